What follows belongs to an exercise in optimizing a design on an open flow for small area; a production flow would make more cautious choices. In this exercise RTL edits were held to simulation tests only and were not proved equivalent to the original. Runs are listed by start time; runs that overlapped did not see each other's results, and the first one shown may already differ from the original design. Not every run is shown, and edits may drop behaviour that the tests do not exercise. No driver is modelled on the clock port, so clocking that relies on it looks cheaper here than on a real chip.

`flow/config.mk`:
```
export PLATFORM = sky130hd
export DESIGN_NAME = wavelet_transform
export DESIGN_NICKNAME = wavelet_transform
export VERILOG_FILES = /design/flow/design.v
export SDC_FILE = /design/flow/constraint.sdc
export NUM_CORES = 4
export LEC_CHECK = 0
export CAP_MARGIN = 20
export CORE_MARGIN = 2
export CORE_UTILIZATION = 40
export SLEW_MARGIN = 20
```
`flow/constraint.sdc`:
```
create_clock -name core_clock -period 6.0 [get_ports {clk}]
set_input_delay 1.2000 -clock core_clock [delete_from_list [all_inputs] [get_ports {clk}]]
set_output_delay 1.2000 -clock core_clock [all_outputs]
set_load 0.01 [all_outputs]
```
`flow/design.v`:
```
module wavelet_transform(clk, rst, data_stream, H_out, L_out, addr);
input clk, rst;
output reg [0:7] H_out;
output reg [0:7] L_out;
output reg  [0:7] addr;
input [0:7] data_stream;
wire [0:7] MUX_A, MUX_B, MUX_C, MUX_D, MUX_E;
wire [0:7] sub1, sub2;
reg  [0:7] d1out, d2out, d3out;
wire [0:7] add1, add2;
reg  [0:7] Ld1out, Ld2out, Ld3out, Ld4out;
reg  sel;
reg  [0:7] BDU_1, BDU_2, BDU_3, BDU_4, BDU_5, BDU_6, BDU_7, BDU_8, BDU_9, BDU_10, BDU_11;
reg  [0:7] HPDU_1, HPDU_2, HPDU_3, HPDU_4, HPDU_5, HPDU_6, HPDU_7, HPDU_8, HPDU_9, HPDU_10, HPDU_11, HPDU_12, HPDU_13, HPDU_14;
reg  [0:7] LPDU_1, LPDU_2, LPDU_3, LPDU_4, LPDU_5, LPDU_6, LPDU_7, LPDU_8, LPDU_9, LPDU_10, LPDU_11, LPDU_12, LPDU_13, LPDU_14;
assign sub1 = MUX_B - d1out;
assign sub2 = MUX_C - d1out;
assign add1 = MUX_D + (H_out >> 2);
assign add2 = MUX_E + (H_out >> 2);
assign MUX_A =  (addr[7] == 1'b1 ? data_stream : (addr[6:7] == 2'b00 ? BDU_2  : (addr[5:7] == 3'b010 ? BDU_9  : (addr[6:7] == 2'b10 ? BDU_3  : 8'h00))));
assign MUX_B =  (addr[7] == 1'b0 ? data_stream : (addr[6:7] == 2'b01 ? BDU_1  : (addr[5:7] == 3'b011 ? BDU_2  : (addr[6:7] == 2'b11 ? L_out  : 8'h00))));
assign MUX_C =  (addr[7] == 1'b0 ? d3out       : (addr[6:7] == 2'b01 ? HPDU_2 : (addr[5:7] == 3'b011 ? HPDU_14: (addr[6:7] == 2'b11 ? HPDU_6 : 8'h00))));
assign MUX_D =  (addr[7] == 1'b1 ? Ld2out      : (addr[6:7] == 2'b10 ? BDU_4  : (addr[5:7] == 3'b100 ? BDU_11 : (addr[6:7] == 2'b00 ? BDU_5  : 8'h00)))); 
assign MUX_E =  (addr[7] == 1'b1 ? Ld4out      : (addr[6:7] == 2'b10 ? LPDU_2 : (addr[5:7] == 3'b100 ? LPDU_14: (addr[6:7] == 2'b00 ? LPDU_6 : 8'h00))));
always@(posedge clk, negedge rst) begin
    if(!rst) begin
        addr <= 0;
    end else begin
        addr <= addr + 1;
    end
end
always@(posedge clk, negedge rst) begin
    if(!rst) begin
        sel <= 0;
    end else begin
        sel <= !sel;
    end
end
always@(posedge clk, negedge rst) begin
    if(!rst) begin
        d1out <= 0;
        d2out <= 0;
        d3out <= 0;
        H_out <= 0;
    end else begin
        d1out <= MUX_A >> 1;
        d2out <= sub1;
        d3out <= d2out;
        H_out <= sub2;
    end
end
always@(posedge clk, negedge rst) begin
    if(!rst) begin
        Ld1out <= 0; 
        Ld2out <= 0; 
        Ld3out <= 0; 
        Ld4out <= 0; 
        L_out  <= 0; 
    end else begin
        Ld1out <= data_stream;
        Ld2out <= Ld1out;
        Ld3out <= add1;
        Ld4out <= Ld3out;
        L_out  <= add2;
    end
end
always@(posedge clk, negedge rst) begin
    if(!rst) begin
        BDU_1 <= 0; 
        BDU_2 <= 0;
        BDU_3 <= 0;
        BDU_4 <= 0;
        BDU_5 <= 0; 
        BDU_6 <= 0; 
        BDU_7 <= 0; 
        BDU_8 <= 0; 
        BDU_9 <= 0; 
        BDU_10 <= 0; 
        BDU_11 <= 0; 
    end else begin
        BDU_1 <= L_out; 
        BDU_2 <= BDU_1;
        BDU_3 <= BDU_2;
        BDU_4 <= BDU_3;
        BDU_5 <= BDU_4; 
        BDU_6 <= BDU_5; 
        BDU_7 <= BDU_6; 
        BDU_8 <= BDU_7; 
        BDU_9 <= BDU_8; 
        BDU_10 <= BDU_9; 
        BDU_11 <= BDU_10; 
    end
end
always@(posedge clk, negedge rst) begin
    if(!rst) begin
        HPDU_1 <= 0; 
        HPDU_2 <= 0;
        HPDU_3 <= 0;
        HPDU_4 <= 0;
        HPDU_5 <= 0; 
        HPDU_6 <= 0; 
        HPDU_7 <= 0; 
        HPDU_8 <= 0; 
        HPDU_9 <= 0; 
        HPDU_10 <= 0; 
        HPDU_11 <= 0; 
        HPDU_12 <= 0; 
        HPDU_13 <= 0; 
        HPDU_14 <= 0; 
    end else begin
        HPDU_1 <= d3out; 
        HPDU_2 <= HPDU_1;
        HPDU_3 <= HPDU_2;
        HPDU_4 <= HPDU_3;
        HPDU_5 <= HPDU_4; 
        HPDU_6 <= HPDU_5; 
        HPDU_7 <= HPDU_6; 
        HPDU_8 <= HPDU_7; 
        HPDU_9 <= HPDU_8; 
        HPDU_10 <= HPDU_9; 
        HPDU_11 <= HPDU_10; 
        HPDU_12 <= HPDU_11; 
        HPDU_13 <= HPDU_12; 
        HPDU_14 <= HPDU_13; 
    end
end
always@(posedge clk, negedge rst) begin
    if(!rst) begin
        LPDU_1 <= 0; 
        LPDU_2 <= 0;
        LPDU_3 <= 0;
        LPDU_4 <= 0;
        LPDU_5 <= 0; 
        LPDU_6 <= 0; 
        LPDU_7 <= 0; 
        LPDU_8 <= 0; 
        LPDU_9 <= 0; 
        LPDU_10 <= 0; 
        LPDU_11 <= 0; 
        LPDU_12 <= 0; 
        LPDU_13 <= 0; 
        LPDU_14 <= 0; 
    end else begin
        LPDU_1 <= Ld4out; 
        LPDU_2 <= LPDU_1;
        LPDU_3 <= LPDU_2;
        LPDU_4 <= LPDU_3;
        LPDU_5 <= LPDU_4; 
        LPDU_6 <= LPDU_5; 
        LPDU_7 <= LPDU_6; 
        LPDU_8 <= LPDU_7;
        LPDU_9 <= LPDU_8;
        LPDU_10 <= LPDU_9;
        LPDU_11 <= LPDU_10; 
        LPDU_12 <= LPDU_11; 
        LPDU_13 <= LPDU_12; 
        LPDU_14 <= LPDU_13; 
    end
end
endmodule
```
`flow/run.sh`:
```
#!/bin/bash
# synth_recipe.tcl (not shown) runs the flow's synth.tcl, then flattens the netlist and writes it again
# the make line also repeats each setting of config.mk as NAME=value (left out here)
make -C /OpenROAD-flow-scripts/flow DESIGN_CONFIG=/design/flow/config.mk WORK_HOME=/design/flow/orfs CLKGATE_MAP_FILE= SYNTH_SCRIPT=/design/flow/synth_recipe.tcl finish
```
==> run summary, run 1 <==
- The number of cells in the design after placement is 1149.
- For this design, the CTS-stage hold fixing added 0 buffers.
- The number of pins with negative max-slew slack in the final report is 0.
- The count of nets left with antenna violations once routing finished came out at 0.
- The clock drives 391 sinks.
- The boundary pin count is 34.
- The per-instance average area after synthesis is 16.7 um^2.
- Of the synthesized area, sequential elements account for 0.800.
- The final design instance area without fill is 14300 um^2.
- The DRC violation total after the first TritonRoute iteration is 375.
- Across every metal layer, demand over resource in global routing totals 0.141.
- The total overflow reported by the global router is 0.
- The largest family of logic cells by synthesized area is compound AO/OA/AOI/OAI gates.
- The top cell family by delay on the critical path is adder cells.
- The number of global-route vias before repair is 5973.
- The clock tree from TritonCTS is done.
- The mapped netlist covers 12200 um^2.
- After clock tree synthesis, the setup repair step added 0 buffers.
- The worst relative slew slack is 0.415.
- The via-per-instance ratio is 4.67.
- In this run the vertical extent of the chip is 179 um.
- The synthesized-area fraction occupied by ao, oa, aoi and oai cells came to 0.0689.
- The initialized floorplan defines 64 standard-cell rows.
- After clock tree synthesis, the repair step resized 0 gates.
- Traced cell by cell, the critical path runs through buf_4, inv_1, ha_1, nor2b_1, a22oi_1, o21ai_0, mux2i_1, ha_1, fa_1, nor2b_1, o21ai_0, a21boi_0, nor4_1, a311o_1.
- The final RePlAce weighted congestion is 0.796.
- The setup TNS after final layout is 0 ns.
- The number of H-tree branching levels is 2.
- The number of setup violations in the final report is 0.
- The post-route clock skew is 0.0139 ns.
- The fraction of the mapped netlist area in adder cells is 0.0382.
- In the synthesized netlist the dominant register cell turns out to be dfrtp_1.
- At the end of the flow, the number of nets in the layout was 838.
- The effective utilization at floorplan is 0.403.
- STA classifies the critical path startpoint as a flop.
- At the pin with the least slew margin, the transition time is 0.877 ns.
- The die extent in x is 179 um.
- The number of distinct standard cells referenced by the synthesized netlist is 42.
- The peak fanout along the critical path is 28.
- After clock tree synthesis, the clock-pin slew on the worst setup and hold paths is 0.07 ns.
- The synthesized flop and latch total is 391.
- The post-layout minimum cycle time is 3.89 ns.
- The type of the most critical hold path is reg -> reg.
- The post-synthesis simple-gate area fraction is 0.0250.
- The floorplan die area is 32000 um^2.
- The share of the clock period used by the worst path is 0.648.
- The worst setup path is of the reg -> reg kind.
- The share of flip-flops with an asynchronous set or reset is 1.00.
- The total DRC errors in the routed layout is 0.
- The instance area at placement is 13000 um^2.
- The met3 track utilization from global routing is 0.0254.
- The routing usage on met2 is 0.207.
- The final cell count without fillers is 1215.
- The region available for standard cell placement spans 30300 um^2.
- The largest stage delay on the critical path is 0.49 ns.
- The post-detailed-routing wire length is 21000 um.
- The data required time at the worst endpoint is 6.40 ns.
- The number of clock buffers added by TritonCTS is 38.
- The layout cell share with drive strength beyond 1 is 0.123.
- The capturing element type of the critical path is a flop.
- Setup repair after global routing left no endpoint under its margin.
- In this run the most used layer during global routing was met1.
- The count of final hold-check violations is 0.
- Among all stages on the critical path, the largest delay is contributed by nor2b_1.
- The clock passes through at most 3 buffers.
- The first global-routing pass estimated 34300 um of wire.
- For this run, global-route usage on met1 was measured as 0.211.
- The root buffer cell chosen for the clock tree is clkbuf_16.
- The total of buffers placed on input and output ports is 33.
- The flow ran to the end and the layout has no timing, DRC or antenna violations.
- After legalization and detailed placement, the total HPWL measured 13100 um.
- The number of enable-type register cells in the synthesized netlist is 0.
- Entering global routing, the biggest net connects 167 pins.
- Data arrives at the worst endpoint at 4.28 ns.
- For this run, the number of Yosys warnings is 1.
- Of the total synthesized cell area, the portion taken by XOR and XNOR cells is 0.0165.
- The number of iterations in the first detailed-routing pass is 4.
- The antenna diode instance count is 0.
- Measured on the finished design, the core utilization comes to 0.471.
- The total number of vias is 5676.
- The number of instances in the synthesized netlist is 735.
- The area growth from synthesis to layout is 16.9%.
- The average wire length per cell after detail routing is 17.3 um.
- Based on the critical path, the design can be clocked at up to 0.257 GHz.
- The max-capacitance violation count is 0.
- The initial antenna violation count is 0.
- The insertion delay to the later sink of the worst-skew pair is 0.51 ns.
- The portion of synthesized area spent on multiplexers is 0.0298.
- The number of buffers and inverters on the critical path is 2.
## path summary, 6_finish.rpt
| kind | start | cells after the start | slack [ns] | end |
|---|---|---|---|---|
| max reg2reg | addr[5] | 14 | 2.11 | H_out[1] |
| min | HPDU_3[6] | 0 | 0.34 | HPDU_4[6] |
| min reg2reg | HPDU_3[6] | 0 | 0.34 | HPDU_4[6] |
| min in group asynchronous | rst | 1 | 0.67 | addr[0] |
| max | addr[5] | 14 | 2.11 | H_out[1] |
| max in group asynchronous | rst | 2 | 4.07 | HPDU_3[5] |
## through the flow
stage	worst slack [ns]	hold WS, ns
2_1_floorplan	2.55	0.331
3_3_place_gp	2.07	0.331
3_5_place_dp	2.08	0.335
4_1_cts	2.06	0.343
5_1_grt	1.81	0.349
6_report	2.11	0.343
## synthesized netlist by cell type, drive strengths merged (5+ instances only)
library cell | count | area (um^2)
nor3 | 5 | 35.0
a221o | 7 | 70.1
nor2b | 8 | 50.1
xor2 | 6 | 52.6
nand2 | 21 | 78.8
o21a | 6 | 45.0
o21ai | 29 | 153
clkbuf | 12 | 46.3
nor2 | 20 | 75.1
buf | 10 | 58.8
xnor2 | 17 | 149
a221oi | 20 | 175
a21oi | 23 | 115
mux2 | 29 | 334
ha | 31 | 388
nand3 | 6 | 30.0
dfrtp | 391 | 9780
inv | 44 | 165
a22oi | 12 | 90.1
## metal layers
layer / wire length (um) / share of wire
met2: 9410 / 0.45
met5: 0 / 0
met3: 636 / 0.030
met4: 558 / 0.027
met1: 10400 / 0.50
## cell families (layout without fill, tap and decap cells)
logic type | count (synthesis) | in the layout
buffers and inverters | 66 | 150
XOR/XNOR | 23 | 23
AND/OR/NAND/NOR | 66 | 66
multiplexers | 32 | 32
AO/OA/AOI/OAI | 122 | 122
adder cells (fa/ha/maj) | 35 | 35
flip-flops | 391 | 391
## layout make-up
cell class,instances,area (um^2)
clock buffer,58,1190
clock inverter,8,75.1
fill,2603,16000
inverter,44,165
multi-input combinational,278,2180
sequential,391,9790
tap,396,495
timing repair buffer,40,413
## placed cells by master, fill, tap and decap left out, drive strengths merged, types with 3 or more instances in the layout
master and count:
a221o 7, nand2 21, clkinv 4, a21oi 23
nand3 6, mux2i 3, xor2 6, buf 8
mux2 29, clkbuf 58, xnor2 17, nor2b 8
o21bai 3, a221oi 20, o21a 6, a211oi 4
o211ai 3, inv 46, nor4 4, o21ai 29
clkdlybuf4s50 32, dfrtp 391, nor3 5, a21o 4
nor2 20, ha 31, fa 4, a22oi 12
## worst reg2reg max path: cells and delay by family, from the launching register on
family	cells	cell delay, ns
adder cells (fa/ha/maj)	3	1.13
AO/OA/AOI/OAI	5	1.05
AND/OR/NAND/NOR	3	0.71
buffers and inverters	2	0.48
flip-flops	1	0.32
multiplexers	1	0.10
Power of run 1 is not shown: the default activity estimate is doubtful for this run.
==> inputs of run 2 (changes only) <==
==> flow/design.v (replaced) <==
module wavelet_transform(clk, rst, data_stream, H_out, L_out, addr);
input clk, rst;
output reg [0:7] H_out;
output reg [0:7] L_out;
output reg  [0:7] addr;
input [0:7] data_stream;
wire [2:0] p = addr[5:7];
reg  [6:0] d1;           
reg  [7:0] xr;           
reg  [7:0] se, sf, sg1, sg2, sk;
reg  [7:0] ao, af, ag1, ag2, ak;
reg  [7:0] lq, lp1a, lp1b, lp3;
reg  [7:0] mux_a, mux_b, mux_c, mux_d, mux_e;
always @* begin
    case (p)
    3'd0: begin mux_a = lq;   mux_b = data_stream; mux_c = se;  mux_d = lp3;  mux_e = ak;  end
    3'd1: begin mux_a = data_stream; mux_b = lp3;  mux_c = sf;  mux_d = xr;   mux_e = ao;  end
    3'd2: begin mux_a = lp1b; mux_b = data_stream; mux_c = se;  mux_d = lq;   mux_e = af;  end
    3'd3: begin mux_a = data_stream; mux_b = lp1a; mux_c = sg2; mux_d = xr;   mux_e = ao;  end
    3'd4: begin mux_a = lq;   mux_b = data_stream; mux_c = se;  mux_d = lp1b; mux_e = ag2; end
    3'd5: begin mux_a = data_stream; mux_b = lp1b; mux_c = sf;  mux_d = xr;   mux_e = ao;  end
    3'd6: begin mux_a = lp3;  mux_b = data_stream; mux_c = se;  mux_d = lq;   mux_e = af;  end
    default: begin mux_a = data_stream; mux_b = L_out; mux_c = sk; mux_d = xr; mux_e = ao; end
    endcase
end
wire [7:0] sub1 = mux_b - {1'b0, d1};
wire [7:0] sub2 = mux_c - {1'b0, d1};
wire [7:0] hq   = {2'b00, H_out[0:5]};
wire [7:0] add1 = mux_d + hq;
wire [7:0] add2 = mux_e + hq;
always @(posedge clk, negedge rst) begin
    if (!rst) begin
        addr  <= 0;
        H_out <= 0;
        L_out <= 0;
        d1    <= 0;
    end else begin
        addr  <= addr + 1;
        H_out <= sub2;
        L_out <= add2;
        d1    <= mux_a[7:1];
    end
end
always @(posedge clk, negedge rst) begin
    if (!rst) begin
        xr <= 0;
        se <= 0; sf <= 0; sg1 <= 0; sg2 <= 0; sk <= 0;
        ao <= 0; af <= 0; ag1 <= 0; ag2 <= 0; ak <= 0;
        lq <= 0; lp1a <= 0; lp1b <= 0; lp3 <= 0;
    end else begin
        if (p[0]) xr <= data_stream;
        if (!p[0]) se <= sub1;
        if (p[1:0] == 2'b01) sf <= sub1;
        if (p == 3'd3) begin sg1 <= sub1; sg2 <= sg1; end
        if (p == 3'd7) sk <= sub1;
        if (p[0]) ao <= add1;
        if (p[1:0] == 2'b10) af <= add1;
        if (p == 3'd4) begin ag1 <= add1; ag2 <= ag1; end
        if (p == 3'd0) ak <= add1;
        if (p[1:0] == 2'b10) lq <= L_out;
        if (p == 3'd1) lp1a <= L_out;
        if (p == 3'd1) lp1b <= lp1a;
        else if (p == 3'd4) lp1b <= L_out;
        if (p == 3'd0 || p == 3'd3) lp3 <= L_out;
    end
end
endmodule
==> run summary, run 2 <==
- The setup TNS after final layout came to 0 ns (unchanged).
- The path class of the tightest hold or removal check is reg -> reg.
- The post-detailed-routing wire length is 18200 um (-13%).
- The worst relative slew slack is 0.413 (-0.00219).
- The synthesized-area fraction occupied by ao, oa, aoi and oai cells is 0.130 (+0.0610).
- The remaining antenna violation count after routing is 0 (unchanged).
- The number of instances in the synthesized netlist is 708 (-3.7%).
- The sort of element at the start of the critical path is a flop.
- The count of final hold-check violations is 0 (unchanged).
- The boundary pin count is 34 (unchanged).
- The worst hold path cell count is 1 (+1).
- The fmax is 0.217 GHz (-16%).
- The data required time at the worst endpoint is 6.29 ns (-0.11 ns).
- The number of nets in the finished design is 778 (-7.2%).
- The overall global routing resource usage is 0.192 (+0.0511).
- The floorplan die area is 20100 um^2 (-37%).
- The most common cell after layout, fill and taps aside is dfrtp_1.
- The proportion of synthesized area in mux cells came to 0.145 (+0.115).
- The worst-case setup slack after placement came to 1.45 ns (-0.637 ns).
- The run finished with no timing, DRC or antenna violations.
- The average wire length per cell after detail routing was 18.6 um (+7.5%).
- The number of iterations in the first detailed-routing pass is 6 (+2).
- The post-route clock skew is 0.0128 ns (-0.00112 ns).
- The global-route wire length before repair came to 29900 um (-13%).
- The number of buffers inserted to repair setup after CTS is 0 (unchanged).
- The clock-pin slew reported for the worst setup and hold paths after clock tree synthesis is 0.07 ns (about the same).
- The post-synthesis instance area is 7580 um^2 (-38%).
- The number of global-route vias before repair was 5666 (-5.1%).
- The total number of vias is 5427 (-4.4%).
- The data arrival time of the critical path came to 4.89 ns (+0.61 ns).
- The cts-stage hold buffer count is 0 (unchanged).
- The insertion delay to the later sink of the worst-skew pair is 0.43 ns (-0.08 ns).
- By area, the combinational part of the netlist is dominated by multiplexers.
- The largest net degree at the start of global routing was 95 (-43%).
- Leaving out fill and tap cells, the most frequent cells in the layout are dfrtp_1 (151), nand2_1 (98), mux2_2 (95).
- The yosys synthesis warning count is 1 (unchanged).
- The core box area came to 18600 um^2 (-39%).
- The parity-gate share of the synthesized area counting xor and xnor cells is 0.0277 (+0.0113).
- The per-instance average area after synthesis is 10.7 um^2 (-36%).
- The most used standard cell by instance count after synthesis is dfrtp_1.
- The via-per-instance ratio came to 5.54 (+19%).
- After synthesis, the most frequently instantiated cells are dfrtp_1 (151), nand2_1 (98), mux2_2 (95).
- The cell chosen for the clock root is clkbuf_16.
- The capturing element type of the critical path is a flop.
- The die extent in x came to 142 um (-21%).
- The area share of the leading cell type in the synthesized netlist is 0.498 (-0.301).
- The least setup slack across all paths after layout was 1.40 ns (-0.716 ns).
- The HPWL after detailed placement is 12600 um (-3.3%).
- The layout cell share with drive strength beyond 1 is 0.187 (+0.0633).
- The slew of the pin with the lowest slew margin is 0.881 ns (+0.00328 ns).
- The number of setup violations in the final report is 0 (unchanged).
- The max-capacitance violation count is 0 (unchanged).
- The number of enable-type register cells in the synthesized netlist is 0 (unchanged).
- The peak fanout along the critical path came to 43 (+54%).
- The maximum number of buffers from clock root to sink was 2 (-1).
- The initial antenna violation count came to 0 (unchanged).
- The critical path class is reg -> reg.
- The floorplan die height is 142 um (-21%).
- The CTS buffer count is 17 (-55%).
- The post-synthesis simple-gate area fraction is 0.103 (+0.0778).
- The top flip-flop cell by instance count after synthesis is dfrtp_1.
- The share of flip-flops with an asynchronous set or reset came to 1.00 (unchanged).
- The number of pins with negative max-slew slack in the final report is 0 (unchanged).
- The number of instances resized during post-cts repair is 0 (unchanged).
- The number of clock sinks is 151 (-61%).
- The total overflow reported by the global router is 0 (unchanged).
- The dominant cell type by area after synthesis is dfrtp_1.
- From synthesis to final layout, the design area changed by 14.5%.
- The post-layout minimum cycle time is 4.60 ns (+0.716 ns).
- The portion of the post-synthesis area used by sequential elements is 0.498 (-0.301).
- Setup repair after global routing left no endpoint under its margin.
- The number of H-tree branching levels is 4 (+2).
- The count of standard-cell rows came to 50 (-22%).
- The effective utilization at floorplan is 0.407 (+0.00340).
- Yosys attributes the largest share of cell area to dfrtp_1 (50%), mux2_2 (14%), ha_1 (5.3%), nand2_1 (4.9%), nor2_1 (3.0%).
- The final design instance area without fill is 8680 um^2 (-39%).
- The total DRC errors in the routed layout was 0 (unchanged).
- The total of buffers placed on input and output ports is 33 (unchanged).
- The antenna diode instance count is 0 (unchanged).
- TritonCTS built the clock tree.
- The instance area at placement is 8120 um^2 (-38%).
- The DRC violation total after the first TritonRoute iteration was 433 (+15%).
- The fraction of the mapped netlist area in adder cells is 0.0634 (+0.0251).
- The share of the clock period used by the worst path came to 0.767 (+0.119).
- The path depth of the worst reg2reg path was 14 (unchanged).
- The synthesized flop and latch total is 151 (-61%).
- The final RePlAce weighted congestion is 0.945 (+19%).
- The number of distinct standard cells referenced by the synthesized netlist is 52 (+24%).
[run 2: worst paths after layout]
| check | start | to | slack [ns] |
|---|---|---|---|
| max in group asynchronous | rst | ag1[7] | 3.82 |
| max | addr[7] | sg1[6] | 1.40 |
| min reg2reg | addr[0] | addr[0] | 0.47 |
| min | addr[0] | addr[0] | 0.47 |
| min in group asynchronous | rst | sg2[2] | 0.84 |
| max reg2reg | addr[7] | sg1[6] | 1.40 |
[run 2: cells by family (layout without fill, tap and decap cells)]
group                    Yosys count  in the layout
AND/OR/NAND/NOR                  189            189
AO/OA/AOI/OAI                    148            148
flip-flops                       151            151
adder cells (fa/ha/maj)           36             36
multiplexers                      98             98
buffers and inverters             62             99
XOR/XNOR                          24             24
[run 2: metal layers]
metal  global-route usage  wire (um)
met5                    0          0
met4               0.0647        241
met3               0.0358        891
met2                0.325       9160
met1                0.249       7940
[run 2: per-stage QoR]
stage	util	instances	hold slack, ns
2_1_floorplan	-	708	0.443
3_3_place_gp	0.436	947	0.457
3_5_place_dp	0.436	947	0.462
4_1_cts	0.466	979	0.475
5_1_grt	0.466	979	0.493
6_report	0.466	979	0.468
[run 2: final cells by class]
cell class | count | area, um^2
fill | 1697 | 9960
sequential | 151 | 3780
multi-input combinational | 495 | 3550
clock buffer | 19 | 443
timing repair buffer | 42 | 399
tap | 234 | 293
clock inverter | 13 | 119
inverter | 25 | 93.8
[run 2: critical path, cell delays in order (launching register included)]
cell,delay (ns)
dfrtp_1,0.70
clkinv_1,0.46
ha_1,0.34
buf_4,0.29
nor2_2,0.29
o211ai_2,0.33
nand2_1,0.12
o21ai_0,0.09
ha_1,0.24
fa_1,0.42
nor2b_1,0.13
o21ai_1,0.08
a21boi_1,0.45
nor2_1,0.13
o311ai_0,0.38
Power of run 2 is not shown: the default activity estimate is doubtful for this run.
==> inputs of run 3 (changes only) <==
--- a/flow/config.mk
+++ b/flow/config.mk
@@ -8,4 +8,5 @@
 export CAP_MARGIN = 20
 export CORE_MARGIN = 2
-export CORE_UTILIZATION = 40
+export CORE_UTILIZATION = 55
+export CTS_BUF_LIST = sky130_fd_sc_hd__clkbuf_8
 export SLEW_MARGIN = 20
==> run summary, run 3 <==
- The flow ran to the end and the layout has no timing, DRC or antenna violations.
- The dominant cell type by area after synthesis is dfrtp_1.
- The number of setup violations in the final report is 0 (unchanged).
- In this run the critical register-to-register path is captured at se[6].
- The setup TNS after final layout came to 0 ns (unchanged).
- The area share of the leading cell type in the synthesized netlist is 0.498 (unchanged).
- The number of clock sinks is 151 (unchanged).
- The largest net degree at the start of global routing is 98 (+3.2%).
- The remaining antenna violation count after routing was 0 (unchanged).
- The most used standard cell by instance count after synthesis is dfrtp_1.
- By area the synthesized netlist is led by dfrtp_1 (50%), mux2_2 (14%), ha_1 (5.3%), nand2_1 (4.9%), nor2_1 (3.0%).
- The number of iterations in the first detailed-routing pass was 5 (-1).
- The number of instances resized during post-cts repair came to 0 (unchanged).
- The HPWL after detailed placement is 11500 um (-8.9%).
- The worst relative slew slack is 0.400 (-0.0133).
- The fmax is 0.237 GHz (+9.3%).
- The final cell count without fillers is 921 (-5.9%).
- The area added between synthesis and finish is 11.7%.
- The slew of the pin with the lowest slew margin was 0.901 ns (+0.0199 ns).
- The post-route clock skew is 0.0160 ns (+0.00319 ns).
- The min-delay analysis places its worst path in the category reg -> reg.
- The count of final hold-check violations is 0 (unchanged).
- The core box area was 13300 um^2 (-28%).
- The number of cells in the design after placement was 889 (-6.1%).
- The post-layout minimum cycle time is 4.21 ns (-0.391 ns).
- The maximum number of buffers from clock root to sink is 2 (unchanged).
- The via-per-instance ratio is 5.83 (+5.1%).
- The total DRC errors in the routed layout was 0 (unchanged).
- The root buffer cell chosen for the clock tree is clkbuf_8.
- The cts-stage hold buffer count is 0 (unchanged).
- The layout cell share with drive strength beyond 1 is 0.188 (+0.00134).
- The overall global routing resource usage is 0.256 (+0.0640).
- Setup repair after global routing left no endpoint under its margin.
- The number of global-route vias before repair is 5471 (-3.4%).
- The initial antenna violation count is 0 (unchanged).
- The CTS buffer count is 17 (unchanged).
- The yosys synthesis warning count came to 1 (unchanged).
- Counting instances in the post-synthesis netlist gives the leading cell types as dfrtp_1 (151), nand2_1 (98), mux2_2 (95).
- The worst setup path endpoint is se[6].
- The post-detailed-routing wire length is 17400 um (-4.5%).
- The max-capacitance violation count is 0 (unchanged).
- The portion of the post-synthesis area used by sequential elements is 0.498 (unchanged).
- The average wire length per cell after detail routing was 18.9 um (+1.5%).
- The number of pins with negative max-slew slack in the final report is 0 (unchanged).
- The share of the clock period used by the worst path is 0.702 (-0.0652).
- The setup slack of the most critical reg-to-reg path came to 1.79 ns (+0.39 ns).
- The die extent in x is 121 um (-14%).
- STA classifies the critical path startpoint as a flop.
- The data arrival time of the critical path is 4.54 ns (-0.35 ns).
- The synthesized flop and latch total was 151 (unchanged).
- The number of distinct standard cells referenced by the synthesized netlist came to 52 (unchanged).
- The storage element area is 3780 um^2 (unchanged).
- The filler cell count is 1130 (-33%).
- TritonCTS built the clock tree.
- The number of buffers inserted to repair setup after CTS is 0 (unchanged).
- The number of instances in the synthesized netlist was 708 (unchanged).
- The area of combinational cells with multiple inputs came to 3560 um^2 (about the same).
- The effective utilization at floorplan is 0.568 (+0.161).
- The share of flip-flops with an asynchronous set or reset was 1.00 (unchanged).
- The total number of vias is 5367 (-1.1%).
- The number of enable-type register cells in the synthesized netlist came to 0 (unchanged).
- The worst hold path cell count is 1 (unchanged).
- The path depth of the worst reg2reg path came to 14 (unchanged).
- The top flip-flop cell by instance count after synthesis is dfrtp_1.
- The boundary pin count is 34 (unchanged).
- The clock-pin slew reported for the worst setup and hold paths after clock tree synthesis was 0.08 ns (about the same).
- The floorplan die height is 121 um (-14%).
- The final RePlAce weighted congestion is 0.795 (-16%).
- The total overflow reported by the global router is 0 (unchanged).
- The count of standard-cell rows is 42 (-16%).
- The number of nets in the finished design came to 778 (unchanged).
- The DRC violation total after the first TritonRoute iteration is 470 (+8.5%).
- The post-synthesis instance area is 7580 um^2 (unchanged).
- The worst setup path is of the reg -> reg kind.
- The floorplan die area came to 14700 um^2 (-27%).
- The antenna diode instance count came to 0 (unchanged).
- The global-route wire length before repair was 28800 um (-3.5%).
- Leaving out fill and tap cells, the most frequent cell in the layout is dfrtp_1.
- In this run the worst setup path begins at addr[7].
- The total of buffers placed on input and output ports is 33 (unchanged).
- The per-instance average area after synthesis came to 10.7 um^2 (unchanged).
- The worst setup path is captured at a flop.
- The peak fanout along the critical path is 44 (+2.3%).
- The number of H-tree branching levels is 4 (unchanged).
- The startpoint identified for the worst register-to-register timing path is addr[7].
- In the layout the commonest cells are dfrtp_1 (151), nand2_1 (98), mux2_2 (95).
- The data required time at the worst endpoint was 6.33 ns (+0.04 ns).
- The insertion delay to the later sink of the worst-skew pair is 0.45 ns (+0.02 ns).
-- run 3: cell count changes in the layout (fill, tap and decap cells not counted), sizes merged --
cell      delta
bufinv       +2
clkbuf       -1
clkinv       +1
clkinvlp     -1
inv          -1
-- run 3: cell families after synthesis --
| family | Yosys count | synth area share |
|---|---|---|
| flip-flops | 151 | 0.498 |
| buffers and inverters | 62 | 0.0327 |
| AND/OR/NAND/NOR | 189 | 0.103 |
| multiplexers | 98 | 0.145 |
| XOR/XNOR | 24 | 0.0277 |
| adder cells (fa/ha/maj) | 36 | 0.0634 |
| AO/OA/AOI/OAI | 148 | 0.130 |
-- run 3: routing by layer --
| layer | vias up | track usage | wire [um] |
|---|---|---|---|
| met3 | 12 | 0.0583 | 829 |
| met5 | - | 0 | 0 |
| li1 | 2564 | - | - |
| met1 | 2655 | 0.369 | 8430 |
| met2 | 136 | 0.395 | 8010 |
| met4 | 0 | 0.0618 | 138 |
-- run 3: critical path, stage by stage, from the launching register on --
cell and delay (ns):
dfrtp_1 0.39, clkinv_1 0.19, ha_2 0.21, buf_4 0.43
or2_1 0.63, a222oi_1 0.19, nand2_1 0.10, o21ai_0 0.10
ha_1 0.25, fa_1 0.41, nor2b_1 0.13, o21ai_1 0.08
a21boi_1 0.49, nor2_1 0.14, o311ai_0 0.33
-- run 3: final cells by class --
cell class	instances	share of cell area
clock buffer	18	0.0292
clock inverter	14	0.0205
inverter	25	0.0111
multi-input combinational	495	0.420
sequential	151	0.446
tap	176	0.0260
timing repair buffer	42	0.0471
-- run 3: worst min path at each step --
stage                     endpoint  startpoint
after floorplan              se[2]       se[2]
after global placement      ag1[6]      ag1[6]
after detailed placement   addr[0]     addr[0]
after CTS                  addr[0]     addr[0]
after global routing       addr[0]     addr[0]
final                      addr[0]     addr[0]
-- run 3: metrics by stage --
| stage | util | setup slack [ns] | hold WS (ns) | area [um^2] |
|---|---|---|---|---|
| after CTS | 0.635 | 1.82 | 0.477 | 8470 |
| after detailed placement | 0.603 | 1.87 | 0.466 | 8050 |
| final | 0.635 | 1.79 | 0.475 | 8470 |
| after global placement | 0.603 | 1.95 | 0.457 | 8050 |
| after global routing | 0.635 | 1.30 | 0.509 | 8470 |
| after floorplan | - | 2.36 | 0.443 | 7580 |
Power of run 3 is not shown: the default activity estimate is doubtful for this run.
==> inputs of run 4 (changes only) <==
==> flow/design.v (replaced) <==
module wavelet_transform(clk, rst, data_stream, H_out, L_out, addr);
input clk, rst;
output reg [0:7] H_out;
output reg [0:7] L_out;
output reg  [0:7] addr;
input [0:7] data_stream;
wire [2:0] p = addr[5:7];
reg  [7:0] a1, a2;       
reg  [7:0] se, sf, sg1, sg2, sk;
reg  [7:0] ao, af, ag1, ag2, ak;
reg  [7:0] lp1, lpx, lp3;
reg  [7:0] mux_a, mux_b, mux_c, mux_e;
always @* begin
    case (p)
    3'd0: begin mux_a = lpx;         mux_b = data_stream; mux_c = se;  mux_e = ak;  end
    3'd1: begin mux_a = data_stream; mux_b = lpx;         mux_c = sf;  mux_e = ao;  end
    3'd2: begin mux_a = lpx;         mux_b = data_stream; mux_c = se;  mux_e = af;  end
    3'd3: begin mux_a = data_stream; mux_b = lp1;         mux_c = sg2; mux_e = ao;  end
    3'd4: begin mux_a = lpx;         mux_b = data_stream; mux_c = se;  mux_e = ag2; end
    3'd5: begin mux_a = data_stream; mux_b = lpx;         mux_c = sf;  mux_e = ao;  end
    3'd6: begin mux_a = lp3;         mux_b = data_stream; mux_c = se;  mux_e = af;  end
    default: begin mux_a = data_stream; mux_b = L_out;    mux_c = sk;  mux_e = ao;  end
    endcase
end
function [7:0] add8(input [7:0] x, input [7:0] y, input ci);
    integer i;
    reg c;
    begin
        c = ci;
        for (i = 0; i < 8; i = i + 1) begin
            add8[i] = (x[i] ^ y[i]) ^ c;
            c = (x[i] & y[i]) | (c & (x[i] ^ y[i]));
        end
    end
endfunction
wire [7:0] nd1  = ~{1'b0, a1[7:1]};
wire [7:0] sub1 = add8(mux_b, nd1, 1'b1);
wire [7:0] sub2 = add8(mux_c, nd1, 1'b1);
wire [7:0] hq   = {2'b00, H_out[0:5]};
wire [7:0] add1 = add8(a2, hq, 1'b0);
wire [7:0] add2 = add8(mux_e, hq, 1'b0);
always @(posedge clk, negedge rst) begin
    if (!rst) begin
        addr  <= 0;
        H_out <= 0;
        L_out <= 0;
        a1    <= 0;
        a2    <= 0;
    end else begin
        addr  <= addr + 1;
        H_out <= sub2;
        L_out <= add2;
        a1    <= mux_a;
        a2    <= a1;
    end
end
always @(posedge clk, negedge rst) begin
    if (!rst) begin
        se <= 0; sf <= 0; sg1 <= 0; sg2 <= 0; sk <= 0;
        ao <= 0; af <= 0; ag1 <= 0; ag2 <= 0; ak <= 0;
        lp1 <= 0; lpx <= 0; lp3 <= 0;
    end else begin
        if (!p[0]) se <= sub1;
        if (p[1:0] == 2'b01) sf <= sub1;
        if (p == 3'd3) begin sg1 <= sub1; sg2 <= sg1; end
        if (p == 3'd7) sk <= sub1;
        if (p[0]) ao <= add1;
        if (p[1:0] == 2'b10) af <= add1;
        if (p == 3'd4) begin ag1 <= add1; ag2 <= ag1; end
        if (p == 3'd0) ak <= add1;
        if (p == 3'd1) lp1 <= L_out;
        if (p == 3'd1) lpx <= lp1;
        else if (p[1:0] != 2'b11) lpx <= L_out;
        if (p == 3'd3) lp3 <= L_out;
    end
end
endmodule
==> run summary, run 4 <==
- The flow ran to the end and the layout has no timing, DRC or antenna violations.
- The largest net degree at the start of global routing is 99 (+1.0%).
- The largest stage delay on the critical path is 0.49 ns (-0.14 ns).
- The die extent in x is 112 um (-7.8%).
- The worst hold path cell count was 0 (-1).
- The worst-case setup slack after placement is 0.944 ns (-0.922 ns).
- Ranked by instance count, the synthesized netlist is headed by dfrtp_1 (144), mux2_2 (87), nand2_1 (44).
- The most used flip-flop cell after synthesis is dfrtp_1.
- The top cell types in the final layout, fill and taps aside, are dfrtp_1 (144), mux2_2 (87), nand2_1 (44).
- The most used standard cell by instance count after synthesis is dfrtp_1.
- Setup repair after global routing left no endpoint under its margin.
- The setup slack of the most critical reg-to-reg path came to 1.17 ns (-0.62 ns).
- The global-route wire length before repair is 21500 um (-25%).
- The data arrival time of the critical path came to 5.17 ns (+0.63 ns).
- The final design instance area without fill came to 7350 um^2 (-13%).
- The average wire length per cell after detail routing is 19.0 um (+0.40%).
- The number of instances in the synthesized netlist was 484 (-32%).
- The total DRC errors in the routed layout was 0 (unchanged).
- The total overflow reported by the global router is 0 (unchanged).
- Grouping stages by cell kind, the critical path spends the most delay in adder cells.
- The final RePlAce weighted congestion is 0.779 (-2.0%).
- The dominant cell type by area after synthesis is dfrtp_1.
- The fmax is 0.207 GHz (-13%).
- The initial antenna violation count is 0 (unchanged).
- The yosys synthesis warning count is 1 (unchanged).
- The per-instance average area after synthesis is 13.2 um^2 (+24%).
- The count of standard-cell rows is 39 (-7.1%).
- The least setup slack across all paths after layout came to 1.17 ns (-0.622 ns).
- The core box area is 11400 um^2 (-14%).
- The worst relative slew slack was 0.371 (-0.0288).
- The number of buffers and inverters on the critical path is 3 (+1).
- The filler cell count was 865 (-23%).
- The instance area at placement is 6900 um^2 (-14%).
- The remaining antenna violation count after routing is 0 (unchanged).
- TritonCTS built the clock tree.
- The area share of the leading cell type in the synthesized netlist came to 0.562 (+0.0635).
- The number of H-tree branching levels is 4 (unchanged).
- The insertion delay to the later sink of the worst-skew pair is 0.45 ns (about the same).
- Counting stages on the worst path, the most repeated cell is fa_1.
- The data required time at the worst endpoint is 6.34 ns (about the same).
- The slew of the pin with the lowest slew margin is 0.942 ns (+0.0413 ns).
- The share of flip-flops with an asynchronous set or reset came to 1.00 (unchanged).
- The setup TNS after final layout came to 0 ns (unchanged).
- The path depth of the worst reg2reg path is 15 (+1).
- The share of the clock period used by the worst path is 0.806 (+0.104).
- Walking the worst path, the cells encountered are buf_4, ha_1, ha_2, nor4_4, buf_4, a221oi_1, ha_1, inv_1, fa_1, fa_1, fa_1, fa_1, fa_1, fa_1, mux2_2.
- The floorplan die area came to 12500 um^2 (-15%).
- The effective utilization at floorplan is 0.562 (-0.00638).
- The overall global routing resource usage came to 0.224 (-0.0318).
- The floorplan die height is 112 um (-7.8%).
- The number of setup violations in the final report was 0 (unchanged).
- The number of distinct standard cells referenced by the synthesized netlist is 29 (-44%).
- In this run the critical register-to-register path is launched from addr[7].
- The via-per-instance ratio is 5.69 (-2.4%).
- The slowest stage of the critical path belongs to the cell fa_1.
- The HPWL after detailed placement is 8550 um (-26%).
- The portion of the post-synthesis area used by sequential elements is 0.562 (+0.0635).
- The start point of the worst min-delay path is a1[0].
- The cts-stage hold buffer count is 0 (unchanged).
- The area added between synthesis and finish is 14.6%.
- The layout cell share with drive strength beyond 1 came to 0.255 (+0.0668).
- The most common cell after layout, fill and taps aside is dfrtp_1.
- The count of final hold-check violations is 0 (unchanged).
- The CTS buffer count was 17 (unchanged).
- The boundary pin count is 34 (unchanged).
- The clock-pin slew reported for the worst setup and hold paths after clock tree synthesis came to 0.08 ns (about the same).
- The sort of element at the start of the critical path is a flop.
- STA classifies the critical path endpoint as a flop.
- The number of pins with negative max-slew slack in the final report is 0 (unchanged).
- The maximum number of buffers from clock root to sink is 2 (unchanged).
- The capture instance of the worst register-to-register path is sf[6].
- The setup path with the least slack is of type reg -> reg.
- The cell chosen for the clock root is clkbuf_8.
- The number of buffers inserted to repair setup after CTS is 0 (unchanged).
- The peak fanout along the critical path is 19 (-57%).
- The area of combinational cells with multiple inputs came to 2550 um^2 (-28%).
- The number of enable-type register cells in the synthesized netlist is 0 (unchanged).
- The post-detailed-routing wire length is 12800 um (-26%).
- The final cell count without fillers is 677 (-26%).
- The storage element area was 3600 um^2 (-4.6%).
- The number of nets in the finished design is 565 (-27%).
- The total number of vias was 3850 (-28%).
- The total of buffers placed on input and output ports is 33 (unchanged).
- The DRC violation total after the first TritonRoute iteration is 222 (-53%).
- The number of cells in the design after placement came to 645 (-27%).
- The post-layout minimum cycle time is 4.83 ns (+0.622 ns).
- The number of iterations in the first detailed-routing pass came to 5 (unchanged).
- The terminating pin of the worst hold path is a2[0].
- Sorting the synthesized cells by area gives the leading types as dfrtp_1 (56%), mux2_2 (15%), fa_1 (6.9%), a222oi_1 (3.3%), nand2_1 (2.6%).
- The number of clock sinks is 144 (-4.6%).
- The post-route clock skew was 0.0107 ns (-0.00529 ns).
- The number of instances resized during post-cts repair is 0 (unchanged).
- The post-synthesis instance area is 6410 um^2 (-15%).
- The min-delay analysis places its worst path in the category reg -> reg.
- The number of global-route vias before repair came to 4133 (-24%).
- The max-capacitance violation count is 0 (unchanged).
- The synthesized flop and latch total came to 144 (-4.6%).
- The antenna diode instance count is 0 (unchanged).
run 4: area by class of cell:
type | count | area share
flip-flops and latches | 144 | 0.490
clock inverters | 11 | 0.0218
repair buffers | 45 | 0.0574
clock buffers | 21 | 0.0393
inverters | 39 | 0.0199
well taps | 143 | 0.0243
multi-input cells | 274 | 0.347
run 4: worst max path at each step:
stage / startpoint / end / depth (start not counted)
after CTS: addr[7] / sk[7] / 16
final: addr[7] / sf[6] / 15
after floorplan: addr[7] / sf[6] / 16
after global routing: addr[7] / se[7] / 16
after global placement: data_stream[7] / sg1[6] / 11
after detailed placement: data_stream[7] / se[7] / 12
run 4: cells by family (layout without fill, tap and decap cells):
kind of cell | after synthesis | after routing | share of synthesized area
DFF | 144 | 144 | 0.562
muxes | 98 | 98 | 0.170
and+or+nand+nor | 67 | 67 | 0.0453
buffers and inverters | 66 | 116 | 0.0408
AOI/OAI and AO/OA | 65 | 65 | 0.0763
adders and majority gates | 34 | 34 | 0.0921
xor gates and xnor gates | 10 | 10 | 0.0137
run 4: stage by stage:
stage	hold WS, ns	utilization
floorplan	0.331	-
global placement	0.345	0.604
detailed placement	0.352	0.604
CTS	0.363	0.644
global route	0.369	0.644
finish	0.360	0.644
run 4: routing by layer:
layer / vias to the layer above / share of wire / wire, um / GRT usage
met5: - / 0 / 0 / 0
met4: 0 / 0.019 / 240 / 0.0911
met3: 23 / 0.046 / 590 / 0.0561
met2: 94 / 0.48 / 6200 / 0.354
met1: 1985 / 0.45 / 5820 / 0.302
li1: 1748 / - / - / -
Power of run 4 is not shown: the default activity estimate is doubtful for this run.
==> inputs of run 5 (changes only) <==
--- a/flow/config.mk
+++ b/flow/config.mk
@@ -9,4 +9,5 @@
 export CORE_MARGIN = 2
 export CORE_UTILIZATION = 55
-export CTS_BUF_LIST = sky130_fd_sc_hd__clkbuf_8
+export CTS_BUF_LIST = sky130_fd_sc_hd__clkbuf_4 sky130_fd_sc_hd__clkbuf_8
+export CTS_CLUSTER_SIZE = 8
 export SLEW_MARGIN = 20
==> run summary, run 5 <==
- The number of instances resized during post-cts repair is 0 (unchanged).
- The final RePlAce weighted congestion was 0.779 (unchanged).
- The number of enable-type register cells in the synthesized netlist is 0 (unchanged).
- The data arrival time of the critical path is 5.15 ns (-0.02 ns).
- The peak fanout along the critical path is 19 (unchanged).
- The per-instance average area after synthesis is 13.2 um^2 (unchanged).
- The clock-pin slew reported for the worst setup and hold paths after clock tree synthesis was 0.08 ns (about the same).
- The total of buffers placed on input and output ports is 33 (unchanged).
- The number of nets in the finished design is 565 (unchanged).
- The dominant cell type by area after synthesis is dfrtp_1.
- The commonest cells after synthesis are dfrtp_1 (144), mux2_2 (87), nand2_1 (44).
- The post-route clock skew is 0.0113 ns (+0.000576 ns).
- The core box area is 11400 um^2 (unchanged).
- The slew of the pin with the lowest slew margin is 0.942 ns (-0.0000248 ns).
- The total overflow reported by the global router is 0 (unchanged).
- Setup repair after global routing left no endpoint under its margin.
- The capturing element type of the critical path is a flop.
- Ranked by total cell area, the synthesized netlist is headed by dfrtp_1 (56%), mux2_2 (15%), fa_1 (6.9%), a222oi_1 (3.3%), nand2_1 (2.6%).
- The CTS buffer count came to 17 (unchanged).
- The boundary pin count was 34 (unchanged).
- The floorplan die height is 112 um (unchanged).
- The DRC violation total after the first TritonRoute iteration is 201 (-9.5%).
- The cts-stage hold buffer count came to 0 (unchanged).
- The post-detailed-routing wire length is 12800 um (-0.20%).
- The number of global-route vias before repair is 4134 (+0.024%).
- The share of the clock period used by the worst path is 0.805 (about the same).
- The number of distinct standard cells referenced by the synthesized netlist is 29 (unchanged).
- Among the stages of the critical path, the cell type that occurs most often is fa_1.
- The critical path class is reg -> reg.
- The tightest min-delay check is of the reg -> reg type.
- The largest stage delay on the critical path is 0.43 ns (-0.06 ns).
- The fmax is 0.207 GHz (about the same).
- The insertion delay to the later sink of the worst-skew pair is 0.45 ns (about the same).
- The number of instances in the synthesized netlist is 484 (unchanged).
- The largest net degree at the start of global routing was 99 (unchanged).
- The run finished with no timing, DRC or antenna violations.
- The HPWL after detailed placement is 8550 um (unchanged).
- The top flip-flop cell by instance count after synthesis is dfrtp_1.
- The filler cell count is 864 (-0.12%).
- The number of setup violations in the final report is 0 (unchanged).
- The via-per-instance ratio is 5.71 (+0.39%).
- The portion of the post-synthesis area used by sequential elements came to 0.562 (unchanged).
- The overall global routing resource usage came to 0.224 (-0.000353).
- Traced cell by cell, the critical path runs through buf_4, ha_1, ha_2, nor4_4, buf_4, a221oi_1, ha_1, inv_1, fa_1, fa_1, fa_1, fa_1, fa_1, fa_1, xnor2_1, a21oi_1.
- The number of iterations in the first detailed-routing pass came to 8 (+3).
- The root buffer cell chosen for the clock tree is clkbuf_8.
- The cell with the largest stage delay on the worst path is fa_1.
- The layout cell share with drive strength beyond 1 came to 0.257 (+0.00187).
- The number of H-tree branching levels came to 4 (unchanged).
- The worst relative slew slack was 0.371 (about the same).
- The number of buffers inserted to repair setup after CTS is 0 (unchanged).
- The max-capacitance violation count is 0 (unchanged).
- The total number of vias came to 3865 (+0.39%).
- The yosys synthesis warning count was 1 (unchanged).
- The post-synthesis instance area was 6410 um^2 (unchanged).
- The average wire length per cell after detail routing was 18.9 um (-0.20%).
- The most used standard cell by instance count after synthesis is dfrtp_1.
- The number of clock sinks is 144 (unchanged).
- The setup TNS after final layout is 0 ns (unchanged).
- STA classifies the critical path startpoint as a flop.
- The most common cell after layout, fill and taps aside is dfrtp_1.
- The global-route wire length before repair was 21400 um (-0.16%).
- The share of flip-flops with an asynchronous set or reset is 1.00 (unchanged).
- The count of final hold-check violations is 0 (unchanged).
- The number of pins with negative max-slew slack in the final report was 0 (unchanged).
- The maximum number of buffers from clock root to sink is 2 (unchanged).
- The remaining antenna violation count after routing is 0 (unchanged).
- The area share of the leading cell type in the synthesized netlist is 0.562 (unchanged).
- The floorplan die area is 12500 um^2 (unchanged).
- The effective utilization at floorplan was 0.562 (unchanged).
- The post-layout minimum cycle time was 4.83 ns (-0.00342 ns).
- TritonCTS built the clock tree.
- The die extent in x is 112 um (unchanged).
- The data required time at the worst endpoint is 6.32 ns (-0.02 ns).
- The total DRC errors in the routed layout is 0 (unchanged).
- The synthesized flop and latch total came to 144 (unchanged).
- In the layout the commonest cells are dfrtp_1 (144), mux2_2 (87), nand2_1 (44).
- The initial antenna violation count is 0 (unchanged).
- The antenna diode instance count came to 0 (unchanged).
- The area added between synthesis and finish is 14.7% (about the same).
- The count of standard-cell rows is 39 (unchanged).
[run 5: cell count changes in the layout (fill, tap and decap cells not counted), sizes merged]
cell	change
inv	-1
clkbuf	+1
[run 5: area by class of cell]
class | count | area, um^2 | area share
inverters | 39 | 146 | 0.0199
well taps | 143 | 179 | 0.0243
clock buffers | 22 | 297 | 0.0403
clock inverters | 10 | 156 | 0.0213
flip-flops and latches | 144 | 3600 | 0.490
multi-input cells | 274 | 2550 | 0.347
repair buffers | 45 | 422 | 0.0573
[run 5: cell families (layout without fill, tap and decap cells)]
logic type / Yosys count / count (layout) / synth area share
AOI/OAI and AO/OA: 65 / 65 / 0.0763
buffers and inverters: 66 / 116 / 0.0408
DFF: 144 / 144 / 0.562
adders and majority gates: 34 / 34 / 0.0921
and+or+nand+nor: 67 / 67 / 0.0453
muxes: 98 / 98 / 0.170
xor gates and xnor gates: 10 / 10 / 0.0137
[run 5: path summary, 6_finish.rpt]
path / startpoint / endpoint / slack [ns] / cells past startpoint
max in group asynchronous: rst / lp1[5] / 4.08 / 2
min: a1[0] / a2[0] / 0.36 / 0
min in group asynchronous: rst / ag2[1] / 0.81 / 1
max reg2reg: addr[7] / sf[7] / 1.17 / 16
max: addr[7] / sf[7] / 1.17 / 16
min reg2reg: a1[0] / a2[0] / 0.36 / 0
[run 5: worst max-delay path: cells and delay by family, from the launching register on]
family | cells | cell delay (ns)
xor gates and xnor gates | 1 | 0.23
adders and majority gates | 9 | 3.09
buffers and inverters | 3 | 0.58
DFF | 1 | 0.35
and+or+nand+nor | 1 | 0.06
AOI/OAI and AO/OA | 2 | 0.38
[run 5: metrics by stage]
step / util / area [um^2] / setup WS, ns / hold slack [ns] / std cells
finish: 0.644 / 7350 / 1.17 / 0.360 / 677
global route: 0.644 / 7350 / 0.811 / 0.369 / 677
CTS: 0.644 / 7350 / 1.13 / 0.363 / 677
detailed placement: 0.604 / 6900 / 0.944 / 0.352 / 645
global placement: 0.604 / 6900 / 0.977 / 0.345 / 645
floorplan: - / 6410 / 1.18 / 0.331 / 484
[run 5: layer usage]
metal / global-route usage / vias to the layer above / part of all wire
met1: 0.301 / 1989 / 0.45
met4: 0.0911 / 0 / 0.018
li1: - / 1750 / -
met2: 0.354 / 105 / 0.48
met3: 0.0561 / 21 / 0.048
met5: 0 / - / 0
Power of run 5 is not shown: the default activity estimate is doubtful for this run.
==> inputs of run 6 (changes only) <==
==> flow/design.v (replaced) <==
module wavelet_transform(clk, rst, data_stream, H_out, L_out, addr);
input clk, rst;
output reg [0:7] H_out;
output reg [0:7] L_out;
output reg  [0:7] addr;
input [0:7] data_stream;
wire [2:0] p = addr[5:7];
reg  [7:0] a1, a2;       
reg  [7:0] se, sf, sg1, sg2, sk;
reg  [7:0] ao, af, ag1, ag2, ak;
reg  [7:0] lp1, lpx, lp3;
reg  [7:0] mux_a, mux_b, mux_c, mux_e;
reg  warm;
wire early = !warm && !addr[4];
always @* begin
    case (p)
    3'd0: begin mux_a = early ? 8'h00 : lpx; mux_b = data_stream;
                mux_c = early ? 8'h00 : se;  mux_e = early ? 8'h00 : ak;  end
    3'd1: begin mux_a = data_stream;         mux_b = lpx;
                mux_c = early ? 8'h00 : sf;  mux_e = early ? 8'h00 : ao;  end
    3'd2: begin mux_a = early ? 8'h00 : lpx; mux_b = data_stream;
                mux_c = se;                  mux_e = early ? 8'h00 : af;  end
    3'd3: begin mux_a = data_stream;         mux_b = lp1;
                mux_c = warm ? sg2 : 8'h00;  mux_e = ao;  end
    3'd4: begin mux_a = lpx;                 mux_b = data_stream;
                mux_c = se;                  mux_e = warm ? ag2 : 8'h00; end
    3'd5: begin mux_a = data_stream;         mux_b = lpx;
                mux_c = sf;                  mux_e = ao;  end
    3'd6: begin mux_a = lp3;                 mux_b = data_stream;
                mux_c = se;                  mux_e = af;  end
    default: begin mux_a = data_stream;      mux_b = L_out;
                mux_c = early ? 8'h00 : sk;  mux_e = ao;  end
    endcase
end
function [7:0] add8(input [7:0] x, input [7:0] y, input ci);
    integer i;
    reg c;
    begin
        c = ci;
        for (i = 0; i < 8; i = i + 1) begin
            add8[i] = (x[i] ^ y[i]) ^ c;
            c = (x[i] & y[i]) | (c & (x[i] ^ y[i]));
        end
    end
endfunction
wire [7:0] nd1  = ~{1'b0, a1[7:1]};
wire [7:0] sub1 = add8(mux_b, nd1, 1'b1);
wire [7:0] sub2 = add8(mux_c, nd1, 1'b1);
wire [7:0] hq   = {2'b00, H_out[0:5]};
wire [7:0] add1 = add8(a2, hq, 1'b0);
wire [7:0] add2 = add8(mux_e, hq, 1'b0);
always @(posedge clk, negedge rst) begin
    if (!rst) begin
        addr  <= 0;
        H_out <= 0;
        L_out <= 0;
        a1    <= 0;
        a2    <= 0;
    end else begin
        addr  <= addr + 1;
        H_out <= sub2;
        L_out <= add2;
        a1    <= mux_a;
        a2    <= a1;
    end
end
always @(posedge clk, negedge rst) begin
    if (!rst)
        warm <= 1'b0;
    else if (addr[4:7] == 4'hf)
        warm <= 1'b1;
end
always @(posedge clk) begin
    if (!p[0]) se <= sub1;
    if (p[1:0] == 2'b01) sf <= sub1;
    if (p == 3'd3) begin sg1 <= sub1; sg2 <= sg1; end
    if (p == 3'd7) sk <= sub1;
    if (p[0]) ao <= add1;
    if (p[1:0] == 2'b10) af <= add1;
    if (p == 3'd4) begin ag1 <= add1; ag2 <= ag1; end
    if (p == 3'd0) ak <= add1;
    if (p == 3'd1) lp1 <= L_out;
    if (p == 3'd1) lpx <= lp1;
    else if (p[1:0] != 2'b11) lpx <= L_out;
    if (p == 3'd3) lp3 <= L_out;
end
endmodule
--- a/flow/config.mk
+++ b/flow/config.mk
@@ -9,5 +9,4 @@
 export CORE_MARGIN = 2
 export CORE_UTILIZATION = 55
-export CTS_BUF_LIST = sky130_fd_sc_hd__clkbuf_4 sky130_fd_sc_hd__clkbuf_8
-export CTS_CLUSTER_SIZE = 8
+export CTS_BUF_LIST = sky130_fd_sc_hd__clkbuf_8
 export SLEW_MARGIN = 20
==> run summary, run 6 <==
- The remaining antenna violation count after routing was 0 (unchanged).
- The peak fanout along the critical path is 14 (-5).
- The number of H-tree branching levels was 4 (unchanged).
- The most used standard cell by instance count after synthesis is edfxtp_1.
- The flow ran to the end and the layout has no timing, DRC or antenna violations.
- In the layout the commonest cells are edfxtp_1 (104), dfrtp_1 (41), nand2_1 (37).
- The number of instances in the synthesized netlist came to 382 (-21%).
- By area the synthesized netlist is led by edfxtp_1 (52%), dfrtp_1 (17%), fa_1 (7.4%), a222oi_1 (3.2%), ha_1 (2.5%).
- The number of setup violations in the final report is 0 (unchanged).
- The post-detailed-routing wire length came to 12200 um (-5.2%).
- The total of buffers placed on input and output ports was 33 (unchanged).
- The critical path in this run is classified as reg -> reg.
- The core box area is 10700 um^2 (-6.3%).
- The total number of vias came to 3359 (-13%).
- The worst relative slew slack was 0.365 (-0.00599).
- The cts-stage hold buffer count was 0 (unchanged).
- Setup repair after global routing left no endpoint under its margin.
- The number of pins with negative max-slew slack in the final report is 0 (unchanged).
- The setup slack of the most critical reg-to-reg path was 0.90 ns (-0.27 ns).
- The insertion delay to the later sink of the worst-skew pair was 0.44 ns (about the same).
- The overall global routing resource usage was 0.229 (+0.00540).
- The fmax is 0.196 GHz (-5.2%).
- STA classifies the critical path startpoint as a flop.
- The antenna diode instance count is 0 (unchanged).
- The post-route clock skew is 0.00897 ns (-0.00228 ns).
- The number of distinct standard cells referenced by the synthesized netlist was 44 (+52%).
- The post-synthesis instance area is 5960 um^2 (-7.0%).
- The critical path goes through inv_1, ha_1, or3_1, a211oi_2, o21a_1, ha_1, inv_1, fa_1, fa_1, fa_1, fa_1, fa_1, fa_1, xnor2_1.
- The setup TNS after final layout was 0 ns (unchanged).
- The number of instances resized during post-cts repair is 0 (unchanged).
- The number of nets in the finished design is 473 (-16%).
- The DRC violation total after the first TritonRoute iteration is 286 (+42%).
- The average wire length per cell after detail routing is 20.9 um (+10%).
- The max-capacitance violation count is 0 (unchanged).
- The number of enable-type register cells in the synthesized netlist was 104 (+104).
- The largest stage delay on the critical path is 0.66 ns (+0.23 ns).
- Leaving out fill and tap cells, the most frequent cell in the layout is edfxtp_1.
- The number of clock sinks came to 145 (+0.69%).
- The clock tree from TritonCTS is done.
- The die extent in x is 108 um (-3.4%).
- The cell chosen for the clock root is clkbuf_8.
- The clock-pin slew reported for the worst setup and hold paths after clock tree synthesis is 0.08 ns (about the same).
- The capturing element type of the critical path is a flop.
- The data required time at the worst endpoint is 6.33 ns (about the same).
- The HPWL after detailed placement came to 8400 um (-1.8%).
- The slowest stage of the critical path belongs to the cell a211oi_2.
- The CTS buffer count is 17 (unchanged).
- The share of the clock period used by the worst path came to 0.849 (+0.0445).
- The initial antenna violation count came to 0 (unchanged).
- For this run, the leading register cell type out of synthesis is edfxtp_1.
- The boundary pin count was 34 (unchanged).
- The yosys synthesis warning count came to 1 (unchanged).
- The count of final hold-check violations is 0 (unchanged).
- The layout cell share with drive strength beyond 1 was 0.124 (-0.132).
- The per-instance average area after synthesis came to 15.6 um^2 (+18%).
- The floorplan die area is 11700 um^2 (-6.8%).
- The largest net degree at the start of global routing is 42 (-58%).
- The total DRC errors in the routed layout is 0 (unchanged).
- The final RePlAce weighted congestion came to 0.812 (+4.1%).
- The number of iterations in the first detailed-routing pass came to 5 (-3).
- The synthesized flop and latch total is 145 (+0.69%).
- The most numerous cell on the critical path is fa_1.
- The global-route wire length before repair is 19200 um (-11%).
- The type of the most critical hold path is reg -> reg.
- The post-layout minimum cycle time is 5.10 ns (+0.267 ns).
- The number of buffers inserted to repair setup after CTS was 0 (unchanged).
- The count of standard-cell rows was 38 (-2.6%).
- Relative to the synthesized area, the layout overhead comes to 15.2%.
- The via-per-instance ratio is 5.77 (+1.1%).
- The filler cell count is 832 (-3.7%).
- The total overflow reported by the global router is 0 (unchanged).
- The data arrival time of the critical path is 5.42 ns (+0.27 ns).
- The floorplan die height is 108 um (-3.4%).
- The biggest area contributor in the post-synthesis netlist is edfxtp_1.
- The slew of the pin with the lowest slew margin was 0.953 ns (+0.0109 ns).
- The maximum number of buffers from clock root to sink is 2 (unchanged).
- The number of global-route vias before repair is 3390 (-18%).
- The share of flip-flops with an asynchronous set or reset is 0.283 (-0.717).
- The effective utilization at floorplan was 0.557 (-0.00427).
- The portion of the post-synthesis area used by sequential elements is 0.696 (+0.134).
- By count the netlist is led by edfxtp_1 (104), dfrtp_1 (41), nand2_1 (37).
- The area share of the leading cell type in the synthesized netlist came to 0.524 (-0.0381).
==> run 6: cell count changes in the layout (fill, tap and decap cells not counted), sizes merged, moves of 8 or more <==
cell,before,now
edfxtp,0,104
dfrtp,144,41
mux2,87,9
a21oi,17,1
nand3,3,19
mux2i,11,1
a32oi,0,8
nand2,45,37
nor2,12,4
==> run 6: path summary, 6_finish.rpt <==
check                           endpoint     from  depth (start not counted)
worst max-delay path            H_out[0]  addr[6]                         14
worst min-delay path               a2[0]    a1[0]                          0
worst max register to register  H_out[0]  addr[6]                         14
worst min register to register     a2[0]    a1[0]                          0
max in group asynchronous        addr[4]      rst                          1
min in group asynchronous       L_out[0]      rst                          1
==> run 6: logic make-up after synthesis <==
logic type                 synth area share
AOI/OAI and AO/OA                    0.0839
xor gates and xnor gates             0.0132
adders and majority gates            0.0991
buffers and inverters                0.0306
DFF                                   0.696
muxes                                0.0193
and+or+nand+nor                      0.0579
==> run 6: stage by stage <==
stage                util  instance area, um^2  setup slack, ns  cells  hold WS [ns]
floorplan               -                 5960            0.747    382         0.331
global placement    0.605                 6470            0.790    550         0.337
detailed placement  0.605                 6470            0.719    550         0.337
CTS                 0.642                 6870            0.886    582         0.358
global route        0.642                 6870            0.513    582         0.371
finish              0.642                 6870            0.903    582         0.352
==> run 6: critical path: cells and delay by family, from the launching register on <==
family / cells / cell delay [ns]
flip-flops: 1 / 0.46
XOR/XNOR: 1 / 0.14
adder cells (fa/ha/maj): 8 / 2.89
buffers and inverters: 2 / 0.14
AO/OA/AOI/OAI: 2 / 0.89
AND/OR/NAND/NOR: 1 / 0.46
==> run 6: cell type report <==
cell class	instances	area [um^2]	area share
Clock buffer	17	234	0.0341
Clock inverter	15	161	0.0235
Multi-Input combinational cell	191	1630	0.237
Timing Repair Buffer	44	408	0.0594
Inverter	30	113	0.0164
Sequential cell	145	4150	0.604
Tap cell	140	175	0.0255
==> run 6: layer usage <==
layer  vias to the layer above  track usage  share of wire
met1                      1703        0.322           0.45
met4                         0       0.0879          0.016
met2                       124        0.347           0.48
met5                         -            0              0
li1                       1516            -              -
met3                        16       0.0615          0.060
Power of run 6 is not shown: the default activity estimate is doubtful for this run.
==> inputs of run 7 (changes only) <==
==> flow/design.v: back to that of run 4 <==
==> flow/flow/run.sh (new file) <==
#!/bin/bash
# Own layout flow: the standard synthesis and ORFS steps, with
#  - single-size buffers on the ports (buf_1 instead of clkdlybuf4s50_1),
#  - a clock tree of small clock buffers without dummy loads.
# Each call's full output goes to a log file in the work folder.
set -euo pipefail
export BUFFER_PORTS_ARGS="-buffer_cell sky130_fd_sc_hd__buf_1"
export CTS_ARGS="-sink_clustering_enable -repair_clock_nets -buf_list sky130_fd_sc_hd__clkbuf_8 -dont_use_dummy_load"
bash standard.sh synth > synth.log 2>&1
bash standard.sh finish > layout.log 2>&1
==> flow/standard.sh (new file) <==
#!/bin/bash
# synth_recipe.tcl (not shown) runs the flow's synth.tcl, then flattens the netlist and writes it again
# the make line also repeats each setting of config.mk as NAME=value (left out here)
make -C /OpenROAD-flow-scripts/flow DESIGN_CONFIG=/design/flow/config.mk WORK_HOME=/design/flow/orfs CLKGATE_MAP_FILE= SYNTH_SCRIPT=/design/flow/synth_recipe.tcl "${@:-finish}"
removed: flow/run.sh
==> run summary, run 7 <==
- The share of the clock period used by the worst path was 0.807 (-0.0429).
- The worst hold path cell count came to 0 (unchanged).
- The number of setup violations in the final report is 0 (unchanged).
- The capturing element type of the critical path is a flop.
- The max-capacitance violation count is 0 (unchanged).
- The dominant cell type by area after synthesis is dfrtp_1.
- The terminating pin of the worst hold path is a2[0].
- The global-route wire length before repair is 21600 um (+13%).
- The global-route met1 utilization was 0.314 (-0.00758).
- The library cell used most frequently in the layout, excluding fill and tap cells, is dfrtp_1.
- The largest net degree at the start of global routing is 79 (+88%).
- The boundary pin count is 34 (unchanged).
- The floorplan die area is 12500 um^2 (+7.3%).
- The effective utilization at floorplan is 0.562 (+0.00427).
- The layout cell share with drive strength beyond 1 is 0.238 (+0.114).
- The fmax came to 0.207 GHz (+5.3%).
- The CTS buffer count is 17 (unchanged).
- In this run the clock root is driven by a clkbuf_8.
- The filler cell count is 915 (+10%).
- The commonest cells after synthesis are dfrtp_1 (144), mux2_2 (87), nand2_1 (44).
- In the post-synthesis netlist, the cell with the most instances is dfrtp_1.
- The number of instances resized during post-cts repair is 0 (unchanged).
- The peak fanout along the critical path came to 40 (+26).
- The total overflow reported by the global router came to 0 (unchanged).
- Sorting the synthesized cells by area gives the leading types as dfrtp_1 (56%), mux2_2 (15%), fa_1 (6.9%), a222oi_1 (3.3%), nand2_1 (2.6%).
- Among all flip-flop cells after synthesis, the most frequent one is dfrtp_1.
- The cts-stage hold buffer count is 0 (unchanged).
- The capture instance of the worst register-to-register path is sk[7].
- The count of standard-cell rows is 39 (+2.6%).
- The number of instances in the synthesized netlist is 484 (+27%).
- The worst relative slew slack came to 0.368 (+0.00297).
- met2 is the most crowded layer.
- The slew of the pin with the lowest slew margin is 0.946 ns (-0.00640 ns).
- The HPWL after detailed placement is 8770 um (+4.5%).
- The number of buffers inserted to repair setup after CTS was 0 (unchanged).
- The number of pins with negative max-slew slack in the final report is 0 (unchanged).
- The final RePlAce weighted congestion is 0.794 (-2.1%).
- The data arrival time of the critical path is 5.15 ns (-0.27 ns).
- The core box area is 11400 um^2 (+6.7%).
- The per-instance average area after synthesis is 13.2 um^2 (-15%).
- By instance count, the cell type seen most on the critical path is fa_1.
- The post-route clock skew is 0.0235 ns (+0.0145 ns).
- The routing usage on met2 is 0.354 (+0.00753).
- The overall global routing resource usage was 0.227 (-0.00277).
- The insertion delay to the later sink of the worst-skew pair is 0.45 ns (about the same).
- The largest stage delay on the critical path was 0.42 ns (-0.24 ns).
- The number of nets in the finished design is 567 (+20%).
- The share of flip-flops with an asynchronous set or reset came to 1.00 (+0.717).
- The worst reg2reg path startpoint is addr[7].
- The post-synthesis instance area came to 6410 um^2 (+7.6%).
- The synthesized flop and latch total is 144 (-0.69%).
- The maximum number of buffers from clock root to sink was 2 (unchanged).
- The number of distinct standard cells referenced by the synthesized netlist is 29 (-34%).
- The start point of the worst min-delay path is a1[0].
- The count of final hold-check violations is 0 (unchanged).
- The DRC violation total after the first TritonRoute iteration is 323 (+13%).
- The yosys synthesis warning count is 1 (unchanged).
- The number of enable-type register cells in the synthesized netlist is 0 (-100%).
- The setup TNS after final layout is 0 ns (unchanged).
- The portion of the post-synthesis area used by sequential elements is 0.562 (-0.134).
- On the critical path, the stage with the largest delay is an instance of fa_1.
- The via-per-instance ratio is 5.77 (about the same).
- TritonCTS built the clock tree.
- The number of global-route vias before repair is 4085 (+21%).
- The worst setup path is of the reg -> reg kind.
- The path depth of the worst reg2reg path is 14 (unchanged).
- The data required time at the worst endpoint is 6.31 ns (-0.02 ns).
- The remaining antenna violation count after routing was 0 (unchanged).
- The top cell types in the final layout, fill and taps aside, are dfrtp_1 (144), mux2_2 (87), nand2_1 (44).
- The area growth from synthesis to layout is 8.62%.
- The post-detailed-routing wire length is 12900 um (+5.8%).
- The clock-pin slew reported for the worst setup and hold paths after clock tree synthesis was 0.07 ns (about the same).
- The floorplan die height is 112 um (+3.6%).
- The number of iterations in the first detailed-routing pass is 7 (+2).
- The die extent in x was 112 um (+3.6%).
- The total of buffers placed on input and output ports came to 33 (unchanged).
- The number of clock sinks is 144 (-0.69%).
- The total DRC errors in the routed layout is 0 (unchanged).
- The run finished with no timing, DRC or antenna violations.
- The total number of vias came to 3829 (+14%).
- The initial antenna violation count is 0 (unchanged).
- The area share of the leading cell type in the synthesized netlist was 0.562 (+0.0381).
- The met3 track utilization from global routing is 0.0517 (-0.00977).
- The worst hold path belongs to the class reg -> reg.
- The setup slack of the most critical reg-to-reg path is 1.16 ns (+0.26 ns).
- The worst setup path is launched from a flop.
- The post-layout minimum cycle time was 4.84 ns (-0.257 ns).
- The average wire length per cell after detail routing is 19.4 um (-7.3%).
- The critical path goes through buf_4, ha_1, ha_2, buf_4, a222oi_1, nand2_1, fa_1, fa_1, fa_1, fa_1, fa_1, fa_1, xnor2_1, a21oi_1.
- The antenna diode instance count is 0 (unchanged).
- The number of H-tree branching levels was 4 (unchanged).
- Setup repair after global routing left no endpoint under its margin.
-- run 7: cell types whose count changed in the layout (fill, tap and decap cells not counted), sizes merged, moves of 10 or more --
| cell | delta |
|---|---|
| mux2i | +10 |
| dfrtp | +103 |
| mux2 | +78 |
| clkdlybuf4s50 | -32 |
| edfxtp | -104 |
| a21oi | +16 |
| buf | +35 |
| nand3 | -16 |
-- run 7: how the worst max path moves through the flow --
| stage | start | end | slack [ns] | cells after the start |
|---|---|---|---|---|
| 2_1_floorplan | addr[7] | sf[6] | 1.18 | 16 |
| 3_3_place_gp | addr[7] | sk[7] | 1.23 | 14 |
| 3_5_place_dp | addr[7] | sk[7] | 1.14 | 14 |
| 4_1_cts | addr[7] | sk[7] | 1.13 | 14 |
| 5_1_grt | addr[7] | sk[7] | 0.88 | 16 |
| 6_report | addr[7] | sk[7] | 1.16 | 14 |
-- run 7: cell families after synthesis --
family	Yosys count	share of synthesized area
flip-flops	144	0.562
multiplexers	98	0.170
AND/OR/NAND/NOR	67	0.0453
buffers and inverters	66	0.0408
AO/OA/AOI/OAI	65	0.0763
adder cells (fa/ha/maj)	34	0.0921
XOR/XNOR	10	0.0137
-- run 7: worst max-delay path: cells and delay by family (launching register included) --
kind	cells	cell delay [ns]
fa+ha+maj	8	2.89
buf+inv	2	0.54
compound gates	2	0.50
flops	1	0.38
xor+xnor	1	0.29
simple gates	1	0.12
-- run 7: per-stage QoR --
stage,std cells,area (um^2),setup slack (ns),util,hold slack [ns]
floorplan,484,6410,1.18,-,0.331
global placement,646,6700,1.23,0.587,0.340
detailed placement,646,6700,1.14,0.587,0.348
CTS,663,6940,1.13,0.608,0.362
global route,664,6970,0.883,0.610,0.374
finish,664,6970,1.16,0.610,0.358
-- run 7: cell type report --
class	instances	area [um^2]	area share
clock buffer	17	234	0.0336
inverter	39	146	0.0210
multi-input combinational	274	2550	0.366
sequential	144	3600	0.517
tap	143	179	0.0257
timing repair buffer	47	253	0.0363
-- run 7: per-layer routing --
metal,share of wire,vias to the layer above
met5,0,-
met3,0.049,17
met4,0.015,0
met1,0.46,1967
li1,-,1736
met2,0.48,109
Power of run 7 is not shown: the default activity estimate is doubtful for this run.
==> inputs of run 8 (changes only) <==
==> flow/design.v: back to that of run 6 <==
--- a/flow/flow/run.sh
+++ b/flow/flow/run.sh
@@ -6,5 +6,5 @@
 set -euo pipefail
 export BUFFER_PORTS_ARGS="-buffer_cell sky130_fd_sc_hd__buf_1"
-export CTS_ARGS="-sink_clustering_enable -repair_clock_nets -buf_list sky130_fd_sc_hd__clkbuf_8 -dont_use_dummy_load"
+export CTS_ARGS="-sink_clustering_enable -repair_clock_nets -buf_list sky130_fd_sc_hd__clkbuf_4 -sink_clustering_size 10 -dont_use_dummy_load"
 bash standard.sh synth > synth.log 2>&1
 bash standard.sh finish > layout.log 2>&1
==> run summary, run 8 <==
- The run finished with no timing, DRC or antenna violations.
- The HPWL after detailed placement is 8570 um (-2.3%).
- Sorting the synthesized cells by how often they occur yields edfxtp_1 (104), dfrtp_1 (41), nand2_1 (37).
- The number of instances resized during post-cts repair is 0 (unchanged).
- The total number of vias came to 3303 (-14%).
- The cts-stage hold buffer count was 0 (unchanged).
- The least setup slack across all paths after layout is 0.714 ns (-0.447 ns).
- The dominant cell type by area after synthesis is edfxtp_1.
- The total DRC errors in the routed layout came to 0 (unchanged).
- The data arrival time of the critical path is 5.67 ns (+0.52 ns).
- STA classifies the critical path startpoint as a flop.
- The share of the clock period used by the worst path is 0.881 (+0.0745).
- The final cell count without fillers came to 568 (-14%).
- The floorplan die area is 11700 um^2 (-6.8%).
- In the layout the commonest cells are edfxtp_1 (104), dfrtp_1 (41), nand2_1 (37).
- The number of enable-type register cells in the synthesized netlist is 104 (+104).
- The number of cells in the design after placement is 551 (-15%).
- The share of flip-flops with an asynchronous set or reset is 0.283 (-0.717).
- STA classifies the critical path endpoint as a flop.
- The signal on the critical path passes through inv_1, ha_1, or3_1, a211oi_2, o21a_1, ha_1, inv_1, fa_1, fa_1, fa_1, fa_1, fa_1, fa_1, xnor2_1.
- The number of nets in the finished design is 474 (-16%).
- The number of instances in the synthesized netlist is 382 (-21%).
- The overall global routing resource usage is 0.235 (+0.00868).
- The total of buffers placed on input and output ports is 33 (unchanged).
- The number of setup violations in the final report is 0 (unchanged).
- Relative to the synthesized area, the layout overhead comes to 7.51%.
- The number of pins with negative max-slew slack in the final report is 0 (unchanged).
- By startpoint and endpoint, the worst setup path is classified as reg -> reg.
- The final RePlAce weighted congestion was 0.800 (+0.68%).
- The yosys synthesis warning count is 1 (unchanged).
- The per-instance average area after synthesis came to 15.6 um^2 (+18%).
- The global-route wire length before repair is 19700 um (-8.8%).
- On the critical path the largest part of the delay comes from adder cells.
- The portion of the post-synthesis area used by sequential elements is 0.696 (+0.134).
- The peak fanout along the critical path is 14 (-65%).
- The most common cell in the synthesized netlist is edfxtp_1.
- The path depth of the worst reg2reg path is 14 (unchanged).
- The post-synthesis instance area is 5960 um^2 (-7.0%).
- The cell chosen for the clock root is clkbuf_4.
- The synthesized flop and latch total is 145 (+0.69%).
- The die extent in x is 108 um (-3.4%).
- Yosys attributes the largest share of cell area to edfxtp_1 (52%), dfrtp_1 (17%), fa_1 (7.4%), a222oi_1 (3.2%), ha_1 (2.5%).
- The top flip-flop cell by instance count after synthesis is edfxtp_1.
- The number of clock sinks is 145 (+0.69%).
- The effective utilization at floorplan is 0.557 (-0.00427).
- On the critical path, the stage with the largest delay is an instance of a211oi_2.
- The remaining antenna violation count after routing is 0 (unchanged).
- The clock-pin slew reported for the worst setup and hold paths after clock tree synthesis is 0.10 ns (+0.03 ns).
- Leaving out fill and tap cells, the most frequent cell in the layout is edfxtp_1.
- The number of iterations in the first detailed-routing pass is 6 (-1).
- The setup slack of the most critical reg-to-reg path came to 0.71 ns (-0.45 ns).
- The most numerous cell on the critical path is fa_1.
- The number of buffers and inverters on the critical path was 2 (unchanged).
- The number of cells on the critical path is 14 (unchanged).
- The final standard cell utilization of the core came to 0.599 (-0.0108).
- The worst relative slew slack is 0.344 (-0.0237).
- The count of final hold-check violations is 0 (unchanged).
- The data required time at the worst endpoint is 6.38 ns (+0.07 ns).
- The number of global-route vias before repair is 3456 (-15%).
- The DRC violation total after the first TritonRoute iteration is 276 (-15%).
- The max-capacitance violation count is 0 (unchanged).
- The worst reg2reg path startpoint is addr[7].
- The type of the most critical hold path is reg -> reg.
- The boundary pin count is 34 (unchanged).
- The slew of the pin with the lowest slew margin came to 0.984 ns (+0.0375 ns).
- The largest stage delay on the critical path came to 0.68 ns (+0.26 ns).
- The path with the worst hold slack has its endpoint at a2[0].
- The post-layout minimum cycle time is 5.29 ns (+0.447 ns).
- The average wire length per cell after detail routing came to 21.6 um (+11%).
- The worst-case setup slack after placement was 0.736 ns (-0.406 ns).
- The worst hold path cell count is 0 (unchanged).
- The antenna diode instance count is 0 (unchanged).
- The largest net degree at the start of global routing was 42 (-47%).
- The setup TNS after final layout is 0 ns (unchanged).
- The worst hold path begins at a1[0].
- The area share of the leading cell type in the synthesized netlist is 0.524 (-0.0381).
- The number of buffers inserted to repair setup after CTS was 0 (unchanged).
- The floorplan die height is 108 um (-3.4%).
- The via-per-instance ratio came to 5.82 (+0.84%).
- The layout cell share with drive strength beyond 1 is 0.0981 (-0.140).
- The endpoint identified for the worst register-to-register timing path is H_out[0].
- The number of H-tree branching levels came to 4 (unchanged).
- The count of standard-cell rows is 38 (-2.6%).
- The initial antenna violation count is 0 (unchanged).
- The number of distinct standard cells referenced by the synthesized netlist was 44 (+52%).
- The clock tree from TritonCTS is done.
- The post-route clock skew is 0.0360 ns (+0.0125 ns).
- Setup repair after global routing left no endpoint under its margin.
- The total overflow reported by the global router came to 0 (unchanged).
- The post-detailed-routing wire length came to 12300 um (-4.7%).
- The insertion delay to the later sink of the worst-skew pair is 0.53 ns (+0.08 ns).
- The fmax is 0.189 GHz (-8.5%).
- The CTS buffer count is 17 (unchanged).
- The maximum number of buffers from clock root to sink is 2 (unchanged).
- The core box area is 10700 um^2 (-6.3%).
==> run 8: through the flow <==
step	hold WS, ns	instance area (um^2)
global placement	0.336	6280
floorplan	0.331	5960
CTS	0.368	6410
detailed placement	0.340	6280
global route	0.398	6410
finish	0.374	6410
==> run 8: layout make-up <==
class                   count  area (um^2)
inverters                  30          113
clock buffers              17          128
well taps                 140          175
multi-input cells         191         1630
repair buffers             45          215
fillers                   854         4290
flip-flops and latches    145         4150
==> run 8: kinds of logic (layout without fill, tap and decap cells) <==
kind of cell    count (synthesis)  after routing  share of synthesized area
compound gates                 62             62                     0.0839
mux                            10             10                     0.0193
simple gates                   76             76                     0.0579
fa+ha+maj                      34             34                     0.0991
xor+xnor                        9              9                     0.0132
buf+inv                        46             92                     0.0306
flops                         145            145                      0.696
==> run 8: how the worst max path moves through the flow <==
stage / startpoint / to
floorplan: addr[7] / se[7]
global placement: addr[7] / H_out[0]
detailed placement: addr[7] / H_out[0]
CTS: addr[7] / H_out[0]
global route: addr[7] / H_out[0]
finish: addr[7] / H_out[0]
==> run 8: metal layers <==
metal,vias to the layer above,part of all wire,GRT usage
li1,1502,-,-
met2,120,0.49,0.366
met4,0,0.0071,0.0632
met5,-,0,0
met1,1675,0.45,0.333
met3,6,0.058,0.0645
Power of run 8 is not shown: the default activity estimate is doubtful for this run.
==> inputs of run 9 (changes only) <==
--- a/flow/flow/run.sh
+++ b/flow/flow/run.sh
@@ -6,5 +6,5 @@
 set -euo pipefail
 export BUFFER_PORTS_ARGS="-buffer_cell sky130_fd_sc_hd__buf_1"
-export CTS_ARGS="-sink_clustering_enable -repair_clock_nets -buf_list sky130_fd_sc_hd__clkbuf_4 -sink_clustering_size 10 -dont_use_dummy_load"
+export CTS_ARGS="-sink_clustering_enable -repair_clock_nets -buf_list sky130_fd_sc_hd__clkbuf_8 -dont_use_dummy_load"
 bash standard.sh synth > synth.log 2>&1
 bash standard.sh finish > layout.log 2>&1
--- a/flow/config.mk
+++ b/flow/config.mk
@@ -6,7 +6,7 @@
 export NUM_CORES = 4
 export LEC_CHECK = 0
-export CAP_MARGIN = 20
+export CAP_MARGIN = 0
 export CORE_MARGIN = 2
-export CORE_UTILIZATION = 55
+export CORE_UTILIZATION = 70
 export CTS_BUF_LIST = sky130_fd_sc_hd__clkbuf_8
-export SLEW_MARGIN = 20
+export SLEW_MARGIN = 0
==> run summary, run 9 <==
- After synthesis, the cell types taking the most area are edfxtp_1 (52%), dfrtp_1 (17%), fa_1 (7.4%), a222oi_1 (3.2%), ha_1 (2.5%).
- The cts-stage hold buffer count is 0 (unchanged).
- The total overflow reported by the global router is 0 (unchanged).
- The flow ran to the end and the layout has no timing, DRC or antenna violations.
- The total number of vias is 3458 (+4.7%).
- The area share of the leading cell type in the synthesized netlist is 0.524 (unchanged).
- The max-capacitance violation count is 0 (unchanged).
- The number of buffers inserted to repair setup after CTS was 0 (unchanged).
- The clock-pin slew reported for the worst setup and hold paths after clock tree synthesis is 0.07 ns (-0.03 ns).
- Setup repair after global routing left no endpoint under its margin.
- The global-route met1 utilization is 0.454 (+0.121).
- The HPWL after detailed placement is 8470 um (-1.2%).
- The number of distinct standard cells referenced by the synthesized netlist came to 44 (unchanged).
- The DRC violation total after the first TritonRoute iteration came to 528 (+91%).
- The worst hold path belongs to the class reg -> reg.
- The number of instances in the synthesized netlist was 382 (unchanged).
- The routing usage on met2 is 0.447 (+0.0817).
- The number of enable-type register cells in the synthesized netlist came to 104 (unchanged).
- The final standard cell utilization of the core is 0.789 (+0.189).
- The via-per-instance ratio came to 6.48 (+11%).
- The count of final hold-check violations is 0 (unchanged).
- The sort of element at the start of the critical path is a flop.
- The post-synthesis instance area came to 5960 um^2 (unchanged).
- The number of clock sinks was 145 (unchanged).
- The slew of the pin with the lowest slew margin is 1.08 ns (+0.100 ns).
- Summed over all instances, the cell type with the most area after synthesis is edfxtp_1.
- The number of nets in the finished design came to 475 (+0.21%).
- The fmax came to 0.191 GHz (+0.86%).
- The effective utilization at floorplan is 0.726 (+0.168).
- The remaining antenna violation count after routing was 0 (unchanged).
- The largest net degree at the start of global routing is 42 (unchanged).
- The overall global routing resource usage is 0.300 (+0.0644).
- The critical path is of the reg -> reg type.
- The per-instance average area after synthesis is 15.6 um^2 (unchanged).
- The setup TNS after final layout is 0 ns (unchanged).
- The insertion delay to the later sink of the worst-skew pair is 0.44 ns (-0.09 ns).
- The capturing element type of the critical path is a flop.
- The antenna diode instance count came to 0 (unchanged).
- The yosys synthesis warning count came to 1 (unchanged).
- The total DRC errors in the routed layout came to 0 (unchanged).
- The layout cell share with drive strength beyond 1 is 0.100 (+0.00210).
- The synthesized flop and latch total is 145 (unchanged).
- TritonCTS built the clock tree.
- The number of instances resized during post-cts repair was 0 (unchanged).
- The average wire length per cell after detail routing is 23.1 um (+7.2%).
- The post-layout minimum cycle time is 5.24 ns (-0.0452 ns).
- The number of H-tree branching levels is 4 (unchanged).
- The number of iterations in the first detailed-routing pass came to 7 (+1).
- The cell chosen for the clock root is clkbuf_8.
- The setup slack of the most critical reg-to-reg path is 0.76 ns (+0.05 ns).
- The post-detailed-routing wire length is 12400 um (+0.74%).
- The share of flip-flops with an asynchronous set or reset was 0.283 (unchanged).
- The maximum number of buffers from clock root to sink was 2 (unchanged).
- The CTS buffer count is 17 (unchanged).
- The worst relative slew slack came to 0.277 (-0.0669).
- The number of setup violations in the final report is 0 (unchanged).
- Relative to the synthesized area, the layout overhead comes to 8.69%.
- Leaving out fill and tap cells, the most frequent cells in the layout are edfxtp_1 (104), dfrtp_1 (41), nand2_1 (37).
- The most common cell after layout, fill and taps aside is edfxtp_1.
- The floorplan die height was 96.3 um (-11%).
- The number of global-route vias before repair was 3446 (-0.29%).
- Counting instances in the post-synthesis netlist gives the leading cell types as edfxtp_1 (104), dfrtp_1 (41), nand2_1 (37).
- The share of the clock period used by the worst path is 0.874 (-0.00753).
- The peak fanout along the critical path was 14 (unchanged).
- In this run the most used layer during global routing was met1.
- The total of buffers placed on input and output ports came to 33 (unchanged).
- The data arrival time of the critical path came to 5.47 ns (-0.20 ns).
- The top flip-flop cell by instance count after synthesis is edfxtp_1.
- The worst-case setup slack after placement is 0.767 ns (+0.0310 ns).
- The boundary pin count was 34 (unchanged).
- The floorplan die area was 9270 um^2 (-21%).
- The die extent in x is 96.3 um (-11%).
- The number of pins with negative max-slew slack in the final report is 0 (unchanged).
- The initial antenna violation count was 0 (unchanged).
- The portion of the post-synthesis area used by sequential elements is 0.696 (unchanged).
- The final RePlAce weighted congestion is 0.860 (+7.5%).
- The core box area is 8220 um^2 (-23%).
- The most used standard cell by instance count after synthesis is edfxtp_1.
- The data required time at the worst endpoint was 6.23 ns (-0.15 ns).
- The global-route wire length before repair was 19200 um (-2.3%).
- The post-route clock skew is 0.0288 ns (-0.00725 ns).
- The count of standard-cell rows is 33 (-13%).
- The met3 track utilization from global routing was 0.0595 (-0.00498).
- The least setup slack across all paths after layout is 0.759 ns (+0.0452 ns).
-- run 9: cell count changes in the layout (fill, tap and decap cells not counted), sizes merged --
cell / change
clkbuf: +1
-- run 9: final cells by class --
| cell class | count | area [um^2] |
|---|---|---|
| clock buffers | 17 | 234 |
| fillers | 466 | 1740 |
| inverters | 30 | 113 |
| multi-input cells | 191 | 1630 |
| flip-flops and latches | 145 | 4150 |
| well taps | 105 | 131 |
| repair buffers | 46 | 223 |
-- run 9: logic make-up after synthesis --
family / Yosys count / share of synthesized area
DFF: 145 / 0.696
and+or+nand+nor: 76 / 0.0579
AOI/OAI and AO/OA: 62 / 0.0839
buffers and inverters: 46 / 0.0306
adders and majority gates: 34 / 0.0991
muxes: 10 / 0.0193
xor gates and xnor gates: 9 / 0.0132
-- run 9: path summary, 6_finish.rpt --
check	startpoint	to	depth (start not counted)
setup / recovery	addr[7]	sk[7]	16
hold / removal	a1[0]	a2[0]	0
setup reg to reg	addr[7]	sk[7]	16
hold reg to reg	a1[0]	a2[0]	0
max in group asynchronous	rst	addr[7]	1
min in group asynchronous	rst	addr[0]	1
-- run 9: through the flow --
stage               hold WS [ns]  std cells  area (um^2)
global route               0.360        534         6480
global placement           0.340        517         6250
finish                     0.350        534         6480
floorplan                  0.331        382         5960
detailed placement         0.361        517         6250
CTS                        0.361        534         6480
-- run 9: critical path, stage by stage, from the launching register on --
cell and delay [ns]:
dfrtp_1 0.35, buf_4 0.22, ha_1 0.26, ha_1 0.64, nor2_1 0.17, nor2_1 0.14
o21ai_0 0.09, o31ai_1 0.08, ha_1 0.18, inv_1 0.05, fa_1 0.41, fa_1 0.44
fa_1 0.45, fa_1 0.43, fa_1 0.43, fa_1 0.41, xnor2_1 0.28
-- run 9: layer usage --
| metal | share of wire | up-vias |
|---|---|---|
| met5 | 0 | - |
| met4 | 0.016 | 0 |
| met3 | 0.066 | 23 |
| met2 | 0.49 | 166 |
| met1 | 0.43 | 1768 |
| li1 | - | 1501 |
Power of run 9 is not shown: the default activity estimate is doubtful for this run.
==> inputs of run 10 (changes only) <==
--- a/flow/config.mk
+++ b/flow/config.mk
@@ -6,7 +6,7 @@
 export NUM_CORES = 4
 export LEC_CHECK = 0
-export CAP_MARGIN = 0
+export CAP_MARGIN = 20
 export CORE_MARGIN = 2
-export CORE_UTILIZATION = 70
+export CORE_UTILIZATION = 55
 export CTS_BUF_LIST = sky130_fd_sc_hd__clkbuf_8
-export SLEW_MARGIN = 0
+export SLEW_MARGIN = 20
==> run summary, run 10 <==
- The synthesized flop and latch total is 145 (unchanged).
- The cell with the largest stage delay on the worst path is a211oi_2.
- The post-synthesis instance area is 5960 um^2 (unchanged).
- The number of buffers inserted to repair setup after CTS is 0 (unchanged).
- The number of enable-type register cells in the synthesized netlist was 104 (unchanged).
- Setup repair after global routing left no endpoint under its margin.
- The most common cell after layout, fill and taps aside is edfxtp_1.
- The number of clock sinks was 145 (unchanged).
- The flow ran to the end and the layout has no timing, DRC or antenna violations.
- The storage element area is 4150 um^2 (unchanged).
- The die extent in x is 108 um (+12%).
- The overall global routing resource usage is 0.235 (-0.0646).
- The max-capacitance violation count is 0 (unchanged).
- The average wire length per cell after detail routing is 21.6 um (-6.5%).
- The slew of the pin with the lowest slew margin is 0.981 ns (-0.103 ns).
- The number of global-route vias before repair was 3468 (+0.64%).
- The total overflow reported by the global router is 0 (unchanged).
- The boundary pin count is 34 (unchanged).
- The parity-gate share of the synthesized area counting xor and xnor cells is 0.0132 (unchanged).
- The count of standard-cell rows came to 38 (+15%).
- The post-synthesis simple-gate area fraction came to 0.0579 (unchanged).
- The peak fanout along the critical path is 14 (unchanged).
- The launching element of the worst setup path is addr[7].
- Walking the worst path, the cells encountered are inv_1, ha_1, or3_1, a211oi_2, o21a_1, ha_1, inv_1, fa_1, fa_1, fa_1, fa_1, fa_1, fa_1, xnor2_1.
- The post-detailed-routing wire length came to 12300 um (-0.57%).
- The worst reg2reg path startpoint is addr[7].
- In the synthesized netlist, the cells that appear most often are edfxtp_1 (104), dfrtp_1 (41), nand2_1 (37).
- The top flip-flop cell by instance count after synthesis is edfxtp_1.
- The worst hold path cell count came to 0 (unchanged).
- The DRC violation total after the first TritonRoute iteration is 249 (-53%).
- The largest net degree at the start of global routing is 42 (unchanged).
- The floorplan die height is 108 um (+12%).
- The number of pins with negative max-slew slack in the final report is 0 (unchanged).
- The number of instances resized during post-cts repair came to 0 (unchanged).
- The remaining antenna violation count after routing is 0 (unchanged).
- The antenna diode instance count is 0 (unchanged).
- The area of combinational cells with multiple inputs is 1630 um^2 (unchanged).
- The CTS buffer count is 17 (unchanged).
- The data required time at the worst endpoint is 6.31 ns (+0.08 ns).
- The area share of the leading cell type in the synthesized netlist came to 0.524 (unchanged).
- The proportion of synthesized area in mux cells is 0.0193 (unchanged).
- The number of setup violations in the final report came to 0 (unchanged).
- The number of H-tree branching levels is 4 (unchanged).
- The post-route clock skew is 0.0242 ns (-0.00452 ns).
- In this design, the critical path's most frequently occurring cell is fa_1.
- The data arrival time of the critical path came to 5.57 ns (+0.10 ns).
- The yosys synthesis warning count is 1 (unchanged).
- The core box area came to 10700 um^2 (+30%).
- The total number of vias came to 3322 (-3.9%).
- Among all cell types in the netlist, the one instantiated most often is edfxtp_1.
- The count of final hold-check violations is 0 (unchanged).
- The per-instance average area after synthesis is 15.6 um^2 (unchanged).
- Compared with the post-synthesis result, the final layout area differs by 9.30%.
- After synthesis, the largest family of logic cells by area is adder cells.
- The worst relative slew slack is 0.346 (+0.0688).
- The floorplan die area is 11700 um^2 (+26%).
- The cts-stage hold buffer count is 0 (unchanged).
- The layout cell share with drive strength beyond 1 is 0.0981 (-0.00210).
- Sorting the synthesized cells by area gives the leading types as edfxtp_1 (52%), dfrtp_1 (17%), fa_1 (7.4%), a222oi_1 (3.2%), ha_1 (2.5%).
- TritonCTS built the clock tree.
- The type of the most critical hold path is reg -> reg.
- The via-per-instance ratio is 5.85 (-9.7%).
- The cell chosen for the clock root is clkbuf_8.
- The total of buffers placed on input and output ports is 33 (unchanged).
- The final RePlAce weighted congestion is 0.800 (-6.9%).
- Leaving out fill and tap cells, the most frequent cells in the layout are edfxtp_1 (104), dfrtp_1 (41), nand2_1 (37).
- The share of the clock period used by the worst path is 0.876 (+0.00288).
- The setup TNS after final layout is 0 ns (unchanged).
- The share of flip-flops with an asynchronous set or reset is 0.283 (unchanged).
- The largest stage delay on the critical path is 0.67 ns (+0.03 ns).
- The fmax is 0.190 GHz (-0.33%).
- The number of iterations in the first detailed-routing pass came to 5 (-2).
- The number of nets in the finished design came to 474 (-0.21%).
- The total DRC errors in the routed layout is 0 (unchanged).
- The critical path in this run is classified as reg -> reg.
- The portion of the post-synthesis area used by sequential elements is 0.696 (unchanged).
- The final cell count without fillers is 568 (+6.4%).
- The number of cells in the design after placement is 551 (+6.6%).
- The fraction of the mapped netlist area in adder cells is 0.0991 (unchanged).
- The effective utilization at floorplan was 0.557 (-0.168).
- The initial antenna violation count is 0 (unchanged).
- The number of distinct standard cells referenced by the synthesized netlist is 44 (unchanged).
- The worst setup path is launched from a flop.
- The start point of the worst min-delay path is a1[0].
- The dominant cell type by area after synthesis is edfxtp_1.
- The HPWL after detailed placement is 8570 um (+1.2%).
- The path depth of the worst reg2reg path came to 14 (-2).
- The insertion delay to the later sink of the worst-skew pair was 0.44 ns (about the same).
- The synthesized-area fraction occupied by ao, oa, aoi and oai cells was 0.0839 (unchanged).
- The capturing element type of the critical path is a flop.
- The number of instances in the synthesized netlist is 382 (unchanged).
- The clock-pin slew reported for the worst setup and hold paths after clock tree synthesis was 0.07 ns (about the same).
- The maximum number of buffers from clock root to sink is 2 (unchanged).
- The filler cell count is 845 (+81%).
- The post-layout minimum cycle time is 5.26 ns (+0.0173 ns).
- The global-route wire length before repair is 19700 um (+2.4%).
run 10: cell counts after synthesis:
Identical to the previous run, type by type.
run 10: worst max-delay path: cells and delay by family, from the launching register on:
kind                       cells  cell delay, ns
AOI/OAI and AO/OA              2            0.90
buffers and inverters          2            0.26
adders and majority gates      8            3.02
DFF                            1            0.35
and+or+nand+nor                1            0.47
xor gates and xnor gates       1            0.14
run 10: final timing paths:
kind,endpoint,slack (ns)
max reg2reg,H_out[0],0.74
max in group asynchronous,H_out[4],4.45
min,a2[0],0.36
min reg2reg,a2[0],0.36
min in group asynchronous,a1[5],0.92
max,H_out[0],0.74
run 10: routing by layer:
| metal | GRT usage | routed length, um |
|---|---|---|
| met1 | 0.332 | 5510 |
| met2 | 0.363 | 5950 |
| met3 | 0.0645 | 705 |
| met4 | 0.0705 | 113 |
| met5 | 0 | 0 |
run 10: area by class of cell:
cell class / count / area share
clock buffers: 17 / 0.0359
inverters: 30 / 0.0173
multi-input cells: 191 / 0.250
well taps: 140 / 0.0269
repair buffers: 45 / 0.0330
flip-flops and latches: 145 / 0.637
run 10: stage by stage:
stage / area [um^2] / setup WS (ns) / hold slack (ns) / util
finish: 6520 / 0.742 / 0.357 / 0.609
global route: 6520 / 0.419 / 0.381 / 0.609
detailed placement: 6280 / 0.736 / 0.340 / 0.587
CTS: 6520 / 0.725 / 0.359 / 0.609
global placement: 6280 / 0.881 / 0.336 / 0.587
floorplan: 5960 / 0.747 / 0.331 / -
run 10: cell families (layout without fill, tap and decap cells):
family | count (synthesis) | after routing
XOR/XNOR | 9 | 9
flip-flops | 145 | 145
AO/OA/AOI/OAI | 62 | 62
multiplexers | 10 | 10
AND/OR/NAND/NOR | 76 | 76
adder cells (fa/ha/maj) | 34 | 34
buffers and inverters | 46 | 92
Power of run 10 is not shown: the default activity estimate is doubtful for this run.
==> inputs of run 11 (changes only) <==
==> flow/flow/run.sh (replaced) <==
#!/bin/bash
# Own layout flow: the standard synthesis and ORFS steps, with
#  - single-size buffers on the ports (buf_1 instead of clkdlybuf4s50_1),
#  - a clock tree of clkbuf_4 cells without dummy loads, where the clock
#    buffers whose loads see too high a slew are upsized to clkbuf_8
#    (flow/fixclk.tcl) before routing.
# Each step's full output goes to a log file of its own in the work folder.
set -euo pipefail
export BUFFER_PORTS_ARGS="-buffer_cell sky130_fd_sc_hd__buf_1"
export CTS_ARGS="-sink_clustering_enable -repair_clock_nets -buf_list sky130_fd_sc_hd__clkbuf_4 -dont_use_dummy_load"
bash standard.sh synth > synth.log 2>&1
bash standard.sh cts > place_cts.log 2>&1
RESULTS="$PWD/orfs/results/$FLOW_PLATFORM/wavelet_transform/base" openroad -no_init -exit flow/fixclk.tcl > fixclk.log 2>&1
bash standard.sh finish > route_finish.log 2>&1
==> flow/flow/fixclk.tcl (new file) <==
# After CTS: the clock tree is built from clkbuf_4 cells. Upsize to clkbuf_8
# every clock buffer whose loads see a slew above the target, then legalise
# the placement again.
set plat $::env(FLOW_HOME)/platforms/sky130hd
set res $::env(RESULTS)
read_liberty $plat/lib/sky130_fd_sc_hd__tt_025C_1v80.lib
read_db $res/4_cts.odb
read_sdc $res/4_cts.sdc
source $plat/setRC.tcl
set_propagated_clock [all_clocks]

set target 0.105
for {set iter 0} {$iter < 5} {incr iter} {
  estimate_parasitics -placement
  set changed 0
  foreach inst [get_cells *] {
    if {[get_property $inst ref_name] ne "sky130_fd_sc_hd__clkbuf_4"} { continue }
    set out [get_pins -of_objects $inst -filter "direction == output"]
    set worst 0
    foreach p [get_pins -of_objects [get_nets -of_objects $out] -filter "direction == input"] {
      set s [get_property $p slew_max]
      if {$s > $worst} { set worst $s }
    }
    if {$worst > $target} {
      replace_cell $inst [get_lib_cells */sky130_fd_sc_hd__clkbuf_8]
      puts "upsized [get_full_name $inst]: load slew [format %.3f $worst] ns"
      set changed 1
    }
  }
  if {!$changed} { break }
}
detailed_placement
check_placement -verbose
estimate_parasitics -placement
set worst 0
foreach p [get_pins -hierarchical */CLK] {
  set s [get_property $p slew_max]
  if {$s > $worst} { set worst $s }
}
puts "worst flip-flop clock pin slew after fix: [format %.3f $worst] ns"
report_checks -path_delay min_max -format end
write_db $res/4_cts.odb
--- a/flow/config.mk
+++ b/flow/config.mk
@@ -9,4 +9,4 @@
 export CORE_MARGIN = 2
 export CORE_UTILIZATION = 55
-export CTS_BUF_LIST = sky130_fd_sc_hd__clkbuf_8
+export GPL_TIMING_DRIVEN = 0
 export SLEW_MARGIN = 20
==> run summary, run 11 <==
- The setup TNS after final layout is 0 ns (unchanged).
- The sort of element at the start of the critical path is a flop.
- The critical path class is reg -> reg.
- The number of setup violations in the final report is 0 (unchanged).
- The cell with the largest stage delay on the worst path is dfrtp_2.
- The number of global-route vias before repair was 3413 (-1.6%).
- The floorplan die height is 108 um (unchanged).
- The fmax is 0.177 GHz (-6.7%).
- The HPWL after detailed placement came to 8690 um (+1.4%).
- The start point of the worst min-delay path is a1[5].
- The setup slack of the most critical reg-to-reg path came to 0.36 ns (-0.38 ns).
- The max-capacitance violation count is 0 (unchanged).
- The core box area is 10700 um^2 (unchanged).
- The area added between synthesis and finish is 9.21% (about the same).
- Among the stages of the critical path, the cell type that occurs most often is fa_1.
- The overall global routing resource usage is 0.232 (-0.00270).
- The yosys synthesis warning count is 1 (unchanged).
- The number of buffers and inverters on the critical path was 2 (unchanged).
- The number of iterations in the first detailed-routing pass is 7 (+2).
- The routing usage on met2 came to 0.352 (-0.0108).
- The largest stage delay on the critical path is 0.56 ns (-0.11 ns).
- The average wire length per cell after detail routing is 21.3 um (-1.6%).
- The boundary pin count is 34 (unchanged).
- The number of instances in the synthesized netlist is 382 (unchanged).
- The remaining antenna violation count after routing is 0 (unchanged).
- The largest net degree at the start of global routing is 32 (-24%).
- The global-route met1 utilization is 0.321 (-0.0107).
- The floorplan die area is 11700 um^2 (unchanged).
- The initial antenna violation count is 0 (unchanged).
- The post-route clock skew came to 0.0277 ns (+0.00345 ns).
- The startpoint identified for the worst register-to-register timing path is addr[7].
- The top cell types in the final layout, fill and taps aside, are edfxtp_1 (104), dfrtp_1 (40), nand2_1 (37).
- The die extent in x was 108 um (unchanged).
- The effective utilization at floorplan is 0.557 (unchanged).
- Setup repair after global routing left no endpoint under its margin.
- The area share of the leading cell type in the synthesized netlist is 0.524 (unchanged).
- The final RePlAce weighted congestion came to 0.764 (-4.5%).
- The path depth of the worst reg2reg path came to 14 (unchanged).
- The insertion delay to the later sink of the worst-skew pair came to 0.42 ns (-0.02 ns).
- The via-per-instance ratio is 5.83 (-0.37%).
- In the post-synthesis netlist, the biggest area contributors are edfxtp_1 (52%), dfrtp_1 (17%), fa_1 (7.4%), a222oi_1 (3.2%), ha_1 (2.5%).
- The number of H-tree branching levels is 4 (unchanged).
- The most used flip-flop cell after synthesis is edfxtp_1.
- By count the netlist is led by edfxtp_1 (104), dfrtp_1 (41), nand2_1 (37).
- The DRC violation total after the first TritonRoute iteration is 361 (+45%).
- The number of clock sinks is 145 (unchanged).
- The share of flip-flops with an asynchronous set or reset came to 0.283 (unchanged).
- The per-instance average area after synthesis is 15.6 um^2 (unchanged).
- The instance area at placement is 6310 um^2 (+0.48%).
- The count of standard-cell rows is 38 (unchanged).
- The clock-pin slew reported for the worst setup and hold paths after clock tree synthesis was 0.10 ns (+0.03 ns).
- The synthesized flop and latch total is 145 (unchanged).
- The worst relative slew slack is 0.309 (-0.0371).
- The capturing element type of the critical path is a flop.
- The CTS buffer count is 17 (unchanged).
- Broken down by cell family, the worst path's largest delay share belongs to adder cells.
- The number of nets in the finished design was 484 (+2.1%).
- The worst hold path cell count was 0 (unchanged).
- The data required time at the worst endpoint is 6.21 ns (-0.10 ns).
- The share of the clock period used by the worst path is 0.940 (+0.0632).
- The total overflow reported by the global router was 0 (unchanged).
- The flow ran to the end and the layout has no timing, DRC or antenna violations.
- The filler cell count was 852 (+0.83%).
- The post-layout minimum cycle time is 5.64 ns (+0.379 ns).
- The portion of the post-synthesis area used by sequential elements came to 0.696 (unchanged).
- The slew of the pin with the lowest slew margin was 1.04 ns (+0.0556 ns).
- The number of pins with negative max-slew slack in the final report is 0 (unchanged).
- The total of buffers placed on input and output ports is 33 (unchanged).
- The total number of vias is 3368 (+1.4%).
- The signal on the critical path passes through ha_1, ha_2, clkbuf_1, a22o_1, o31ai_1, ha_1, inv_1, fa_1, fa_1, fa_1, fa_1, fa_1, fa_1, xnor2_2.
- The antenna diode instance count came to 0 (unchanged).
- The capture instance of the worst register-to-register path is sk[7].
- TritonCTS built the clock tree.
- The global-route wire length before repair is 19000 um (-3.3%).
- The count of final hold-check violations is 0 (unchanged).
- The post-detailed-routing wire length is 12300 um (+0.12%).
- The maximum number of buffers from clock root to sink came to 2 (unchanged).
- The post-synthesis instance area is 5960 um^2 (unchanged).
- The number of enable-type register cells in the synthesized netlist is 104 (unchanged).
- The total DRC errors in the routed layout is 0 (unchanged).
- The met3 track utilization from global routing came to 0.0645 (unchanged).
- The cell chosen for the clock root is clkbuf_4.
- The final cell count without fillers was 578 (+1.8%).
- The type of the most critical hold path is reg -> reg.
- The number of distinct standard cells referenced by the synthesized netlist was 44 (unchanged).
- The dominant cell type by area after synthesis is edfxtp_1.
- For hold timing, the worst endpoint is a2[5].
- The layout cell share with drive strength beyond 1 is 0.103 (+0.00461).
- The most common cell after layout, fill and taps aside is edfxtp_1.
- The peak fanout along the critical path came to 15 (+1).
- The data arrival time of the critical path is 5.85 ns (+0.28 ns).
- The final design instance area without fill is 6510 um^2 (about the same).
- The number of cells in the design after placement is 557 (+1.1%).
- The most common cell in the synthesized netlist is edfxtp_1.
- The layer carrying the most global-route usage is met2.
-- run 11: cell types whose count changed in the layout (fill, tap and decap cells not counted), sizes merged --
cell	change
clkinvlp	+1
inv	-1
clkbuf	+10
-- run 11: layout make-up --
| cell class | instances | area [um^2] | area share |
|---|---|---|---|
| clock buffer | 17 | 153 | 0.0234 |
| sequential | 145 | 4150 | 0.637 |
| inverter | 30 | 116 | 0.0179 |
| multi-input combinational | 191 | 1640 | 0.252 |
| tap | 140 | 175 | 0.0269 |
| timing repair buffer | 39 | 203 | 0.0311 |
| buffer | 16 | 71.3 | 0.0110 |
-- run 11: metal layers --
layer / part of all wire / wire length [um]
met1: 0.45 / 5500
met2: 0.48 / 5840
met3: 0.059 / 725
met4: 0.018 / 227
met5: 0 / 0
-- run 11: worst max-delay path by stage --
| stage | from | slack [ns] | cells after the start | to |
|---|---|---|---|---|
| 2_1_floorplan | addr[7] | 0.75 | 15 | se[7] |
| 3_3_place_gp | addr[7] | -0.69 | 13 | sk[7] |
| 3_5_place_dp | addr[7] | -0.35 | 15 | sk[7] |
| 4_1_cts | addr[7] | 0.05 | 15 | sk[7] |
| 5_1_grt | addr[7] | 0.09 | 14 | sk[7] |
| 6_report | addr[7] | 0.36 | 14 | sk[7] |
-- run 11: repair_timing --
action                                  in CTS  in global routing
endpoints found under the setup margin      10                  4
buffers inserted                             0                  4
endpoints found under the hold margin        0                  0
hold buffers                                 0                  0
resized for setup                            2                  4
-- run 11: cell families (layout without fill, tap and decap cells) --
logic type | after synthesis | count (layout) | share of synthesized area
buf+inv | 46 | 102 | 0.0306
xor+xnor | 9 | 9 | 0.0132
mux | 10 | 10 | 0.0193
fa+ha+maj | 34 | 34 | 0.0991
flops | 145 | 145 | 0.696
simple gates | 76 | 76 | 0.0579
compound gates | 62 | 62 | 0.0839
-- run 11: through the flow --
| step | util | hold WS (ns) | setup WS, ns |
|---|---|---|---|
| floorplan | - | 0.331 | 0.747 |
| global placement | 0.585 | 0.359 | -0.686 |
| detailed placement | 0.590 | 0.355 | -0.347 |
| CTS | 0.602 | 0.366 | 0.0470 |
| global route | 0.609 | 0.391 | 0.0859 |
| finish | 0.609 | 0.366 | 0.362 |
Power of run 11 is not shown: the default activity estimate is doubtful for this run.
==> inputs of run 12 (changes only) <==
--- a/flow/flow/run.sh
+++ b/flow/flow/run.sh
@@ -8,4 +8,5 @@
 set -euo pipefail
 export BUFFER_PORTS_ARGS="-buffer_cell sky130_fd_sc_hd__buf_1"
+export RECOVER_POWER=100
 export CTS_ARGS="-sink_clustering_enable -repair_clock_nets -buf_list sky130_fd_sc_hd__clkbuf_4 -dont_use_dummy_load"
 bash standard.sh synth > synth.log 2>&1
--- a/flow/config.mk
+++ b/flow/config.mk
@@ -9,4 +9,3 @@
 export CORE_MARGIN = 2
 export CORE_UTILIZATION = 55
-export GPL_TIMING_DRIVEN = 0
 export SLEW_MARGIN = 20
==> run summary, run 12 <==
- The run finished, with violations left.
- The layout checks failed on max-capacitance violations, max-slew violations.
- The portion of the post-synthesis area used by sequential elements is 0.696 (unchanged).
- The number of buffers inserted to repair setup after CTS came to 0 (unchanged).
- The instance area at placement came to 6280 um^2 (-0.48%).
- The storage element area is 4150 um^2 (about the same).
- The top flip-flop cell by instance count after synthesis is edfxtp_1.
- The final cell count without fillers was 568 (-1.7%).
- The dominant cell type by area after synthesis is edfxtp_1.
- The floorplan die height is 108 um (unchanged).
- The final RePlAce weighted congestion was 0.800 (+4.7%).
- The top cell types in the final layout, fill and taps aside, are edfxtp_1 (104), dfrtp_1 (41), nand2_1 (37).
- The insertion delay to the later sink of the worst-skew pair is 0.42 ns (about the same).
- The area share of the leading cell type in the synthesized netlist is 0.524 (unchanged).
- The data required time at the worst endpoint was 6.32 ns (+0.11 ns).
- The count of standard-cell rows is 38 (unchanged).
- The number of instances in the synthesized netlist came to 382 (unchanged).
- Among all cell types in the netlist, the one instantiated most often is edfxtp_1.
- The effective utilization at floorplan came to 0.557 (unchanged).
- The initial antenna violation count is 0 (unchanged).
- The number of global-route vias before repair came to 3452 (+1.1%).
- The core box area is 10700 um^2 (unchanged).
- Setup repair after global routing left no endpoint under its margin.
- STA classifies the critical path endpoint as a flop.
- The count of final hold-check violations came to 0 (unchanged).
- Counting instances in the post-synthesis netlist gives the leading cell types as edfxtp_1 (104), dfrtp_1 (41), nand2_1 (37).
- The average wire length per cell after detail routing is 21.6 um (+1.4%).
- The worst hold path belongs to the class reg -> reg.
- The filler cell count is 855 (+0.35%).
- The number of clock sinks is 145 (unchanged).
- The number of distinct standard cells referenced by the synthesized netlist came to 44 (unchanged).
- The remaining antenna violation count after routing is 0 (unchanged).
- The peak fanout along the critical path is 21 (+6).
- The cell chosen for the clock root is clkbuf_4.
- The share of the clock period used by the worst path was 0.896 (-0.0437).
- TritonCTS built the clock tree.
- The final design instance area without fill is 6410 um^2 (-1.5%).
- The max-capacitance violation count is 1 (+1).
- The total of buffers placed on input and output ports was 33 (unchanged).
- Compared with the post-synthesis result, the final layout area differs by 7.53%.
- The largest net degree at the start of global routing is 42 (+31%).
- The total number of vias is 3341 (-0.80%).
- The slew of the pin with the lowest slew margin is 2.33 ns (+1.29 ns).
- The layout cell share with drive strength beyond 1 is 0.0818 (-0.0210).
- The number of H-tree branching levels is 4 (unchanged).
- The synthesized flop and latch total is 145 (unchanged).
- Sorting the synthesized cells by area gives the leading types as edfxtp_1 (52%), dfrtp_1 (17%), fa_1 (7.4%), a222oi_1 (3.2%), ha_1 (2.5%).
- The area of combinational cells with multiple inputs came to 1630 um^2 (-0.99%).
- The fmax came to 0.186 GHz (+4.9%).
- The worst setup path is launched from a flop.
- The number of nets in the finished design is 474 (-2.1%).
- The data arrival time of the critical path is 5.70 ns (-0.15 ns).
- The post-route clock skew came to 0.0299 ns (+0.00226 ns).
- The antenna diode instance count was 0 (unchanged).
- The share of flip-flops with an asynchronous set or reset is 0.283 (unchanged).
- The CTS buffer count was 17 (unchanged).
- The number of instances resized during post-cts repair is 0 (-2).
- The HPWL after detailed placement is 8570 um (-1.4%).
- The boundary pin count was 34 (unchanged).
- The post-layout minimum cycle time is 5.38 ns (-0.262 ns).
- The die extent in x is 108 um (unchanged).
- The yosys synthesis warning count is 1 (unchanged).
- The number of iterations in the first detailed-routing pass is 5 (-2).
- The number of setup violations in the final report came to 0 (unchanged).
- The DRC violation total after the first TritonRoute iteration is 283 (-22%).
- Leaving out fill and tap cells, the most frequent cell in the layout is edfxtp_1.
- The overall global routing resource usage was 0.235 (+0.00286).
- The floorplan die area is 11700 um^2 (unchanged).
- The number of pins with negative max-slew slack in the final report came to 42 (+42).
- The maximum number of buffers from clock root to sink was 2 (unchanged).
- The final standard cell utilization of the core is 0.599 (-0.00936).
- The setup TNS after final layout is 0 ns (unchanged).
- The cts-stage hold buffer count is 0 (unchanged).
- The worst setup path is of the reg -> reg kind.
- The global-route wire length before repair is 19700 um (+3.4%).
- The clock-pin slew reported for the worst setup and hold paths after clock tree synthesis is 0.10 ns (about the same).
- The post-detailed-routing wire length is 12300 um (-0.31%).
- The worst relative slew slack is -0.551 (-0.860).
- The post-synthesis instance area is 5960 um^2 (unchanged).
- The per-instance average area after synthesis is 15.6 um^2 (unchanged).
- The total overflow reported by the global router is 0 (unchanged).
- The via-per-instance ratio is 5.88 (+0.94%).
- The number of cells in the design after placement was 551 (-1.1%).
- The number of enable-type register cells in the synthesized netlist is 104 (unchanged).
- The total DRC errors in the routed layout is 0 (unchanged).
## run 12: cell counts after synthesis
Identical to the previous run, type by type.
## run 12: kinds of logic after synthesis
logic type,synth area share
adder cells (fa/ha/maj),0.0991
AND/OR/NAND/NOR,0.0579
buffers and inverters,0.0306
flip-flops,0.696
XOR/XNOR,0.0132
AO/OA/AOI/OAI,0.0839
multiplexers,0.0193
## run 12: worst paths after layout
kind | start | to | slack [ns] | cells after the start
min in group asynchronous | rst | a1[5] | 1.48 | 1
max in group asynchronous | rst | L_out[7] | 3.18 | 1
setup reg to reg | addr[7] | L_out[0] | 0.62 | 18
setup / recovery | addr[7] | L_out[0] | 0.62 | 18
hold / removal | a1[0] | a2[0] | 0.37 | 0
hold reg to reg | a1[0] | a2[0] | 0.37 | 0
## run 12: cell type report
cell class	count	share of cell area
inverters	30	0.0176
repair buffers	45	0.0304
clock buffers	17	0.0238
well taps	140	0.0273
flip-flops and latches	145	0.647
multi-input cells	191	0.254
## run 12: worst max-delay path, cell delays in order, from the launching register on
cell and delay, ns:
dfrtp_1 0.36, buf_4 0.23, ha_1 0.20, buf_4 0.28, nor2b_1 0.17, clkbuf_1 0.78, mux2_1 0.47, a22o_1 0.20
a21o_1 0.09, ha_1 0.14, inv_1 0.06, fa_1 0.40, fa_1 0.40, fa_1 0.39, fa_1 0.39, fa_1 0.36
inv_1 0.06, ha_1 0.14, xnor2_1 0.13
## run 12: per-stage QoR
| stage | setup WS [ns] | hold WS (ns) |
|---|---|---|
| finish | 0.625 | 0.373 |
| global route | 0.215 | 0.398 |
| CTS | 0.713 | 0.368 |
| detailed placement | 0.736 | 0.340 |
| global placement | 0.881 | 0.336 |
| floorplan | 0.747 | 0.331 |
## run 12: metal layers
metal / up-vias / wire, um / GRT usage
met1: 1712 / 5430 / 0.334
li1: 1500 / - / -
met4: 0 / 163 / 0.0632
met5: - / 0 / 0
met2: 115 / 5920 / 0.365
met3: 14 / 744 / 0.0645
Power of run 12 is not shown: the default activity estimate is doubtful for this run.
==> inputs of run 13 (changes only) <==
--- a/flow/flow/run.sh
+++ b/flow/flow/run.sh
@@ -8,5 +8,4 @@
 set -euo pipefail
 export BUFFER_PORTS_ARGS="-buffer_cell sky130_fd_sc_hd__buf_1"
-export RECOVER_POWER=100
 export CTS_ARGS="-sink_clustering_enable -repair_clock_nets -buf_list sky130_fd_sc_hd__clkbuf_4 -dont_use_dummy_load"
 bash standard.sh synth > synth.log 2>&1
==> run summary, run 13 <==
- By area the synthesized netlist is led by edfxtp_1 (52%), dfrtp_1 (17%), fa_1 (7.4%), a222oi_1 (3.2%), ha_1 (2.5%).
- The clock-pin slew reported for the worst setup and hold paths after clock tree synthesis was 0.10 ns (about the same).
- The number of pins with negative max-slew slack in the final report is 0 (-100%).
- The DRC violation total after the first TritonRoute iteration is 282 (-0.35%).
- The total DRC errors in the routed layout is 0 (unchanged).
- The cts-stage hold buffer count is 0 (unchanged).
- By startpoint and endpoint, the worst setup path is classified as reg -> reg.
- The share of flip-flops with an asynchronous set or reset was 0.283 (unchanged).
- The number of H-tree branching levels was 4 (unchanged).
- The per-instance average area after synthesis came to 15.6 um^2 (unchanged).
- The layout cell share with drive strength beyond 1 came to 0.0981 (+0.0164).
- The number of setup violations in the final report came to 0 (unchanged).
- The portion of the post-synthesis area used by sequential elements was 0.696 (unchanged).
- The average wire length per cell after detail routing is 21.7 um (+0.78%).
- The share of the clock period used by the worst path is 0.882 (-0.0134).
- The fmax is 0.189 GHz (+1.5%).
- The number of buffers inserted to repair setup after CTS is 0 (unchanged).
- Setup repair after global routing left no endpoint under its margin.
- The slew of the pin with the lowest slew margin is 0.994 ns (-1.33 ns).
- The total number of vias is 3319 (-0.66%).
- Leaving out fill and tap cells, the most frequent cell in the layout is edfxtp_1.
- The most used flip-flop cell after synthesis is edfxtp_1.
- The insertion delay to the later sink of the worst-skew pair came to 0.42 ns (about the same).
- The post-route clock skew is 0.0295 ns (-0.000490 ns).
- The yosys synthesis warning count came to 1 (unchanged).
- The number of instances resized during post-cts repair is 0 (unchanged).
- The global-route wire length before repair is 19700 um (unchanged).
- The setup TNS after final layout is 0 ns (unchanged).
- The boundary pin count is 34 (unchanged).
- The total of buffers placed on input and output ports came to 33 (unchanged).
- The total overflow reported by the global router is 0 (unchanged).
- The synthesized design spends more area on one cell type than any other, namely edfxtp_1.
- The number of instances in the synthesized netlist is 382 (unchanged).
- The type of the most critical hold path is reg -> reg.
- STA classifies the critical path startpoint as a flop.
- The max-capacitance violation count is 0 (-1).
- The remaining antenna violation count after routing is 0 (unchanged).
- The effective utilization at floorplan is 0.557 (unchanged).
- The number of cells in the design after placement is 551 (unchanged).
- The data required time at the worst endpoint is 6.29 ns (-0.03 ns).
- The capturing element type of the critical path is a flop.
- The number of clock sinks is 145 (unchanged).
- The worst relative slew slack came to 0.337 (+0.888).
- The CTS buffer count is 17 (unchanged).
- The floorplan die area is 11700 um^2 (unchanged).
- The clock tree from TritonCTS is done.
- Yosys instantiated no cell more often than edfxtp_1.
- By count the netlist is led by edfxtp_1 (104), dfrtp_1 (41), nand2_1 (37).
- The tightest hold margin was 0.373 ns (+0.000308 ns).
- The number of global-route vias before repair is 3452 (unchanged).
- The final RePlAce weighted congestion is 0.800 (unchanged).
- The post-layout minimum cycle time is 5.29 ns (-0.0806 ns).
- The root buffer cell chosen for the clock tree is clkbuf_4.
- The floorplan die height was 108 um (unchanged).
- The via-per-instance ratio is 5.84 (-0.66%).
- The number of nets in the finished design was 474 (unchanged).
- The post-detailed-routing wire length was 12400 um (+0.78%).
- The count of final hold-check violations came to 0 (unchanged).
- The initial antenna violation count is 0 (unchanged).
- The antenna diode instance count is 0 (unchanged).
- The maximum number of buffers from clock root to sink came to 2 (unchanged).
- The synthesized flop and latch total came to 145 (unchanged).
- The number of distinct standard cells referenced by the synthesized netlist is 44 (unchanged).
- The number of enable-type register cells in the synthesized netlist was 104 (unchanged).
- The number of iterations in the first detailed-routing pass is 5 (unchanged).
- In the layout the commonest cells are edfxtp_1 (104), dfrtp_1 (41), nand2_1 (37).
- The peak fanout along the critical path is 14 (-33%).
- The largest net degree at the start of global routing is 42 (unchanged).
- The run finished with no timing, DRC or antenna violations.
- The area share of the leading cell type in the synthesized netlist came to 0.524 (unchanged).
- The core box area came to 10700 um^2 (unchanged).
- The HPWL after detailed placement came to 8570 um (unchanged).
- From synthesis to final layout, the design area changed by 7.93%.
- The overall global routing resource usage came to 0.235 (unchanged).
- The data arrival time of the critical path came to 5.59 ns (-0.11 ns).
- The count of standard-cell rows is 38 (unchanged).
- The die extent in x is 108 um (unchanged).
- The post-synthesis instance area was 5960 um^2 (unchanged).
- The final cell count without fillers was 568 (unchanged).
[run 13: cell families after synthesis]
logic type / share of synthesized area
buffers and inverters: 0.0306
XOR/XNOR: 0.0132
AO/OA/AOI/OAI: 0.0839
multiplexers: 0.0193
flip-flops: 0.696
AND/OR/NAND/NOR: 0.0579
adder cells (fa/ha/maj): 0.0991
[run 13: through the flow]
stage               instance area (um^2)  setup WS (ns)   util
floorplan                           5960          0.747      -
global placement                    6280          0.881  0.587
detailed placement                  6280          0.736  0.587
CTS                                 6410          0.713  0.599
global route                        6430          0.398  0.602
finish                              6430          0.705  0.602
[run 13: layout make-up]
cell class	count	area, um^2
multi-input cells	191	1630
well taps	140	175
flip-flops and latches	145	4150
clock buffers	17	153
inverters	30	113
fillers	849	4260
repair buffers	45	215
[run 13: path summary, 6_finish.rpt]
kind	slack [ns]	depth (start not counted)	endpoint	from
max	0.71	14	H_out[0]	addr[7]
min	0.37	0	a2[0]	a1[0]
max reg2reg	0.71	14	H_out[0]	addr[7]
min reg2reg	0.37	0	a2[0]	a1[0]
max in group asynchronous	4.43	1	L_out[7]	rst
min in group asynchronous	0.94	1	a1[5]	rst
[run 13: routing by layer]
metal / up-vias / part of all wire / GRT usage
met2: 114 / 0.48 / 0.365
li1: 1504 / - / -
met4: 0 / 0.013 / 0.0632
met1: 1688 / 0.45 / 0.334
met3: 13 / 0.057 / 0.0645
met5: - / 0 / 0
[run 13: worst max-delay path, cell delays in order, from the launching register on]
cell and delay, ns:
dfrtp_1 0.36, inv_1 0.21, ha_1 0.47, or3_1 0.47
a211oi_2 0.69, o21a_1 0.23, ha_1 0.14, inv_1 0.05
fa_1 0.41, fa_1 0.43, fa_1 0.42, fa_1 0.39
fa_1 0.39, fa_1 0.39, xnor2_1 0.14
Power of run 13 is not shown: the default activity estimate is doubtful for this run.
==> inputs of run 14 (changes only) <==
--- a/flow/flow/run.sh
+++ b/flow/flow/run.sh
@@ -8,4 +8,5 @@
 set -euo pipefail
 export BUFFER_PORTS_ARGS="-buffer_cell sky130_fd_sc_hd__buf_1"
+export REMOVE_ABC_BUFFERS=1
 export CTS_ARGS="-sink_clustering_enable -repair_clock_nets -buf_list sky130_fd_sc_hd__clkbuf_4 -dont_use_dummy_load"
 bash standard.sh synth > synth.log 2>&1
--- a/flow/config.mk
+++ b/flow/config.mk
@@ -9,3 +9,4 @@
 export CORE_MARGIN = 2
 export CORE_UTILIZATION = 55
+export GPL_TIMING_DRIVEN = 0
 export SLEW_MARGIN = 20
==> run summary, run 14 <==
- The run finished with no timing, DRC or antenna violations.
- The largest stage delay on the critical path came to 0.61 ns (-0.08 ns).
- The CTS buffer count was 17 (unchanged).
- The clock-pin slew reported for the worst setup and hold paths after clock tree synthesis was 0.09 ns (about the same).
- The most critical setup path has its endpoint at H_out[0].
- The cts-stage hold buffer count is 0 (unchanged).
- Ranked by instance count, the synthesized netlist is headed by edfxtp_1 (104), dfrtp_1 (41), nand2_1 (37).
- The HPWL after detailed placement is 8040 um (-6.2%).
- The critical path goes through inv_1, ha_2, or2_2, o31a_1, a222oi_1, o21a_1, ha_1, inv_1, fa_1, fa_1, fa_1, fa_1, fa_1, fa_1, xnor2_1.
- The worst setup path is of the reg -> reg kind.
- The fraction of the mapped netlist area in adder cells was 0.0991 (unchanged).
- The data required time at the worst endpoint is 6.28 ns (about the same).
- The number of nets in the finished design came to 465 (-1.9%).
- The most used standard cell by instance count after synthesis is edfxtp_1.
- The average wire length per cell after detail routing is 21.6 um (-0.74%).
- The total of buffers placed on input and output ports is 33 (unchanged).
- The share of flip-flops with an asynchronous set or reset is 0.283 (unchanged).
- The capturing element type of the critical path is a flop.
- The setup slack of the most critical reg-to-reg path came to 0.40 ns (-0.30 ns).
- Setup repair after global routing left no endpoint under its margin.
- The number of distinct standard cells referenced by the synthesized netlist is 44 (unchanged).
- The total DRC errors in the routed layout is 0 (unchanged).
- The final design instance area without fill was 6460 um^2 (+0.35%).
- The sort of element at the start of the critical path is a flop.
- The die extent in x is 108 um (unchanged).
- The area share of the leading cell type in the synthesized netlist came to 0.524 (unchanged).
- The total overflow reported by the global router is 0 (unchanged).
- The post-route clock skew was 0.0286 ns (-0.000821 ns).
- The startpoint identified for the worst register-to-register timing path is addr[7].
- The post-synthesis instance area is 5960 um^2 (unchanged).
- The count of standard-cell rows is 38 (unchanged).
- By area, the combinational part of the netlist is dominated by adder cells.
- The cell with the largest stage delay on the worst path is dfrtp_2.
- The number of instances in the synthesized netlist is 382 (unchanged).
- The worst-case setup slack after placement is -0.771 ns (-1.51 ns).
- The launching element of the worst setup path is addr[7].
- The number of H-tree branching levels was 4 (unchanged).
- The antenna diode instance count was 0 (unchanged).
- The peak fanout along the critical path is 15 (+1).
- The overall global routing resource usage was 0.229 (-0.00646).
- The number of pins with negative max-slew slack in the final report is 0 (unchanged).
- The top flip-flop cell by instance count after synthesis is edfxtp_1.
- The share of the clock period used by the worst path is 0.933 (+0.0505).
- The post-layout minimum cycle time is 5.60 ns (+0.303 ns).
- The count of final hold-check violations is 0 (unchanged).
- The final RePlAce weighted congestion is 0.762 (-4.7%).
- The setup TNS after final layout is 0 ns (unchanged).
- The post-detailed-routing wire length was 12100 um (-2.3%).
- The DRC violation total after the first TritonRoute iteration is 316 (+12%).
- The worst relative slew slack is 0.364 (+0.0265).
- The least setup slack across all paths after layout is 0.402 ns (-0.303 ns).
- The synthesized flop and latch total is 145 (unchanged).
- The insertion delay to the later sink of the worst-skew pair is 0.41 ns (about the same).
- The via-per-instance ratio was 5.82 (-0.41%).
- The effective utilization at floorplan is 0.557 (unchanged).
- In this run the clock root is driven by a clkbuf_4.
- TritonCTS built the clock tree.
- The post-synthesis simple-gate area fraction is 0.0579 (unchanged).
- The number of setup violations in the final report was 0 (unchanged).
- The most numerous cell on the critical path is fa_1.
- The core box area is 10700 um^2 (unchanged).
- The synthesized-area fraction occupied by ao, oa, aoi and oai cells was 0.0839 (unchanged).
- The library cells used most frequently in the layout, excluding fill and tap cells, are edfxtp_1 (104), dfrtp_1 (39), nand2_1 (37).
- The min-delay analysis places its worst path in the category reg -> reg.
- The maximum number of buffers from clock root to sink is 2 (unchanged).
- The max-capacitance violation count is 0 (unchanged).
- The initial antenna violation count is 0 (unchanged).
- The yosys synthesis warning count is 1 (unchanged).
- The floorplan die height came to 108 um (unchanged).
- The fmax is 0.179 GHz (-5.4%).
- The number of global-route vias before repair is 3302 (-4.3%).
- The global-route wire length before repair is 19100 um (-2.9%).
- From synthesis to final layout, the design area changed by 8.31%.
- The data arrival time of the critical path is 5.88 ns (+0.29 ns).
- In the post-synthesis netlist, the biggest area contributors are edfxtp_1 (52%), dfrtp_1 (17%), fa_1 (7.4%), a222oi_1 (3.2%), ha_1 (2.5%).
- The boundary pin count is 34 (unchanged).
- The per-instance average area after synthesis came to 15.6 um^2 (unchanged).
- The total number of vias is 3253 (-2.0%).
- The layout cell share with drive strength beyond 1 was 0.0955 (-0.00267).
- The remaining antenna violation count after routing is 0 (unchanged).
- The parity-gate share of the synthesized area counting xor and xnor cells came to 0.0132 (unchanged).
- The instance area at placement came to 6260 um^2 (-0.34%).
- The largest net degree at the start of global routing was 41 (-2.4%).
- The portion of the post-synthesis area used by sequential elements is 0.696 (unchanged).
- The number of enable-type register cells in the synthesized netlist is 104 (unchanged).
- The number of iterations in the first detailed-routing pass is 7 (+2).
- The slew of the pin with the lowest slew margin is 0.955 ns (-0.0397 ns).
- The most common cell after layout, fill and taps aside is edfxtp_1.
- The floorplan die area is 11700 um^2 (unchanged).
- The capture instance of the worst register-to-register path is H_out[0].
- edfxtp_1 takes more of the synthesized area than any other cell.
- The proportion of synthesized area in mux cells is 0.0193 (unchanged).
- The number of clock sinks is 145 (unchanged).
- The path depth of the worst reg2reg path is 15 (+1).
==> run 14: metrics by stage <==
stage | cells | hold WS (ns) | util
6_report | 559 | 0.382 | 0.604
5_1_grt | 559 | 0.394 | 0.604
4_1_cts | 559 | 0.385 | 0.599
3_5_place_dp | 542 | 0.346 | 0.585
3_3_place_gp | 539 | 0.337 | 0.579
2_1_floorplan | 366 | 0.331 | -
==> run 14: final cells by class <==
type,count,area (um^2)
clock buffer,17,153
inverter,30,113
sequential,145,4150
tap,140,175
timing repair buffer,36,188
fill,853,4240
multi-input combinational,191,1680
==> run 14: cells by family (layout without fill, tap and decap cells) <==
kind of cell,count (synthesis),in the layout
compound gates,62,62
simple gates,76,76
buf+inv,46,83
xor+xnor,9,9
mux,10,10
fa+ha+maj,34,34
flops,145,145
==> run 14: critical path: cells and delay by family, from the launching register on <==
family	cells	cell delay [ns]
compound gates	3	0.78
simple gates	1	0.45
fa+ha+maj	8	3.07
buf+inv	2	0.44
xor+xnor	1	0.14
flops	1	0.61
==> run 14: worst min-delay path by stage <==
stage	from	to	slack (ns)	cells after the start
2_1_floorplan	a1[0]	a2[0]	0.33	0
3_3_place_gp	a1[0]	a2[0]	0.34	0
3_5_place_dp	a1[0]	a2[0]	0.35	0
4_1_cts	a1[0]	a2[0]	0.38	0
5_1_grt	a1[0]	a2[0]	0.39	0
6_report	a1[5]	a2[5]	0.38	0
==> run 14: metal layers <==
metal  vias up  track usage  wire length (um)
met2       106        0.342              5830
met5         -            0                 0
li1       1479            -                 -
met4         0       0.0623                87
met1      1661        0.343              5530
met3         7       0.0536               618
==> run 14: repair_timing <==
action                                 CTS  global route
endpoints found under the hold margin    0             0
setup endpoints to repair               17             5
gates cloned                             0             0
buffers inserted                         0             0
gates resized for setup                  5             4
Power of run 14 is not shown: the default activity estimate is doubtful for this run.
==> inputs of run 15 (changes only) <==
--- a/flow/design.v
+++ b/flow/design.v
@@ -16,5 +16,5 @@
     case (p)
     3'd0: begin mux_a = early ? 8'h00 : lpx; mux_b = data_stream;
-                mux_c = early ? 8'h00 : se;  mux_e = early ? 8'h00 : ak;  end
+                mux_c = early ? 8'h00 : se;  mux_e = warm ? ak : 8'h00;  end
     3'd1: begin mux_a = data_stream;         mux_b = lpx;
                 mux_c = early ? 8'h00 : sf;  mux_e = early ? 8'h00 : ao;  end
@@ -56,5 +56,4 @@
         L_out <= 0;
         a1    <= 0;
-        a2    <= 0;
     end else begin
         addr  <= addr + 1;
@@ -62,5 +61,4 @@
         L_out <= add2;
         a1    <= mux_a;
-        a2    <= a1;
     end
 end
@@ -72,4 +70,5 @@
 end
 always @(posedge clk) begin
+    a2 <= a1;
     if (!p[0]) se <= sub1;
     if (p[1:0] == 2'b01) sf <= sub1;
--- a/flow/flow/run.sh
+++ b/flow/flow/run.sh
@@ -8,5 +8,4 @@
 set -euo pipefail
 export BUFFER_PORTS_ARGS="-buffer_cell sky130_fd_sc_hd__buf_1"
-export REMOVE_ABC_BUFFERS=1
 export CTS_ARGS="-sink_clustering_enable -repair_clock_nets -buf_list sky130_fd_sc_hd__clkbuf_4 -dont_use_dummy_load"
 bash standard.sh synth > synth.log 2>&1
--- a/flow/config.mk
+++ b/flow/config.mk
@@ -9,4 +9,3 @@
 export CORE_MARGIN = 2
 export CORE_UTILIZATION = 55
-export GPL_TIMING_DRIVEN = 0
 export SLEW_MARGIN = 20
==> run summary, run 15 <==
- The count of final hold-check violations is 0 (unchanged).
- The portion of the post-synthesis area used by sequential elements came to 0.692 (-0.00366).
- The number of buffers inserted to repair setup after CTS is 0 (unchanged).
- The worst relative slew slack came to 0.375 (+0.0114).
- The boundary pin count is 34 (unchanged).
- For this run, the leading register cell type out of synthesis is edfxtp_1.
- The post-detailed-routing wire length is 12000 um (-0.60%).
- Setup repair after global routing left no endpoint under its margin.
- The number of nets in the finished design is 463 (-0.43%).
- The share of the clock period used by the worst path is 0.841 (-0.0921).
- The insertion delay to the later sink of the worst-skew pair is 0.43 ns (+0.02 ns).
- The fmax is 0.198 GHz (+11%).
- The floorplan die area was 11600 um^2 (-0.43%).
- The number of pins with negative max-slew slack in the final report came to 0 (unchanged).
- The effective utilization at floorplan was 0.570 (+0.0125).
- The overall global routing resource usage came to 0.232 (+0.00288).
- The largest stage delay on the critical path is 0.52 ns (-0.09 ns).
- The setup TNS after final layout is 0 ns (unchanged).
- Sorting the synthesized cells by area gives the leading types as edfxtp_1 (53%), dfrtp_1 (14%), fa_1 (7.4%), dfxtp_1 (2.7%), ha_1 (2.5%).
- The CTS buffer count is 17 (unchanged).
- The final RePlAce weighted congestion is 0.875 (+15%).
- The via-per-instance ratio was 5.73 (-1.5%).
- The DRC violation total after the first TritonRoute iteration is 220 (-30%).
- The area added between synthesis and finish is 7.42%.
- The data arrival time of the critical path is 5.35 ns (-0.53 ns).
- TritonCTS built the clock tree.
- The most numerous cell type found on the critical path is fa_1.
- The post-synthesis instance area is 5940 um^2 (-0.44%).
- The biggest area contributor in the post-synthesis netlist is edfxtp_1.
- The total of buffers placed on input and output ports is 33 (unchanged).
- The synthesized flop and latch total came to 145 (unchanged).
- The clock-pin slew reported for the worst setup and hold paths after clock tree synthesis is 0.08 ns (about the same).
- The remaining antenna violation count after routing is 0 (unchanged).
- The layout cell share with drive strength beyond 1 is 0.108 (+0.0124).
- The total DRC errors in the routed layout was 0 (unchanged).
- The total number of vias is 3171 (-2.5%).
- The antenna diode instance count is 0 (unchanged).
- The number of enable-type register cells in the synthesized netlist is 104 (unchanged).
- The number of global-route vias before repair was 3249 (-1.6%).
- The floorplan die height is 108 um (-0.21%).
- The count of standard-cell rows is 37 (-2.6%).
- In the layout the commonest cells are edfxtp_1 (104), dfrtp_1 (33), nand2_1 (32), buf_1 (32), inv_1 (30).
- The type of the most critical hold path is reg -> reg.
- The number of distinct standard cells referenced by the synthesized netlist came to 46 (+4.5%).
- The per-instance average area after synthesis is 16.0 um^2 (+2.8%).
- The number of setup violations in the final report was 0 (unchanged).
- The most used standard cell by instance count after synthesis is edfxtp_1.
- The core box area is 10400 um^2 (-2.6%).
- The signal on the critical path passes through inv_1, ha_1, or3_4, a211oi_4, o21a_1, ha_1, inv_1, fa_1, fa_1, fa_1, fa_1, fa_1, fa_1, xnor2_1.
- The global-route wire length before repair is 18900 um (-1.2%).
- The area share of the leading cell type in the synthesized netlist is 0.526 (+0.00232).
- The max-capacitance violation count is 0 (unchanged).
- The yosys synthesis warning count is 1 (unchanged).
- The kind of cell with the highest combined delay along the critical path is adder cells.
- The die extent in x is 108 um (-0.21%).
- The maximum number of buffers from clock root to sink is 2 (unchanged).
- The setup path with the least slack is of type reg -> reg.
- The post-layout minimum cycle time is 5.05 ns (-0.553 ns).
- The number of H-tree branching levels came to 4 (unchanged).
- The root buffer cell chosen for the clock tree is clkbuf_4.
- Sorting the synthesized cells by how often they occur yields edfxtp_1 (104), dfrtp_1 (33), nand2_1 (32).
- The cell with the largest stage delay on the worst path is a211oi_4.
- The peak fanout along the critical path is 14 (-1).
- The number of buffers and inverters on the critical path is 2 (unchanged).
- The most common cell after layout, fill and taps aside is edfxtp_1.
- The largest net degree at the start of global routing is 34 (-17%).
- The number of instances in the synthesized netlist was 370 (-3.1%).
- The run finished with no timing, DRC or antenna violations.
- The number of clock sinks was 145 (unchanged).
- The final design instance area without fill is 6380 um^2 (-1.3%).
- The instance area at placement is 6240 um^2 (-0.40%).
- The post-route clock skew is 0.0284 ns (-0.000224 ns).
- The capturing element type of the critical path is a flop.
- The number of instances resized during post-cts repair is 0 (-5).
- The data required time at the worst endpoint is 6.30 ns (+0.02 ns).
- The share of flip-flops with an asynchronous set or reset came to 0.228 (-0.0552).
- The number of iterations in the first detailed-routing pass is 6 (-1).
- The initial antenna violation count came to 0 (unchanged).
- The average wire length per cell after detail routing is 21.7 um (+0.48%).
- The total overflow reported by the global router was 0 (unchanged).
- The HPWL after detailed placement was 8440 um (+5.0%).
- The slew of the pin with the lowest slew margin is 0.938 ns (-0.0171 ns).
- The sort of element at the start of the critical path is a flop.
- The cts-stage hold buffer count is 0 (unchanged).
[run 15: changes by cell type after synthesis, sizes merged, moves of 8 or more]
cell / before / now
dfrtp: 41 / 33
mux2i: 1 / 9
dfxtp: 0 / 8
nand3: 19 / 10
[run 15: layout make-up]
type / instances / area [um^2]
Inverter: 30 / 113
Clock buffer: 17 / 140
Multi-Input combinational cell: 183 / 1650
Fill cell: 830 / 4040
Sequential cell: 145 / 4110
Timing Repair Buffer: 42 / 193
Tap cell: 136 / 170
[run 15: path summary, 6_finish.rpt]
kind | cells past startpoint | end | from | slack [ns]
worst max-delay path | 14 | H_out[0] | addr[6] | 0.95
worst min-delay path | 0 | a2[0] | a1[0] | 0.35
worst max register to register | 14 | H_out[0] | addr[6] | 0.95
worst min register to register | 0 | a2[0] | a1[0] | 0.35
max in group asynchronous | 1 | H_out[2] | rst | 4.50
min in group asynchronous | 1 | warm | rst | 0.90
[run 15: cell families (layout without fill, tap and decap cells)]
group | count (synthesis) | after routing | synth area share
AO/OA/AOI/OAI | 54 | 54 | 0.0801
buffers and inverters | 42 | 89 | 0.0295
adder cells (fa/ha/maj) | 34 | 34 | 0.0995
AND/OR/NAND/NOR | 68 | 68 | 0.0525
flip-flops | 145 | 145 | 0.692
XOR/XNOR | 9 | 9 | 0.0133
multiplexers | 18 | 18 | 0.0329
[run 15: worst reg2reg max path: cells and delay by family (launching register included)]
kind,cells,cell delay (ns)
compound gates,2,0.73
fa+ha+maj,8,2.98
buf+inv,2,0.15
xor+xnor,1,0.14
flops,1,0.48
simple gates,1,0.47
[run 15: metrics by stage]
step | util | worst slack [ns] | hold WS (ns) | std cells
floorplan | - | 0.400 | 0.324 | 370
global placement | 0.599 | 1.07 | 0.340 | 536
detailed placement | 0.599 | 0.962 | 0.336 | 536
CTS | 0.611 | 0.954 | 0.359 | 553
global route | 0.612 | 0.648 | 0.369 | 553
finish | 0.612 | 0.955 | 0.355 | 553
[run 15: layer usage]
| metal | vias up | part of all wire | track usage |
|---|---|---|---|
| li1 | 1455 | - | - |
| met2 | 98 | 0.47 | 0.332 |
| met3 | 20 | 0.050 | 0.0636 |
| met5 | - | 0 | 0 |
| met4 | 0 | 0.019 | 0.107 |
| met1 | 1598 | 0.47 | 0.332 |
Power of run 15 is not shown: the default activity estimate is doubtful for this run.
==> inputs of run 16 (changes only) <==
==> flow/design.v: back to that of run 4 <==
==> run summary, run 16 <==
- The filler cell count was 938 (+13%).
- The number of cells in the design after placement is 646 (+21%).
- The largest stage delay on the critical path came to 0.42 ns (-0.10 ns).
- Setup repair after global routing left no endpoint under its margin.
- The cts-stage hold buffer count is 0 (unchanged).
- The post-synthesis instance area came to 6410 um^2 (+8.0%).
- The largest net degree at the start of global routing came to 79 (+130%).
- The area added between synthesis and finish is 7.12%.
- Ranked by instance count, the synthesized netlist is headed by dfrtp_1 (144), mux2_2 (87), nand2_1 (44).
- The total of buffers placed on input and output ports is 33 (unchanged).
- The worst relative slew slack is 0.370 (-0.00506).
- The post-detailed-routing wire length is 12800 um (+6.6%).
- The per-instance average area after synthesis is 13.2 um^2 (-17%).
- The insertion delay to the later sink of the worst-skew pair is 0.43 ns (about the same).
- The floorplan die area is 12500 um^2 (+7.7%).
- The initial antenna violation count is 0 (unchanged).
- In the layout the commonest cells are dfrtp_1 (144), mux2_2 (87), nand2_1 (44).
- The global-route wire length before repair is 21600 um (+14%).
- The worst hold path cell count is 0 (unchanged).
- Of all cell types, the one taking the most synthesized area is dfrtp_1.
- The HPWL after detailed placement is 8770 um (+4.0%).
- The post-layout minimum cycle time is 4.84 ns (-0.202 ns).
- The post-route clock skew was 0.0304 ns (+0.00198 ns).
- The die extent in x is 112 um (+3.8%).
- The setup TNS after final layout is 0 ns (unchanged).
- The portion of the post-synthesis area used by sequential elements came to 0.562 (-0.130).
- The clock-pin slew reported for the worst setup and hold paths after clock tree synthesis is 0.09 ns (about the same).
- The worst-case setup slack after placement is 1.14 ns (+0.180 ns).
- The share of flip-flops with an asynchronous set or reset was 1.00 (+0.772).
- The CTS buffer count is 17 (unchanged).
- The total number of vias is 3821 (+20%).
- The final RePlAce weighted congestion is 0.794 (-9.2%).
- The synthesized flop and latch total came to 144 (-0.69%).
- The number of clock sinks is 144 (-0.69%).
- The number of iterations in the first detailed-routing pass is 8 (+2).
- The count of final hold-check violations is 0 (unchanged).
- The layout cell share with drive strength beyond 1 is 0.237 (+0.129).
- The total overflow reported by the global router came to 0 (unchanged).
- The number of instances in the synthesized netlist is 484 (+31%).
- The total DRC errors in the routed layout was 0 (unchanged).
- The path depth of the worst reg2reg path was 14 (unchanged).
- The number of nets in the finished design was 566 (+22%).
- The path class of the tightest hold or removal check is reg -> reg.
- The flow ran to the end and the layout has no timing, DRC or antenna violations.
- The area share of the leading cell type in the synthesized netlist is 0.562 (+0.0358).
- The via-per-instance ratio is 5.76 (+0.51%).
- The number of pins with negative max-slew slack in the final report is 0 (unchanged).
- CTS placed an instance of clkbuf_4 at the clock tree root.
- The maximum number of buffers from clock root to sink is 2 (unchanged).
- The number of distinct standard cells referenced by the synthesized netlist is 29 (-37%).
- Among all cell types in the netlist, the one instantiated most often is dfrtp_1.
- The data required time at the worst endpoint is 6.31 ns (about the same).
- The instance area at placement is 6700 um^2 (+7.5%).
- The final cell count without fillers is 663 (+20%).
- The number of enable-type register cells in the synthesized netlist is 0 (-100%).
- The worst setup path is of the reg -> reg kind.
- The clock tree from TritonCTS is done.
- Grouping stages by cell kind, the critical path spends the most delay in adder cells.
- The floorplan die height is 112 um (+3.8%).
- The share of the clock period used by the worst path came to 0.807 (-0.0337).
- The max-capacitance violation count came to 0 (unchanged).
- The number of instances resized during post-cts repair is 0 (unchanged).
- The remaining antenna violation count after routing is 0 (unchanged).
- The overall global routing resource usage is 0.227 (-0.00487).
- The yosys synthesis warning count came to 1 (unchanged).
- Walking the worst path, the cells encountered are buf_4, ha_1, ha_2, buf_4, a222oi_1, nand2_1, fa_1, fa_1, fa_1, fa_1, fa_1, fa_1, xnor2_1, a21oi_1.
- The peak fanout along the critical path is 40 (+26).
- The data arrival time of the critical path is 5.15 ns (-0.20 ns).
- The average wire length per cell after detail routing is 19.3 um (-11%).
- The sort of element at the start of the critical path is a flop.
- The count of standard-cell rows is 39 (+5.4%).
- On the critical path, the stage with the largest delay is an instance of fa_1.
- By instance count, the cell type seen most on the critical path is fa_1.
- The number of setup violations in the final report is 0 (unchanged).
- The number of H-tree branching levels is 4 (unchanged).
- The antenna diode instance count is 0 (unchanged).
- The core box area is 11400 um^2 (+9.6%).
- The boundary pin count is 34 (unchanged).
- The fmax is 0.206 GHz (+4.2%).
- The top flip-flop cell by instance count after synthesis is dfrtp_1.
- By area the synthesized netlist is led by dfrtp_1 (56%), mux2_2 (15%), fa_1 (6.9%), a222oi_1 (3.3%), nand2_1 (2.6%).
- The most common cell after layout, fill and taps aside is dfrtp_1.
- The slew of the pin with the lowest slew margin is 0.943 ns (+0.00565 ns).
- The worst setup path is captured at a flop.
- The number of cells on the critical path came to 14 (unchanged).
- The number of buffers and inverters on the critical path was 2 (unchanged).
- The effective utilization at floorplan came to 0.562 (-0.00827).
- The number of buffers inserted to repair setup after CTS is 0 (unchanged).
- The final design instance area without fill is 6870 um^2 (+7.7%).
- The number of global-route vias before repair is 4120 (+27%).
- The DRC violation total after the first TritonRoute iteration is 269 (+22%).
- The least setup slack across all paths after layout is 1.16 ns (+0.202 ns).
==> run 16: changes by cell type in the layout (fill, tap and decap cells not counted), moves of 4 or more <==
| cell | delta |
|---|---|
| nand3_1 | -7 |
| inv_1 | +9 |
| a21oi_1 | +16 |
| a222oi_1 | +8 |
| clkbuf_8 | +4 |
| dfrtp_1 | +111 |
| buf_4 | +4 |
| mux2_2 | +79 |
| edfxtp_1 | -104 |
| nand2_1 | +12 |
| a32oi_1 | -8 |
| dfxtp_1 | -8 |
| a22o_1 | +7 |
==> run 16: area by class of cell <==
class | instances | area [um^2] | area share
inverters | 39 | 146 | 0.0213
flip-flops and latches | 144 | 3600 | 0.525
well taps | 143 | 179 | 0.0260
multi-input cells | 274 | 2550 | 0.371
clock buffers | 17 | 159 | 0.0231
repair buffers | 46 | 231 | 0.0337
==> run 16: worst register-to-register path, delay by kind of cell (launching register included) <==
kind	cells	cell delay [ns]
buf+inv	2	0.54
xor+xnor	1	0.29
compound gates	2	0.50
flops	1	0.39
fa+ha+maj	8	2.89
simple gates	1	0.12
==> run 16: per-stage QoR <==
step / utilization / hold WS, ns
2_1_floorplan: - / 0.331
3_5_place_dp: 0.587 / 0.348
5_1_grt: 0.602 / 0.373
3_3_place_gp: 0.587 / 0.340
4_1_cts: 0.598 / 0.370
6_report: 0.602 / 0.365
==> run 16: layer usage <==
metal | GRT usage | wire (um)
met5 | 0 | 0
met4 | 0.0756 | 95
met3 | 0.0615 | 678
met2 | 0.358 | 6180
met1 | 0.310 | 5820
==> run 16: worst paths after layout <==
check | start | end | slack, ns
max | addr[7] | sk[7] | 1.16
min reg2reg | a1[0] | a2[0] | 0.36
min in group asynchronous | rst | ag2[2] | 0.77
max reg2reg | addr[7] | sk[7] | 1.16
max in group asynchronous | rst | sf[3] | 4.09
min | a1[0] | a2[0] | 0.36
==> run 16: logic make-up after synthesis <==
logic type,count (synthesis),synth area share
xor+xnor,10,0.0137
fa+ha+maj,34,0.0921
buf+inv,66,0.0408
flops,144,0.562
simple gates,67,0.0453
compound gates,65,0.0763
mux,98,0.170
Power of run 16 is not shown: the default activity estimate is doubtful for this run.
==> inputs of run 17 (changes only) <==
==> flow/design.v (replaced) <==
module wavelet_transform(clk, rst, data_stream, H_out, L_out, addr);
input clk, rst;
output reg [0:7] H_out;
output reg [0:7] L_out;
output reg  [0:7] addr;
input [0:7] data_stream;
wire [2:0] p = addr[5:7];
reg  [7:0] a1, a2;       
reg  [7:0] se, sf, sg1, sg2, sk;
reg  [7:0] ao, af, ag1, ag2, ak;
reg  [7:0] c1, c2, c3, lr;
reg  [7:0] mux_a, mux_b, mux_c, mux_e;
reg  warm;
wire early = !warm && !addr[4];
always @* begin
    case (p)
    3'd0: begin mux_a = early ? 8'h00 : c2;  mux_b = data_stream;
                mux_c = early ? 8'h00 : se;  mux_e = warm ? ak : 8'h00;  end
    3'd1: begin mux_a = data_stream;         mux_b = c1;
                mux_c = early ? 8'h00 : sf;  mux_e = early ? 8'h00 : ao;  end
    3'd2: begin mux_a = early ? 8'h00 : lr;  mux_b = data_stream;
                mux_c = se;                  mux_e = early ? 8'h00 : af;  end
    3'd3: begin mux_a = data_stream;         mux_b = c2;
                mux_c = warm ? sg2 : 8'h00;  mux_e = ao;  end
    3'd4: begin mux_a = c2;                  mux_b = data_stream;
                mux_c = se;                  mux_e = warm ? ag2 : 8'h00; end
    3'd5: begin mux_a = data_stream;         mux_b = c1;
                mux_c = sf;                  mux_e = ao;  end
    3'd6: begin mux_a = c3;                  mux_b = data_stream;
                mux_c = se;                  mux_e = af;  end
    default: begin mux_a = data_stream;      mux_b = L_out;
                mux_c = early ? 8'h00 : sk;  mux_e = ao;  end
    endcase
end
function [7:0] add8(input [7:0] x, input [7:0] y, input ci);
    integer i;
    reg c;
    begin
        c = ci;
        for (i = 0; i < 8; i = i + 1) begin
            add8[i] = (x[i] ^ y[i]) ^ c;
            c = (x[i] & y[i]) | (c & (x[i] ^ y[i]));
        end
    end
endfunction
wire [7:0] nd1  = ~{1'b0, a1[7:1]};
wire [7:0] sub1 = add8(mux_b, nd1, 1'b1);
wire [7:0] sub2 = add8(mux_c, nd1, 1'b1);
wire [7:0] hq   = {2'b00, H_out[0:5]};
wire [7:0] add1 = add8(a2, hq, 1'b0);
wire [7:0] add2 = add8(mux_e, hq, 1'b0);
always @(posedge clk, negedge rst) begin
    if (!rst) begin
        addr  <= 0;
        H_out <= 0;
        L_out <= 0;
        a1    <= 0;
    end else begin
        addr  <= addr + 1;
        H_out <= sub2;
        L_out <= add2;
        a1    <= mux_a;
    end
end
always @(posedge clk, negedge rst) begin
    if (!rst)
        warm <= 1'b0;
    else if (addr[4:7] == 4'hf)
        warm <= 1'b1;
end
always @(posedge clk) begin
    a2 <= a1;
    if (!p[0]) se <= sub1;
    if (p[1:0] == 2'b01) sf <= sub1;
    if (p == 3'd3) begin sg1 <= sub1; sg2 <= sg1; end
    if (p == 3'd7) sk <= sub1;
    if (p[0]) ao <= add1;
    if (p[1:0] == 2'b10) af <= add1;
    if (p == 3'd4) begin ag1 <= add1; ag2 <= ag1; end
    if (p == 3'd0) ak <= add1;
    c1 <= L_out;
    c2 <= c1;
    c3 <= c2;
    if (p == 3'd3) lr <= c2;
end
endmodule
==> run summary, run 17 <==
- For this design, the slowest cell found on the critical path is dfrtp_1.
- The die extent in x is 107 um (-4.2%).
- By count the netlist is led by edfxtp_1 (88), dfrtp_1 (33), dfxtp_1 (32).
- The dominant cell type by area after synthesis is edfxtp_1.
- The number of pins with negative max-slew slack in the final report came to 0 (unchanged).
- The global-route wire length before repair is 18300 um (-15%).
- The fmax is 0.186 GHz (-10%).
- The final design instance area without fill is 6330 um^2 (-7.9%).
- The parity-gate share of the synthesized area counting xor and xnor cells is 0.0134 (-0.000214).
- The clock-pin slew reported for the worst setup and hold paths after clock tree synthesis came to 0.09 ns (about the same).
- The filler cell count was 792 (-16%).
- The data required time at the worst endpoint is 6.20 ns (-0.11 ns).
- The post-synthesis simple-gate area fraction is 0.0536 (+0.00830).
- Setup repair after global routing left no endpoint under its margin.
- The layout cell share with drive strength beyond 1 was 0.0816 (-0.155).
- The proportion of synthesized area in mux cells is 0.0171 (-0.153).
- The largest stage delay on the critical path is 0.61 ns (+0.19 ns).
- The CTS buffer count is 17 (unchanged).
- The synthesized-area fraction occupied by ao, oa, aoi and oai cells is 0.0807 (+0.00437).
- The per-instance average area after synthesis is 15.3 um^2 (+16%).
- The share of the clock period used by the worst path is 0.897 (+0.0900).
- The boundary pin count came to 34 (unchanged).
- The number of nets in the finished design is 475 (-16%).
- The total DRC errors in the routed layout is 0 (unchanged).
- In the post-synthesis netlist, the biggest area contributors are edfxtp_1 (45%), dfrtp_1 (14%), dfxtp_1 (11%), fa_1 (7.5%), ha_1 (2.6%).
- The number of setup violations in the final report was 0 (unchanged).
- The worst setup path is launched from a flop.
- STA classifies the critical path endpoint as a flop.
- The slew of the pin with the lowest slew margin came to 0.845 ns (-0.0978 ns).
- The via-per-instance ratio is 5.70 (-1.2%).
- The data arrival time of the critical path is 5.58 ns (+0.43 ns).
- The number of distinct standard cells referenced by the synthesized netlist was 40 (+38%).
- The average wire length per cell after detail routing is 20.5 um (+6.5%).
- The antenna diode instance count is 0 (unchanged).
- The portion of the post-synthesis area used by sequential elements is 0.701 (+0.139).
- The number of global-route vias before repair came to 3360 (-18%).
- The number of buffers and inverters on the critical path is 3 (+1).
- The critical path class is reg -> reg.
- The setup TNS after final layout is 0 ns (unchanged).
- The number of instances in the synthesized netlist is 382 (-21%).
- The area share of the leading cell type in the synthesized netlist came to 0.451 (-0.111).
- The floorplan die area is 11500 um^2 (-8.3%).
- The number of instances resized during post-cts repair was 0 (unchanged).
- The share of flip-flops with an asynchronous set or reset is 0.216 (-0.784).
- The post-detailed-routing wire length is 11600 um (-9.2%).
- The core box area is 10300 um^2 (-9.6%).
- The maximum number of buffers from clock root to sink is 2 (unchanged).
- The remaining antenna violation count after routing is 0 (unchanged).
- After synthesis, the largest family of logic cells by area is adder cells.
- The top cell family by delay on the critical path is adder cells.
- The overall global routing resource usage came to 0.226 (-0.000624).
- Clock tree synthesis selected as its root buffer the cell clkbuf_4.
- The count of standard-cell rows is 37 (-5.1%).
- Counting stages on the worst path, the most repeated cell is fa_1.
- The library cells used most frequently in the layout, excluding fill and tap cells, are edfxtp_1 (88), dfrtp_1 (33), dfxtp_1 (32), buf_1 (32), inv_1 (30).
- The post-route clock skew is 0.0281 ns (-0.00233 ns).
- The largest net degree at the start of global routing is 34 (-57%).
- The instance area at placement is 6160 um^2 (-8.1%).
- The final RePlAce weighted congestion is 0.848 (+6.8%).
- The max-capacitance violation count is 0 (unchanged).
- The number of H-tree branching levels is 4 (unchanged).
- The total number of vias was 3218 (-16%).
- Leaving out fill and tap cells, the most frequent cell in the layout is edfxtp_1.
- The total overflow reported by the global router is 0 (unchanged).
- The effective utilization at floorplan is 0.568 (+0.00635).
- The post-layout minimum cycle time is 5.38 ns (+0.540 ns).
- The count of final hold-check violations came to 0 (unchanged).
- The fraction of the mapped netlist area in adder cells was 0.101 (+0.00863).
- The most used standard cell by instance count after synthesis is edfxtp_1.
- The number of buffers inserted to repair setup after CTS is 0 (unchanged).
- The type of the most critical hold path is reg -> reg.
- The insertion delay to the later sink of the worst-skew pair is 0.43 ns (about the same).
- The number of clock sinks came to 153 (+6.3%).
- The number of enable-type register cells in the synthesized netlist came to 88 (+88).
- The peak fanout along the critical path is 15 (-63%).
- The synthesized flop and latch total is 153 (+6.3%).
- The number of iterations in the first detailed-routing pass came to 5 (-3).
- The HPWL after detailed placement is 8390 um (-4.4%).
- The DRC violation total after the first TritonRoute iteration is 249 (-7.4%).
- The yosys synthesis warning count is 1 (unchanged).
- The top flip-flop cell by instance count after synthesis is edfxtp_1.
- The tightest hold margin is 0.343 ns (-0.0220 ns).
- The initial antenna violation count is 0 (unchanged).
- The post-synthesis instance area is 5860 um^2 (-8.6%).
- The worst relative slew slack is 0.435 (+0.0653).
- The total of buffers placed on input and output ports came to 33 (unchanged).
- TritonCTS built the clock tree.
- The area added between synthesis and finish is 7.94%.
- The cts-stage hold buffer count is 0 (unchanged).
- The critical path goes through inv_1, ha_1, nor2_1, buf_4, o31ai_1, ha_1, inv_1, fa_1, fa_1, fa_1, fa_1, fa_1, fa_1, xnor2_1.
- The floorplan die height is 107 um (-4.2%).
- The run finished with no timing, DRC or antenna violations.
run 17: kinds of logic (layout without fill, tap and decap cells):
kind of cell,count (synthesis),in the layout
AOI/OAI and AO/OA,61,61
xor gates and xnor gates,9,9
adders and majority gates,34,34
buffers and inverters,45,92
DFF,153,153
muxes,10,10
and+or+nand+nor,70,70
run 17: area by class of cell:
type / count / area (um^2) / share of cell area
Clock buffer: 17 / 165 / 0.0261
Inverter: 30 / 113 / 0.0178
Multi-Input combinational cell: 184 / 1560 / 0.246
Sequential cell: 153 / 4110 / 0.649
Tap cell: 136 / 170 / 0.0269
Timing Repair Buffer: 45 / 215 / 0.0340
run 17: path summary, 6_finish.rpt:
check | from | end | slack (ns) | cells after the start
worst max-delay path | addr[7] | se[7] | 0.62 | 14
max in group asynchronous | rst | L_out[0] | 4.58 | 1
worst min register to register | c1[6] | c2[6] | 0.34 | 0
min in group asynchronous | rst | a1[0] | 0.86 | 1
worst max register to register | addr[7] | se[7] | 0.62 | 14
worst min-delay path | c1[6] | c2[6] | 0.34 | 0
run 17: routing by layer:
metal	GRT usage	vias to the layer above	routed length, um
li1	-	1466	-
met3	0.0690	19	637
met2	0.335	132	5470
met4	0.0937	0	229
met5	0	-	0
met1	0.315	1601	5270
run 17: through the flow:
step,util,instances,setup WS [ns]
after floorplan,-,382,0.772
after global placement,0.597,548,0.740
after detailed placement,0.597,548,0.601
after CTS,0.609,565,0.577
after global routing,0.613,565,0.146
final,0.613,565,0.617
run 17: worst register-to-register path, stage by stage, from the launching register on:
cell and delay, ns:
dfrtp_1 0.61, inv_1 0.23, ha_1 0.57, nor2_1 0.09
buf_4 0.20, o31ai_1 0.36, ha_1 0.21, inv_1 0.05
fa_1 0.41, fa_1 0.43, fa_1 0.43, fa_1 0.43
fa_1 0.42, fa_1 0.41, xnor2_1 0.31
Power of run 17 is not shown: the default activity estimate is doubtful for this run.
==> inputs of run 18 (changes only) <==
--- a/flow/config.mk
+++ b/flow/config.mk
@@ -8,4 +8,4 @@
 export CAP_MARGIN = 20
 export CORE_MARGIN = 2
-export CORE_UTILIZATION = 55
+export CORE_UTILIZATION = 70
 export SLEW_MARGIN = 20
==> run summary, run 18 <==
- The core box area is 8180 um^2 (-21%).
- The clock-pin slew reported for the worst setup and hold paths after clock tree synthesis is 0.09 ns (about the same).
- The cts-stage hold buffer count is 0 (unchanged).
- The number of instances resized during post-cts repair is 0 (unchanged).
- The number of cells in the design after placement is 516 (-5.8%).
- The CTS buffer count is 17 (unchanged).
- The dominant cell type by area after synthesis is edfxtp_1.
- The top flip-flop cell by instance count after synthesis is edfxtp_1.
- The HPWL after detailed placement came to 8540 um (+1.8%).
- The count of standard-cell rows is 33 (-11%).
- The portion of the post-synthesis area used by sequential elements is 0.701 (unchanged).
- The peak fanout along the critical path is 16 (+1).
- Broken down by cell family, the worst path's largest delay share belongs to adder cells.
- The count of final hold-check violations came to 0 (unchanged).
- The largest stage delay on the critical path is 0.61 ns (about the same).
- The worst relative slew slack came to 0.425 (-0.00983).
- The boundary pin count is 34 (unchanged).
- Setup repair after global routing left no endpoint under its margin.
- The post-route clock skew is 0.0234 ns (-0.00470 ns).
- The number of buffers inserted to repair setup after CTS is 0 (unchanged).
- The number of global-route vias before repair was 3294 (-2.0%).
- The die extent in x is 95.5 um (-11%).
- The effective utilization at floorplan is 0.717 (+0.149).
- The number of clock sinks came to 153 (unchanged).
- The number of nets in the finished design is 474 (-0.21%).
- By area the synthesized netlist is led by edfxtp_1 (45%), dfrtp_1 (14%), dfxtp_1 (11%), fa_1 (7.5%), ha_1 (2.6%).
- By count the netlist is led by edfxtp_1 (88), dfrtp_1 (33), dfxtp_1 (32).
- The remaining antenna violation count after routing is 0 (unchanged).
- The final cell count without fillers was 533 (-5.7%).
- The insertion delay to the later sink of the worst-skew pair is 0.41 ns (-0.02 ns).
- The worst setup path is captured at a flop.
- The launching element of the worst setup path is addr[7].
- The floorplan die height is 95.5 um (-11%).
- The instance area at placement is 6120 um^2 (-0.75%).
- The startpoint identified for the worst register-to-register timing path is addr[7].
- The data arrival time of the critical path is 5.38 ns (-0.20 ns).
- The total of buffers placed on input and output ports is 33 (unchanged).
- The layout cell share with drive strength beyond 1 was 0.0794 (-0.00215).
- The total number of vias came to 3312 (+2.9%).
- The floorplan die area is 9120 um^2 (-21%).
- The number of instances in the synthesized netlist came to 382 (unchanged).
- The most numerous cell on the critical path is fa_1.
- The number of buffers and inverters on the critical path is 2 (-1).
- The slew of the pin with the lowest slew margin is 0.862 ns (+0.0165 ns).
- The total overflow reported by the global router was 0 (unchanged).
- The sort of element at the start of the critical path is a flop.
- The area share of the leading cell type in the synthesized netlist is 0.451 (unchanged).
- The DRC violation total after the first TritonRoute iteration is 350 (+41%).
- The largest net degree at the start of global routing came to 34 (unchanged).
- The number of iterations in the first detailed-routing pass is 5 (unchanged).
- The post-layout minimum cycle time was 5.20 ns (-0.185 ns).
- The maximum number of buffers from clock root to sink is 2 (unchanged).
- The worst setup path is of the reg -> reg kind.
- The run finished with no timing, DRC or antenna violations.
- TritonCTS built the clock tree.
- The number of distinct standard cells referenced by the synthesized netlist is 40 (unchanged).
- The signal on the critical path passes through inv_1, ha_1, or2_2, nor3_1, buf_4, nand2_1, nand2_1, fa_1, fa_1, fa_1, fa_1, fa_1, fa_1, xnor2_1.
- The synthesized flop and latch total is 153 (unchanged).
- The total DRC errors in the routed layout is 0 (unchanged).
- The path class of the tightest hold or removal check is reg -> reg.
- The antenna diode instance count is 0 (unchanged).
- In the layout the commonest cells are edfxtp_1 (88), dfrtp_1 (33), dfxtp_1 (32), buf_1 (32), inv_1 (30).
- The number of setup violations in the final report came to 0 (unchanged).
- The cell sitting at the root of the clock tree is a clkbuf_4.
- The via-per-instance ratio came to 6.21 (+9.1%).
- The final RePlAce weighted congestion is 0.851 (+0.28%).
- The start point of the worst min-delay path is a1[0].
- The max-capacitance violation count was 0 (unchanged).
- The yosys synthesis warning count is 1 (unchanged).
- The filler cell count was 540 (-32%).
- The setup TNS after final layout is 0 ns (unchanged).
- The initial antenna violation count is 0 (unchanged).
- The final design instance area without fill is 6280 um^2 (-0.73%).
- The average wire length per cell after detail routing is 21.9 um (+6.4%).
- The fmax is 0.192 GHz (+3.6%).
- The post-synthesis instance area came to 5860 um^2 (unchanged).
- The library cell used most frequently in the layout, excluding fill and tap cells, is edfxtp_1.
- The data required time at the worst endpoint is 6.18 ns (-0.02 ns).
- The share of the clock period used by the worst path is 0.866 (-0.0308).
- The per-instance average area after synthesis is 15.3 um^2 (unchanged).
- The number of pins with negative max-slew slack in the final report came to 0 (unchanged).
- The most used standard cell by instance count after synthesis is edfxtp_1.
- The global-route wire length before repair is 18100 um (-1.3%).
- The number of enable-type register cells in the synthesized netlist is 88 (unchanged).
- The cell with the largest stage delay on the worst path is ha_1.
- The overall global routing resource usage is 0.285 (+0.0592).
- The share of flip-flops with an asynchronous set or reset is 0.216 (unchanged).
- The area added between synthesis and finish is 7.15%.
- The post-detailed-routing wire length was 11600 um (+0.36%).
- The number of H-tree branching levels came to 4 (unchanged).
[run 18: cell count changes in the layout (fill, tap and decap cells not counted)]
cell / before / now
buf_4: 12 / 11
[run 18: kinds of logic after synthesis]
logic type | share of synthesized area
mux | 0.0171
compound gates | 0.0807
flops | 0.701
xor+xnor | 0.0134
simple gates | 0.0536
buf+inv | 0.0337
fa+ha+maj | 0.101
[run 18: final timing paths]
path                            end  cells past startpoint  slack [ns]
max                           sf[7]                     14        0.80
min                           a2[0]                      0        0.35
max reg2reg                   sf[7]                     14        0.80
min reg2reg                   a2[0]                      0        0.35
max in group asynchronous  L_out[1]                      1        4.55
min in group asynchronous  H_out[7]                      1        0.89
[run 18: final cells by class]
class	count	area (um^2)	share of cell area
multi-input cells	184	1560	0.248
clock buffers	17	165	0.0263
inverters	30	113	0.0179
flip-flops and latches	153	4110	0.654
well taps	105	131	0.0209
repair buffers	44	208	0.0331
[run 18: through the flow]
stage / util / setup slack (ns) / hold WS (ns)
6_report: 0.768 / 0.802 / 0.352
3_5_place_dp: 0.748 / 0.786 / 0.340
4_1_cts: 0.764 / 0.787 / 0.322
2_1_floorplan: - / 0.772 / 0.324
5_1_grt: 0.768 / 0.460 / 0.348
3_3_place_gp: 0.748 / 0.994 / 0.330
[run 18: routing by layer]
metal	track usage	vias up	share of wire
met4	0.0988	0	0.016
met1	0.400	1683	0.42
li1	-	1471	-
met3	0.0822	18	0.083
met2	0.437	140	0.48
met5	0	-	0
[run 18: worst register-to-register path, delay by kind of cell (launching register included)]
| kind | cells | cell delay, ns |
|---|---|---|
| simple gates | 4 | 0.61 |
| flops | 1 | 0.38 |
| buf+inv | 2 | 0.51 |
| fa+ha+maj | 7 | 3.18 |
| xor+xnor | 1 | 0.32 |
Power of run 18 is not shown: the default activity estimate is doubtful for this run.
==> inputs of run 19 (changes only) <==
--- a/flow/config.mk
+++ b/flow/config.mk
@@ -8,4 +8,4 @@
 export CAP_MARGIN = 20
 export CORE_MARGIN = 2
-export CORE_UTILIZATION = 70
+export CORE_UTILIZATION = 40
 export SLEW_MARGIN = 20
==> run summary, run 19 <==
- The filler cell count is 1289 (+140%).
- The number of global-route vias before repair is 3260 (-1.0%).
- In the layout the commonest cells are edfxtp_1 (88), dfrtp_1 (33), dfxtp_1 (32), buf_1 (32), inv_1 (30).
- The number of iterations in the first detailed-routing pass was 5 (unchanged).
- The post-route clock skew is 0.0328 ns (+0.00949 ns).
- The floorplan die area is 15600 um^2 (+71%).
- The HPWL after detailed placement is 8370 um (-1.9%).
- The most common cell after layout, fill and taps aside is edfxtp_1.
- The setup TNS after final layout is 0 ns (unchanged).
- The number of pins with negative max-slew slack in the final report is 0 (unchanged).
- The DRC violation total after the first TritonRoute iteration was 320 (-8.6%).
- The critical path is of the reg -> reg type.
- The yosys synthesis warning count is 1 (unchanged).
- The worst-case setup slack after placement is 0.919 ns (+0.133 ns).
- The number of nets in the finished design is 474 (unchanged).
- The synthesized flop and latch total is 153 (unchanged).
- The number of setup violations in the final report is 0 (unchanged).
- The fmax is 0.195 GHz (+1.2%).
- The peak fanout along the critical path came to 15 (-1).
- The initial antenna violation count is 0 (unchanged).
- The global-route wire length before repair came to 18800 um (+3.8%).
- The total of buffers placed on input and output ports is 33 (unchanged).
- The effective utilization at floorplan came to 0.406 (-0.311).
- The worst relative slew slack is 0.386 (-0.0399).
- The number of clock sinks is 153 (unchanged).
- The via-per-instance ratio is 5.26 (-15%).
- Setup repair after global routing left no endpoint under its margin.
- The maximum number of buffers from clock root to sink is 2 (unchanged).
- The post-layout minimum cycle time is 5.14 ns (-0.0621 ns).
- The number of enable-type register cells in the synthesized netlist was 88 (unchanged).
- The total overflow reported by the global router is 0 (unchanged).
- The overall global routing resource usage came to 0.162 (-0.124).
- The number of instances resized during post-cts repair is 0 (unchanged).
- The final RePlAce weighted congestion is 0.827 (-2.8%).
- The area share of the leading cell type in the synthesized netlist is 0.451 (unchanged).
- The average wire length per cell after detail routing came to 19.1 um (-13%).
- The max-capacitance violation count is 0 (unchanged).
- The share of flip-flops with an asynchronous set or reset is 0.216 (unchanged).
- The parity-gate share of the synthesized area counting xor and xnor cells is 0.0134 (unchanged).
- The data arrival time of the critical path is 5.35 ns (-0.03 ns).
- The post-synthesis simple-gate area fraction is 0.0536 (unchanged).
- The total number of vias came to 3220 (-2.8%).
- The area added between synthesis and finish is 9.15%.
- The remaining antenna violation count after routing is 0 (unchanged).
- The boundary pin count came to 34 (unchanged).
- The insertion delay to the later sink of the worst-skew pair is 0.45 ns (+0.04 ns).
- The number of buffers inserted to repair setup after CTS was 0 (unchanged).
- The die extent in x is 125 um (+31%).
- The portion of the post-synthesis area used by sequential elements is 0.701 (unchanged).
- The share of the clock period used by the worst path is 0.856 (-0.0103).
- The type of the most critical hold path is reg -> reg.
- The fraction of the mapped netlist area in adder cells is 0.101 (unchanged).
- The post-detailed-routing wire length is 11700 um (+0.15%).
- The least setup slack across all paths after layout is 0.864 ns (+0.0621 ns).
- The top flip-flop cell by instance count after synthesis is edfxtp_1.
- Summed over all instances, the cell type with the most area after synthesis is edfxtp_1.
- The largest net degree at the start of global routing is 34 (unchanged).
- The cell chosen for the clock root is clkbuf_4.
- TritonCTS built the clock tree.
- The cts-stage hold buffer count is 0 (unchanged).
- The number of distinct standard cells referenced by the synthesized netlist was 40 (unchanged).
- The synthesized-area fraction occupied by ao, oa, aoi and oai cells is 0.0807 (unchanged).
- STA classifies the critical path startpoint as a flop.
- The proportion of synthesized area in mux cells is 0.0171 (unchanged).
- The total DRC errors in the routed layout is 0 (unchanged).
- The core box area is 14400 um^2 (+76%).
- The clock-pin slew reported for the worst setup and hold paths after clock tree synthesis came to 0.10 ns (about the same).
- The count of final hold-check violations is 0 (unchanged).
- The antenna diode instance count came to 0 (unchanged).
- The run finished with no timing, DRC or antenna violations.
- Ranked by total cell area, the synthesized netlist is headed by edfxtp_1 (45%), dfrtp_1 (14%), dfxtp_1 (11%), fa_1 (7.5%), ha_1 (2.6%).
- The number of instances in the synthesized netlist came to 382 (unchanged).
- The floorplan die height is 125 um (+31%).
- By area, the combinational part of the netlist is dominated by adder cells.
- The most used standard cell by instance count after synthesis is edfxtp_1.
- The count of standard-cell rows came to 44 (+33%).
- The commonest cells after synthesis are edfxtp_1 (88), dfrtp_1 (33), dfxtp_1 (32).
- The CTS buffer count is 17 (unchanged).
- The capturing element type of the critical path is a flop.
- The number of H-tree branching levels was 4 (unchanged).
- The post-synthesis instance area came to 5860 um^2 (unchanged).
- The per-instance average area after synthesis is 15.3 um^2 (unchanged).
- The data required time at the worst endpoint is 6.21 ns (+0.03 ns).
- The slew of the pin with the lowest slew margin came to 0.920 ns (+0.0580 ns).
- The layout cell share with drive strength beyond 1 is 0.0794 (unchanged).
[run 19: cell counts after synthesis]
Identical to the previous run, type by type.
[run 19: cells by family (layout without fill, tap and decap cells)]
family / count (synthesis) / after routing
AOI/OAI and AO/OA: 61 / 61
buffers and inverters: 45 / 91
muxes: 10 / 10
DFF: 153 / 153
adders and majority gates: 34 / 34
and+or+nand+nor: 70 / 70
xor gates and xnor gates: 9 / 9
[run 19: path summary, 6_finish.rpt]
check | cells past startpoint | slack (ns) | to | startpoint
min reg2reg | 0 | 0.35 | c2[1] | c1[1]
max reg2reg | 13 | 0.86 | se[7] | addr[6]
max in group asynchronous | 1 | 4.55 | addr[4] | rst
max | 13 | 0.86 | se[7] | addr[6]
min in group asynchronous | 1 | 0.86 | L_out[7] | rst
min | 0 | 0.35 | c2[1] | c1[1]
[run 19: per-stage QoR]
stage	utilization	std cells	hold slack [ns]	area [um^2]
after floorplan	-	382	0.324	5860
after global placement	0.431	595	0.330	6220
after detailed placement	0.431	595	0.335	6220
after CTS	0.440	612	0.347	6340
after global routing	0.444	612	0.356	6400
final	0.444	612	0.349	6400
[run 19: worst max-delay path: stages (launching register included)]
cell     delay [ns]
dfrtp_1        0.46
ha_1           0.43
nor2_1         0.62
o21ai_0        0.20
o31ai_1        0.11
ha_1           0.18
inv_1          0.05
fa_1           0.41
fa_1           0.42
fa_1           0.43
fa_1           0.44
fa_1           0.44
fa_1           0.42
xnor2_1        0.31
[run 19: final cells by class]
class | count | area (um^2) | area share
sequential | 153 | 4110 | 0.642
multi-input combinational | 184 | 1560 | 0.243
tap | 184 | 230 | 0.0360
timing repair buffer | 44 | 208 | 0.0325
clock buffer | 17 | 184 | 0.0287
inverter | 30 | 113 | 0.0176
[run 19: routing by layer]
metal	wire length, um	part of all wire	track usage	up-vias
met4	223	0.019	0.0693	0
met2	5180	0.44	0.226	110
li1	-	-	-	1472
met5	0	0	0	-
met3	750	0.064	0.0509	22
met1	5510	0.47	0.233	1616
Power of run 19 is not shown: the default activity estimate is doubtful for this run.
==> inputs of run 20 (changes only) <==
--- a/flow/flow/run.sh
+++ b/flow/flow/run.sh
@@ -8,4 +8,5 @@
 set -euo pipefail
 export BUFFER_PORTS_ARGS="-buffer_cell sky130_fd_sc_hd__buf_1"
+export GPL_KEEP_OVERFLOW=0
 export CTS_ARGS="-sink_clustering_enable -repair_clock_nets -buf_list sky130_fd_sc_hd__clkbuf_4 -dont_use_dummy_load"
 bash standard.sh synth > synth.log 2>&1
--- a/flow/config.mk
+++ b/flow/config.mk
@@ -8,4 +8,4 @@
 export CAP_MARGIN = 20
 export CORE_MARGIN = 2
-export CORE_UTILIZATION = 40
+export CORE_UTILIZATION = 55
 export SLEW_MARGIN = 20
==> run summary, run 20 <==
- The count of final hold-check violations came to 0 (unchanged).
- The number of iterations in the first detailed-routing pass is 5 (unchanged).
- In this run the worst hold path is classified as reg -> reg.
- The global-route wire length before repair is 19000 um (+0.92%).
- The number of buffers inserted to repair setup after CTS came to 0 (unchanged).
- The post-synthesis instance area is 5860 um^2 (unchanged).
- The number of pins with negative max-slew slack in the final report came to 0 (unchanged).
- The largest net degree at the start of global routing is 26 (-24%).
- The sort of element at the start of the critical path is a flop.
- The data required time at the worst endpoint is 6.23 ns (+0.02 ns).
- The share of flip-flops with an asynchronous set or reset came to 0.216 (unchanged).
- The CTS buffer count came to 17 (unchanged).
- The floorplan die area was 11500 um^2 (-26%).
- The number of nets in the finished design is 465 (-1.9%).
- The final RePlAce weighted congestion was 0.794 (-4.0%).
- The setup slack of the most critical reg-to-reg path is 0.41 ns (-0.45 ns).
- STA classifies the critical path endpoint as a flop.
- The commonest cells after synthesis are edfxtp_1 (88), dfrtp_1 (33), dfxtp_1 (32).
- The total of buffers placed on input and output ports came to 33 (unchanged).
- The number of enable-type register cells in the synthesized netlist is 88 (unchanged).
- The portion of the post-synthesis area used by sequential elements is 0.701 (unchanged).
- The cts-stage hold buffer count is 0 (unchanged).
- The die extent in x was 107 um (-14%).
- The most used standard cell by instance count after synthesis is edfxtp_1.
- The total overflow reported by the global router came to 0 (unchanged).
- The number of instances in the synthesized netlist is 382 (unchanged).
- The maximum number of buffers from clock root to sink is 2 (unchanged).
- The antenna diode instance count is 0 (unchanged).
- The floorplan die height is 107 um (-14%).
- The remaining antenna violation count after routing came to 0 (unchanged).
- The area share of the leading cell type in the synthesized netlist is 0.451 (unchanged).
- The filler cell count came to 819 (-36%).
- The tightest hold margin was 0.352 ns (+0.00294 ns).
- The yosys synthesis warning count is 1 (unchanged).
- The max-capacitance violation count is 0 (unchanged).
- The number of clock sinks came to 153 (unchanged).
- The clock tree from TritonCTS is done.
- The number of setup violations in the final report is 0 (unchanged).
- The boundary pin count is 34 (unchanged).
- The total DRC errors in the routed layout is 0 (unchanged).
- The number of distinct standard cells referenced by the synthesized netlist is 40 (unchanged).
- The synthesized flop and latch total was 153 (unchanged).
- The share of the clock period used by the worst path is 0.932 (+0.0756).
- The cell chosen for the clock root is clkbuf_4.
- The HPWL after detailed placement is 8410 um (+0.37%).
- The initial antenna violation count is 0 (unchanged).
- The total number of vias was 3227 (+0.22%).
- The worst relative slew slack is 0.336 (-0.0499).
- The dominant cell type by area after synthesis is edfxtp_1.
- The data arrival time of the critical path is 5.82 ns (+0.47 ns).
- The effective utilization at floorplan came to 0.568 (+0.161).
- Setup repair after global routing left no endpoint under its margin.
- The post-detailed-routing wire length is 11900 um (+2.0%).
- The area added between synthesis and finish is 7.43%.
- The count of standard-cell rows is 37 (-16%).
- The flow ran to the end and the layout has no timing, DRC or antenna violations.
- Ranked by total cell area, the synthesized netlist is headed by edfxtp_1 (45%), dfrtp_1 (14%), dfxtp_1 (11%), fa_1 (7.5%), ha_1 (2.6%).
- For this run, the leading register cell type out of synthesis is edfxtp_1.
- The fmax is 0.179 GHz (-8.1%).
- The overall global routing resource usage was 0.233 (+0.0714).
- The via-per-instance ratio is 5.81 (+11%).
- The worst setup path is of the reg -> reg kind.
- The post-route clock skew came to 0.0311 ns (-0.00180 ns).
- The DRC violation total after the first TritonRoute iteration came to 240 (-25%).
- The peak fanout along the critical path came to 22 (+7).
- The number of global-route vias before repair was 3323 (+1.9%).
- The library cells used most frequently in the layout, excluding fill and tap cells, are edfxtp_1 (88), dfrtp_1 (32), dfxtp_1 (32), buf_1 (32), inv_1 (30).
- The post-layout minimum cycle time came to 5.59 ns (+0.453 ns).
- The clock-pin slew reported for the worst setup and hold paths after clock tree synthesis was 0.10 ns (about the same).
- The per-instance average area after synthesis was 15.3 um^2 (unchanged).
- The slew of the pin with the lowest slew margin is 0.997 ns (+0.0768 ns).
- The layout cell share with drive strength beyond 1 is 0.0716 (-0.00784).
- The average wire length per cell after detail routing is 21.4 um (+13%).
- The number of H-tree branching levels is 4 (unchanged).
- The insertion delay to the later sink of the worst-skew pair is 0.43 ns (-0.02 ns).
- Leaving out fill and tap cells, the most frequent cell in the layout is edfxtp_1.
- The core box area came to 10300 um^2 (-28%).
==> run 20: cell counts after synthesis <==
No cell type changed its count.
==> run 20: area by class of cell <==
cell class              count  area (um^2)  share of cell area
inverters                  30          113              0.0179
clock buffers              17          153              0.0242
multi-input cells         184         1580               0.251
well taps                 136          170              0.0270
flip-flops and latches    153         4110               0.653
repair buffers             35          173              0.0274
==> run 20: worst paths after layout <==
kind	startpoint	to	cells after the start
max	addr[5]	sg1[7]	16
min	c1[2]	c2[2]	0
max reg2reg	addr[5]	sg1[7]	16
min reg2reg	c1[2]	c2[2]	0
max in group asynchronous	rst	L_out[1]	2
min in group asynchronous	rst	H_out[4]	1
==> run 20: logic make-up after synthesis <==
logic type | synth area share
AOI/OAI and AO/OA | 0.0807
adders and majority gates | 0.101
DFF | 0.701
and+or+nand+nor | 0.0536
muxes | 0.0171
xor gates and xnor gates | 0.0134
buffers and inverters | 0.0337
==> run 20: repair_timing <==
item	4_1_cts	5_1_grt
resized for setup	1	5
setup endpoints to repair	8	13
endpoints found under the hold margin	0	0
==> run 20: metal layers <==
layer	GRT usage	wire length (um)
met3	0.0642	825
met2	0.340	5560
met5	0	0
met4	0.0900	221
met1	0.337	5300
==> run 20: per-stage QoR <==
step	instance area [um^2]	std cells	worst slack (ns)	setup TNS (ns)	utilization
floorplan	5860	382	0.772	0	-
global placement	6070	536	-0.132	-0.857	0.588
detailed placement	6120	538	-0.141	-0.787	0.593
CTS	6250	555	0.0204	0	0.606
global route	6300	555	0.0222	0	0.610
finish	6300	555	0.411	0	0.610
==> run 20: critical path: stages, from the launching register on <==
cell,delay [ns]
dfrtp_1,0.97
inv_1,0.20
ha_2,0.42
buf_16,0.24
a22o_1,0.23
nor2_1,0.09
o21ai_0,0.08
o31ai_1,0.09
ha_1,0.18
inv_1,0.05
fa_1,0.41
fa_1,0.42
fa_1,0.42
fa_1,0.42
fa_1,0.43
fa_1,0.41
xnor2_1,0.32
Power of run 20 is not shown: the default activity estimate is doubtful for this run.
==> inputs of run 21 (changes only) <==
--- a/flow/flow/run.sh
+++ b/flow/flow/run.sh
@@ -11,4 +11,6 @@
 export CTS_ARGS="-sink_clustering_enable -repair_clock_nets -buf_list sky130_fd_sc_hd__clkbuf_4 -dont_use_dummy_load"
 bash standard.sh synth > synth.log 2>&1
+# after synthesis, keep the resizer off the largest buffers and inverters
+export DONT_USE_CELLS="sky130_fd_sc_hd__buf_6 sky130_fd_sc_hd__buf_8 sky130_fd_sc_hd__buf_12 sky130_fd_sc_hd__buf_16 sky130_fd_sc_hd__bufbuf_8 sky130_fd_sc_hd__bufbuf_16 sky130_fd_sc_hd__bufinv_8 sky130_fd_sc_hd__bufinv_16 sky130_fd_sc_hd__inv_6 sky130_fd_sc_hd__inv_8 sky130_fd_sc_hd__inv_12 sky130_fd_sc_hd__inv_16 sky130_fd_sc_hd__clkinv_8 sky130_fd_sc_hd__clkinv_16"
 bash standard.sh cts > place_cts.log 2>&1
 RESULTS="$PWD/orfs/results/$FLOW_PLATFORM/wavelet_transform/base" openroad -no_init -exit flow/fixclk.tcl > fixclk.log 2>&1
==> run summary, run 21 <==
- The synthesized flop and latch total is 153 (unchanged).
- The total overflow reported by the global router is 0 (unchanged).
- The total number of vias is 3227 (unchanged).
- The area of combinational cells with multiple inputs came to 1580 um^2 (unchanged).
- The post-detailed-routing wire length came to 11900 um (unchanged).
- The floorplan die height came to 107 um (unchanged).
- The number of clock sinks is 153 (unchanged).
- The remaining antenna violation count after routing is 0 (unchanged).
- The number of H-tree branching levels is 4 (unchanged).
- The number of iterations in the first detailed-routing pass is 5 (unchanged).
- The number of instances in the synthesized netlist came to 382 (unchanged).
- The insertion delay to the later sink of the worst-skew pair is 0.43 ns (about the same).
- The final design instance area without fill was 6300 um^2 (unchanged).
- The overall global routing resource usage is 0.233 (unchanged).
- The fmax was 0.179 GHz (unchanged).
- The least setup slack across all paths after layout was 0.411 ns (unchanged).
- The core box area is 10300 um^2 (unchanged).
- The HPWL after detailed placement is 8410 um (unchanged).
- The via-per-instance ratio is 5.81 (unchanged).
- The die extent in x was 107 um (unchanged).
- The layout cell share with drive strength beyond 1 came to 0.0716 (unchanged).
- The filler cell count came to 819 (unchanged).
- The number of setup violations in the final report was 0 (unchanged).
- The floorplan die area is 11500 um^2 (unchanged).
- The DRC violation total after the first TritonRoute iteration was 240 (unchanged).
- In the synthesized netlist the dominant register cell turns out to be edfxtp_1.
- The number of pins with negative max-slew slack in the final report came to 0 (unchanged).
- The number of global-route vias before repair was 3323 (unchanged).
- By area the synthesized netlist is led by edfxtp_1 (45%), dfrtp_1 (14%), dfxtp_1 (11%), fa_1 (7.5%), ha_1 (2.6%).
- The count of final hold-check violations is 0 (unchanged).
- The min-delay analysis places its worst path in the category reg -> reg.
- The tightest hold margin is 0.352 ns (unchanged).
- The data arrival time of the critical path came to 5.82 ns (about the same).
- The critical path in this run is classified as reg -> reg.
- The area share of the leading cell type in the synthesized netlist was 0.451 (unchanged).
- The initial antenna violation count is 0 (unchanged).
- The max-capacitance violation count came to 0 (unchanged).
- The clock-pin slew reported for the worst setup and hold paths after clock tree synthesis was 0.10 ns (about the same).
- The per-instance average area after synthesis is 15.3 um^2 (unchanged).
- The number of enable-type register cells in the synthesized netlist is 88 (unchanged).
- Setup repair after global routing left no endpoint under its margin.
- The sort of element at the start of the critical path is a flop.
- The worst-case setup slack after placement is -0.141 ns (unchanged).
- The total DRC errors in the routed layout is 0 (unchanged).
- The global-route wire length before repair is 19000 um (unchanged).
- The data required time at the worst endpoint is 6.23 ns (about the same).
- The share of flip-flops with an asynchronous set or reset is 0.216 (unchanged).
- The number of nets in the finished design is 465 (unchanged).
- The final RePlAce weighted congestion is 0.794 (unchanged).
- The largest net degree at the start of global routing is 26 (unchanged).
- The total of buffers placed on input and output ports is 33 (unchanged).
- The commonest cells after synthesis are edfxtp_1 (88), dfrtp_1 (33), dfxtp_1 (32).
- The effective utilization at floorplan is 0.568 (unchanged).
- The number of distinct standard cells referenced by the synthesized netlist is 40 (unchanged).
- The portion of the post-synthesis area used by sequential elements is 0.701 (unchanged).
- The cell chosen for the clock root is clkbuf_4.
- The post-layout minimum cycle time was 5.59 ns (unchanged).
- The peak fanout along the critical path is 22 (unchanged).
- The final standard cell utilization of the core is 0.610 (unchanged).
- TritonCTS built the clock tree.
- The storage element area is 4110 um^2 (unchanged).
- Leaving out fill and tap cells, the most frequent cells in the layout are edfxtp_1 (88), dfrtp_1 (32), dfxtp_1 (32), buf_1 (32), inv_1 (30).
- The share of the clock period used by the worst path is 0.932 (unchanged).
- The CTS buffer count is 17 (unchanged).
- The yosys synthesis warning count was 1 (unchanged).
- The area added between synthesis and finish is 7.43% (unchanged).
- The number of buffers inserted to repair setup after CTS is 0 (unchanged).
- The slew of the pin with the lowest slew margin is 0.997 ns (unchanged).
- The worst relative slew slack is 0.336 (unchanged).
- The cts-stage hold buffer count is 0 (unchanged).
- The antenna diode instance count came to 0 (unchanged).
- The instance area at placement is 6120 um^2 (unchanged).
- The most used standard cell by instance count after synthesis is edfxtp_1.
- The dominant cell type by area after synthesis is edfxtp_1.
- The average wire length per cell after detail routing was 21.4 um (unchanged).
- The boundary pin count came to 34 (unchanged).
- The flow ran to the end and the layout has no timing, DRC or antenna violations.
- The maximum number of buffers from clock root to sink was 2 (unchanged).
- The post-synthesis instance area is 5860 um^2 (unchanged).
- The count of standard-cell rows is 37 (unchanged).
- The post-route clock skew is 0.0311 ns (unchanged).
- The most common cell after layout, fill and taps aside is edfxtp_1.
- The capturing element type of the critical path is a flop.
run 21: cell counts in the layout (fill, tap and decap cells not counted):
Identical to the previous run, type by type.
run 21: final timing paths:
path / start / endpoint / slack [ns] / cells past startpoint
max: addr[5] / sg1[7] / 0.41 / 16
min: c1[2] / c2[2] / 0.35 / 0
max reg2reg: addr[5] / sg1[7] / 0.41 / 16
min reg2reg: c1[2] / c2[2] / 0.35 / 0
max in group asynchronous: rst / L_out[1] / 4.94 / 2
min in group asynchronous: rst / H_out[4] / 0.62 / 1
run 21: final cells by class:
cell class | count | share of cell area
Timing Repair Buffer | 35 | 0.0274
Sequential cell | 153 | 0.653
Tap cell | 136 | 0.0270
Inverter | 30 | 0.0179
Multi-Input combinational cell | 184 | 0.251
Clock buffer | 17 | 0.0242
run 21: layer usage:
| metal | share of wire | track usage | vias up |
|---|---|---|---|
| li1 | - | - | 1449 |
| met1 | 0.45 | 0.337 | 1641 |
| met2 | 0.47 | 0.340 | 117 |
| met3 | 0.069 | 0.0642 | 20 |
| met4 | 0.019 | 0.0900 | 0 |
| met5 | 0 | 0 | - |
run 21: what timing repair did:
action | in CTS | in global routing
endpoints found under the hold margin | 0 | 0
gates resized for setup | 1 | 5
endpoints found under the setup margin | 8 | 13
run 21: through the flow:
stage / TNS [ns] / std cells
6_report: 0 / 555
5_1_grt: 0 / 555
4_1_cts: 0 / 555
3_5_place_dp: -0.787 / 538
3_3_place_gp: -0.857 / 536
2_1_floorplan: 0 / 382
run 21: cells by family (layout without fill, tap and decap cells):
family          count (synthesis)  in the layout  share of synthesized area
compound gates                 61             61                     0.0807
xor+xnor                        9              9                     0.0134
fa+ha+maj                      34             34                      0.101
buf+inv                        45             82                     0.0337
flops                         153            153                      0.701
mux                            10             10                     0.0171
simple gates                   70             70                     0.0536
run 21: critical path, stage by stage (launching register included):
cell and delay, ns:
dfrtp_1 0.97, inv_1 0.20, ha_2 0.42, buf_16 0.24, a22o_1 0.23, nor2_1 0.09
o21ai_0 0.08, o31ai_1 0.09, ha_1 0.18, inv_1 0.05, fa_1 0.41, fa_1 0.42
fa_1 0.42, fa_1 0.42, fa_1 0.43, fa_1 0.41, xnor2_1 0.32
Power of run 21 is not shown: the default activity estimate is doubtful for this run.
==> inputs of run 22 (changes only) <==
==> flow/flow/run.sh (replaced) <==
#!/bin/bash
# Own layout flow: the standard synthesis and ORFS steps, with
#  - single-size buffers on the ports (buf_1 instead of clkdlybuf4s50_1),
#  - a clock tree of clkbuf_4 cells without dummy loads, where the clock
#    buffers whose loads see too high a slew are upsized to clkbuf_8
#    (flow/fixclk.tcl) before routing,
#  - timing-driven global placement that does not keep the resizer's buffers
#    (GPL_KEEP_OVERFLOW=0); repair_design still fixes slew and capacitance.
# Each step's full output goes to a log file of its own in the work folder.
set -euo pipefail
export BUFFER_PORTS_ARGS="-buffer_cell sky130_fd_sc_hd__buf_1"
export GPL_KEEP_OVERFLOW=0
export CTS_ARGS="-sink_clustering_enable -repair_clock_nets -buf_list sky130_fd_sc_hd__clkbuf_4 -dont_use_dummy_load"
bash standard.sh synth > synth.log 2>&1
bash standard.sh cts > place_cts.log 2>&1
RESULTS="$PWD/orfs/results/$FLOW_PLATFORM/wavelet_transform/base" openroad -no_init -exit flow/fixclk.tcl > fixclk.log 2>&1
bash standard.sh finish > route_finish.log 2>&1
==> run summary, run 22 <==
- The flow ran to the end and the layout has no timing, DRC or antenna violations.
- The yosys synthesis warning count was 1 (unchanged).
- The number of instances in the synthesized netlist was 382 (unchanged).
- The total of buffers placed on input and output ports came to 33 (unchanged).
- The floorplan die height is 107 um (unchanged).
- The number of iterations in the first detailed-routing pass is 5 (unchanged).
- Counting stages on the worst path, the most repeated cell is fa_1.
- The average wire length per cell after detail routing is 21.4 um (unchanged).
- In the post-synthesis netlist, the biggest area contributors are edfxtp_1 (45%), dfrtp_1 (14%), dfxtp_1 (11%), fa_1 (7.5%), ha_1 (2.6%).
- The total DRC errors in the routed layout is 0 (unchanged).
- The insertion delay to the later sink of the worst-skew pair was 0.43 ns (about the same).
- The type of the most critical hold path is reg -> reg.
- The least setup slack across all paths after layout is 0.411 ns (unchanged).
- The worst-case setup slack after placement is -0.141 ns (unchanged).
- The clock tree from TritonCTS is done.
- The most common cell after layout, fill and taps aside is edfxtp_1.
- The data required time at the worst endpoint is 6.23 ns (about the same).
- The number of buffers and inverters on the critical path is 3 (unchanged).
- The post-synthesis instance area is 5860 um^2 (unchanged).
- The setup slack of the most critical reg-to-reg path is 0.41 ns (about the same).
- Leaving out fill and tap cells, the most frequent cells in the layout are edfxtp_1 (88), dfrtp_1 (32), dfxtp_1 (32), buf_1 (32), inv_1 (30).
- The final design instance area without fill was 6300 um^2 (unchanged).
- The total number of vias is 3227 (unchanged).
- Walking the worst path, the cells encountered are inv_1, ha_2, buf_16, a22o_1, nor2_1, o21ai_0, o31ai_1, ha_1, inv_1, fa_1, fa_1, fa_1, fa_1, fa_1, fa_1, xnor2_1.
- The fmax is 0.179 GHz (unchanged).
- The top flip-flop cell by instance count after synthesis is edfxtp_1.
- The number of global-route vias before repair was 3323 (unchanged).
- The largest net degree at the start of global routing was 26 (unchanged).
- The via-per-instance ratio is 5.81 (unchanged).
- The number of H-tree branching levels is 4 (unchanged).
- The capture instance of the worst register-to-register path is sg1[7].
- The cts-stage hold buffer count was 0 (unchanged).
- The path depth of the worst reg2reg path was 16 (unchanged).
- The tightest hold margin is 0.352 ns (unchanged).
- The die extent in x is 107 um (unchanged).
- The number of distinct standard cells referenced by the synthesized netlist was 40 (unchanged).
- The CTS buffer count is 17 (unchanged).
- Setup repair after global routing left no endpoint under its margin.
- The final RePlAce weighted congestion was 0.794 (unchanged).
- The most used standard cell by instance count after synthesis is edfxtp_1.
- The count of standard-cell rows came to 37 (unchanged).
- The layout cell share with drive strength beyond 1 is 0.0716 (unchanged).
- The number of nets in the finished design is 465 (unchanged).
- The per-instance average area after synthesis is 15.3 um^2 (unchanged).
- The number of setup violations in the final report is 0 (unchanged).
- The number of clock sinks was 153 (unchanged).
- The worst setup path is captured at a flop.
- The clock-pin slew reported for the worst setup and hold paths after clock tree synthesis is 0.10 ns (about the same).
- The largest stage delay on the critical path is 0.97 ns (about the same).
- The initial antenna violation count came to 0 (unchanged).
- The effective utilization at floorplan came to 0.568 (unchanged).
- The worst setup path is of the reg -> reg kind.
- The cell with the largest stage delay on the worst path is dfrtp_1.
- The portion of the post-synthesis area used by sequential elements is 0.701 (unchanged).
- The worst reg2reg path startpoint is addr[5].
- The boundary pin count is 34 (unchanged).
- The slew of the pin with the lowest slew margin is 0.997 ns (unchanged).
- The peak fanout along the critical path was 22 (unchanged).
- The launching element of the worst setup path is addr[5].
- Clock tree synthesis selected as its root buffer the cell clkbuf_4.
- The instance area at placement is 6120 um^2 (unchanged).
- The maximum number of buffers from clock root to sink is 2 (unchanged).
- The number of buffers inserted to repair setup after CTS is 0 (unchanged).
- Ranked by instance count, the synthesized netlist is headed by edfxtp_1 (88), dfrtp_1 (33), dfxtp_1 (32).
- The overall global routing resource usage was 0.233 (unchanged).
- The synthesized flop and latch total is 153 (unchanged).
- The count of final hold-check violations is 0 (unchanged).
- The top cell family by delay on the critical path is adder cells.
- The number of enable-type register cells in the synthesized netlist is 88 (unchanged).
- The floorplan die area is 11500 um^2 (unchanged).
- The max-capacitance violation count was 0 (unchanged).
- The post-layout minimum cycle time came to 5.59 ns (unchanged).
- The total overflow reported by the global router is 0 (unchanged).
- The DRC violation total after the first TritonRoute iteration is 240 (unchanged).
- The antenna diode instance count is 0 (unchanged).
- The share of the clock period used by the worst path came to 0.932 (unchanged).
- STA classifies the critical path startpoint as a flop.
- The area added between synthesis and finish is 7.43% (unchanged).
- The number of cells on the critical path was 16 (unchanged).
- The HPWL after detailed placement is 8410 um (unchanged).
- The post-detailed-routing wire length is 11900 um (unchanged).
- The share of flip-flops with an asynchronous set or reset is 0.216 (unchanged).
- The filler cell count came to 819 (unchanged).
- The remaining antenna violation count after routing is 0 (unchanged).
- The post-route clock skew is 0.0311 ns (unchanged).
- The worst relative slew slack is 0.336 (unchanged).
- The data arrival time of the critical path is 5.82 ns (about the same).
- In this run the worst setup path terminates at sg1[7].
- The core box area is 10300 um^2 (unchanged).
- The setup TNS after final layout is 0 ns (unchanged).
- The number of pins with negative max-slew slack in the final report is 0 (unchanged).
- The global-route wire length before repair is 19000 um (unchanged).
- The area share of the leading cell type in the synthesized netlist is 0.451 (unchanged).
- The dominant cell type by area after synthesis is edfxtp_1.
==> run 22: cell counts in the layout (fill, tap and decap cells not counted) <==
No cell type changed its count.
==> run 22: final cells by class <==
class,instances,area [um^2],share of cell area
clock buffer,17,153,0.0242
timing repair buffer,35,173,0.0274
tap,136,170,0.0270
multi-input combinational,184,1580,0.251
inverter,30,113,0.0179
sequential,153,4110,0.653
==> run 22: logic make-up after synthesis <==
| family | synth area share |
|---|---|
| simple gates | 0.0536 |
| mux | 0.0171 |
| compound gates | 0.0807 |
| xor+xnor | 0.0134 |
| flops | 0.701 |
| buf+inv | 0.0337 |
| fa+ha+maj | 0.101 |
==> run 22: what timing repair did <==
action	CTS	global route
gates resized for setup	1	5
pin swaps	0	0
endpoints found under the setup margin	8	13
endpoints found under the hold margin	0	0
==> run 22: how the worst min path moves through the flow <==
stage                     startpoint    end  slack (ns)  cells past startpoint
after detailed placement       a1[0]  a2[0]        0.33                      0
after global routing           c1[2]  c2[2]        0.35                      0
after floorplan                a1[0]  a2[0]        0.32                      0
final                          c1[2]  c2[2]        0.35                      0
after global placement         a1[0]  a2[0]        0.33                      0
after CTS                      c1[2]  c2[2]        0.35                      0
==> run 22: per-layer routing <==
| metal | global-route usage | wire length, um |
|---|---|---|
| met1 | 0.337 | 5300 |
| met2 | 0.340 | 5560 |
| met3 | 0.0642 | 825 |
| met4 | 0.0900 | 221 |
| met5 | 0 | 0 |
==> run 22: stage by stage <==
step / cells / util
final: 555 / 0.610
after global routing: 555 / 0.610
after CTS: 555 / 0.606
after detailed placement: 538 / 0.593
after global placement: 536 / 0.588
after floorplan: 382 / -
Power of run 22 is not shown: the default activity estimate is doubtful for this run.
==> inputs of run 23 (changes only) <==
==> flow/design.v: back to that of run 4 <==
==> run summary, run 23 <==
- The slew of the pin with the lowest slew margin was 1.07 ns (+0.0778 ns).
- The slowest stage of the critical path is the dfrtp_2 cell.
- The boundary pin count is 34 (unchanged).
- The share of flip-flops with an asynchronous set or reset is 1.00 (+0.784).
- The setup TNS after final layout is 0 ns (unchanged).
- The worst relative slew slack was 0.278 (-0.0573).
- Among the stages of the critical path, the cell type that occurs most often is fa_1.
- Setup repair after global routing left no endpoint under its margin.
- The post-synthesis instance area is 6410 um^2 (+9.4%).
- The number of H-tree branching levels is 4 (unchanged).
- The die extent in x came to 112 um (+4.4%).
- The largest net degree at the start of global routing came to 34 (+31%).
- The total number of vias is 3754 (+16%).
- The area share of the leading cell type in the synthesized netlist is 0.562 (+0.111).
- The remaining antenna violation count after routing is 0 (unchanged).
- The cell chosen for the clock root is clkbuf_4.
- Among all cell types in the netlist, the one instantiated most often is dfrtp_1.
- By count the netlist is led by dfrtp_1 (144), mux2_2 (87), nand2_1 (44).
- The top cell family by delay on the critical path is adder cells.
- The per-instance average area after synthesis is 13.2 um^2 (-14%).
- In this run the worst hold path is classified as reg -> reg.
- The number of instances resized during post-cts repair is 1 (unchanged).
- The number of pins with negative max-slew slack in the final report was 0 (unchanged).
- The number of enable-type register cells in the synthesized netlist is 0 (-100%).
- The total DRC errors in the routed layout is 0 (unchanged).
- The post-detailed-routing wire length is 12500 um (+5.0%).
- The number of instances in the synthesized netlist is 484 (+27%).
- The filler cell count is 946 (+16%).
- The count of standard-cell rows came to 39 (+5.4%).
- The critical path is of the reg -> reg type.
- The total overflow reported by the global router was 0 (unchanged).
- The area of combinational cells with multiple inputs is 2560 um^2 (+62%).
- The number of cells in the design after placement is 640 (+19%).
- The flow ran to the end and the layout has no timing, DRC or antenna violations.
- The storage element area came to 3600 um^2 (-12%).
- The number of nets in the finished design came to 560 (+20%).
- The area added between synthesis and finish is 8.04%.
- The sort of element at the start of the critical path is a flop.
- The overall global routing resource usage is 0.223 (-0.0101).
- The number of clock sinks is 144 (-5.9%).
- Among all flip-flop cells after synthesis, the most frequent one is dfrtp_1.
- The count of final hold-check violations is 0 (unchanged).
- The number of iterations in the first detailed-routing pass is 6 (+1).
- The global-route wire length before repair was 21500 um (+13%).
- The total of buffers placed on input and output ports came to 33 (unchanged).
- The data arrival time of the critical path is 5.93 ns (+0.11 ns).
- The number of setup violations in the final report was 0 (unchanged).
- dfrtp_1 takes more of the synthesized area than any other cell.
- The post-layout minimum cycle time was 5.63 ns (+0.0440 ns).
- The synthesized flop and latch total is 144 (-5.9%).
- The clock-pin slew reported for the worst setup and hold paths after clock tree synthesis is 0.09 ns (about the same).
- The data required time at the worst endpoint was 6.30 ns (+0.07 ns).
- The antenna diode instance count was 0 (unchanged).
- The critical path goes through inv_1, ha_1, or2_2, a221oi_1, ha_1, inv_1, fa_1, fa_1, fa_1, fa_1, fa_1, fa_1, mux2_2.
- The via-per-instance ratio is 5.71 (-1.7%).
- The final cell count without fillers is 657 (+18%).
- The number of buffers and inverters on the critical path is 2 (-1).
- The average wire length per cell after detail routing came to 19.0 um (-11%).
- TritonCTS built the clock tree.
- The maximum number of buffers from clock root to sink came to 2 (unchanged).
- The insertion delay to the later sink of the worst-skew pair was 0.42 ns (about the same).
- The number of global-route vias before repair was 4124 (+24%).
- The DRC violation total after the first TritonRoute iteration is 312 (+30%).
- The floorplan die area was 12500 um^2 (+9.0%).
- The most common cell after layout, fill and taps aside is dfrtp_1.
- The cts-stage hold buffer count is 0 (unchanged).
- The share of the clock period used by the worst path is 0.939 (+0.00733).
- The CTS buffer count is 17 (unchanged).
- The tightest hold margin is 0.358 ns (+0.00583 ns).
- The number of buffers inserted to repair setup after CTS is 0 (unchanged).
- The core box area is 11400 um^2 (+11%).
- By area the synthesized netlist is led by dfrtp_1 (56%), mux2_2 (15%), fa_1 (6.9%), a222oi_1 (3.3%), nand2_1 (2.6%).
- Leaving out fill and tap cells, the most frequent cells in the layout are dfrtp_1 (143), mux2_2 (87), nand2_1 (44).
- The effective utilization at floorplan is 0.562 (-0.00635).
- The final RePlAce weighted congestion came to 0.801 (+0.91%).
- The max-capacitance violation count is 0 (unchanged).
- The number of distinct standard cells referenced by the synthesized netlist came to 29 (-28%).
- The fmax came to 0.178 GHz (-0.78%).
- The yosys synthesis warning count is 1 (unchanged).
- The largest stage delay on the critical path is 0.71 ns (-0.26 ns).
- The portion of the post-synthesis area used by sequential elements came to 0.562 (-0.139).
- The post-route clock skew came to 0.0323 ns (+0.00120 ns).
- The HPWL after detailed placement is 8900 um (+5.9%).
- The layout cell share with drive strength beyond 1 is 0.241 (+0.170).
- The floorplan die height is 112 um (+4.4%).
- The initial antenna violation count came to 0 (unchanged).
- STA classifies the critical path endpoint as a flop.
- The peak fanout along the critical path is 20 (-9.1%).
## run 23: changes by cell type after synthesis, moves of 9 or more
cell,delta
inv_1,+9
mux2_2,+87
nand2_1,+20
dfrtp_1,+111
dfxtp_1,-32
edfxtp_1,-88
buf_2,+9
a221oi_1,-12
## run 23: cells by family (layout without fill, tap and decap cells)
kind of cell | Yosys count | in the layout | synth area share
buf+inv | 66 | 96 | 0.0408
simple gates | 67 | 67 | 0.0453
compound gates | 65 | 65 | 0.0763
flops | 144 | 144 | 0.562
xor+xnor | 10 | 10 | 0.0137
mux | 98 | 98 | 0.170
fa+ha+maj | 34 | 34 | 0.0921
## run 23: per-stage QoR
stage,utilization,area (um^2),setup slack [ns]
after global routing,0.607,6930,0.0364
after CTS,0.604,6900,0.0927
after detailed placement,0.593,6770,-0.279
final,0.607,6930,0.367
after floorplan,-,6410,1.18
after global placement,0.578,6600,-2.71
## run 23: per-layer routing
layer / wire [um] / vias to the layer above / share of wire / track usage
li1: - / 1737 / - / -
met1: 5800 / 1917 / 0.46 / 0.307
met2: 6000 / 92 / 0.48 / 0.356
met3: 568 / 8 / 0.045 / 0.0533
met4: 116 / 0 / 0.0093 / 0.0715
met5: 0 / - / 0 / 0
## run 23: final timing paths
check | startpoint | slack (ns) | to | cells after the start
min reg2reg | a1[0] | 0.36 | a2[0] | 0
max in group asynchronous | rst | 4.43 | lpx[3] | 4
max reg2reg | addr[7] | 0.37 | sk[6] | 13
min | a1[0] | 0.36 | a2[0] | 0
max | addr[7] | 0.37 | sk[6] | 13
min in group asynchronous | rst | 0.70 | L_out[6] | 1
## run 23: final cells by class
type | instances | area share
Timing Repair Buffer | 40 | 0.0408
Inverter | 39 | 0.0211
Tap cell | 143 | 0.0258
Clock buffer | 17 | 0.0220
Sequential cell | 144 | 0.520
Multi-Input combinational cell | 274 | 0.370
Power of run 23 is not shown: the default activity estimate is doubtful for this run.
==> inputs of run 24 (changes only) <==
==> flow/design.v (replaced) <==
module wavelet_transform(clk, rst, data_stream, H_out, L_out, addr);
input clk, rst;
output reg [0:7] H_out;
output reg [0:7] L_out;
output reg  [0:7] addr;
input [0:7] data_stream;
wire [2:0] p = addr[5:7];
reg  [7:0] a1, a2;       
reg  [7:0] se, sf, sg1, sg2, sk;
reg  [7:0] ao, af, ag1, ag2, ak;
reg  [7:0] c1, c2, c3, lr;
reg  warm;
wire early = !warm && !addr[4];
wire ph0 = (p == 3'd0), ph1 = (p == 3'd1), ph2 = (p == 3'd2), ph3 = (p == 3'd3);
wire ph4 = (p == 3'd4), ph5 = (p == 3'd5), ph6 = (p == 3'd6), ph7 = (p == 3'd7);
wire [7:0] mux_a, mux_b, mux_c, mux_e;
wt_mux4 u_mux_a (.d0(data_stream), .s0(p[0]),
                 .d1(c2),  .s1(ph0 & !early | ph4),
                 .d2(lr),  .s2(ph2 & !early),
                 .d3(c3),  .s3(ph6), .y(mux_a));
wt_mux4 u_mux_b (.d0(data_stream), .s0(!p[0]),
                 .d1(c1),  .s1(ph1 | ph5),
                 .d2(c2),  .s2(ph3),
                 .d3(L_out), .s3(ph7), .y(mux_b));
wt_mux4 u_mux_c (.d0(se),  .s0(!p[0] & !(ph0 & early)),
                 .d1(sf),  .s1(ph1 & !early | ph5),
                 .d2(sg2), .s2(ph3 & warm),
                 .d3(sk),  .s3(ph7 & !early), .y(mux_c));
wt_mux4 u_mux_e (.d0(ao),  .s0(p[0] & !(ph1 & early)),
                 .d1(af),  .s1(ph2 & !early | ph6),
                 .d2(ag2), .s2(ph4 & warm),
                 .d3(ak),  .s3(ph0 & warm), .y(mux_e));
function [7:0] add8(input [7:0] x, input [7:0] y, input ci);
    integer i;
    reg c;
    begin
        c = ci;
        for (i = 0; i < 8; i = i + 1) begin
            add8[i] = (x[i] ^ y[i]) ^ c;
            c = (x[i] & y[i]) | (c & (x[i] ^ y[i]));
        end
    end
endfunction
wire [7:0] nd1  = ~{1'b0, a1[7:1]};
wire [7:0] sub1 = add8(mux_b, nd1, 1'b1);
wire [7:0] sub2 = add8(mux_c, nd1, 1'b1);
wire [7:0] hq   = {2'b00, H_out[0:5]};
wire [7:0] add1 = add8(a2, hq, 1'b0);
wire [7:0] add2 = add8(mux_e, hq, 1'b0);
always @(posedge clk, negedge rst) begin
    if (!rst) begin
        addr  <= 0;
        H_out <= 0;
        L_out <= 0;
        a1    <= 0;
    end else begin
        addr  <= addr + 1;
        H_out <= sub2;
        L_out <= add2;
        a1    <= mux_a;
    end
end
always @(posedge clk, negedge rst) begin
    if (!rst)
        warm <= 1'b0;
    else if (addr[4:7] == 4'hf)
        warm <= 1'b1;
end
always @(posedge clk) begin
    a2 <= a1;
    if (!p[0]) se <= sub1;
    if (p[1:0] == 2'b01) sf <= sub1;
    if (p == 3'd3) begin sg1 <= sub1; sg2 <= sg1; end
    if (p == 3'd7) sk <= sub1;
    if (p[0]) ao <= add1;
    if (p[1:0] == 2'b10) af <= add1;
    if (p == 3'd4) begin ag1 <= add1; ag2 <= ag1; end
    if (p == 3'd0) ak <= add1;
    c1 <= L_out;
    c2 <= c1;
    c3 <= c2;
    if (p == 3'd3) lr <= c2;
end
endmodule
module wt_mux4(d0, d1, d2, d3, s0, s1, s2, s3, y);
input  [7:0] d0, d1, d2, d3;
input        s0, s1, s2, s3;
output [7:0] y;
assign y = ({8{s0}} & d0) | ({8{s1}} & d1) | ({8{s2}} & d2) | ({8{s3}} & d3);
endmodule
==> run summary, run 24 <==
- The overall global routing resource usage is 0.213 (-0.0102).
- The number of pins with negative max-slew slack in the final report was 0 (unchanged).
- The per-instance average area after synthesis is 16.2 um^2 (+23%).
- The post-layout minimum cycle time was 5.63 ns (-0.00208 ns).
- The instance area at placement is 6050 um^2 (-11%).
- The floorplan die height is 106 um (-5.0%).
- The remaining antenna violation count after routing is 0 (unchanged).
- The average wire length per cell after detail routing is 20.1 um (+5.5%).
- The dominant cell type by area after synthesis is edfxtp_1.
- The number of global-route vias before repair came to 3248 (-21%).
- The filler cell count was 829 (-12%).
- The total overflow reported by the global router was 0 (unchanged).
- The core box area was 10200 um^2 (-10%).
- The global-route wire length before repair is 17300 um (-20%).
- The number of nets in the finished design is 439 (-22%).
- STA classifies the critical path startpoint as a flop.
- The top cell family by delay on the critical path is adder cells.
- The CTS buffer count is 17 (unchanged).
- The post-synthesis instance area is 5760 um^2 (-10%).
- The final design instance area without fill is 6230 um^2 (-10%).
- The fmax was 0.178 GHz (about the same).
- For this run, the leading register cell type out of synthesis is edfxtp_1.
- The peak fanout along the critical path is 22 (+10%).
- The insertion delay to the later sink of the worst-skew pair is 0.43 ns (about the same).
- The setup TNS after final layout was 0 ns (unchanged).
- The slew of the pin with the lowest slew margin is 0.915 ns (-0.160 ns).
- The path depth of the worst reg2reg path is 11 (-2).
- The boundary pin count is 34 (unchanged).
- The post-route clock skew is 0.0293 ns (-0.00295 ns).
- The number of clock sinks was 153 (+6.3%).
- The number of enable-type register cells in the synthesized netlist is 88 (+88).
- The critical path is of the reg -> reg type.
- The synthesized flop and latch total came to 153 (+6.3%).
- The yosys synthesis warning count is 1 (unchanged).
- The DRC violation total after the first TritonRoute iteration is 164 (-47%).
- The worst hold path cell count came to 0 (unchanged).
- The number of buffers inserted to repair setup after CTS is 0 (unchanged).
- The cell chosen for the clock root is clkbuf_4.
- The run finished with no timing, DRC or antenna violations.
- In this design, the critical path's most frequently occurring cell is fa_1.
- The number of instances in the synthesized netlist is 355 (-27%).
- The max-capacitance violation count came to 0 (unchanged).
- The total number of vias was 2983 (-21%).
- The number of iterations in the first detailed-routing pass is 5 (-1).
- The number of cells on the critical path is 11 (-2).
- The post-detailed-routing wire length is 10600 um (-15%).
- The effective utilization at floorplan is 0.563 (+0.00183).
- The count of final hold-check violations is 0 (unchanged).
- STA classifies the critical path endpoint as a flop.
- The antenna diode instance count is 0 (unchanged).
- The worst relative slew slack was 0.390 (+0.112).
- The maximum number of buffers from clock root to sink is 2 (unchanged).
- The largest net degree at the start of global routing was 33 (-2.9%).
- The type of the most critical hold path is reg -> reg.
- The clock tree from TritonCTS is done.
- The total DRC errors in the routed layout is 0 (unchanged).
- The portion of the post-synthesis area used by sequential elements is 0.713 (+0.151).
- Ranked by total cell area, the synthesized netlist is headed by edfxtp_1 (46%), dfrtp_1 (14%), dfxtp_1 (11%), fa_1 (7.6%), ha_1 (2.6%).
- The data required time at the worst endpoint came to 6.17 ns (-0.13 ns).
- In the layout the commonest cells are edfxtp_1 (88), dfrtp_1 (33), dfxtp_1 (32), buf_1 (32), inv_1 (29).
- The final RePlAce weighted congestion is 0.790 (-1.3%).
- The floorplan die area came to 11300 um^2 (-9.8%).
- The HPWL after detailed placement is 7210 um (-19%).
- The initial antenna violation count came to 0 (unchanged).
- The number of setup violations in the final report was 0 (unchanged).
- The largest stage delay on the critical path is 0.95 ns (+0.24 ns).
- The most common cell in the synthesized netlist is edfxtp_1.
- The layout cell share with drive strength beyond 1 is 0.0662 (-0.175).
- Leaving out fill and tap cells, the most frequent cell in the layout is edfxtp_1.
- Setup repair after global routing left no endpoint under its margin.
- In the synthesized netlist, the cells that appear most often are edfxtp_1 (88), dfrtp_1 (33), dfxtp_1 (32).
- The share of the clock period used by the worst path is 0.939 (about the same).
- The number of H-tree branching levels is 4 (unchanged).
- The clock-pin slew reported for the worst setup and hold paths after clock tree synthesis is 0.10 ns (about the same).
- The data arrival time of the critical path is 5.80 ns (-0.13 ns).
- The total of buffers placed on input and output ports came to 33 (unchanged).
- The count of standard-cell rows was 37 (-5.1%).
- The number of buffers and inverters on the critical path is 2 (unchanged).
- The cell with the largest stage delay on the worst path is clkinv_1.
- Traced cell by cell, the critical path runs through clkinv_1, a221oi_1, ha_1, inv_1, fa_1, fa_1, fa_1, fa_1, fa_1, fa_1, xor2_1.
- The area added between synthesis and finish came to 8.14% (about the same).
- The via-per-instance ratio is 5.64 (-1.3%).
- The area share of the leading cell type in the synthesized netlist came to 0.458 (-0.104).
- The number of distinct standard cells referenced by the synthesized netlist is 32 (+10%).
- The share of flip-flops with an asynchronous set or reset is 0.216 (-0.784).
- The die extent in x is 106 um (-5.0%).
run 24: changes by cell type in the layout (fill, tap and decap cells not counted), sizes merged, moves of 15 or more:
cell,change
dfrtp,-111
edfxtp,+88
mux2,-87
dfxtp,+32
nand2,-26
a21oi,-15
run 24: through the flow:
stage | setup WS (ns) | util | hold WS (ns) | cells
detailed placement | 0.284 | 0.592 | 0.333 | 512
floorplan | 0.693 | - | 0.324 | 355
CTS | 0.267 | 0.604 | 0.356 | 529
finish | 0.369 | 0.609 | 0.354 | 529
global route | 0.00844 | 0.609 | 0.357 | 529
global placement | 0.0776 | 0.586 | 0.333 | 510
run 24: path summary, 6_finish.rpt:
kind                               from       end  slack [ns]
worst min register to register    c2[4]     c3[4]        0.35
min in group asynchronous           rst      warm        0.60
worst min-delay path              c2[4]     c3[4]        0.35
max in group asynchronous           rst  H_out[2]        5.00
worst max-delay path            addr[7]     sf[7]        0.37
worst max register to register  addr[7]     sf[7]        0.37
run 24: area by class of cell:
| class | count | area, um^2 | share of cell area |
|---|---|---|---|
| Clock buffer | 17 | 178 | 0.0285 |
| Inverter | 30 | 113 | 0.0181 |
| Multi-Input combinational cell | 158 | 1490 | 0.239 |
| Sequential cell | 153 | 4110 | 0.659 |
| Tap cell | 136 | 170 | 0.0273 |
| Timing Repair Buffer | 35 | 173 | 0.0277 |
run 24: kinds of logic (layout without fill, tap and decap cells):
| logic type | after synthesis | count (layout) | synth area share |
|---|---|---|---|
| AO/OA/AOI/OAI | 61 | 61 | 0.0912 |
| AND/OR/NAND/NOR | 46 | 46 | 0.0360 |
| XOR/XNOR | 9 | 9 | 0.0137 |
| flip-flops | 153 | 153 | 0.713 |
| multiplexers | 8 | 8 | 0.0139 |
| adder cells (fa/ha/maj) | 34 | 34 | 0.102 |
| buffers and inverters | 44 | 82 | 0.0300 |
run 24: what timing repair did:
item	in CTS	in global routing
hold buffers	0	0
setup endpoints to repair	0	3
gates resized for setup	0	1
run 24: layer usage:
layer	wire length, um	vias up	track usage
met4	182	0	0.0855
met3	590	17	0.0638
met1	4840	1514	0.291
met2	5000	84	0.322
li1	-	1368	-
met5	0	-	0
Power of run 24 is not shown: the default activity estimate is doubtful for this run.
==> inputs of run 25 (changes only) <==
==> flow/flow/run.sh (replaced) <==
#!/bin/bash
# Own layout flow: the standard synthesis and ORFS steps, with
#  - single-size buffers on the ports (buf_1 instead of clkdlybuf4s50_1),
#  - timing-driven global placement that does not keep the resizer's buffers
#    (GPL_KEEP_OVERFLOW=0); repair_design still fixes slew and capacitance,
#  - a clock tree without dummy loads, whose buffers flow/postcts.tcl then
#    sizes to the smallest that keep the clock-pin slew at or under 110 ps,
#    and which also downsizes repair_design's slew buffers (see its header).
# Each step's full output goes to a log file of its own in the work folder.
set -euo pipefail
export BUFFER_PORTS_ARGS="-buffer_cell sky130_fd_sc_hd__buf_1"
export GPL_KEEP_OVERFLOW=0
export CTS_ARGS="-sink_clustering_enable -repair_clock_nets -buf_list sky130_fd_sc_hd__clkbuf_4 -dont_use_dummy_load"
bash standard.sh synth > synth.log 2>&1
bash standard.sh cts > place_cts.log 2>&1
RESULTS="$PWD/orfs/results/$FLOW_PLATFORM/wavelet_transform/base" openroad -no_init -exit flow/postcts.tcl > postcts.log 2>&1
bash standard.sh finish > route_finish.log 2>&1
==> flow/flow/postcts.tcl (new file) <==
# Runs between ORFS's cts and global-route steps, on 4_cts.odb:
#  1. Sizes the clock buffers: each buffer that drives flip-flops starts as
#     clkbuf_2 and is upsized (clkbuf_2 -> 4 -> 8 -> 16) until the clock pins
#     it drives see a slew of at most 110 ps; the buffers above them until
#     their loads see at most 250 ps.
#  2. Downsizes each buffer that repair_design inserted for slew (load_slew*)
#     to the smallest buf_N that leaves no max-slew or max-capacitance
#     violation and no worse setup slack.
#  3. Legalises the placement again and writes 4_cts.odb back.
set plat $::env(FLOW_HOME)/platforms/sky130hd
set res $::env(RESULTS)
read_liberty $plat/lib/sky130_fd_sc_hd__tt_025C_1v80.lib
read_db $res/4_cts.odb
read_sdc $res/4_cts.sdc
source $plat/setRC.tcl
set_propagated_clock [all_clocks]
estimate_parasitics -placement
puts "before: setup slack [sta::worst_slack_cmd max], area [rsz::design_area]"

proc load_slew {inst} {
  set out [get_pins -of_objects $inst -filter "direction == output"]
  set worst 0
  foreach p [get_pins -of_objects [get_nets -of_objects $out] -filter "direction == input"] {
    set s [get_property $p slew_max]
    if {$s > $worst} { set worst $s }
  }
  return $worst
}
proc drives_ff {inst} {
  set out [get_pins -of_objects $inst -filter "direction == output"]
  foreach p [get_pins -of_objects [get_nets -of_objects $out] -filter "direction == input"] {
    if {[get_property $p name] eq "CLK"} { return 1 }
  }
  return 0
}

# 1. clock buffers
set next [dict create sky130_fd_sc_hd__clkbuf_2 sky130_fd_sc_hd__clkbuf_4 \
  sky130_fd_sc_hd__clkbuf_4 sky130_fd_sc_hd__clkbuf_8 \
  sky130_fd_sc_hd__clkbuf_8 sky130_fd_sc_hd__clkbuf_16]
set clkbufs [get_cells clkbuf*]
foreach inst $clkbufs {
  if {[drives_ff $inst]} { replace_cell $inst [get_lib_cells */sky130_fd_sc_hd__clkbuf_2] }
}
for {set iter 0} {$iter < 8} {incr iter} {
  estimate_parasitics -placement
  set changed 0
  foreach inst $clkbufs {
    set m [get_property $inst ref_name]
    if {![dict exists $next $m]} { continue }
    set t [expr {[drives_ff $inst] ? 0.110 : 0.250}]
    if {[load_slew $inst] > $t} {
      replace_cell $inst [get_lib_cells */[dict get $next $m]]
      set changed 1
    }
  }
  if {!$changed} { break }
}
foreach inst $clkbufs { puts "clock buffer [get_full_name $inst]: [get_property $inst ref_name]" }

# 2. slew buffers
proc net_slew {inst} {
  set out [get_pins -of_objects $inst -filter "direction == output"]
  set worst 0
  foreach p [get_pins -of_objects [get_nets -of_objects $out]] {
    set s [get_property $p slew_max]
    if {$s > $worst} { set worst $s }
  }
  return $worst
}
estimate_parasitics -placement
foreach inst [get_cells -quiet load_slew*] {
  set orig [get_property $inst ref_name]
  set wns0 [sta::worst_slack_cmd max]
  foreach size {1 2 4 6 8 12} {
    set m sky130_fd_sc_hd__buf_$size
    if {$m eq $orig} { break }
    replace_cell $inst [get_lib_cells */$m]
    estimate_parasitics -placement
    if {[sta::max_slew_violation_count] == 0 && [sta::max_capacitance_violation_count] == 0
        && [net_slew $inst] < 1.0 && [sta::worst_slack_cmd max] >= $wns0 - 1e-13} {
      puts "[get_full_name $inst]: $orig -> $m"
      break
    }
    replace_cell $inst [get_lib_cells */$orig]
    estimate_parasitics -placement
  }
}

# 3. legalise and write back
detailed_placement
check_placement -verbose
estimate_parasitics -placement
set worst 0
foreach p [get_pins -hierarchical */CLK] {
  set s [get_property $p slew_max]
  if {$s > $worst} { set worst $s }
}
puts "after: setup slack [sta::worst_slack_cmd max], area [rsz::design_area], worst flip-flop clock pin slew [format %.3f $worst] ns"
puts "max slew violations [sta::max_slew_violation_count], max cap violations [sta::max_capacitance_violation_count]"
write_db $res/4_cts.odb
removed: flow/flow/fixclk.tcl
==> run summary, run 25 <==
- The flow ran to the end and the layout has no timing, DRC or antenna violations.
- The HPWL after detailed placement is 7210 um (unchanged).
- The number of global-route vias before repair is 3250 (+0.062%).
- Clock tree synthesis selected as its root buffer the cell clkbuf_4.
- The effective utilization at floorplan is 0.563 (unchanged).
- In the layout the commonest cells are edfxtp_1 (88), dfrtp_1 (32), dfxtp_1 (32), buf_1 (32), inv_1 (29).
- The die extent in x is 106 um (unchanged).
- The top flip-flop cell by instance count after synthesis is edfxtp_1.
- The slew of the pin with the lowest slew margin was 0.929 ns (+0.0148 ns).
- The total of buffers placed on input and output ports is 33 (unchanged).
- The number of cells on the critical path is 14 (+3).
- The number of iterations in the first detailed-routing pass was 5 (unchanged).
- The number of nets in the finished design was 439 (unchanged).
- Following the worst setup path forward leads to its endpoint at sf[7].
- The number of H-tree branching levels is 4 (unchanged).
- The area added between synthesis and finish is 7.08%.
- The average wire length per cell after detail routing is 20.0 um (-0.45%).
- The floorplan die area is 11300 um^2 (unchanged).
- The setup slack of the most critical reg-to-reg path is 0.41 ns (+0.05 ns).
- The peak fanout along the critical path is 24 (+9.1%).
- The core box area is 10200 um^2 (unchanged).
- The number of pins with negative max-slew slack in the final report is 0 (unchanged).
- The critical path class is reg -> reg.
- The top cell family by delay on the critical path is adder cells.
- The boundary pin count is 34 (unchanged).
- The number of instances resized during post-cts repair came to 0 (unchanged).
- The DRC violation total after the first TritonRoute iteration is 165 (+0.61%).
- The cts-stage hold buffer count came to 0 (unchanged).
- For this design, the slowest cell found on the critical path is dfrtp_1.
- The initial antenna violation count is 0 (unchanged).
- The fmax came to 0.179 GHz (+0.83%).
- The count of final hold-check violations is 0 (unchanged).
- The number of enable-type register cells in the synthesized netlist is 88 (unchanged).
- The number of buffers and inverters on the critical path is 3 (+1).
- The data required time at the worst endpoint is 6.14 ns (-0.03 ns).
- The number of distinct standard cells referenced by the synthesized netlist is 32 (unchanged).
- In this run the worst hold path is classified as reg -> reg.
- The commonest cells after synthesis are edfxtp_1 (88), dfrtp_1 (33), dfxtp_1 (32).
- The final RePlAce weighted congestion is 0.790 (unchanged).
- The count of standard-cell rows is 37 (unchanged).
- The critical path goes through inv_1, ha_2, buf_2, a22o_1, a221oi_1, ha_1, inv_1, fa_1, fa_1, fa_1, fa_1, fa_1, fa_1, xor2_1.
- The share of flip-flops with an asynchronous set or reset came to 0.216 (unchanged).
- The capture instance of the worst register-to-register path is sf[7].
- The synthesized flop and latch total is 153 (unchanged).
- The capturing element type of the critical path is a flop.
- The largest stage delay on the critical path is 0.91 ns (-0.04 ns).
- The layout cell share with drive strength beyond 1 is 0.0687 (+0.00254).
- The via-per-instance ratio is 5.60 (-0.74%).
- The max-capacitance violation count is 0 (unchanged).
- The antenna diode instance count is 0 (unchanged).
- The number of clock sinks is 153 (unchanged).
- The CTS buffer count was 17 (unchanged).
- Setup repair after global routing left no endpoint under its margin.
- The total DRC errors in the routed layout is 0 (unchanged).
- The number of buffers inserted to repair setup after CTS is 0 (unchanged).
- The portion of the post-synthesis area used by sequential elements is 0.713 (unchanged).
- The clock-pin slew reported for the worst setup and hold paths after clock tree synthesis was 0.09 ns (about the same).
- In this run the critical register-to-register path is launched from addr[5].
- The share of the clock period used by the worst path is 0.931 (-0.00768).
- The worst relative slew slack is 0.380 (-0.00983).
- The overall global routing resource usage came to 0.213 (unchanged).
- The sort of element at the start of the critical path is a flop.
- The yosys synthesis warning count is 1 (unchanged).
- The total number of vias is 2961 (-0.74%).
- The setup TNS after final layout is 0 ns (unchanged).
- The data arrival time of the critical path was 5.73 ns (-0.07 ns).
- The per-instance average area after synthesis came to 16.2 um^2 (unchanged).
- The post-detailed-routing wire length is 10600 um (-0.45%).
- The post-layout minimum cycle time is 5.59 ns (-0.0461 ns).
- The insertion delay to the later sink of the worst-skew pair is 0.42 ns (about the same).
- The remaining antenna violation count after routing is 0 (unchanged).
- The floorplan die height came to 106 um (unchanged).
- The total overflow reported by the global router was 0 (unchanged).
- The most common cell after layout, fill and taps aside is edfxtp_1.
- The global-route wire length before repair is 17300 um (unchanged).
- The number of setup violations in the final report is 0 (unchanged).
- The clock tree from TritonCTS is done.
- The number of instances in the synthesized netlist was 355 (unchanged).
- The most used standard cell by instance count after synthesis is edfxtp_1.
- Summed over all instances, the cell type with the most area after synthesis is edfxtp_1.
- The maximum number of buffers from clock root to sink is 2 (unchanged).
- Counting stages on the worst path, the most repeated cell is fa_1.
- The area share of the leading cell type in the synthesized netlist is 0.458 (unchanged).
- The largest net degree at the start of global routing is 33 (unchanged).
- The post-route clock skew is 0.0311 ns (+0.00179 ns).
- The launching element of the worst setup path is addr[5].
- The post-synthesis instance area came to 5760 um^2 (unchanged).
- The path depth of the worst reg2reg path is 14 (+3).
- After synthesis, the cell types taking the most area are edfxtp_1 (46%), dfrtp_1 (14%), dfxtp_1 (11%), fa_1 (7.6%), ha_1 (2.6%).
## run 25: cell counts after synthesis
No cell type changed its count.
## run 25: metrics by stage
step / setup slack (ns) / instances / hold WS [ns] / cell area [um^2] / utilization
2_1_floorplan: 0.693 / 355 / 0.324 / 5760 / -
3_3_place_gp: 0.0776 / 510 / 0.333 / 6000 / 0.586
3_5_place_dp: 0.284 / 512 / 0.333 / 6050 / 0.592
4_1_cts: 0.267 / 529 / 0.356 / 6180 / 0.604
5_1_grt: 0.0737 / 529 / 0.365 / 6170 / 0.603
6_report: 0.415 / 529 / 0.357 / 6170 / 0.603
## run 25: how the worst min path moves through the flow
stage,to,startpoint,depth (start not counted)
global placement,a2[0],a1[0],0
finish,a2[0],a1[0],0
detailed placement,a2[0],a1[0],0
floorplan,a2[0],a1[0],0
CTS,c2[2],c1[2],0
global route,c2[2],c1[2],0
## run 25: worst reg2reg max path: stages (launching register included)
cell      delay, ns
dfrtp_1        0.91
inv_1          0.16
ha_2           0.37
buf_2          0.35
a22o_1         0.31
a221oi_1       0.22
ha_1           0.20
inv_1          0.05
fa_1           0.42
fa_1           0.43
fa_1           0.43
fa_1           0.43
fa_1           0.43
fa_1           0.41
xor2_1         0.20
## run 25: kinds of logic (layout without fill, tap and decap cells)
group	after synthesis	after routing	synth area share
multiplexers	8	8	0.0139
adder cells (fa/ha/maj)	34	34	0.102
AND/OR/NAND/NOR	46	46	0.0360
XOR/XNOR	9	9	0.0137
buffers and inverters	44	82	0.0300
flip-flops	153	153	0.713
AO/OA/AOI/OAI	61	61	0.0912
## run 25: metal layers
| layer | global-route usage | wire length [um] |
|---|---|---|
| met5 | 0 | 0 |
| met4 | 0.0996 | 68 |
| met3 | 0.0564 | 655 |
| met2 | 0.321 | 5030 |
| met1 | 0.291 | 4820 |
## run 25: final cells by class
cell class / count / area (um^2)
Sequential cell: 153 / 4110
Fill cell: 835 / 4060
Multi-Input combinational cell: 158 / 1490
Tap cell: 136 / 170
Clock buffer: 17 / 153
Timing Repair Buffer: 35 / 135
Inverter: 30 / 116
Power of run 25 is not shown: the default activity estimate is doubtful for this run.
==> inputs of run 26 (changes only) <==
==> flow/design.v: back to that of run 4 <==
==> run summary, run 26 <==
- The largest stage delay on the critical path was 0.71 ns (-0.20 ns).
- The number of H-tree branching levels is 4 (unchanged).
- The least setup slack across all paths after layout is 0.352 ns (-0.0632 ns).
- The fraction of the mapped netlist area in adder cells came to 0.0921 (-0.0104).
- The share of flip-flops with an asynchronous set or reset is 1.00 (+0.784).
- The per-instance average area after synthesis is 13.2 um^2 (-18%).
- The commonest cells after synthesis are dfrtp_1 (144), mux2_2 (87), nand2_1 (44).
- The portion of the post-synthesis area used by sequential elements is 0.562 (-0.151).
- The most numerous cell on the critical path is fa_1.
- The area share of the leading cell type in the synthesized netlist is 0.562 (+0.104).
- The floorplan die area is 12500 um^2 (+11%).
- The floorplan die height is 112 um (+5.3%).
- The largest family of logic cells by synthesized area is multiplexers.
- The most common cell after layout, fill and taps aside is dfrtp_1.
- The share of the clock period used by the worst path is 0.941 (+0.0105).
- The total of buffers placed on input and output ports was 33 (unchanged).
- The clock-pin slew reported for the worst setup and hold paths after clock tree synthesis was 0.09 ns (about the same).
- The effective utilization at floorplan is 0.562 (-0.00183).
- The insertion delay to the later sink of the worst-skew pair is 0.40 ns (-0.02 ns).
- CTS placed an instance of clkbuf_4 at the clock tree root.
- The worst setup path is of the reg -> reg kind.
- The die extent in x was 112 um (+5.3%).
- The parity-gate share of the synthesized area counting xor and xnor cells is 0.0137 (-0.0000163).
- The worst relative slew slack came to 0.277 (-0.104).
- The global-route wire length before repair is 21500 um (+24%).
- The number of setup violations in the final report is 0 (unchanged).
- The number of global-route vias before repair was 4112 (+27%).
- The initial antenna violation count is 0 (unchanged).
- The yosys synthesis warning count is 1 (unchanged).
- The number of clock sinks came to 144 (-5.9%).
- The tightest hold margin is 0.357 ns (+0.000761 ns).
- The number of instances in the synthesized netlist is 484 (+36%).
- The slew of the pin with the lowest slew margin is 1.08 ns (+0.147 ns).
- The post-route clock skew is 0.0188 ns (-0.0123 ns).
- The data arrival time of the critical path is 5.93 ns (+0.20 ns).
- The post-layout minimum cycle time is 5.65 ns (+0.0632 ns).
- The post-synthesis simple-gate area fraction was 0.0453 (+0.00924).
- The number of enable-type register cells in the synthesized netlist was 0 (-100%).
- The CTS buffer count was 17 (unchanged).
- The average wire length per cell after detail routing is 19.1 um (-4.5%).
- In the post-synthesis netlist, the cell with the most instances is dfrtp_1.
- The run finished with no timing, DRC or antenna violations.
- The clock tree from TritonCTS is done.
- The final design instance area without fill is 6800 um^2 (+10%).
- The antenna diode instance count came to 0 (unchanged).
- The DRC violation total after the first TritonRoute iteration is 335 (+100%).
- The post-detailed-routing wire length is 12500 um (+19%).
- The largest net degree at the start of global routing came to 34 (+3.0%).
- The number of nets in the finished design is 560 (+28%).
- The final standard cell utilization of the core is 0.596 (-0.00773).
- The cell with the largest stage delay on the worst path is dfrtp_2.
- The post-synthesis instance area was 6410 um^2 (+11%).
- The number of buffers inserted to repair setup after CTS came to 0 (unchanged).
- The fmax is 0.177 GHz (-1.1%).
- Ranked by total cell area, the synthesized netlist is headed by dfrtp_1 (56%), mux2_2 (15%), fa_1 (6.9%), a222oi_1 (3.3%), nand2_1 (2.6%).
- The dominant cell type by area after synthesis is dfrtp_1.
- From synthesis to final layout, the design area changed by 6.05%.
- Setup repair after global routing left no endpoint under its margin.
- The synthesized-area fraction occupied by ao, oa, aoi and oai cells is 0.0763 (-0.0149).
- The proportion of synthesized area in mux cells is 0.170 (+0.156).
- The number of iterations in the first detailed-routing pass is 6 (+1).
- The synthesized flop and latch total is 144 (-5.9%).
- The instance area at placement is 6770 um^2 (+12%).
- Leaving out fill and tap cells, the most frequent cells in the layout are dfrtp_1 (143), mux2_2 (87), nand2_1 (44).
- The data required time at the worst endpoint is 6.28 ns (+0.14 ns).
- The total overflow reported by the global router is 0 (unchanged).
- The total DRC errors in the routed layout came to 0 (unchanged).
- The maximum number of buffers from clock root to sink came to 2 (unchanged).
- The max-capacitance violation count was 0 (unchanged).
- The sort of element at the start of the critical path is a flop.
- The core box area is 11400 um^2 (+12%).
- The capturing element type of the critical path is a flop.
- The peak fanout along the critical path is 20 (-17%).
- The final RePlAce weighted congestion is 0.801 (+1.4%).
- The count of standard-cell rows is 39 (+5.4%).
- The top flip-flop cell by instance count after synthesis is dfrtp_1.
- The total number of vias is 3769 (+27%).
- The count of final hold-check violations is 0 (unchanged).
- The boundary pin count is 34 (unchanged).
- The number of distinct standard cells referenced by the synthesized netlist came to 29 (-9.4%).
- The overall global routing resource usage is 0.223 (+0.0105).
- The remaining antenna violation count after routing is 0 (unchanged).
- The worst-case setup slack after placement was -0.279 ns (-0.563 ns).
- The via-per-instance ratio is 5.74 (+2.5%).
- The type of the most critical hold path is reg -> reg.
- The HPWL after detailed placement was 8900 um (+24%).
- The number of pins with negative max-slew slack in the final report is 0 (unchanged).
- The layout cell share with drive strength beyond 1 is 0.239 (+0.171).
- The critical path goes through inv_1, ha_1, or2_2, a221oi_1, ha_1, inv_1, fa_1, fa_1, fa_1, fa_1, fa_1, fa_1, mux2_2.
-- run 26: what timing repair did --
action / in CTS / in global routing
resized for setup: 1 / 3
hold buffers: 0 / 0
endpoints found under the setup margin: 8 / 8
pin swaps: 0 / 0
-- run 26: worst paths after layout --
kind                            to  cells past startpoint  slack [ns]    start
setup / recovery             sk[6]                     13        0.35  addr[7]
hold / removal               a2[0]                      0        0.36    a1[0]
setup reg to reg             sk[6]                     13        0.35  addr[7]
hold reg to reg              a2[0]                      0        0.36    a1[0]
max in group asynchronous    sk[5]                      4        3.38      rst
min in group asynchronous  addr[6]                      1        0.68      rst
-- run 26: cell families after synthesis --
family	Yosys count
XOR/XNOR	10
flip-flops	144
adder cells (fa/ha/maj)	34
AND/OR/NAND/NOR	67
AO/OA/AOI/OAI	65
multiplexers	98
buffers and inverters	66
-- run 26: critical path: cells and delay by family, from the launching register on --
kind	cells	cell delay, ns
mux	1	0.29
simple gates	1	0.58
compound gates	1	0.38
buf+inv	2	0.38
fa+ha+maj	8	3.18
flops	1	0.71
-- run 26: metal layers --
metal,part of all wire,vias up,routed length (um),global-route usage
li1,-,1735,-,-
met1,0.47,1936,5870,0.306
met2,0.48,90,6030,0.355
met3,0.042,8,525,0.0582
met4,0.0093,0,116,0.0691
met5,0,-,0,0
-- run 26: cell type report --
cell class,instances,area (um^2)
clock buffers,17,134
fillers,957,4620
inverters,39,146
multi-input cells,274,2560
flip-flops and latches,144,3600
well taps,143,179
repair buffers,40,174
-- run 26: through the flow --
stage	instances	setup TNS [ns]
global placement	633	-401.30
floorplan	484	0
global route	657	0
finish	657	0
CTS	657	0
detailed placement	640	-2.04
Power of run 26 is not shown: the default activity estimate is doubtful for this run.
==> inputs of run 27 (changes only) <==
==> flow/design.v: back to that of run 24 <==
--- a/flow/flow/run.sh
+++ b/flow/flow/run.sh
@@ -4,8 +4,4 @@
 #  - timing-driven global placement that does not keep the resizer's buffers
 #    (GPL_KEEP_OVERFLOW=0); repair_design still fixes slew and capacitance,
-#  - a clock tree without dummy loads, whose buffers flow/postcts.tcl then
-#    sizes to the smallest that keep the clock-pin slew at or under 110 ps,
-#    and which also downsizes repair_design's slew buffers (see its header).
-# Each step's full output goes to a log file of its own in the work folder.
 set -euo pipefail
 export BUFFER_PORTS_ARGS="-buffer_cell sky130_fd_sc_hd__buf_1"
--- a/flow/flow/postcts.tcl
+++ b/flow/flow/postcts.tcl
@@ -7,5 +7,9 @@
 #     to the smallest buf_N that leaves no max-slew or max-capacitance
 #     violation and no worse setup slack.
-#  3. Legalises the placement again and writes 4_cts.odb back.
+#  3. Downsizes every other cell with a drive strength above 1 (but not the
+#     clock and port buffers) to the smallest variant of the same cell that
+#     leaves no max-slew or max-capacitance violation and no worse setup
+#     slack.
+#  4. Legalises the placement again and writes 4_cts.odb back.
 set plat $::env(FLOW_HOME)/platforms/sky130hd
 set res $::env(RESULTS)
@@ -88,5 +92,29 @@
 }
 
-# 3. legalise and write back
+# 3. other cells
+foreach inst [get_cells *] {
+  set name [get_full_name $inst]
+  if {[string match clkbuf* $name] || [string match input* $name] || [string match output* $name]} { continue }
+  set orig [get_property $inst ref_name]
+  if {![regexp {^(sky130_fd_sc_hd__.*)_(\d+)$} $orig -> base drive]} { continue }
+  if {$drive <= 1} { continue }
+  set wns0 [sta::worst_slack_cmd max]
+  foreach d {0 1 2 4} {
+    if {$d >= $drive} { break }
+    set m ${base}_$d
+    if {[llength [get_lib_cells -quiet */$m]] == 0} { continue }
+    replace_cell $inst [get_lib_cells */$m]
+    estimate_parasitics -placement
+    if {[sta::max_slew_violation_count] == 0 && [sta::max_capacitance_violation_count] == 0
+        && [sta::worst_slack_cmd max] >= $wns0 - 1e-13} {
+      puts "$name: $orig -> $m"
+      break
+    }
+    replace_cell $inst [get_lib_cells */$orig]
+    estimate_parasitics -placement
+  }
+}
+
+# 4. legalise and write back
 detailed_placement
 check_placement -verbose
==> run summary, run 27 <==
- The flow ran to the end and the layout has no timing, DRC or antenna violations.
- The library cell used most frequently in the layout, excluding fill and tap cells, is edfxtp_1.
- The most critical setup path has its startpoint at addr[5].
- The critical path is of the reg -> reg type.
- The number of instances resized during post-cts repair is 0 (-1).
- The share of the clock period used by the worst path is 0.924 (-0.0174).
- The top flip-flop cell by instance count after synthesis is edfxtp_1.
- The die extent in x is 106 um (-5.0%).
- The total DRC errors in the routed layout is 0 (unchanged).
- The largest stage delay on the critical path was 0.87 ns (+0.16 ns).
- The area added between synthesis and finish is 6.66%.
- The synthesized flop and latch total is 153 (+6.3%).
- The yosys synthesis warning count is 1 (unchanged).
- The CTS buffer count is 17 (unchanged).
- The global-route wire length before repair came to 17300 um (-19%).
- The cts-stage hold buffer count is 0 (unchanged).
- The path depth of the worst reg2reg path was 14 (+1).
- The total of buffers placed on input and output ports is 33 (unchanged).
- The number of cells in the design after placement is 512 (-20%).
- The number of enable-type register cells in the synthesized netlist was 88 (+88).
- The clock tree from TritonCTS is done.
- The number of instances in the synthesized netlist is 355 (-27%).
- The total number of vias came to 3000 (-20%).
- The share of flip-flops with an asynchronous set or reset is 0.216 (-0.784).
- The average wire length per cell after detail routing is 20.0 um (+5.0%).
- The final cell count without fillers is 529 (-19%).
- The post-synthesis instance area came to 5760 um^2 (-10%).
- The layout cell share with drive strength beyond 1 is 0.0611 (-0.178).
- The boundary pin count is 34 (unchanged).
- The filler cell count was 834 (-13%).
- The capturing element type of the critical path is a flop.
- The total overflow reported by the global router is 0 (unchanged).
- The core box area is 10200 um^2 (-10%).
- The most numerous cell type found on the critical path is fa_1.
- The number of buffers inserted to repair setup after CTS is 0 (unchanged).
- The DRC violation total after the first TritonRoute iteration is 141 (-58%).
- The post-route clock skew was 0.0312 ns (+0.0123 ns).
- The worst hold path cell count is 0 (unchanged).
- The final standard cell utilization of the core came to 0.601 (+0.00540).
- The portion of the post-synthesis area used by sequential elements is 0.713 (+0.151).
- The dominant cell type by area after synthesis is edfxtp_1.
- The effective utilization at floorplan was 0.563 (+0.00183).
- The number of nets in the finished design is 439 (-22%).
- The number of setup violations in the final report is 0 (unchanged).
- In the layout the commonest cells are edfxtp_1 (88), dfrtp_1 (32), dfxtp_1 (32), buf_1 (32), inv_1 (29).
- Traced cell by cell, the critical path runs through inv_1, ha_2, buf_2, a22o_1, a221oi_1, ha_1, inv_1, fa_1, fa_1, fa_1, fa_1, fa_1, fa_1, xor2_1.
- The maximum number of buffers from clock root to sink came to 2 (unchanged).
- The most used standard cell by instance count after synthesis is edfxtp_1.
- Setup repair after global routing left no endpoint under its margin.
- The peak fanout along the critical path is 24 (+20%).
- The clock-pin slew reported for the worst setup and hold paths after clock tree synthesis was 0.09 ns (about the same).
- The post-detailed-routing wire length came to 10600 um (-15%).
- The fmax was 0.180 GHz (+1.9%).
- The data arrival time of the critical path came to 5.70 ns (-0.23 ns).
- The worst relative slew slack is 0.383 (+0.106).
- The cell with the largest stage delay on the worst path is dfrtp_1.
- The area share of the leading cell type in the synthesized netlist was 0.458 (-0.104).
- Yosys attributes the largest share of cell area to edfxtp_1 (46%), dfrtp_1 (14%), dfxtp_1 (11%), fa_1 (7.6%), ha_1 (2.6%).
- The slew of the pin with the lowest slew margin was 0.926 ns (-0.151 ns).
- The count of standard-cell rows is 37 (-5.1%).
- The worst setup path is launched from a flop.
- The remaining antenna violation count after routing came to 0 (unchanged).
- The number of distinct standard cells referenced by the synthesized netlist is 32 (+10%).
- The final RePlAce weighted congestion is 0.790 (-1.3%).
- The data required time at the worst endpoint is 6.15 ns (-0.13 ns).
- The floorplan die height is 106 um (-5.0%).
- The cell chosen for the clock root is clkbuf_4.
- Ranked by instance count, the synthesized netlist is headed by edfxtp_1 (88), dfrtp_1 (33), dfxtp_1 (32).
- The tightest min-delay check is of the reg -> reg type.
- The floorplan die area is 11300 um^2 (-9.8%).
- The insertion delay to the later sink of the worst-skew pair is 0.43 ns (+0.03 ns).
- The number of pins with negative max-slew slack in the final report came to 0 (unchanged).
- The worst-case setup slack after placement is 0.284 ns (+0.563 ns).
- The antenna diode instance count is 0 (unchanged).
- The worst reg2reg path startpoint is addr[5].
- The number of H-tree branching levels is 4 (unchanged).
- The number of iterations in the first detailed-routing pass is 5 (-1).
- The initial antenna violation count is 0 (unchanged).
- The largest net degree at the start of global routing came to 33 (-2.9%).
- The per-instance average area after synthesis is 16.2 um^2 (+23%).
- The post-layout minimum cycle time is 5.54 ns (-0.104 ns).
- In this run the most critical hold path is launched from a1[0].
- The number of global-route vias before repair is 3249 (-21%).
- The overall global routing resource usage was 0.213 (-0.0102).
- The HPWL after detailed placement was 7210 um (-19%).
- The via-per-instance ratio is 5.67 (-1.1%).
- The max-capacitance violation count is 0 (unchanged).
- The number of clock sinks was 153 (+6.3%).
- The count of final hold-check violations is 0 (unchanged).
- The setup TNS after final layout is 0 ns (unchanged).
- The least setup slack across all paths after layout is 0.456 ns (+0.104 ns).
run 27: area by class of cell:
cell class	count	area [um^2]	share of cell area
Tap cell	136	170	0.0277
Sequential cell	153	4110	0.668
Timing Repair Buffer	35	135	0.0220
Inverter	30	116	0.0189
Multi-Input combinational cell	158	1460	0.238
Clock buffer	17	153	0.0248
run 27: kinds of logic after synthesis:
logic type                 synth area share
muxes                                0.0139
AOI/OAI and AO/OA                    0.0912
buffers and inverters                0.0300
xor gates and xnor gates             0.0137
adders and majority gates             0.102
and+or+nand+nor                      0.0360
DFF                                   0.713
run 27: path summary, 6_finish.rpt:
kind	end	slack, ns
setup / recovery	sf[7]	0.46
hold / removal	a2[0]	0.36
setup reg to reg	sf[7]	0.46
hold reg to reg	a2[0]	0.36
max in group asynchronous	addr[7]	4.49
min in group asynchronous	warm	0.59
run 27: worst max-delay path, delay by kind of cell (launching register included):
family,cells,cell delay [ns]
DFF,1,0.87
adders and majority gates,8,3.12
xor gates and xnor gates,1,0.20
buffers and inverters,3,0.55
AOI/OAI and AO/OA,2,0.54
run 27: metal layers:
layer	routed length, um	vias up	GRT usage
li1	-	1373	-
met2	4970	90	0.322
met3	611	16	0.0564
met4	202	0	0.0996
met1	4810	1521	0.291
met5	0	-	0
run 27: stage by stage:
stage,hold slack [ns],instance area (um^2)
global route,0.365,6150
detailed placement,0.333,6050
CTS,0.356,6180
global placement,0.333,6000
finish,0.357,6150
floorplan,0.324,5760
Power of run 27 is not shown: the default activity estimate is doubtful for this run.
==> inputs of run 28 (changes only) <==
==> flow/design.v: back to that of run 4 <==
==> run summary, run 28 <==
- The fmax is 0.178 GHz (-1.5%).
- The share of the clock period used by the worst path is 0.939 (+0.0145).
- The maximum number of buffers from clock root to sink is 2 (unchanged).
- The slew of the pin with the lowest slew margin is 1.08 ns (+0.155 ns).
- The count of final hold-check violations is 0 (unchanged).
- The boundary pin count is 34 (unchanged).
- The clock-pin slew reported for the worst setup and hold paths after clock tree synthesis is 0.09 ns (about the same).
- The worst relative slew slack is 0.274 (-0.109).
- The number of distinct standard cells referenced by the synthesized netlist is 29 (-9.4%).
- The max-capacitance violation count is 0 (unchanged).
- The largest total area in the synthesized netlist belongs to dfrtp_1.
- In this run the worst hold path is classified as reg -> reg.
- The per-instance average area after synthesis is 13.2 um^2 (-18%).
- The number of pins with negative max-slew slack in the final report is 0 (unchanged).
- The flow ran to the end and the layout has no timing, DRC or antenna violations.
- The clock tree from TritonCTS is done.
- The die extent in x came to 112 um (+5.3%).
- The final design instance area without fill was 6790 um^2 (+10%).
- Counting instances in the post-synthesis netlist gives the leading cell types as dfrtp_1 (144), mux2_2 (87), nand2_1 (44).
- The post-layout minimum cycle time is 5.63 ns (+0.0869 ns).
- The share of flip-flops with an asynchronous set or reset is 1.00 (+0.784).
- Relative to the synthesized area, the layout overhead comes to 5.87%.
- The synthesized flop and latch total is 144 (-5.9%).
- Ranked by total cell area, the synthesized netlist is headed by dfrtp_1 (56%), mux2_2 (15%), fa_1 (6.9%), a222oi_1 (3.3%), nand2_1 (2.6%).
- The floorplan die area is 12500 um^2 (+11%).
- The number of iterations in the first detailed-routing pass is 7 (+2).
- The area share of the leading cell type in the synthesized netlist was 0.562 (+0.104).
- The count of standard-cell rows is 39 (+5.4%).
- The total overflow reported by the global router is 0 (unchanged).
- The most common cell after layout, fill and taps aside is dfrtp_1.
- The post-synthesis instance area was 6410 um^2 (+11%).
- The cell chosen for the clock root is clkbuf_4.
- The largest stage delay on the critical path is 0.71 ns (-0.16 ns).
- The capturing element type of the critical path is a flop.
- In the synthesized netlist the dominant register cell turns out to be dfrtp_1.
- The critical path class is reg -> reg.
- The via-per-instance ratio is 5.75 (+1.5%).
- The HPWL after detailed placement is 8900 um (+24%).
- The floorplan die height is 112 um (+5.3%).
- The layout cell share with drive strength beyond 1 is 0.121 (+0.0596).
- Grouping stages by cell kind, the critical path spends the most delay in adder cells.
- Setup repair after global routing left no endpoint under its margin.
- The filler cell count came to 959 (+15%).
- The insertion delay to the later sink of the worst-skew pair was 0.41 ns (-0.02 ns).
- The effective utilization at floorplan was 0.562 (-0.00183).
- The number of buffers and inverters on the critical path came to 2 (-1).
- The overall global routing resource usage is 0.222 (+0.00875).
- The yosys synthesis warning count was 1 (unchanged).
- The number of H-tree branching levels is 4 (unchanged).
- The number of nets in the finished design was 560 (+28%).
- The number of instances in the synthesized netlist is 484 (+36%).
- The total number of vias is 3780 (+26%).
- The number of enable-type register cells in the synthesized netlist is 0 (-100%).
- The CTS buffer count is 17 (unchanged).
- The portion of the post-synthesis area used by sequential elements is 0.562 (-0.151).
- In the post-synthesis netlist, the cell with the most instances is dfrtp_1.
- The initial antenna violation count was 0 (unchanged).
- The peak fanout along the critical path was 20 (-17%).
- The core box area is 11400 um^2 (+12%).
- The data arrival time of the critical path is 5.92 ns (+0.22 ns).
- The instance area at placement was 6770 um^2 (+12%).
- The number of global-route vias before repair is 4093 (+26%).
- In the layout the commonest cells are dfrtp_1 (143), mux2_1 (57), nand2_1 (45).
- The largest net degree at the start of global routing is 34 (+3.0%).
- The global-route wire length before repair came to 21300 um (+23%).
- The data required time at the worst endpoint is 6.29 ns (+0.14 ns).
- The sort of element at the start of the critical path is a flop.
- The number of clock sinks was 144 (-5.9%).
- The antenna diode instance count is 0 (unchanged).
- The number of setup violations in the final report is 0 (unchanged).
- The cell with the largest stage delay on the worst path is dfrtp_2.
- The remaining antenna violation count after routing was 0 (unchanged).
- The total DRC errors in the routed layout is 0 (unchanged).
- The post-route clock skew was 0.0190 ns (-0.0121 ns).
- The signal on the critical path passes through inv_1, ha_1, or2_2, a221oi_1, ha_1, inv_1, fa_1, fa_1, fa_1, fa_1, fa_1, fa_1, mux2_1.
- The post-detailed-routing wire length is 12500 um (+18%).
- The most numerous cell on the critical path is fa_1.
- The total of buffers placed on input and output ports was 33 (unchanged).
- The DRC violation total after the first TritonRoute iteration is 350 (+150%).
- The cts-stage hold buffer count is 0 (unchanged).
- The average wire length per cell after detail routing is 19.1 um (-4.9%).
- The final standard cell utilization of the core came to 0.595 (-0.00639).
- The final RePlAce weighted congestion is 0.801 (+1.4%).
-- run 28: per-layer routing --
metal | vias to the layer above | global-route usage | share of wire
met5 | - | 0 | 0
met3 | 9 | 0.0582 | 0.051
met1 | 1942 | 0.307 | 0.46
met4 | 0 | 0.0691 | 0.0093
li1 | 1733 | - | -
met2 | 96 | 0.349 | 0.48
-- run 28: cell families after synthesis --
| kind of cell | synth area share |
|---|---|
| AO/OA/AOI/OAI | 0.0763 |
| XOR/XNOR | 0.0137 |
| adder cells (fa/ha/maj) | 0.0921 |
| buffers and inverters | 0.0408 |
| flip-flops | 0.562 |
| multiplexers | 0.170 |
| AND/OR/NAND/NOR | 0.0453 |
-- run 28: final timing paths --
| check | start | to | slack (ns) | cells after the start |
|---|---|---|---|---|
| hold reg to reg | a1[0] | a2[0] | 0.36 | 0 |
| setup / recovery | addr[7] | sg1[6] | 0.37 | 13 |
| max in group asynchronous | rst | sk[5] | 3.31 | 4 |
| hold / removal | a1[0] | a2[0] | 0.36 | 0 |
| setup reg to reg | addr[7] | sg1[6] | 0.37 | 13 |
| min in group asynchronous | rst | addr[6] | 0.67 | 1 |
-- run 28: cell type report --
class	count	area [um^2]	share of cell area
clock buffer	17	134	0.0197
inverter	39	146	0.0216
multi-input combinational	274	2550	0.376
sequential	144	3600	0.531
tap	143	179	0.0264
timing repair buffer	40	174	0.0256
-- run 28: timing repair --
action	CTS	global route
setup endpoints to repair	8	8
setup buffers	0	0
resized for setup	1	3
-- run 28: metrics by stage --
step | hold slack, ns | setup WS (ns) | setup TNS [ns] | cells
final | 0.358 | 0.369 | 0 | 657
after global routing | 0.366 | 0.0439 | 0 | 657
after CTS | 0.360 | 0.0927 | 0 | 657
after detailed placement | 0.339 | -0.279 | -2.04 | 640
after global placement | 0.336 | -2.71 | -401.30 | 633
after floorplan | 0.331 | 1.18 | 0 | 484
Power of run 28 is not shown: the default activity estimate is doubtful for this run.

-- re-timing with driven ports --
How much do the figures lean on ideal ports? The routed layouts below were timed once more, with nothing changed but the port constraints.
Step 1 (the two cells are an assumption about what drives the block):
set clk [get_ports {clk}]
set_driving_cell -lib_cell sky130_fd_sc_hd__clkbuf_16 $clk
set_driving_cell -lib_cell sky130_fd_sc_hd__buf_2 [delete_from_list [all_inputs] $clk]
Step 2 adds t to the input delays and takes it off the output delays; t is the mean of the earliest and latest rising clock arrival at the registers after step 1. Input paths then give back, and output paths get back, about the clock's delay inside the block.
Slacks: ideal ports / drivers / drivers and shift; pairs: ideal ports / drivers.
| run | t (ns) | setup slack, ns | worst hold slack (ns) | worst slew at a driven data input, ns |
|---|---|---|---|---|
| run 1 | 0.552 | 2.114 / 2.114 / 2.114 | 0.343 / 0.343 / 0.343 | 0.05 |
| run 2 | 0.462 | 1.398 / 1.398 / 1.398 | 0.468 / 0.468 / 0.468 | 0.04 |
| run 3 | 0.479 | 1.789 / 1.789 / 1.789 | 0.475 / 0.475 / 0.475 | 0.04 |
| run 4 | 0.486 | 1.167 / 1.167 / 0.961 | 0.360 / 0.360 / 0.360 | 0.04 |
| run 5 | 0.482 | 1.170 / 1.170 / 0.972 | 0.360 / 0.360 / 0.360 | 0.04 |
| run 6 | 0.471 | 0.903 / 0.903 / 0.746 | 0.352 / 0.352 / 0.352 | 0.03 |
| run 7 | 0.469 | 1.160 / 1.160 / 1.160 | 0.358 / 0.358 / 0.358 | 0.03 |
| run 8 | 0.540 | 0.714 / 0.714 / 0.714 | 0.374 / 0.374 / 0.374 | 0.03 |
| run 9 | 0.465 | 0.759 / 0.759 / 0.759 | 0.350 / 0.350 / 0.350 | 0.04 |
| run 10 | 0.465 | 0.742 / 0.742 / 0.742 | 0.357 / 0.357 / 0.357 | 0.03 |
| run 11 | 0.441 | 0.362 / 0.362 / 0.362 | 0.366 / 0.366 / 0.366 | 0.03 |
| run 12 | 0.440 | 0.625 / 0.625 / 0.625 | 0.373 / 0.373 / 0.373 | 0.03 |
| run 13 | 0.442 | 0.705 / 0.705 / 0.705 | 0.373 / 0.373 / 0.373 | 0.03 |
| run 14 | 0.426 | 0.402 / 0.402 / 0.402 | 0.382 / 0.382 / 0.382 | 0.03 |
| run 15 | 0.453 | 0.955 / 0.955 / 0.955 | 0.355 / 0.355 / 0.355 | 0.03 |
| run 16 | 0.450 | 1.157 / 1.157 / 1.157 | 0.365 / 0.365 / 0.365 | 0.04 |
| run 17 | 0.449 | 0.617 / 0.617 / 0.617 | 0.343 / 0.343 / 0.343 | 0.04 |
| run 18 | 0.428 | 0.802 / 0.802 / 0.802 | 0.352 / 0.352 / 0.352 | 0.05 |
| run 19 | 0.471 | 0.864 / 0.864 / 0.864 | 0.349 / 0.349 / 0.349 | 0.03 |
| run 20 | 0.455 | 0.411 / 0.411 / 0.411 | 0.352 / 0.352 / 0.352 | 0.05 |
| run 21 | 0.455 | 0.411 / 0.411 / 0.411 | 0.352 / 0.352 / 0.352 | 0.05 |
| run 22 | 0.455 | 0.411 / 0.411 / 0.411 | 0.352 / 0.352 / 0.352 | 0.05 |
| run 23 | 0.434 | 0.367 / 0.367 / 0.367 | 0.358 / 0.358 / 0.358 | 0.04 |
| run 24 | 0.454 | 0.369 / 0.369 / 0.369 | 0.354 / 0.354 / 0.354 | 0.03 |
| run 25 | 0.439 | 0.415 / 0.415 / 0.415 | 0.357 / 0.357 / 0.357 | 0.03 |
| run 26 | 0.431 | 0.352 / 0.352 / 0.352 | 0.357 / 0.357 / 0.357 | 0.04 |
| run 27 | 0.447 | 0.456 / 0.456 / 0.456 | 0.357 / 0.357 / 0.357 | 0.03 |
| run 28 | 0.432 | 0.369 / 0.369 / 0.369 | 0.358 / 0.358 / 0.358 | 0.04 |
For run 4, which loses most, drivers alone change the setup slack by 0.000 ns; drivers and shift together by -0.206 ns.
